Source: an optimization exercise on an open RTL-to-GDS flow (aim: small area). Production flows keep margins and buffers that such runs may drop. Where RTL was checked, it was by simulation tests only, not by an equivalence proof against the original. The runs stand in the order in which they began. Some may have run side by side, so a run need not build on the results above it, and the first need not be the original design. Not every run is shown, and edits may drop behaviour that the tests do not exercise. Only the layout flow was run in runs 3 to 5; the RTL was not checked for function there. In runs 5 to 16 the design's own scripts or RTL, not TritonCTS, make the clock network. The clock input has no modelled driver; a real chip could not lean on it and would need a root buffer or a full tree.

[run.sh]
#!/bin/bash
# synth_recipe.tcl (not shown) runs the flow's synth.tcl, then flattens the netlist and writes it again
# the make line also repeats each setting of config.mk as NAME=value (left out here)
make -C /OpenROAD-flow-scripts/flow DESIGN_CONFIG=/design/flow/config.mk WORK_HOME=/design/flow/orfs CLKGATE_MAP_FILE= SYNTH_SCRIPT=/design/flow/synth_recipe.tcl finish
[config.mk]
export PLATFORM = sky130hd
export DESIGN_NAME = uart_top
export DESIGN_NICKNAME = uart_top
export VERILOG_FILES = /design/flow/design.v
export SDC_FILE = /design/flow/constraint.sdc
export NUM_CORES = 4
export LEC_CHECK = 0
export CAP_MARGIN = 20
export CORE_MARGIN = 2
export CORE_UTILIZATION = 40
export SLEW_MARGIN = 20
[constraint.sdc]
create_clock -name core_clock -period 10.0 [get_ports {clk}]
set_input_delay 2.0000 -clock core_clock [delete_from_list [all_inputs] [get_ports {clk}]]
set_output_delay 2.0000 -clock core_clock [all_outputs]
set_load 0.01 [all_outputs]
[design.v]
module uart_debounce
#(
	parameter integer CLK_FREQ = 27_000_000, 	 
	parameter integer HOLD_MS  = 5				 
)
(
	input 	wire 	clk,		 
	input 	wire 	btn_press,	 
	output 	reg 	btn_result	 
);
localparam integer hold_max = (CLK_FREQ / 1000) * HOLD_MS; 	 
reg [17:0] counter;
reg 	   sync1;
reg        sync2;						  
always @(posedge clk)
begin
	sync1 <= btn_press;
	sync2 <= sync1;
end
wire btn_debounced = sync2;
always @(posedge clk)
begin
	if (sync2 == btn_result)		 
		counter <= 0;
	else if (counter == hold_max) 	 
	begin
		btn_result <= btn_debounced;
		counter <= 0;
	end
	else
		counter <= counter + 18'd1;
end
endmodule
module uart_rx 
#(
	parameter integer clk_frequency = 27, 	  
	parameter integer baud_rate 	= 115200  
)
(
	input 				i_clk, 			 
	input 				i_rst_n,	 	 
	input 				i_byte_accept, 	 
	input 				i_data_bit, 	 
	output reg 			o_done, 		 
	output reg [7:0] 	o_data_byte, 	 
	output reg 			framing_error	 
);
localparam integer clk_cycle = (clk_frequency * 1000000) / baud_rate;  
localparam s_idle 				= 3'b000;  
localparam s_start				= 3'b001;  
localparam s_data_byte 			= 3'b010;  
localparam s_stop 				= 3'b011;  
localparam s_hold 				= 3'b100;  
reg [2:0] 	current_state, next_state; 	 
reg		  	rx_sync1, rx_sync2;	    	 
reg [15:0] 	clock_counter;		         
reg [7:0] 	temp_data;					 
reg [2:0] 	bit_index;				     
always @(posedge i_clk or negedge i_rst_n) 
begin
	if (i_rst_n == 1'b0)
	begin
		rx_sync1 <= 1'b1;
		rx_sync2 <= 1'b1;
	end
	else
	begin
		rx_sync1 <= i_data_bit;
		rx_sync2 <= rx_sync1;
	end
end
wire synced_data_bit = rx_sync2;
wire start_fall = rx_sync2 & ~rx_sync1;  
always @(*)
begin
	next_state = current_state;  
	case (current_state)
		s_idle: 
			if (start_fall) 
				next_state = s_start;
		s_start:
			if (clock_counter == (clk_cycle / 2 - 1) && synced_data_bit == 1'b1)  
				next_state = s_idle;
			else if (clock_counter == clk_cycle - 1)  
				next_state = s_data_byte; 
		s_data_byte:
			if (clock_counter == clk_cycle - 1 && bit_index == 3'd7) 
				next_state = s_stop;
		s_stop:
			if (clock_counter == clk_cycle / 2 - 1)  
				next_state = s_hold;
		s_hold:
			if (i_byte_accept) 			
				next_state = s_idle;
		default:
			next_state = s_idle;
	endcase
end
always @(posedge i_clk or negedge i_rst_n)
begin
	if (i_rst_n == 1'b0)
		current_state <= s_idle;
	else
		current_state <= next_state;
end
always @(posedge i_clk or negedge i_rst_n)
begin
	if (i_rst_n == 1'b0)
		clock_counter <= 16'd0;
	else if ((current_state == s_data_byte && clock_counter == clk_cycle - 1) || next_state != current_state)  
		clock_counter <= 16'd0;
	else
		clock_counter <= clock_counter + 16'd1;
end
always @(posedge i_clk or negedge i_rst_n)
begin
	if (i_rst_n == 1'b0)
		bit_index <= 3'd0;
	else if (current_state == s_data_byte && clock_counter == clk_cycle - 1)
		bit_index <= bit_index + 3'd1;
	else if (current_state != s_data_byte)
		bit_index <= 3'd0;
end
always @(posedge i_clk or negedge i_rst_n)
begin
	if (i_rst_n == 1'b0)
		temp_data <= 8'd0;
    else if (current_state == s_idle && next_state == s_start)
		temp_data <= 8'd0;
	else if (current_state == s_data_byte && clock_counter == clk_cycle / 2 - 1)
		temp_data[bit_index] <= synced_data_bit;
end
always @(posedge i_clk or negedge i_rst_n) 
begin
	if (i_rst_n == 1'b0)
		framing_error <= 1'b0;
	else if (current_state ==s_idle && next_state == s_start)
		framing_error <= 1'b0;
	else if (current_state == s_stop && clock_counter == clk_cycle / 2 - 1)
		framing_error <= (synced_data_bit != 1'b1);
end
always @(posedge i_clk or negedge i_rst_n)
begin
	if (i_rst_n == 1'b0)
		o_data_byte <= 8'd0;
	else if (current_state == s_stop && next_state != current_state)
		o_data_byte <= temp_data;
end
always @(posedge i_clk or negedge i_rst_n)
begin
	if (i_rst_n == 1'b0)
		o_done <= 1'b0;
	else if (current_state == s_stop && next_state != current_state)
		o_done <= 1'b1;
	else if (current_state == s_hold && i_byte_accept == 1'b1)
		o_done <= 1'b0;
end
endmodule
module uart_tx
#(
	parameter integer clk_frequency = 27, 	  
	parameter integer baud_rate 	= 115200  
)
(
	input		 	i_clk, 			 
	input 			i_rst_n, 		 
	input [7:0] 	data_send, 		 
	input 			tx_valid,		 
	output reg		ready_tx,		 
	output reg 		o_tx 			 
);
localparam integer clk_cycle = (clk_frequency * 1000000) / baud_rate;  
localparam s_idle 	= 3'b000;  
localparam s_start 	= 3'b001;  
localparam s_send 	= 3'b010;  
localparam s_stop 	= 3'b011;  
reg [2:0] current_state, next_state;  
reg [15:0] clock_counter; 			  
reg [2:0] bit_index; 				  
reg [7:0] temp_data;				  
always @(*)
begin
	next_state = current_state;  
	case (current_state)
		s_idle:
			if (tx_valid == 1'b1)
				next_state = s_start;
		s_start:
			if (clock_counter == clk_cycle - 1)
				next_state = s_send;
		s_send:
			if (clock_counter == clk_cycle - 1 && bit_index == 3'd7)
				next_state = s_stop;
		s_stop:
			if (clock_counter == clk_cycle - 1)
				next_state = s_idle;
		default:
			next_state = s_idle;
	endcase	
end
always @(posedge i_clk or negedge i_rst_n)
begin
	if (i_rst_n == 1'b0)
		current_state <= s_idle;
	else
		current_state <= next_state;
end
always @(posedge i_clk  or negedge i_rst_n)
begin
	if (i_rst_n == 1'b0)
		ready_tx <= 1'b1;
	else
		ready_tx <= (current_state == s_idle);
end
always @(posedge i_clk or negedge i_rst_n)
begin
	if (i_rst_n == 1'b0)
		clock_counter <= 16'd0;
	else if (current_state != next_state || clock_counter == clk_cycle - 1) 
		clock_counter <= 16'd0;
	else
		clock_counter <= clock_counter + 16'd1;
end
always @(posedge i_clk  or negedge i_rst_n)
begin
	if (i_rst_n == 1'b0)
		bit_index <= 3'd0;
	else if (current_state == s_idle)
		bit_index <= 3'd0;
	else if (current_state == s_send && clock_counter == clk_cycle - 1)
		bit_index <= bit_index + 3'd1;
end
always @(posedge i_clk  or negedge i_rst_n)
begin
	if (i_rst_n == 1'b0)
		temp_data  <= 8'd0;
	else if (current_state == s_idle && tx_valid == 1'b1)
		temp_data  <= data_send;
end
always @(posedge i_clk  or negedge i_rst_n)
begin
	if (i_rst_n == 1'b0)
		o_tx <= 1'b1;
	else
	begin
		case (current_state)
			s_idle, s_stop:
				o_tx <= 1'b1;
			s_start:
				o_tx <= 1'b0;
			s_send:
				o_tx <= temp_data[bit_index];		
			default: 
				o_tx <= 1'b1;
		endcase
	end
end
endmodule
module uart_top
(
	input 	wire clk, 				 
	input 	wire rst_btn, 			 
	input 	wire BL616_UART_RX, 	 
	output 	wire BL616_UART_TX, 	 
	output 	reg LED0, 				 
	output	reg LED1,				 
	output 	reg LED2,				 
	output 	reg LED3,				 
	output 	wire LED4				 
);
wire rst_active, rst_n; 
assign rst_n = ~rst_active;  
uart_debounce
#(
	.CLK_FREQ	(27_000_000),
	.HOLD_MS 	(5)
)
DEBOUNCE
(
	.clk 		(clk),
	.btn_press 	(rst_btn),
	.btn_result (rst_active)     
);
wire 		rx_done;			 
wire [7:0] 	rx_data;			 
wire 		rx_framing_err; 	 
reg 		rx_ack;				 
reg 		error_detect;		 
reg [7:0]   rx_data_latched;     
reg [25:0]  delay_counter;       
reg         delay_active;        
reg 	tx_valid;				 
wire 	tx_ready;				 
uart_rx 
#(
	.clk_frequency(27), 		 
	.baud_rate(115200)			 
)
RX
(
	.i_clk         (clk),
    .i_rst_n       (rst_n),
    .i_byte_accept (rx_ack),
    .i_data_bit    (BL616_UART_RX),
    .o_done        (rx_done),
    .o_data_byte   (rx_data),
    .framing_error (rx_framing_err)
);
uart_tx
#(
	.clk_frequency(27), 		 
	.baud_rate(115200)			 
)
TX
(
    .i_clk    	 (clk),
    .i_rst_n   	 (rst_n),
    .data_send 	 (rx_data_latched),
    .tx_valid  	 (tx_valid),
    .ready_tx  	 (tx_ready),
    .o_tx      	 (BL616_UART_TX)
);
always @(posedge clk or negedge rst_n)
begin
    if (!rst_n)
    begin
        rx_data_latched <= 8'd0;
        tx_valid <= 1'b0;
        delay_counter <= 26'd0;
        delay_active <= 1'b0;
        rx_ack <= 1'b0;
    end
    else
    begin
        if (rx_done && !rx_ack)
        begin
            rx_data_latched <= rx_data;  	 
            rx_ack <= 1'b1;             	 
            delay_active <= 1'b1;       	 
            delay_counter <= 26'd0;     	 
        end
        else if (rx_ack && !rx_done)
        begin
            rx_ack <= 1'b0;          		 
        end
        if (delay_active)
        begin
            if (delay_counter < 26'd2_000_000)  
            begin
                delay_counter <= delay_counter + 26'd1;
            end
            else
            begin
                delay_active <= 1'b0;
                tx_valid <= 1'b1;        
            end
        end
        if (tx_valid && tx_ready)
        begin
            tx_valid <= 1'b0;
        end
    end
end
reg [24:0] heart_counter;
always @(posedge clk or negedge rst_n)
begin
	if (!rst_n)
	begin
		heart_counter <= 0;
		LED0 		  <= 1'b1;
	end
	else if (heart_counter == 27_000_000 - 1)
	begin
		heart_counter <= 0;
		LED0 <= ~LED0;
	end
	else
		heart_counter <= heart_counter + 25'd1;
end
reg [23:0] led1_counter, led2_counter;
reg rx_done_d;								 
wire rx_done_rise = rx_done && ~rx_done_d;
wire tx_accept = tx_valid && tx_ready;
always @(posedge clk or negedge rst_n)
begin
    if (!rst_n)
    begin
        led1_counter    <= 0;
        led2_counter    <= 0;
        LED1            <= 1'b1;   
        LED2            <= 1'b1;   
		rx_done_d 		<= 1'b0;
    end
    else
    begin
		rx_done_d <= rx_done;
        if (rx_done_rise)
            led1_counter <= 24'd5_400_000;   
        else if (led1_counter > 0)
        begin
            led1_counter <= led1_counter - 1;
            LED1 <= 1'b0;   
        end
        else
            LED1 <= 1'b1;   
        if (tx_accept)   
            led2_counter <= 24'd5_400_000;   
        else if (led2_counter > 0)
        begin
            led2_counter <= led2_counter - 1;
            LED2 <= 1'b0;   
        end
        else
            LED2 <= 1'b1;   
    end
end
always @(posedge clk or negedge rst_n)
begin
    if (!rst_n)
        error_detect <= 1'b0;   
    else if (rx_framing_err)	
        error_detect <= 1'b1;   
end
always @(posedge clk or negedge rst_n)
begin
    if (!rst_n)
        LED3 <= 1'b1;   
    else
        LED3 <= error_detect ? 1'b0 : 1'b1;   
end
assign LED4 = rst_n;
endmodule
==> results of run 1 <==
## Yosys cell counts, types with 5 or more instances
cell	instances	area, um2
a22o_1	6	52.55
a32o_1	5	50.05
dfstp_2	8	210.2
and3_1	26	162.7
dfxtp_1	20	400.4
inv_1	29	108.9
a31oi_1	22	137.6
nand2b_1	15	93.84
dfrtp_1	182	4554
buf_2	9	45.04
or3_1	12	75.07
o21ai_0	27	135.1
mux2_2	26	292.8
or2_2	5	31.28
nand2_1	75	281.5
or4_1	17	127.6
ha_1	18	225.2
and4_1	10	87.58
and2_1	7	43.79
xnor2_1	45	394.1
nor4_1	24	150.1
o211ai_1	7	52.55
nor3_1	22	110.1
nand3_1	54	270.3
nand4_1	19	118.9
clkbuf_1	26	97.59
xor2_1	44	385.4
nor2_1	131	491.7
a21oi_1	24	120.1
nor2b_1	10	62.56
a41oi_1	5	43.79
mux2i_1	13	130.1
## critical path, stage by stage (launching register included)
cell and delay, ns:
edfxtp_1 0.49, inv_8 0.46, clkdlybuf4s50_1 0.65
## through the flow
stage                     utilization (%)  worst slack [ns]  hold WS, ns
after floorplan                         -             3.645       0.3096
after global placement              41.96             6.349       0.3146
after detailed placement            41.97             6.336       0.3128
after CTS                           45.52             5.785       0.3267
after global routing                45.57             5.673       0.3364
final                               45.57             5.855       0.3257
## layer usage
layer / share of wire [%] / wire length, um / track usage [%]
met3: 2.6 / 482 / 2.285
met4: 2.2 / 415 / 4.183
met2: 46 / 8701 / 24.47
met1: 49 / 9182 / 20.42
met5: 0 / 0 / 0
## cell type report
type	count	area (um2)	area share (%)
flip-flops and latches	211	5195	45.53
multi-input cells	728	4691	41.11
clock buffers	37	750.7	6.580
well taps	330	412.9	3.619
clock inverters	7	137.6	1.206
inverters	29	116.4	1.020
repair buffers	11	106.4	0.9321
## final timing paths
path	depth (start not counted)	from	endpoint
setup reg to reg	7	led1_counter[0]	led1_counter[20]
setup / recovery	2	DEBOUNCE.btn_result	LED4
hold reg to reg	0	DEBOUNCE.sync1	DEBOUNCE.sync2
max in group asynchronous	2	DEBOUNCE.btn_result	TX.temp_data[3]
hold / removal	0	DEBOUNCE.sync1	DEBOUNCE.sync2
min in group asynchronous	1	DEBOUNCE.btn_result	led1_counter[20]
## cell families (layout without fill, tap and decap cells)
logic type | count (synthesis) | count (layout) | share of synthesized area, %
simple gates | 449 | 449 | 22.77
mux | 41 | 41 | 4.616
buf+inv | 67 | 84 | 2.678
fa+ha+maj | 18 | 18 | 2.222
other cells | 1 | 1 | 0.03699
xor+xnor | 89 | 89 | 7.689
flops | 211 | 211 | 51.25
compound gates | 130 | 130 | 8.739
## flip-flops by register name (all words and copies together) (netlist names), 3 cells and up
name and flops:
RX.clock_counter 16, rx_data_latched 8, TX.temp_data 8, RX.current_state 3, TX.bit_index 3, led2_counter 24, RX.o_data_byte 8, TX.clock_counter 16
DEBOUNCE.counter 18, RX.temp_data 8, RX.bit_index 3, led1_counter 24, delay_counter 26, heart_counter 25, TX.current_state 3
==> key figures, run 1 <==
Final layout
  – Fill count: 2,324
  – Post-route insts no fill: 1,353
  – Fin area: approximately 11,000 um2
  – Fin nets: between 1,000 and 1,500
  – Share of cells above drive strength 1: 9.677%
  – Number of diodes: 0
  – Commonest non-fill, non-tap cell in the layout: dfrtp_1
  – Most frequent cells in the layout: dfrtp_1, nor2_1, nand2_1, nand3_1, xnor2_1
  – Layout area overhead: 12.55%

Route
  – Post-route ant nets: 0
  – DR iter-0 viols: 481
  – Vias: around 7,200
  – Drt pass-1 iters: 5
  – Via-to-Cell Ratio: 5.290
  – Wirelength per Cell: between 10 and 15 um
  – DR DRC count: 0
  – Post-Route WL: 18,780 um

STA
  – Final hold viol count: 0
  – Max-Slew Margin vs Limit: 32.91%
  – Fmax: 0.2412 GHz
  – Crit share post-route: 41.45%
  – Final slew viol count: 0
  – RSZ-0062 raised after global routing: false
  – Slew @ Worst Pin: a little over 1 ns
  – Worst Skew: 0.02511 ns
  – Post-route setup TNS: 0 ns
  – Final setup viols: 0
  – Post-layout min period: 4.145 ns

Global route
  – Grt ovf: 0
  – GRT Resource Usage Total: 14.87%
  – First-pass GRT wire length: 33,780 um
  – Pin count of the biggest net entering global routing: 85
  – Initial antenna violation count: 0
  – Vias in the first global route: roughly 7,100

Clocking
  – H-tree Lvls: 1
  – # Post-CTS Setup Buffers: 0
  – Clock tree buffer depth: 3
  – CTS tree: built
  – Post-CTS sizing: 0
  – Worst-path clk slew: 0.06 ns
  – Clk sinks: between 200 and 250
  – Hold_buf cts: 0
  – Clock latency (worst-skew pair): ~0.53 ns
  – Total CTS buffers: 25
  – Root Buffer: clkbuf_16

Setup path
  – Crit Path Class: register to output pin
  – Register-to-register setup slack: roughly 7.1 ns
  – CP Capture Type: output pin
  – Critical Path AT: 2.15 ns
  – Max FO, Critical Path: 84
  – CP Launch Type: register
  – Required @ worst endpoint: 8.00 ns

Synthesis
  – Synth Instances: 1,006
  – Part of the Yosys area used for sequential elements: 51.25%
  – Cell area after synthesis: a little over 10,000 um2
  – Synth warnings: 4
  – Net Count, Synth: between 1,000 and 1,500
  – Seq cells post-synth: 211
  – Post-synth EDFFs: 1
  – Yosys cell types: 71
  – Avg Synthesized Cell Area: a little over 10 um2
  – Synth Flop Type: dfrtp_1
  – Async S/R FF share, synth: 90.05%

Min path
  – Worst hold path class: register to register

Place
  – Placed Area: approximately 11,000 um2
  – HPWL after DPL: 12,100 um
  – Placed Cells: 1,309
  – Gpl congestion: 0.7584
  – IO buf count: 8

Floorplan
  – Row count: 58
  – Die span in x: about 160 um
  – Num ports: 9
  – Die Ht: around 160 um
  – Die area: approximately 27,000 um2
  – Core Footprint: 25,040 um2
  – Initial core utilization: 40.49%

Run
  – Maxcap violations: 0

Outcome
  – Status: no timing/DRC/antenna violations
Power of run 1 is not shown: the default activity estimate is doubtful for this run.
==> run 2: changes to the inputs <==
==> design.v (replaced) <==
module uart_debounce
(
	input 	wire 	clk,
	input 	wire 	btn_press,
	output 	reg 	btn_result,
	output 	wire 	rst
);
localparam [17:0] SEED = 18'hf2be;
reg [17:0] counter;
reg        sync1;
reg        sync2;
always @(posedge clk)
begin
	sync1 <= btn_press;
	sync2 <= sync1;
end
wire diff = sync2 ^ btn_result;
wire term = (counter[16:0] == 17'd0);
assign rst = btn_result | (diff & term);
always @(posedge clk)
begin
	btn_result <= btn_result ^ (diff & term);
	if (!diff || term)
		counter <= SEED;
	else
		counter <= {counter[16:0], counter[17] ^ counter[6]};
end
endmodule
module uart_rx
(
	input 				i_clk,
	input 				i_rst,			 
	input 				i_data_bit,
	output 				o_latch,		 
	output 				o_ferr,			 
	output reg [7:0] 	o_data_byte
);
localparam [3:0] P_STOP = 4'd0, P_H1 = 4'd1, P_H2 = 4'd2, P_IDLE = 4'd3,
                 P_E1 = 4'd4, P_E2 = 4'd5, P_START = 4'd7;
localparam [7:0] CSEED = 8'h70, T116 = 8'h91;
reg [3:0] phase;
reg [7:0] cnt;
reg       rx_sync1, rx_sync2;
wire start_fall = rx_sync2 & ~rx_sync1;
wire t116 = (cnt == T116);
wire t233 = (cnt[6:0] == 7'd0);
wire idle = (phase == P_IDLE);
assign o_latch = (phase == P_H1) | (phase == P_E1);
assign o_ferr  = (phase == P_E2);
always @(posedge i_clk)
begin
	if (i_rst) begin
		rx_sync1 <= 1'b1;
		rx_sync2 <= 1'b1;
	end else begin
		rx_sync1 <= i_data_bit;
		rx_sync2 <= rx_sync1;
	end
end
always @(posedge i_clk)
begin
	if (i_rst || idle || t233)
		cnt <= CSEED;
	else
		cnt <= {cnt[6:0], cnt[7] ^ cnt[5] ^ cnt[4] ^ cnt[3]};
end
always @(posedge i_clk)
begin
	if (i_rst)
		phase <= P_IDLE;
	else case (phase)
		P_IDLE:  if (start_fall) phase <= P_START;
		P_START: if (t116 && rx_sync2) phase <= P_IDLE;
		         else if (t233) phase <= 4'd8;
		P_STOP:  if (t116) phase <= rx_sync2 ? P_H1 : P_E1;
		P_H1:    phase <= P_H2;
		P_E1:    phase <= P_E2;
		P_H2, P_E2: phase <= P_IDLE;
		default: if (phase[3] && t233) phase <= phase + 4'd1;
	endcase
end
always @(posedge i_clk)
begin
	if (phase[3] && t116)
		o_data_byte <= {rx_sync2, o_data_byte[7:1]};
end
endmodule
module uart_tx
(
	input		 	i_clk,
	input 			i_rst,			 
	input [7:0] 	data_send,
	input 			tx_valid,
	output reg		ready_tx,
	output reg 		o_tx
);
localparam [3:0] P_STOP = 4'd0, P_IDLE = 4'd1, P_START = 4'd7;
localparam [7:0] CSEED = 8'h70;
reg [3:0] phase;
reg [7:0] cnt;
reg [7:0] temp_data;
wire idle = (phase == P_IDLE);
wire t233 = (cnt[6:0] == 7'd0);
always @(posedge i_clk)
begin
	if (i_rst || idle || t233)
		cnt <= CSEED;
	else
		cnt <= {cnt[6:0], cnt[7] ^ cnt[5] ^ cnt[4] ^ cnt[3]};
end
always @(posedge i_clk)
begin
	if (i_rst)
		phase <= P_IDLE;
	else if (idle) begin
		if (tx_valid) phase <= P_START;
	end else if (t233)
		phase <= phase + 4'd1;
end
always @(posedge i_clk)
begin
	if (i_rst)
		ready_tx <= 1'b1;
	else
		ready_tx <= idle;
end
always @(posedge i_clk)
begin
	if (idle && tx_valid)
		temp_data <= data_send;
end
always @(posedge i_clk)
begin
	if (i_rst)
		o_tx <= 1'b1;
	else if (phase[3])
		o_tx <= temp_data[phase[2:0]];
	else
		o_tx <= (phase != P_START);
end
endmodule
module uart_top
(
	input 	wire clk,
	input 	wire rst_btn,
	input 	wire BL616_UART_RX,
	output 	wire BL616_UART_TX,
	output 	reg LED0,
	output	reg LED1,
	output 	reg LED2,
	output 	reg LED3,
	output 	wire LED4
);
localparam [20:0] DLY_SEED = 21'h17de1f;	 
localparam [22:0] LED_SEED = 23'h17fac4;	 
localparam [24:0] HB_SEED  = 25'h6145f8;	 
wire rst_active, rst;
uart_debounce DEBOUNCE
(
	.clk 		(clk),
	.btn_press 	(rst_btn),
	.btn_result (rst_active),
	.rst        (rst)
);
assign LED4 = ~rst_active;
wire       rx_latch, rx_ferr;
wire [7:0] rx_data;
reg  [7:0] rx_data_latched;
reg        tx_valid;
wire       tx_ready;
uart_rx RX
(
	.i_clk       (clk),
	.i_rst       (rst),
	.i_data_bit  (BL616_UART_RX),
	.o_latch     (rx_latch),
	.o_ferr      (rx_ferr),
	.o_data_byte (rx_data)
);
uart_tx TX
(
	.i_clk     (clk),
	.i_rst     (rst),
	.data_send (rx_data_latched),
	.tx_valid  (tx_valid),
	.ready_tx  (tx_ready),
	.o_tx      (BL616_UART_TX)
);
wire tx_accept = tx_valid & tx_ready;
always @(posedge clk)
	if (rx_latch)
		rx_data_latched <= rx_data;
reg  [20:0] dly;
wire dly_low0  = (dly[19:0] == 20'd0);
wire dly_idle  = dly_low0 & ~dly[20];
wire dly_end   = dly_low0 &  dly[20];
always @(posedge clk)
begin
	if (rst)
		dly <= 21'd0;
	else if (rx_latch && dly_idle)
		dly <= DLY_SEED;
	else
		dly <= {dly[19:0], (dly[20] ^ dly[1]) & ~dly_low0};
end
always @(posedge clk)
begin
	if (rst)
		tx_valid <= 1'b0;
	else if (tx_accept)
		tx_valid <= 1'b0;
	else if (dly_end)
		tx_valid <= 1'b1;
end
reg  [24:0] hb;
wire hb_end = (hb[23:0] == 24'd0);
always @(posedge clk)
begin
	if (rst || hb_end)
		hb <= HB_SEED;
	else
		hb <= {hb[23:0], hb[24] ^ hb[2]};
end
always @(posedge clk)
begin
	if (rst)
		LED0 <= 1'b1;
	else if (hb_end)
		LED0 <= ~LED0;
end
reg  [22:0] l1, l2;
wire l1_low0 = (l1[21:0] == 22'd0);
wire l2_low0 = (l2[21:0] == 22'd0);
wire l1_idle = l1_low0 & ~l1[22];
wire l2_idle = l2_low0 & ~l2[22];
always @(posedge clk)
begin
	if (rst)
		l1 <= 23'd0;
	else if (rx_latch)
		l1 <= LED_SEED;
	else
		l1 <= {l1[21:0], (l1[22] ^ l1[4]) & ~l1_low0};
end
always @(posedge clk)
begin
	if (rst)
		l2 <= 23'd0;
	else if (tx_accept)
		l2 <= LED_SEED;
	else
		l2 <= {l2[21:0], (l2[22] ^ l2[4]) & ~l2_low0};
end
always @(posedge clk)
begin
	if (rst) begin
		LED1 <= 1'b1;
		LED2 <= 1'b1;
	end else begin
		if (!rx_latch)
			LED1 <= l1_idle;
		if (!tx_accept)
			LED2 <= l2_idle;
	end
end
always @(posedge clk)
begin
	if (rst)
		LED3 <= 1'b1;
	else if (rx_ferr)
		LED3 <= 1'b0;
end
endmodule
==> run 2 against run 1 <==
  * Still clean on timing, DRC and antenna
  * Register-to-register slack improved by 0.41 ns
  * Maximum frequency rose by 17%
  * Worst hold slack improved by 0.012 ns
  * Flip-flop and latch count shrank 41
  * Via count down 50%
  * Cell count down 46%
==> key figures, run 2 <==
Outcome
  – Status: no timing/DRC/antenna violations

STA
  – WHS: 0.3381 ns (+0.01239 ns)
  – Slew @ Worst Pin: 0.9219 ns (-0.08435 ns)
  – Final slew viol count: 0 (unchanged)
  – Max-Slew Margin vs Limit: 38.54% (+5.6 points)
  – Fmax: 0.2828 GHz (+17%)
  – Crit share post-route: 35.36% (-6.1 points)
  – RSZ-0062 raised after global routing: false
  – Post-layout min period: 3.536 ns (-0.6091 ns)
  – Post-route setup TNS: 0 ns (unchanged)
  – Worst Skew: 0.01020 ns (-0.01492 ns)
  – Final setup viols: 0 (unchanged)
  – Final hold viol count: 0 (unchanged)

Floorplan
  – Die area: 15,270 um2 (-43%)
  – Initial core utilization: 41.03% (+0.54 points)
  – Die span in x: 123.6 um (-24%)
  – Row count: 43 (-26%)
  – Die Ht: 123.6 um (-24%)
  – Num ports: 9 (unchanged)
  – Core Footprint: 13,930 um2 (-44%)

Route
  – DR iter-0 viols: 252 (-48%)
  – Post-route ant nets: 0 (unchanged)
  – DR DRC count: 0 (unchanged)
  – Post-Route WL: 9325 um (-50%)
  – Via-to-Cell Ratio: 4.885 (-7.7%)
  – Wirelength per Cell: 12.77 um (-8.0%)
  – Vias: 3,566 (-50%)
  – Drt pass-1 iters: 5 (unchanged)

Final layout
  – Sequential standard cell area: 3654 um2 (-30%)
  – Fin nets: 546 (-47%)
  – Number of diodes: 0 (unchanged)
  – Layout area overhead: 15.19%
  – Fill count: 1,251 (-46%)
  – Multi-input logic area: 1938 um2 (-59%)
  – Commonest non-fill, non-tap cell in the layout: dfxtp_1
  – Reg with most FFs: hb
  – Largest register FFs: 25 (-3.8%)
  – Most frequent cells in the layout: dfxtp_1, nor2_1, and2_1, nor4_1, edfxtp_1
  – Post-route insts no fill: 730 (-46%)
  – Share of cells above drive strength 1: 10.36% (+0.69 points)
  – Regs by FF count: hb: 25 flops, l1: 23 flops, l2: 23 flops
  – Fin area: 6586 um2 (-42%)

Clocking
  – Clock latency (worst-skew pair): 0.42 ns (-0.11 ns)
  – Post-CTS sizing: 0 (unchanged)
  – Hold_buf cts: 0 (unchanged)
  – Clk sinks: 170 (-19%)
  – Total CTS buffers: 17 (-32%)
  – Root Buffer: clkbuf_16
  – H-tree Lvls: 4 (+3)
  – # Post-CTS Setup Buffers: 0 (unchanged)
  – Clock tree buffer depth: 2 (-1)
  – Worst-path clk slew: 0.07 ns (about the same)
  – CTS tree: built

Setup path
  – Crit Path Class: register to output pin
  – Worst path cell trace: inv_1 -> clkdlybuf4s50_1
  – Required @ worst endpoint: 8.00 ns (about the same)
  – Critical-path top delay cell: clkdlybuf4s50_1
  – Slowest Stage Delay on Critical Path: 0.55 ns (-0.10 ns)
  – Critical Path AT: 1.54 ns (-0.61 ns)
  – CP Launch Type: register
  – R2R cell count: 6 (-1)
  – CP Capture Type: output pin
  – Max FO, Critical Path: 3 (-96%)

Synthesis
  – Area leader, netlist: dfxtp_1
  – Async S/R FF share, synth: 0% (-90 points)
  – Cell with the most instances after synthesis: dfxtp_1
  – Avg Synthesized Cell Area: 10.87 um2 (+7.9%)
  – Commonest cells post-synth: dfxtp_1, nor2_1, and2_1, nor4_1, edfxtp_1
  – Cell area after synthesis: 5718 um2 (-44%)
  – Synth warnings: 4 (unchanged)
  – Post-synth EDFFs: 25 (+24)
  – Net Count, Synth: 535 (-48%)
  – Seq cells post-synth: 170 (-19%)
  – Top cells by area, synth: dfxtp_1, edfxtp_1, nor2_1
  – Synth Flop Type: dfxtp_1
  – Top-area cell type share of the netlist area: 50.77% (+5.8 points)
  – Part of the Yosys area used for sequential elements: 63.89% (+13 points)
  – Synth Instances: 526 (-48%)
  – Yosys cell types: 47 (-34%)

Place
  – Placed Cells: 698 (-47%)
  – Placed Area: 5959 um2 (-43%)
  – IO buf count: 8 (unchanged)
  – Gpl congestion: 0.8474 (+12%)
  – HPWL after DPL: 5822 um (-52%)

Global route
  – Pin count of the biggest net entering global routing: 70 (-18%)
  – First-pass GRT wire length: 16,180 um (-52%)
  – Initial antenna violation count: 0 (unchanged)
  – Grt ovf: 0 (unchanged)
  – Vias in the first global route: 3,496 (-51%)
  – GRT Resource Usage Total: 13.65% (-1.2 points)

Min path
  – Hold path depth: 0 (unchanged)
  – Worst hold path class: register to register

Run
  – Maxcap violations: 0 (unchanged)
## run 2: layout make-up
class	count	area share [%]
inverters	12	0.6839
clock buffers	19	6.896
multi-input cells	325	29.43
flip-flops and latches	170	55.47
well taps	180	3.419
repair buffers	11	1.558
clock inverters	13	2.546
## run 2: kinds of logic (layout without fill, tap and decap cells)
kind of cell	count (synthesis)	after routing	synth area share, %
mux	6	6	1.488
flops	170	170	63.89
buf+inv	31	55	2.429
compound gates	33	33	4.420
fa+ha+maj	6	6	1.313
simple gates	266	266	24.31
xor+xnor	14	14	2.144
## run 2: per-stage QoR
stage | utilization, % | setup slack, ns
final | 47.27 | 6.464
after floorplan | - | 7.485
after global routing | 47.27 | 6.381
after CTS | 47.23 | 6.446
after global placement | 42.77 | 6.931
after detailed placement | 42.77 | 6.897
## run 2: worst paths after layout
path                  start             end  slack, ns
min          DEBOUNCE.sync1  DEBOUNCE.sync2       0.34
min reg2reg  DEBOUNCE.sync1  DEBOUNCE.sync2       0.34
max reg2reg     TX.phase[0]     TX.phase[1]       7.55
max                register            LED4       6.46
## run 2: routing by layer
| metal | vias to the layer above | part of all wire, % | global-route usage, % |
|---|---|---|---|
| met5 | - | 0 | 0 |
| met2 | 51 | 46 | 21.77 |
| met3 | 13 | 2.7 | 4.013 |
| li1 | 1819 | - | - |
| met4 | 0 | 2.0 | 6.179 |
| met1 | 1683 | 49 | 17.07 |
## run 2: worst max-delay path, delay by kind of cell (launching register included)
kind     cells  cell delay, ns
buf+inv      2            0.70
flops        1            0.41
Power of run 2 is not shown: the default activity estimate is doubtful for this run.
==> run 3: changes to the inputs <==
--- a/design.v
+++ b/design.v
@@ -190,18 +190,22 @@
 always @(posedge clk)
 	if (rx_latch)
 		rx_data_latched <= rx_data;
-reg  [20:0] dly;
+reg  [20:0] dly_q;
+localparam [20:0] DP = 21'h0aaaaa;
+wire [20:0] dly = dly_q ^ DP;
+reg  [20:0] dly_n;
 wire dly_low0  = (dly[19:0] == 20'd0);
 wire dly_idle  = dly_low0 & ~dly[20];
 wire dly_end   = dly_low0 &  dly[20];
 always @(posedge clk)
 begin
 	if (rst)
-		dly <= 21'd0;
+		dly_n = 21'd0;
 	else if (rx_latch && dly_idle)
-		dly <= DLY_SEED;
-	else
-		dly <= {dly[19:0], (dly[20] ^ dly[1]) & ~dly_low0};
+		dly_n = DLY_SEED;
+	else
+		dly_n = {dly[19:0], (dly[20] ^ dly[1]) & ~dly_low0};
+	dly_q <= dly_n ^ DP;
 end
 always @(posedge clk)
 begin
@@ -212,14 +216,18 @@
 	else if (dly_end)
 		tx_valid <= 1'b1;
 end
-reg  [24:0] hb;
+reg  [24:0] hb_q;
+localparam [24:0] HP = 25'h0aaaaaa;
+wire [24:0] hb = hb_q ^ HP;
+reg  [24:0] hb_n;
 wire hb_end = (hb[23:0] == 24'd0);
 always @(posedge clk)
 begin
 	if (rst || hb_end)
-		hb <= HB_SEED;
-	else
-		hb <= {hb[23:0], hb[24] ^ hb[2]};
+		hb_n = HB_SEED;
+	else
+		hb_n = {hb[23:0], hb[24] ^ hb[2]};
+	hb_q <= hb_n ^ HP;
 end
 always @(posedge clk)
 begin
@@ -228,7 +236,10 @@
 	else if (hb_end)
 		LED0 <= ~LED0;
 end
-reg  [22:0] l1, l2;
+reg  [22:0] l1_q, l2_q, l1_n, l2_n;
+localparam [22:0] LP = 23'h2aaaaa;
+wire [22:0] l1 = l1_q ^ LP;
+wire [22:0] l2 = l2_q ^ LP;
 wire l1_low0 = (l1[21:0] == 22'd0);
 wire l2_low0 = (l2[21:0] == 22'd0);
 wire l1_idle = l1_low0 & ~l1[22];
@@ -236,20 +247,22 @@
 always @(posedge clk)
 begin
 	if (rst)
-		l1 <= 23'd0;
+		l1_n = 23'd0;
 	else if (rx_latch)
-		l1 <= LED_SEED;
-	else
-		l1 <= {l1[21:0], (l1[22] ^ l1[4]) & ~l1_low0};
-end
-always @(posedge clk)
-begin
-	if (rst)
-		l2 <= 23'd0;
+		l1_n = LED_SEED;
+	else
+		l1_n = {l1[21:0], (l1[22] ^ l1[4]) & ~l1_low0};
+	l1_q <= l1_n ^ LP;
+end
+always @(posedge clk)
+begin
+	if (rst)
+		l2_n = 23'd0;
 	else if (tx_accept)
-		l2 <= LED_SEED;
-	else
-		l2 <= {l2[21:0], (l2[22] ^ l2[4]) & ~l2_low0};
+		l2_n = LED_SEED;
+	else
+		l2_n = {l2[21:0], (l2[22] ^ l2[4]) & ~l2_low0};
+	l2_q <= l2_n ^ LP;
 end
 always @(posedge clk)
 begin
==> flow/run.sh (new file) <==
#!/bin/bash
set -e
export CTS_ARGS="-sink_clustering_enable -repair_clock_nets -dont_use_dummy_load -sink_clustering_size 16 -sink_clustering_max_diameter 50 -buf_list {sky130_fd_sc_hd__clkbuf_4 sky130_fd_sc_hd__clkbuf_8}"
export BUFFER_PORTS_ARGS="-buffer_cell sky130_fd_sc_hd__buf_1"
bash standard.sh > standard.log 2>&1
==> standard.sh (new file) <==
#!/bin/bash
# synth_recipe.tcl (not shown) runs the flow's synth.tcl, then flattens the netlist and writes it again
# the make line also repeats each setting of config.mk as NAME=value (left out here)
make -C /OpenROAD-flow-scripts/flow DESIGN_CONFIG=/design/flow/config.mk WORK_HOME=/design/flow/orfs CLKGATE_MAP_FILE= SYNTH_SCRIPT=/design/flow/synth_recipe.tcl "${@:-finish}"
removed: run.sh
==> run 3 against run 2 <==
  * Still clean
  * Maximum frequency up 14%
  * Synthesized cell count is 7.6% lower
  * Count of clock-buffer cells in the layout decreased by 2
  * Worst hold slack worse by 0.0072 ns
  * Register-to-register slack got worse by 0.13 ns
  * Cell area fell by 9.4%
  * Worst setup slack better by 0.43 ns
  * Via count down 6.2%
  * Critical path type unchanged
  * Highest routed layer unchanged
==> key figures, run 3 <==
Outcome
  – Status: no timing/DRC/antenna violations

Route
  – Post-route ant nets: 0 (unchanged)
  – Vias: 3,344 (-6.2%)
  – Post-Route WL: 8736 um (-6.3%)
  – DR iter-0 viols: 185 (-27%)
  – Wirelength per Cell: 12.88 um (+0.87%)
  – Via-to-Cell Ratio: 4.932 (+0.97%)
  – Drt pass-1 iters: 4 (-1)
  – DR DRC count: 0 (unchanged)

STA
  – Final worst setup slack: 6.899 ns (+0.4346 ns)
  – Final setup viols: 0 (unchanged)
  – Post-route setup TNS: 0 ns (unchanged)
  – Worst Skew: 0.03836 ns (+0.02817 ns)
  – Post-layout min period: 3.101 ns (-0.4346 ns)
  – Final hold viol count: 0 (unchanged)
  – Fmax: 0.3224 GHz (+14%)
  – RSZ-0062 raised after global routing: false
  – Max-Slew Margin vs Limit: 44.11% (+5.6 points)
  – Slew @ Worst Pin: 0.8383 ns (-0.08362 ns)
  – Final slew viol count: 0 (unchanged)
  – Crit share post-route: 31.01% (-4.3 points)

Setup path
  – CP Launch Type: register
  – Register-to-register setup slack: 7.42 ns (-0.13 ns)
  – Critical Path AT: 1.10 ns (-0.44 ns)
  – Max FO, Critical Path: 4 (+1)
  – Required @ worst endpoint: 8.00 ns (about the same)
  – CP Capture Type: output pin
  – Crit Path Class: register to output pin

Synthesis
  – Synth Flop Type: dfxtp_1
  – Avg Synthesized Cell Area: 11.42 um2 (+5.0%)
  – Async S/R FF share, synth: 0% (unchanged)
  – Synth warnings: 4 (unchanged)
  – Post-synth EDFFs: 25 (unchanged)
  – Mux contribution to synthesized area: 1.534% (+0.046 points)
  – Cell area after synthesis: 5548 um2 (-3.0%)
  – Part of the Yosys area used for sequential elements: 65.85% (+2.0 points)
  – Top-area cell type share of the netlist area: 52.32% (+1.6 points)
  – Post-Synth XOR/XNOR Area: 2.210% (+0.066 points)
  – Post-synthesis adder-cell area fraction: 1.353% (+0.040 points)
  – Top cells by area, synth: dfxtp_1, edfxtp_1, nand2_1
  – Simple-gate share of the synthesized area: 19.06% (-5.3 points)
  – Area leader, netlist: dfxtp_1
  – Seq cells post-synth: 170 (unchanged)
  – Commonest cells post-synth: dfxtp_1, nand2_1, nor2_1, a21oi_1, edfxtp_1
  – Yosys cell types: 51 (+8.5%)
  – Complex-gate fraction of the synthesized area: 7.736% (+3.3 points)
  – Main combinational cell family by area after synthesis: simple AND/OR/NAND/NOR gates
  – Synth Instances: 486 (-7.6%)
  – Cell with the most instances after synthesis: dfxtp_1
  – Net Count, Synth: 495 (-7.5%)

Floorplan
  – Die span in x: 121.8 um (-1.4%)
  – Num ports: 9 (unchanged)
  – Die area: 14,830 um2 (-2.9%)
  – Initial core utilization: 40.44% (-0.60 points)
  – Core Footprint: 13,720 um2 (-1.5%)
  – Die Ht: 121.8 um (-1.4%)
  – Row count: 43 (unchanged)

Run
  – Maxcap violations: 0 (unchanged)

Clocking
  – Clk sinks: 170 (unchanged)
  – H-tree Lvls: 4 (unchanged)
  – Hold_buf cts: 0 (unchanged)
  – Total CTS buffers: 17 (unchanged)
  – Post-CTS sizing: 0 (unchanged)
  – # Post-CTS Setup Buffers: 0 (unchanged)
  – Root Buffer: clkbuf_8
  – CTS tree: built
  – Worst-path clk slew: 0.08 ns (about the same)
  – Clock latency (worst-skew pair): 0.44 ns (+0.02 ns)
  – Clock tree buffer depth: 2 (unchanged)

Final layout
  – Largest register FFs: 25 (unchanged)
  – Number of diodes: 0 (unchanged)
  – Finished Core Util: 43.50% (-3.8 points)
  – Reg with most FFs: hb_q
  – Fill count: 1,272 (+1.7%)
  – Layout area overhead: 7.578%
  – Post-route insts no fill: 678 (-7.1%)
  – Regs by FF count: hb_q: 25 flops, l1_q: 23 flops, l2_q: 23 flops
  – Most frequent cells in the layout: dfxtp_1, nand2_1, nor2_1, a21oi_1, edfxtp_1
  – Fin nets: 509 (-6.8%)
  – Share of cells above drive strength 1: 8.835% (-1.5 points)
  – Commonest non-fill, non-tap cell in the layout: dfxtp_1

Global route
  – Initial antenna violation count: 0 (unchanged)
  – Vias in the first global route: 3,335 (-4.6%)
  – Grt ovf: 0 (unchanged)
  – GRT Resource Usage Total: 13.27% (-0.38 points)
  – First-pass GRT wire length: 15,320 um (-5.3%)
  – Pin count of the biggest net entering global routing: 40 (-43%)

Place
  – IO buf count: 8 (unchanged)
  – Placed Cells: 661 (-5.3%)
  – HPWL after DPL: 5820 um (about the same)
  – Gpl congestion: 0.8065 (-4.8%)
  – Dpl ws: 7.354 ns (+0.4565 ns)

Min path
  – Worst hold path class: register to register
==> run 3: final timing paths <==
kind / start / endpoint / depth (start not counted)
max: register / LED4 / 2
min reg2reg: DEBOUNCE.sync1 / DEBOUNCE.sync2 / 0
min: DEBOUNCE.sync1 / DEBOUNCE.sync2 / 0
max reg2reg: DEBOUNCE.counter[1] / TX.cnt[3] / 5
==> run 3: cells by family after synthesis <==
group,after synthesis
simple gates,192
flops,170
compound gates,71
buf+inv,27
xor+xnor,14
mux,6
fa+ha+maj,6
==> run 3: critical path: stages, from the launching register on <==
cell and delay (ns):
edfxtp_1 0.45, inv_1 0.08, buf_1 0.14
==> run 3: per-layer routing <==
layer,share of wire (%),global-route usage (%),vias to the layer above,wire length [um]
li1,-,-,1702,-
met1,49,16.42,1590,4283
met2,46,20.91,37,4038
met3,2.6,3.933,15,227
met4,2.1,7.040,0,187
met5,0,0,-,0
==> run 3: per-stage QoR <==
stage	instance area, um2	hold WS [ns]
after floorplan	5548	0.3096
after global placement	5734	0.3113
after detailed placement	5734	0.3150
after CTS	5968	0.3335
after global routing	5968	0.3478
final	5968	0.3309
==> run 3: layout make-up <==
| cell class | instances | area, um2 | area share, % |
|---|---|---|---|
| multi-input cells | 289 | 1769 | 29.64 |
| flip-flops and latches | 170 | 3654 | 61.22 |
| well taps | 180 | 225.2 | 3.774 |
| repair buffers | 9 | 37.54 | 0.6289 |
| clock buffers | 17 | 234.0 | 3.920 |
| inverters | 13 | 48.80 | 0.8176 |
Power of run 3 is not shown: the default activity estimate is doubtful for this run.
==> run 4: changes to the inputs <==
==> design.v (replaced) <==
module uart_debounce
(
	input 	wire 	clk,
	input 	wire 	btn_press,
	output 	reg 	btn_result,
	output 	wire 	rst
);
localparam [17:0] SEED = 18'hf2be;
localparam [17:0] POL  = 18'h2aaaa;
reg  [17:0] cnt_q;
reg         sync1;
reg         sync2;
wire [17:0] s    = cnt_q ^ POL;
wire        diff = sync2 ^ btn_result;
wire        term = (s[16:0] == 17'd0);
assign rst = btn_result | (diff & term);
always @(posedge clk)
begin
	sync1 <= btn_press;
	sync2 <= sync1;
	btn_result <= btn_result ^ (diff & term);
	if (!diff || term)
		cnt_q <= SEED ^ POL;
	else
		cnt_q <= {s[16:0], s[17] ^ s[6]} ^ POL;
end
endmodule
module uart_rx
(
	input 				i_clk,
	input 				i_rst,			 
	input 				i_data_bit,
	output 				o_latch,		 
	output 				o_ferr,			 
	output reg [7:0] 	o_data_byte
);
localparam [3:0] P_STOP = 4'd0, P_H1 = 4'd1, P_H2 = 4'd2, P_IDLE = 4'd3,
                 P_E1 = 4'd4, P_E2 = 4'd5, P_START = 4'd7;
localparam [7:0] CSEED = 8'h70, T116 = 8'h91, CPOL = 8'haa;
reg  [3:0] phase;
reg  [7:0] cnt_q;
reg        rx_sync1, rx_sync2;
wire [7:0] cnt = cnt_q ^ CPOL;
wire start_fall = rx_sync2 & ~rx_sync1;
wire t116 = (cnt == T116);
wire t233 = (cnt[6:0] == 7'd0);
wire idle = (phase == P_IDLE);
assign o_latch = (phase == P_H1) | (phase == P_E1);
assign o_ferr  = (phase == P_E2);
always @(posedge i_clk)
begin
	if (i_rst) begin
		rx_sync1 <= 1'b1;
		rx_sync2 <= 1'b1;
	end else begin
		rx_sync1 <= i_data_bit;
		rx_sync2 <= rx_sync1;
	end
end
always @(posedge i_clk)
begin
	if (i_rst || idle || t233)
		cnt_q <= CSEED ^ CPOL;
	else
		cnt_q <= {cnt[6:0], cnt[7] ^ cnt[5] ^ cnt[4] ^ cnt[3]} ^ CPOL;
end
always @(posedge i_clk)
begin
	if (i_rst)
		phase <= P_IDLE;
	else case (phase)
		P_IDLE:  if (start_fall) phase <= P_START;
		P_START: if (t116 && rx_sync2) phase <= P_IDLE;
		         else if (t233) phase <= 4'd8;
		P_STOP:  if (t116) phase <= rx_sync2 ? P_H1 : P_E1;
		P_H1:    phase <= P_H2;
		P_E1:    phase <= P_E2;
		P_H2, P_E2: phase <= P_IDLE;
		default: if (phase[3] && t233) phase <= phase + 4'd1;
	endcase
end
always @(posedge i_clk)
begin
	if (phase[3] && t116)
		o_data_byte <= {rx_sync2, o_data_byte[7:1]};
end
endmodule
module uart_tx
(
	input		 	i_clk,
	input 			i_rst,			 
	input [7:0] 	data_send,
	input 			tx_valid,
	output reg 		o_tx
);
localparam [3:0] P_STOP = 4'd0, P_IDLE = 4'd1, P_START = 4'd7;
localparam [7:0] CSEED = 8'h70, CPOL = 8'haa;
reg  [3:0] phase;
reg  [7:0] cnt_q;
reg  [7:0] temp_data;
wire [7:0] cnt = cnt_q ^ CPOL;
wire idle = (phase == P_IDLE);
wire t233 = (cnt[6:0] == 7'd0);
always @(posedge i_clk)
begin
	if (i_rst || idle || t233)
		cnt_q <= CSEED ^ CPOL;
	else
		cnt_q <= {cnt[6:0], cnt[7] ^ cnt[5] ^ cnt[4] ^ cnt[3]} ^ CPOL;
end
always @(posedge i_clk)
begin
	if (i_rst)
		phase <= P_IDLE;
	else if (tx_valid)
		phase <= P_START;
	else if (!idle && t233)
		phase <= phase + 4'd1;
end
always @(posedge i_clk)
begin
	if (tx_valid)
		temp_data <= data_send;
end
always @(posedge i_clk)
begin
	if (i_rst)
		o_tx <= 1'b1;
	else if (phase[3])
		o_tx <= temp_data[phase[2:0]];
	else
		o_tx <= (phase != P_START);
end
endmodule
module uart_top
(
	input 	wire clk,
	input 	wire rst_btn,
	input 	wire BL616_UART_RX,
	output 	wire BL616_UART_TX,
	output 	reg LED0,
	output	reg LED1,
	output 	reg LED2,
	output 	reg LED3,
	output 	wire LED4
);
localparam [20:0] DLY_SEED = 21'h17de1f;	 
localparam [22:0] LED_SEED = 23'h17fac4;	 
localparam [24:0] HB_SEED  = 25'h6145f8;	 
localparam [20:0] DLY_POL  = 21'h0aaaaa;
localparam [22:0] LED_POL  = 23'h2aaaaa;
localparam [24:0] HB_POL   = 25'h0aaaaaa;
wire rst_active, rst;
uart_debounce DEBOUNCE
(
	.clk 		(clk),
	.btn_press 	(rst_btn),
	.btn_result (rst_active),
	.rst        (rst)
);
assign LED4 = ~rst_active;
wire       rx_latch, rx_ferr;
wire [7:0] rx_data;
reg  [7:0] rx_data_latched;
reg        tx_valid;
uart_rx RX
(
	.i_clk       (clk),
	.i_rst       (rst),
	.i_data_bit  (BL616_UART_RX),
	.o_latch     (rx_latch),
	.o_ferr      (rx_ferr),
	.o_data_byte (rx_data)
);
uart_tx TX
(
	.i_clk     (clk),
	.i_rst     (rst),
	.data_send (rx_data_latched),
	.tx_valid  (tx_valid),
	.o_tx      (BL616_UART_TX)
);
always @(posedge clk)
	if (rx_latch)
		rx_data_latched <= rx_data;
reg  [20:0] dly_q;
reg  [20:0] dly_n;
wire [20:0] dly      = dly_q ^ DLY_POL;
wire        dly_low0 = (dly[19:0] == 20'd0);
wire        dly_idle = dly_low0 & ~dly[20];
wire        dly_end  = dly_low0 &  dly[20];
always @(*)
begin
	if (rst)
		dly_n = 21'd0;
	else if (rx_latch && dly_idle)
		dly_n = DLY_SEED;
	else
		dly_n = {dly[19:0], (dly[20] ^ dly[1]) & ~dly_low0};
end
always @(posedge clk)
begin
	dly_q    <= dly_n ^ DLY_POL;
	tx_valid <= ~rst & dly_end;
end
reg  [24:0] hb_q;
reg  [24:0] hb_n;
wire [24:0] hb     = hb_q ^ HB_POL;
wire        hb_end = (hb[23:0] == 24'd0);
always @(*)
begin
	if (rst || hb_end)
		hb_n = HB_SEED;
	else
		hb_n = {hb[23:0], hb[24] ^ hb[2]};
end
always @(posedge clk)
begin
	hb_q <= hb_n ^ HB_POL;
	if (rst)
		LED0 <= 1'b1;
	else if (hb_end)
		LED0 <= ~LED0;
end
reg  [22:0] l1_q, l2_q, l1_n, l2_n;
wire [22:0] l1 = l1_q ^ LED_POL;
wire [22:0] l2 = l2_q ^ LED_POL;
wire l1_low0 = (l1[21:0] == 22'd0);
wire l2_low0 = (l2[21:0] == 22'd0);
wire l1_idle = l1_low0 & ~l1[22];
wire l2_idle = l2_low0 & ~l2[22];
always @(*)
begin
	if (rst)
		l1_n = 23'd0;
	else if (rx_latch)
		l1_n = LED_SEED;
	else
		l1_n = {l1[21:0], (l1[22] ^ l1[4]) & ~l1_low0};
	if (rst)
		l2_n = 23'd0;
	else if (tx_valid)
		l2_n = LED_SEED;
	else
		l2_n = {l2[21:0], (l2[22] ^ l2[4]) & ~l2_low0};
end
always @(posedge clk)
begin
	l1_q <= l1_n ^ LED_POL;
	l2_q <= l2_n ^ LED_POL;
	if (rst) begin
		LED1 <= 1'b1;
		LED2 <= 1'b1;
	end else begin
		if (!rx_latch)
			LED1 <= l1_idle;
		if (!tx_valid)
			LED2 <= l2_idle;
	end
end
always @(posedge clk)
begin
	if (rst)
		LED3 <= 1'b1;
	else if (rx_ferr)
		LED3 <= 1'b0;
end
endmodule
==> flow/run.sh (replaced) <==
#!/bin/bash
# The standard layout (standard.sh), with these changes:
#  - synthesis is the standard flow's own script (synth_recipe.tcl) with ABC run on an
#    area-oriented script (flow/area.abc) instead of ORFS's speed script;
#  - CTS adds no dummy loads and uses clkbuf_4 leaves and a clkbuf_8 root;
#    after it, leaf buffers whose flip-flops see a slow clock edge are
#    sized up (flow/post_cts.tcl);
#  - port buffers are buf_1;
# Each tool's output goes to the ORFS logs under orfs/logs; make's own output
# goes to flow_make.log.
set -euo pipefail
W=$PWD
{
  echo "proc abc {args} {"
  echo "  set i [lsearch -exact \$args -script]"
  echo "  if {\$i >= 0} { lset args [expr {\$i + 1}] $W/flow/area.abc }"
  echo "  yosys abc {*}\$args"
  echo "}"
  cat synth_recipe.tcl
} > flow_synth.tcl
sed "s#SYNTH_SCRIPT=[^ ]*#SYNTH_SCRIPT=$W/flow_synth.tcl#" standard.sh > flow_standard.sh
export CTS_ARGS="-sink_clustering_enable -repair_clock_nets -dont_use_dummy_load -root_buf sky130_fd_sc_hd__clkbuf_8 -buf_list sky130_fd_sc_hd__clkbuf_4"
export POST_CTS_TCL=$W/flow/post_cts.tcl
export BUFFER_PORTS_ARGS="-buffer_cell sky130_fd_sc_hd__buf_1"
bash flow_standard.sh > flow_make.log 2>&1
==> flow/area.abc (new file) <==
strash
dch -f
amap
mfs2 -a
strash
dch -f
amap
topo
==> flow/post_cts.tcl (new file) <==
estimate_parasitics -placement
for {set pass 0} {$pass < 3} {incr pass} {
  set slow {}
  foreach pin [get_pins -hierarchical */CLK] {
    if {[get_property $pin slew_max] > 0.100} {
      set net [get_nets -of_objects $pin]
      foreach drv [get_pins -of_objects $net -filter "direction==output"] {
        set inst [get_cells -of_objects $drv]
        set name [get_full_name $inst]
        if {[lsearch -exact $slow $name] < 0} { lappend slow $name }
      }
    }
  }
  if {[llength $slow] == 0} { break }
  foreach name $slow {
    set inst [get_cells $name]
    set master [get_property $inst ref_name]
    switch $master {
      sky130_fd_sc_hd__clkbuf_1 { set up sky130_fd_sc_hd__clkbuf_2 }
      sky130_fd_sc_hd__clkbuf_2 { set up sky130_fd_sc_hd__clkbuf_4 }
      sky130_fd_sc_hd__clkbuf_4 { set up sky130_fd_sc_hd__clkbuf_8 }
      sky130_fd_sc_hd__clkbuf_8 { set up sky130_fd_sc_hd__clkbuf_16 }
      default { set up "" }
    }
    if {$up ne ""} {
      puts "post_cts: $name $master -> $up"
      replace_cell $inst $up
    }
  }
  estimate_parasitics -placement
}
detailed_placement
check_placement -verbose
estimate_parasitics -placement
--- a/config.mk
+++ b/config.mk
@@ -5,7 +5,7 @@
 export SDC_FILE = /design/flow/constraint.sdc
 export NUM_CORES = 4
 export LEC_CHECK = 0
-export CAP_MARGIN = 20
+export CAP_MARGIN = 50
 export CORE_MARGIN = 2
-export CORE_UTILIZATION = 40
-export SLEW_MARGIN = 20
+export CORE_UTILIZATION = 70
+export SLEW_MARGIN = 50
==> run 4 against run 3 <==
  * Still clean on timing, DRC and antenna
  * Cell count is 9.6% lower
  * Synthesized area is 6.0% lower
  * Via count is 1.6% higher
  * Largest cell class unchanged
==> key figures, run 4 <==
Global route
  – Initial antenna violation count: 0 (unchanged)
  – Vias in the first global route: 3,255 (-2.4%)
  – Grt ovf: 0 (unchanged)
  – First-pass GRT wire length: 14,570 um (-4.9%)
  – GRT Resource Usage Total: 22.27% (+9.0 points)
  – Pin count of the biggest net entering global routing: 39 (-2.5%)

Route
  – Post-route ant nets: 0 (unchanged)
  – Drt pass-1 iters: 6 (+2)
  – Via-to-Cell Ratio: 5.542 (+12%)
  – Post-Route WL: 8254 um (-5.5%)
  – DR DRC count: 0 (unchanged)
  – Wirelength per Cell: 13.46 um (+4.5%)
  – DR iter-0 viols: 141 (-24%)
  – Vias: 3,397 (+1.6%)

Synthesis
  – Avg Synthesized Cell Area: 10.71 um2 (-6.1%)
  – Cell area after synthesis: 5218 um2 (-6.0%)
  – Commonest cells post-synth: dfxtp_1, nor2_1, nand2_1, clkinv_1
  – Net Count, Synth: 496 (+0.20%)
  – Top cells by area, synth: dfxtp_1, edfxtp_1, nor2_1
  – Cell with the most instances after synthesis: dfxtp_1
  – Part of the Yosys area used for sequential elements: 69.64% (+3.8 points)
  – Async S/R FF share, synth: 0% (unchanged)
  – Synth warnings: 4 (unchanged)
  – Seq cells post-synth: 169 (-0.59%)
  – Synth Instances: 487 (+0.21%)
  – Post-synth EDFFs: 25 (unchanged)
  – Top-area cell type share of the netlist area: 55.25% (+2.9 points)
  – Area leader, netlist: dfxtp_1
  – Synth Flop Type: dfxtp_1
  – Yosys cell types: 31 (-39%)

Setup path
  – Max FO, Critical Path: 3 (-1)
  – Required @ worst endpoint: 8.00 ns (about the same)
  – Crit Path Class: register to output pin
  – CP Capture Type: output pin
  – Register-to-register setup slack: 7.19 ns (-0.23 ns)
  – CP Launch Type: register
  – RR Startpoint: DEBOUNCE.cnt_q[8]
  – Critical Path AT: 1.11 ns (about the same)

STA
  – Final slew viol count: 0 (unchanged)
  – Max-Slew Margin vs Limit: 55.41% (+11 points)
  – Fmax: 0.3217 GHz (-0.23%)
  – Post-route setup TNS: 0 ns (unchanged)
  – Final setup viols: 0 (unchanged)
  – Final hold viol count: 0 (unchanged)
  – RSZ-0062 raised after global routing: false
  – Slew @ Worst Pin: 0.6680 ns (-0.1704 ns)
  – Crit share post-route: 31.08% (+0.070 points)
  – Worst Skew: 0.02551 ns (-0.01285 ns)
  – Post-layout min period: 3.108 ns (+0.007000 ns)

Final layout
  – Reg with most FFs: hb_q
  – Finished Core Util: 77.35% (+34 points)
  – Commonest non-fill, non-tap cell in the layout: dfxtp_1
  – Share of cells above drive strength 1: 4.864% (-4.0 points)
  – Layout area overhead: 7.530% (about the same)
  – Fin nets: 525 (+3.1%)
  – Regs by FF count: hb_q: 25 flops, l1_q: 23 flops, l2_q: 23 flops
  – Largest register FFs: 25 (unchanged)
  – Most frequent cells in the layout: dfxtp_1, nor2_1, nand2_1, clkinv_1, a21oi_1
  – Number of diodes: 0 (unchanged)

Floorplan
  – Die span in x: 90.34 um (-26%)
  – Core Footprint: 7253 um2 (-47%)
  – Num ports: 9 (unchanged)
  – Initial core utilization: 71.93% (+31 points)
  – Die Ht: 90.34 um (-26%)
  – Die area: 8160 um2 (-45%)
  – Row count: 31 (-28%)

Min path
  – Hold Startpoint: DEBOUNCE.sync1
  – Worst hold path class: register to register

Clocking
  – Clk sinks: 169 (-0.59%)
  – Clock latency (worst-skew pair): 0.42 ns (-0.02 ns)
  – CTS tree: built
  – Worst-path clk slew: 0.09 ns (about the same)

Place
  – Gpl congestion: 0.8641 (+7.1%)
  – IO buf count: 8 (unchanged)
  – HPWL after DPL: 5491 um (-5.7%)

Outcome
  – Status: no timing/DRC/antenna violations

Run
  – Maxcap violations: 0 (unchanged)
## run 4: cell types whose count changed after synthesis, sizes merged, moves of 9 or more
cell	change
nor4bb	-11
inv	-12
nand2	+9
nor2	+19
nand2b	-10
clkinv	+33
and2	-12
nand3	+12
## run 4: critical path: stages (launching register included)
cell and delay (ns):
edfxtp_1 0.41, clkinv_1 0.11, buf_1 0.17
## run 4: kinds of logic (layout without fill, tap and decap cells)
family	Yosys count	after routing	share of synthesized area [%]
AO/OA/AOI/OAI	88	88	9.904
XOR/XNOR	1	1	0.1679
adder cells (fa/ha/maj)	6	6	1.439
buffers and inverters	34	61	2.446
flip-flops	169	169	69.64
AND/OR/NAND/NOR	189	189	16.40
## run 4: path summary, 6_finish.rpt
kind | end | cells after the start
max | LED4 | 2
min | DEBOUNCE.sync2 | 0
max reg2reg | l1_q[10] | 8
min reg2reg | DEBOUNCE.sync2 | 0
## run 4: cell type report
cell class	instances	area, um2
Tap cell	99	123.9
Inverter	34	128.9
Sequential cell	169	3633
Timing Repair Buffer	10	45.04
Clock buffer	17	202.7
Multi-Input combinational cell	284	1476
Fill cell	496	1643
## run 4: per-stage QoR
| step | hold WS (ns) | instances | instance area, um2 | worst slack [ns] |
|---|---|---|---|---|
| final | 0.3291 | 613 | 5610 | 6.892 |
| after floorplan | 0.3096 | 487 | 5218 | 4.937 |
| after global routing | 0.3429 | 613 | 5610 | 6.823 |
| after global placement | 0.3122 | 596 | 5390 | 6.904 |
| after detailed placement | 0.3157 | 596 | 5405 | 7.215 |
## run 4: per-layer routing
metal,routed length (um),up-vias,global-route usage [%],share of wire [%]
li1,-,1749,-,-
met1,3970,1586,29.48,48
met2,3895,51,35.65,47
met3,285,11,6.010,3.5
met4,102,0,8.077,1.2
met5,0,-,0,0
Power of run 4 is not shown: the default activity estimate is doubtful for this run.
==> run 5: changes to the inputs <==
--- a/design.v
+++ b/design.v
@@ -36,7 +36,7 @@
 );
 localparam [3:0] P_STOP = 4'd0, P_H1 = 4'd1, P_H2 = 4'd2, P_IDLE = 4'd3,
                  P_E1 = 4'd4, P_E2 = 4'd5, P_START = 4'd7;
-localparam [7:0] CSEED = 8'h70, T116 = 8'h91, CPOL = 8'haa;
+localparam [7:0] CSEED = 8'he5, T116 = 8'ha7, CPOL = 8'haa;
 reg  [3:0] phase;
 reg  [7:0] cnt_q;
 reg        rx_sync1, rx_sync2;
@@ -62,7 +62,7 @@
 	if (i_rst || idle || t233)
 		cnt_q <= CSEED ^ CPOL;
 	else
-		cnt_q <= {cnt[6:0], cnt[7] ^ cnt[5] ^ cnt[4] ^ cnt[3]} ^ CPOL;
+		cnt_q <= {cnt[6:0], cnt[7] ^ (cnt[3] | cnt[4])} ^ CPOL;
 end
 always @(posedge i_clk)
 begin
@@ -91,45 +91,33 @@
 	input 			i_rst,			 
 	input [7:0] 	data_send,
 	input 			tx_valid,
-	output reg 		o_tx
-);
-localparam [3:0] P_STOP = 4'd0, P_IDLE = 4'd1, P_START = 4'd7;
-localparam [7:0] CSEED = 8'h70, CPOL = 8'haa;
-reg  [3:0] phase;
+	output 			o_tx
+);
+localparam [7:0] CSEED = 8'he5, CPOL = 8'haa;
 reg  [7:0] cnt_q;
-reg  [7:0] temp_data;
+reg  [9:0] frame;
 wire [7:0] cnt = cnt_q ^ CPOL;
-wire idle = (phase == P_IDLE);
-wire t233 = (cnt[6:0] == 7'd0);
-always @(posedge i_clk)
-begin
-	if (i_rst || idle || t233)
+wire t233  = (cnt[6:0] == 7'd0);
+assign o_tx = frame[0];
+always @(posedge i_clk)
+begin
+	if (i_rst)
 		cnt_q <= CSEED ^ CPOL;
-	else
-		cnt_q <= {cnt[6:0], cnt[7] ^ cnt[5] ^ cnt[4] ^ cnt[3]} ^ CPOL;
+	else if (tx_valid)
+		cnt_q <= 8'h80 ^ CPOL;
+	else if (t233)
+		cnt_q <= CSEED ^ CPOL;
+	else
+		cnt_q <= {cnt[6:0], cnt[7] ^ (cnt[3] | cnt[4])} ^ CPOL;
 end
 always @(posedge i_clk)
 begin
 	if (i_rst)
-		phase <= P_IDLE;
+		frame <= 10'h3ff;
 	else if (tx_valid)
-		phase <= P_START;
-	else if (!idle && t233)
-		phase <= phase + 4'd1;
-end
-always @(posedge i_clk)
-begin
-	if (tx_valid)
-		temp_data <= data_send;
-end
-always @(posedge i_clk)
-begin
-	if (i_rst)
-		o_tx <= 1'b1;
-	else if (phase[3])
-		o_tx <= temp_data[phase[2:0]];
-	else
-		o_tx <= (phase != P_START);
+		frame <= {data_send, 2'b01};
+	else if (t233)
+		frame <= {1'b1, frame[9:1]};
 end
 endmodule
 module uart_top
==> flow/run.sh (replaced) <==
#!/bin/bash
# The standard layout (standard.sh), with these changes:
#  - synthesis is the standard flow's own script (synth_recipe.tcl) with ABC run on an
#    area-oriented script (flow/area.abc) instead of ORFS's speed script;
#  - the clock tree is a clkbuf_8 root driving five clkbuf_16 leaves, built
#    by flow/pre_cts.tcl in place of TritonCTS;
#  - port buffers are buf_1.
# Each tool's output goes to the ORFS logs under orfs/logs; make's own output
# goes to flow_make.log.
set -euo pipefail
W=$PWD
{
  echo "proc abc {args} {"
  echo "  set i [lsearch -exact \$args -script]"
  echo "  if {\$i >= 0} { lset args [expr {\$i + 1}] $W/flow/area.abc }"
  echo "  yosys abc {*}\$args"
  echo "}"
  cat synth_recipe.tcl
} > flow_synth.tcl
sed "s#SYNTH_SCRIPT=[^ ]*#SYNTH_SCRIPT=$W/flow_synth.tcl#" standard.sh > flow_standard.sh
export PRE_CTS_TCL=$W/flow/pre_cts.tcl
export BUFFER_PORTS_ARGS="-buffer_cell sky130_fd_sc_hd__buf_1"
bash flow_standard.sh > flow_make.log 2>&1
==> flow/pre_cts.tcl (new file) <==
# Replaces TritonCTS with a two-level clock tree: the clock port drives one
# root buffer, placed at the centre of the leaves, which drives NLEAF leaf
# buffers, each placed at the centre of a cluster of flip-flops (k-means with
# equal-size clusters on their placed positions) and driving their clock pins. The rest of ORFS's
# CTS step (legalisation, timing repair) runs unchanged after it.
proc manual_clock_tree {nleaf master rootmaster} {
  set block [ord::get_db_block]
  set clknet [$block findNet clk]
  set sinks {}
  foreach it [$clknet getITerms] {
    set inst [$it getInst]
    lassign [$inst getLocation] x y
    set m [$inst getMaster]
    set x [expr {$x + [$m getWidth] / 2}]
    set y [expr {$y + [$m getHeight] / 2}]
    lappend sinks [list $it $x $y]
  }
  set n [llength $sinks]
  puts "manual_cts: $n clock sinks, $nleaf leaf buffers of $master"
  set sorted [lsort -integer -index 1 $sinks]
  set cx {}
  set cy {}
  for {set k 0} {$k < $nleaf} {incr k} {
    set s [lindex $sorted [expr {int(($k + 0.5) * $n / $nleaf)}]]
    lappend cx [lindex $s 1]
    lappend cy [lindex $s 2]
  }
  # k-means with a capacity of ceil(n / nleaf) sinks per cluster: each pass
  # assigns sinks to the nearest centre with room, closest pairs first.
  set cap [expr {($n + $nleaf - 1) / $nleaf}]
  for {set iter 0} {$iter < 30} {incr iter} {
    set pairs {}
    set i 0
    foreach s $sinks {
      for {set k 0} {$k < $nleaf} {incr k} {
        set d [expr {abs([lindex $s 1] - [lindex $cx $k]) + abs([lindex $s 2] - [lindex $cy $k])}]
        lappend pairs [list $d $i $k]
      }
      incr i
    }
    set pairs [lsort -integer -index 0 $pairs]
    set asg [lrepeat $n -1]
    set cnt [lrepeat $nleaf 0]
    foreach p $pairs {
      lassign $p d i k
      if {[lindex $asg $i] >= 0 || [lindex $cnt $k] >= $cap} { continue }
      lset asg $i $k
      lset cnt $k [expr {[lindex $cnt $k] + 1}]
    }
    set sx [lrepeat $nleaf 0]
    set sy [lrepeat $nleaf 0]
    foreach s $sinks a $asg {
      lset sx $a [expr {[lindex $sx $a] + [lindex $s 1]}]
      lset sy $a [expr {[lindex $sy $a] + [lindex $s 2]}]
    }
    for {set k 0} {$k < $nleaf} {incr k} {
      if {[lindex $cnt $k] > 0} {
        lset cx $k [expr {[lindex $sx $k] / [lindex $cnt $k]}]
        lset cy $k [expr {[lindex $sy $k] / [lindex $cnt $k]}]
      }
    }
  }
  puts "manual_cts: cluster sizes $cnt"
  set mbuf [[ord::get_db] findMaster $master]
  set rx 0
  set ry 0
  for {set k 0} {$k < $nleaf} {incr k} {
    set rx [expr {$rx + [lindex $cx $k]}]
    set ry [expr {$ry + [lindex $cy $k]}]
  }
  set root [odb::dbInst_create $block [[ord::get_db] findMaster $rootmaster] "clkbuf_root"]
  $root setLocation [expr {$rx / $nleaf}] [expr {$ry / $nleaf}]
  $root setPlacementStatus PLACED
  set rootnet [odb::dbNet_create $block "clknet_root"]
  $rootnet setSigType CLOCK
  [$root findITerm A] connect $clknet
  [$root findITerm X] connect $rootnet
  set leafnets {}
  for {set k 0} {$k < $nleaf} {incr k} {
    set b [odb::dbInst_create $block $mbuf "clkbuf_leaf_$k"]
    $b setLocation [lindex $cx $k] [lindex $cy $k]
    $b setPlacementStatus PLACED
    set net [odb::dbNet_create $block "clknet_leaf_$k"]
    $net setSigType CLOCK
    [$b findITerm A] connect $rootnet
    [$b findITerm X] connect $net
    lappend leafnets $net
  }
  foreach s $sinks a $asg {
    set it [lindex $s 0]
    $it disconnect
    $it connect [lindex $leafnets $a]
  }
  set_propagated_clock [all_clocks]
}

proc remove_manual_clock_tree {nleaf} {
  set block [ord::get_db_block]
  set clknet [$block findNet clk]
  for {set k 0} {$k < $nleaf} {incr k} {
    set net [$block findNet "clknet_leaf_$k"]
    foreach it [$net getITerms] {
      if {[[$it getInst] getName] ne "clkbuf_leaf_$k"} {
        $it disconnect
        $it connect $clknet
      }
    }
    odb::dbInst_destroy [$block findInst "clkbuf_leaf_$k"]
    odb::dbNet_destroy $net
  }
  odb::dbInst_destroy [$block findInst "clkbuf_root"]
  odb::dbNet_destroy [$block findNet "clknet_root"]
}

proc max_clock_pin_slew {} {
  set mx 0
  foreach pin [get_pins -hierarchical */CLK] {
    set s [get_property $pin slew_max]
    if {$s > $mx} { set mx $s }
  }
  return $mx
}

rename clock_tree_synthesis orfs_clock_tree_synthesis
proc clock_tree_synthesis {args} {
  for {set nleaf 5} {$nleaf <= 10} {incr nleaf} {
    manual_clock_tree $nleaf sky130_fd_sc_hd__clkbuf_16 sky130_fd_sc_hd__clkbuf_8
    estimate_parasitics -placement
    set mx [max_clock_pin_slew]
    puts "manual_cts: $nleaf leaves, max clock-pin slew $mx"
    if {$mx < 0.126 || $nleaf == 10} { break }
    remove_manual_clock_tree $nleaf
  }
}
--- a/config.mk
+++ b/config.mk
@@ -5,7 +5,7 @@
 export SDC_FILE = /design/flow/constraint.sdc
 export NUM_CORES = 4
 export LEC_CHECK = 0
-export CAP_MARGIN = 50
+export CAP_MARGIN = 20
 export CORE_MARGIN = 2
-export CORE_UTILIZATION = 70
-export SLEW_MARGIN = 50
+export CORE_UTILIZATION = 60
+export SLEW_MARGIN = 20
removed: flow/post_cts.tcl
==> run 5 against run 4 <==
  * Critical path type is now register to register
  * Critical path depth rose by 7
  * Worst setup slack gained 0.056 ns
  * First-iteration DRC count up 7.8%
  * Sequential share of layout area increased by 0.49 points
  * Largest cell class unchanged
  * Still clean on timing, DRC and antenna
  * Via count decreased by 3.8%
  * Register-to-register slack got worse by 0.24 ns
  * Critical endpoint is now l1_q[0]
  * Flip-flop and latch count decreased by 3
  * Maximum frequency increased by 1.8%
  * Utilization decreased by 12 points
  * Worst hold slack better by 0.016 ns
==> key figures, run 5 <==
Place
  – HPWL after DPL: 5593 um (+1.8%)
  – Gpl congestion: 0.9095 (+5.3%)
  – IO buf count: 8 (unchanged)
  – Placed Area: 5215 um2 (-3.5%)

STA
  – Final setup viols: 0 (unchanged)
  – RSZ-0062 raised after global routing: false
  – Slew @ Worst Pin: 0.9959 ns (+0.3279 ns)
  – Fmax: 0.3276 GHz (+1.8%)
  – Post-route setup TNS: 0 ns (unchanged)
  – WHS: 0.3453 ns (+0.01618 ns)
  – Crit share post-route: 30.52% (-0.56 points)
  – Post-layout min period: 3.052 ns (-0.05639 ns)
  – Final hold viol count: 0 (unchanged)
  – Worst Skew: 0.01572 ns (-0.009787 ns)
  – Max-Slew Margin vs Limit: 33.61% (-22 points)
  – Final slew viol count: 0 (unchanged)

Final layout
  – Number of diodes: 0 (unchanged)
  – Fill count: 675 (+36%)
  – Reg with most FFs: hb_q
  – Fin area: 5354 um2 (-4.6%)
  – Finished Core Util: 65.49% (-12 points)
  – Most frequent cells in the layout: dfxtp_1, nor2_1, nand2_1, clkinv_1, o21ai_0
  – Layout area overhead: 6.337%
  – Largest register FFs: 25 (unchanged)
  – Commonest non-fill, non-tap cell in the layout: dfxtp_1
  – Regs by FF count: hb_q: 25 flops, l1_q: 23 flops, l2_q: 23 flops
  – Fin nets: 500 (-4.8%)
  – Share of cells above drive strength 1: 1.833% (-3.0 points)

Setup path
  – Worst path cell trace: or4_1 -> nor3_1 -> nand4b_1 -> o21ai_2 -> buf_4 -> clkinv_1 -> buf_4 -> nand2_1 -> nor2_1
  – Slowest Stage Delay on Critical Path: 0.53 ns (+0.12 ns)
  – CP delay by family, top: buffers and inverters
  – Max FO, Critical Path: 38 (+35)
  – Required @ worst endpoint: 10.30 ns (+2.30 ns)
  – CP bufs+invs: 3 (+1)
  – CP Capture Type: register
  – Top cell by count, worst path: buf_4
  – Critical-path top delay cell: or4_1
  – Critical Path AT: 3.35 ns (+2.24 ns)
  – Crit Path Class: register to register
  – CP Launch Type: register

Synthesis
  – Cell area after synthesis: 5035 um2 (-3.5%)
  – Synth Instances: 475 (-2.5%)
  – Commonest cells post-synth: dfxtp_1, nor2_1, nand2_1, clkinv_1, o21ai_0
  – Seq cells post-synth: 166 (-1.8%)
  – Net Count, Synth: 482 (-2.8%)
  – Post-synth EDFFs: 17 (-32%)
  – Top cells by area, synth: dfxtp_1, edfxtp_1, nor2_1
  – Yosys cell types: 34 (+9.7%)
  – Top-area cell type share of the netlist area: 59.24% (+4.0 points)
  – Synth warnings: 4 (unchanged)
  – Async S/R FF share, synth: 0% (unchanged)
  – Area leader, netlist: dfxtp_1
  – Synth Flop Type: dfxtp_1
  – Part of the Yosys area used for sequential elements: 69.38% (-0.26 points)
  – Avg Synthesized Cell Area: 10.60 um2 (-1.1%)
  – Cell with the most instances after synthesis: dfxtp_1

Clocking
  – Clock latency (worst-skew pair): 0.39 ns (-0.03 ns)
  – # Post-CTS Setup Buffers: 0
  – Hold_buf cts: 0
  – Post-CTS sizing: 0
  – Worst-path clk slew: 0.12 ns (+0.03 ns)

Global route
  – Pin count of the biggest net entering global routing: 39 (unchanged)
  – Grt ovf: 0 (unchanged)
  – Vias in the first global route: 3,069 (-5.7%)
  – GRT Resource Usage Total: 17.86% (-4.4 points)
  – First-pass GRT wire length: 13,500 um (-7.3%)
  – Initial antenna violation count: 0 (unchanged)

Min path
  – Worst hold path class: register to register

Floorplan
  – Die area: 9140 um2 (+12%)
  – Row count: 33 (+6.5%)
  – Initial core utilization: 61.59% (-10 points)
  – Num ports: 9 (unchanged)
  – Die span in x: 95.61 um (+5.8%)
  – Die Ht: 95.61 um (+5.8%)
  – Core Footprint: 8175 um2 (+13%)

Route
  – Vias: 3,269 (-3.8%)
  – Top routing layer in use: met4
  – Drt pass-1 iters: 4 (-2)
  – Wirelength per Cell: 13.84 um (+2.8%)
  – Post-route ant nets: 0 (unchanged)
  – DR iter-0 viols: 152 (+7.8%)
  – Routed length on met2: 3933 um (+0.98%)
  – Met3 WL: 284 um (-0.35%)
  – Via-to-Cell Ratio: 5.485 (-1.0%)
  – WL met1: 3940 um (-0.76%)
  – DR DRC count: 0 (unchanged)
  – Post-Route WL: 8249 um (about the same)

Run
  – Maxcap violations: 0 (unchanged)

Outcome
  – Status: no timing/DRC/antenna violations
[run 5: path summary, 6_finish.rpt]
kind              slack (ns)              start             end  cells past startpoint
setup reg to reg        6.95  DEBOUNCE.cnt_q[8]         l1_q[0]                      9
setup / recovery        6.95  DEBOUNCE.cnt_q[8]         l1_q[0]                      9
hold / removal          0.35     DEBOUNCE.sync1  DEBOUNCE.sync2                      0
hold reg to reg         0.35     DEBOUNCE.sync1  DEBOUNCE.sync2                      0
[run 5: cells by family after synthesis]
group / count (synthesis) / synth area share (%)
compound gates: 81 / 10.11
fa+ha+maj: 4 / 0.9941
buf+inv: 34 / 2.535
flops: 166 / 69.38
simple gates: 190 / 16.97
[run 5: final cells by class]
| type | instances | area (um2) | share of cell area (%) |
|---|---|---|---|
| plain buffers | 6 | 138.9 | 2.594 |
| inverters | 34 | 127.6 | 2.384 |
| multi-input cells | 275 | 1418 | 26.48 |
| flip-flops and latches | 166 | 3493 | 65.25 |
| well taps | 105 | 131.4 | 2.454 |
| repair buffers | 10 | 45.04 | 0.8413 |
[run 5: layer usage]
layer	vias to the layer above	track usage, %
li1	1678	-
met2	39	31.88
met4	0	1.905
met3	8	1.818
met1	1544	24.37
met5	-	0
[run 5: through the flow]
| stage | setup WS, ns | instances |
|---|---|---|
| floorplan | 4.717 | 475 |
| global placement | 7.075 | 590 |
| detailed placement | 6.961 | 590 |
| CTS | 6.927 | 596 |
| global route | 6.700 | 596 |
| finish | 6.948 | 596 |
Power of run 5 is not shown: the default activity estimate is doubtful for this run.
==> run 6: changes to the inputs <==
--- a/design.v
+++ b/design.v
@@ -18,7 +18,8 @@
 begin
 	sync1 <= btn_press;
 	sync2 <= sync1;
-	btn_result <= btn_result ^ (diff & term);
+	if (diff && term)
+		btn_result <= sync2;
 	if (!diff || term)
 		cnt_q <= SEED ^ POL;
 	else
@@ -34,8 +35,7 @@
 	output 				o_ferr,			 
 	output reg [7:0] 	o_data_byte
 );
-localparam [3:0] P_STOP = 4'd0, P_H1 = 4'd1, P_H2 = 4'd2, P_IDLE = 4'd3,
-                 P_E1 = 4'd4, P_E2 = 4'd5, P_START = 4'd7;
+localparam [3:0] P_STOP = 4'd7, P_H1 = 4'd4, P_H2 = 4'd2, P_IDLE = 4'd5, P_E1 = 4'd1, P_E2 = 4'd0, P_START = 4'd6;
 localparam [7:0] CSEED = 8'he5, T116 = 8'ha7, CPOL = 8'haa;
 reg  [3:0] phase;
 reg  [7:0] cnt_q;
@@ -45,6 +45,18 @@
 wire t116 = (cnt == T116);
 wire t233 = (cnt[6:0] == 7'd0);
 wire idle = (phase == P_IDLE);
+reg [3:0] phase_inc;
+always @(*)
+	case (phase[2:0])
+		3'b000: phase_inc = 4'b1001;
+		3'b001: phase_inc = 4'b1011;
+		3'b011: phase_inc = 4'b1010;
+		3'b010: phase_inc = 4'b1110;
+		3'b110: phase_inc = 4'b1111;
+		3'b111: phase_inc = 4'b1101;
+		3'b101: phase_inc = 4'b1100;
+		default: phase_inc = P_STOP;
+	endcase
 assign o_latch = (phase == P_H1) | (phase == P_E1);
 assign o_ferr  = (phase == P_E2);
 always @(posedge i_clk)
@@ -76,7 +88,7 @@
 		P_H1:    phase <= P_H2;
 		P_E1:    phase <= P_E2;
 		P_H2, P_E2: phase <= P_IDLE;
-		default: if (phase[3] && t233) phase <= phase + 4'd1;
+		default: if (phase[3] && t233) phase <= phase_inc;
 	endcase
 end
 always @(posedge i_clk)
==> run 6 against run 5 <==
  * Still clean
  * Register-to-register slack better by 0.02 ns
  * Critical path depth is 7 lower
  * Worst setup slack worse by 0.0013 ns
  * Cell area fell by 0.35%
  * Synthesized area shrank 0.50%
  * Global-route usage decreased by 0.37 points
  * Worst hold slack gained 0.0073 ns
  * Highest routed layer unchanged
==> key figures, run 6 <==
Outcome
  – Status: no timing/DRC/antenna violations

Synthesis
  – Synth Flop Type: dfxtp_1
  – Top-area cell type share of the netlist area: 59.54% (+0.30 points)
  – Commonest cells post-synth: dfxtp_1, nor2_1, nand2_1, clkinv_1, a21oi_1
  – Seq cells post-synth: 166 (unchanged)
  – Synth warnings: 4 (unchanged)
  – Synth Instances: 485 (+2.1%)
  – Cell with the most instances after synthesis: dfxtp_1
  – Simple-gate share of the synthesized area: 17.31% (+0.33 points)
  – Complex-gate fraction of the synthesized area: 10.41% (+0.30 points)
  – Net Count, Synth: 488 (+1.2%)
  – Yosys cell types: 33 (-2.9%)
  – Post-synthesis adder-cell area fraction: 0% (-0.99 points)
  – Post-Synth XOR/XNOR Area: 0% (unchanged)
  – Main combinational cell family by area after synthesis: simple AND/OR/NAND/NOR gates
  – Mux contribution to synthesized area: 0% (unchanged)
  – Async S/R FF share, synth: 0% (unchanged)
  – Post-synth EDFFs: 17 (unchanged)
  – Part of the Yosys area used for sequential elements: 69.73% (+0.35 points)
  – Cell area after synthesis: 5010 um2 (-0.50%)
  – Avg Synthesized Cell Area: 10.33 um2 (-2.5%)
  – Area leader, netlist: dfxtp_1
  – Top cells by area, synth: dfxtp_1, edfxtp_1, nor2_1

Final layout
  – Layout area overhead: 6.494%
  – Share of cells above drive strength 1: 1.992% (+0.16 points)
  – Regs by FF count: hb_q: 25 flops, l1_q: 23 flops, l2_q: 23 flops
  – Multi-input logic area: 1391 um2 (-1.9%)
  – Number of diodes: 0 (unchanged)
  – Largest register FFs: 25 (unchanged)
  – Most frequent cells in the layout: dfxtp_1, nor2_1, nand2_1, clkinv_1, a21oi_1
  – Commonest non-fill, non-tap cell in the layout: dfxtp_1
  – Fin nets: 507 (+1.4%)
  – Reg with most FFs: hb_q
  – Fill count: 689 (+2.1%)
  – Sequential standard cell area: 3493 um2 (unchanged)

Setup path
  – CP bufs+invs: 2 (-1)
  – Slowest Stage Delay on Critical Path: 0.43 ns (-0.10 ns)
  – Max FO, Critical Path: 3 (-92%)
  – CP delay by family, top: flip-flops
  – Critical Path AT: 1.05 ns (-2.30 ns)
  – Register-to-register setup slack: 6.97 ns (+0.02 ns)
  – R2R cell count: 8 (-1)
  – RR Startpoint: RX.phase[0]
  – CP Capture Type: output pin
  – CP Launch Type: register
  – Required @ worst endpoint: 8.00 ns (-2.30 ns)
  – Crit Path Class: register to output pin
  – Critical-path top delay cell: edfxtp_1
  – Worst path cell trace: clkinv_1 -> buf_1
  – RR Endpoint: dly_q[12]

Route
  – Post-route ant nets: 0 (unchanged)
  – Post-Route WL: 8007 um (-2.9%)
  – Via-to-Cell Ratio: 5.394 (-1.7%)
  – DR DRC count: 0 (unchanged)
  – Wirelength per Cell: 13.19 um (-4.7%)
  – DR iter-0 viols: 188 (+24%)
  – Vias: 3,274 (+0.15%)
  – Drt pass-1 iters: 4 (unchanged)

Min path
  – Hold path depth: 0 (unchanged)
  – Hold Startpoint: DEBOUNCE.sync1
  – Worst hold path class: register to register
  – Hold EP: DEBOUNCE.sync2

Place
  – IO buf count: 8 (unchanged)
  – HPWL after DPL: 5379 um (-3.8%)
  – Gpl congestion: 0.8442 (-7.2%)

STA
  – Post-layout min period: 3.053 ns (+0.001280 ns)
  – Post-route setup TNS: 0 ns (unchanged)
  – Final hold viol count: 0 (unchanged)
  – Crit share post-route: 30.53% (about the same)
  – Final slew viol count: 0 (unchanged)
  – RSZ-0062 raised after global routing: false
  – Fmax: 0.3275 GHz (about the same)
  – Max-Slew Margin vs Limit: 25.55% (-8.1 points)
  – Worst Skew: 0.01026 ns (-0.005462 ns)
  – Final setup viols: 0 (unchanged)
  – Slew @ Worst Pin: 1.089 ns (+0.09268 ns)

Global route
  – Grt ovf: 0 (unchanged)
  – GRT Resource Usage Total: 17.49% (-0.37 points)
  – Pin count of the biggest net entering global routing: 44 (+13%)
  – Initial antenna violation count: 0 (unchanged)
  – First-pass GRT wire length: 13,320 um (-1.3%)
  – Vias in the first global route: 3,053 (-0.52%)

Floorplan
  – Row count: 33 (unchanged)
  – Num ports: 9 (unchanged)
  – Die Ht: 95.38 um (-0.24%)
  – Initial core utilization: 61.59% (about the same)
  – Die span in x: 95.38 um (-0.24%)
  – Die area: 9096 um2 (-0.48%)
  – Core Footprint: 8134 um2 (-0.51%)

Clocking
  – # Post-CTS Setup Buffers: 0 (unchanged)
  – Post-CTS sizing: 0 (unchanged)
  – Worst-path clk slew: 0.11 ns (about the same)
  – Hold_buf cts: 0 (unchanged)
  – Clock latency (worst-skew pair): 0.40 ns (about the same)

Run
  – Maxcap violations: 0 (unchanged)
-- run 6: cell count changes after synthesis, sizes merged, moves of 4 or more --
| cell | previous run | this run |
|---|---|---|
| nor3 | 14 | 18 |
| nor2 | 66 | 77 |
| a222oi | 6 | 2 |
| a21oi | 24 | 29 |
| o22ai | 0 | 5 |
| ha | 4 | 0 |
| or4 | 6 | 2 |
-- run 6: through the flow --
| stage | cell area [um2] | std cells | hold WS [ns] | utilization (%) | setup slack, ns |
|---|---|---|---|---|---|
| after detailed placement | 5196 | 601 | 0.3197 | 63.88 | 6.969 |
| after CTS | 5335 | 607 | 0.3530 | 65.59 | 6.919 |
| after floorplan | 5010 | 485 | 0.3096 | - | 5.961 |
| after global routing | 5335 | 607 | 0.3684 | 65.59 | 6.719 |
| after global placement | 5196 | 601 | 0.3185 | 63.88 | 7.033 |
| final | 5335 | 607 | 0.3526 | 65.59 | 6.947 |
-- run 6: how the worst max path moves through the flow --
stage | startpoint | to | slack, ns | depth (start not counted)
final | DEBOUNCE.btn_result | LED4 | 6.95 | 2
after global routing | RX.phase[0] | dly_q[12] | 6.72 | 8
after CTS | DEBOUNCE.btn_result | LED4 | 6.92 | 2
after detailed placement | RX.phase[0] | dly_q[12] | 6.97 | 8
after global placement | RX.phase[0] | dly_q[4] | 7.03 | 8
after floorplan | DEBOUNCE.btn_result | TX.frame[0] | 5.96 | 8
-- run 6: cells by family after synthesis --
kind of cell / Yosys count
DFF: 166
buffers and inverters: 34
AOI/OAI and AO/OA: 87
and+or+nand+nor: 198
-- run 6: metal layers --
| metal | wire [um] | vias to the layer above | GRT usage, % |
|---|---|---|---|
| met5 | 0 | - | 0 |
| met4 | 105 | 0 | 1.905 |
| met3 | 263 | 11 | 1.818 |
| met2 | 3675 | 40 | 30.63 |
| met1 | 3962 | 1527 | 24.44 |
| li1 | - | 1696 | - |
-- run 6: layout make-up --
class	instances	share of cell area, %
inverters	34	2.392
multi-input cells	285	26.08
well taps	105	2.462
repair buffers	11	0.9850
plain buffers	6	2.603
flip-flops and latches	166	65.48
Power of run 6 is not shown: the default activity estimate is doubtful for this run.
==> run 7: changes to the inputs <==
--- a/design.v
+++ b/design.v
@@ -159,10 +159,9 @@
 	.rst        (rst)
 );
 assign LED4 = ~rst_active;
-wire       rx_latch, rx_ferr;
+wire       rx_latch, rx_ferr, tx_valid;
 wire [7:0] rx_data;
 reg  [7:0] rx_data_latched;
-reg        tx_valid;
 uart_rx RX
 (
 	.i_clk       (clk),
@@ -186,23 +185,22 @@
 reg  [20:0] dly_q;
 reg  [20:0] dly_n;
 wire [20:0] dly      = dly_q ^ DLY_POL;
-wire        dly_low0 = (dly[19:0] == 20'd0);
-wire        dly_idle = dly_low0 & ~dly[20];
-wire        dly_end  = dly_low0 &  dly[20];
+wire        dly_hi0  = (dly[20:1] == 20'd0);
+wire        dly_idle = dly_hi0;
+assign      tx_valid = dly_hi0 & dly[0];
 always @(*)
 begin
 	if (rst)
 		dly_n = 21'd0;
 	else if (rx_latch && dly_idle)
 		dly_n = DLY_SEED;
-	else
-		dly_n = {dly[19:0], (dly[20] ^ dly[1]) & ~dly_low0};
-end
-always @(posedge clk)
-begin
-	dly_q    <= dly_n ^ DLY_POL;
-	tx_valid <= ~rst & dly_end;
-end
+	else if (tx_valid)
+		dly_n = 21'd0;
+	else
+		dly_n = {dly[19:0], dly[20] ^ dly[1]};
+end
+always @(posedge clk)
+	dly_q <= dly_n ^ DLY_POL;
 reg  [24:0] hb_q;
 reg  [24:0] hb_n;
 wire [24:0] hb     = hb_q ^ HB_POL;
==> flow/run.sh (replaced) <==
#!/bin/bash
# The standard layout (standard.sh), with these changes:
#  - synthesis is the standard flow's own script (synth_recipe.tcl), but ABC runs once
#    for each area-oriented script flow/abc_*.script instead of ORFS's speed
#    script, and the smallest result is kept (flow/abc_bestof.tcl);
#  - the clock tree is a clkbuf_8 root driving clkbuf_16 leaves (the fewest,
#    from five, whose estimated clock-pin slew stays under 126 ps), built by
#    flow/pre_cts.tcl in place of TritonCTS;
#  - port buffers are buf_1.
# Each tool's output goes to the ORFS logs under orfs/logs; make's own output
# goes to flow_make.log.
set -euo pipefail
W=$PWD
{
  echo "set ::ABC_SCRIPTS [list $(ls $W/flow/abc_*.script | tr '\n' ' ')]"
  cat flow/abc_bestof.tcl
  cat synth_recipe.tcl
} > flow_synth.tcl
sed "s#SYNTH_SCRIPT=[^ ]*#SYNTH_SCRIPT=$W/flow_synth.tcl#" standard.sh > flow_standard.sh
export PRE_CTS_TCL=$W/flow/pre_cts.tcl
export BUFFER_PORTS_ARGS="-buffer_cell sky130_fd_sc_hd__buf_1"
bash flow_standard.sh > flow_make.log 2>&1
==> flow/abc_a1.script (new file) <==
strash
dch
map -a
mfs2
strash
dch
map -a
topo
dnsize -c
==> flow/abc_bestof.tcl (new file) <==
# Runs ABC once per script in ABC_SCRIPTS and keeps the smallest result.
proc abc {args} {
  set i [lsearch -exact $args -script]
  set l [lsearch -exact $args -liberty]
  if {$i < 0 || $l < 0} {
    yosys abc {*}$args
    return
  }
  set lib [lindex $args [expr {$l + 1}]]
  set report $::env(OBJECTS_DIR)/abc_area.txt
  yosys design -save pre_abc
  set best_area 1e18
  set best_script ""
  foreach script $::ABC_SCRIPTS {
    yosys design -load pre_abc
    lset args [expr {$i + 1}] $script
    yosys abc {*}$args
    yosys tee -q -o $report stat -liberty $lib
    set fh [open $report r]
    set text [read $fh]
    close $fh
    regexp {Chip area for module [^:]*:\s*([0-9.]+)} $text -> area
    puts "abc_bestof: $script area $area"
    if {$area < $best_area} {
      set best_area $area
      set best_script $script
      yosys design -save best_abc
    }
  }
  yosys design -load best_abc
  puts "abc_bestof: kept $best_script area $best_area"
}
==> flow/abc_c1.script (new file) <==
strash
dch
map -a
mfs2
strash
dch
map -a
mfs2
strash
dch
map -a
topo
dnsize -c
==> flow/abc_c6.script (new file) <==
strash
dch
map -a
mfs2 -a
strash
dch
map -a
topo
dnsize -c
==> flow/abc_d3.script (new file) <==
strash
dch -f
amap
mfs2 -a
strash
dch -f
amap
topo
==> flow/abc_ds1.script (new file) <==
strash
&get -n
&deepsyn -T 20 -S 1
&put
dch -f
amap
mfs2 -a
strash
dch -f
amap
topo
==> flow/abc_ds2.script (new file) <==
strash
&get -n
&deepsyn -T 20 -S 2
&put
dch -f
amap
mfs2 -a
strash
dch -f
amap
topo
==> flow/abc_ds3.script (new file) <==
strash
&get -n
&deepsyn -T 20 -S 3
&put
dch -f
amap
mfs2 -a
strash
dch -f
amap
topo
==> flow/abc_e1.script (new file) <==
strash
&get -n
&deepsyn -T 20
&put
dch -f
amap
mfs2 -a
strash
dch -f
amap
topo
removed: flow/area.abc
==> run 7 against run 6 <==
  * Synthesized area fell by 1.7%
  * Routed wire length is 1.9% lower
  * Utilization decreased by 0.11 points
  * Register-to-register slack got worse by 0.32 ns
  * Cell area is 0.68% lower
  * First-iteration DRC count is 39% lower
  * Die area shrank 1.6%
==> key figures, run 7 <==
STA
  – Max-Slew Margin vs Limit: 37.33% (+12 points)
  – Final setup viols: 0 (unchanged)
  – Final hold viol count: 0 (unchanged)
  – Fmax: 0.2984 GHz (-8.9%)
  – RSZ-0062 raised after global routing: false
  – Crit share post-route: 33.52% (+3.0 points)
  – Worst Skew: 0.01134 ns (+0.001075 ns)
  – Final slew viol count: 0 (unchanged)
  – Slew @ Worst Pin: 0.9283 ns (-0.1603 ns)
  – Post-layout min period: 3.352 ns (+0.2983 ns)
  – Post-route setup TNS: 0 ns (unchanged)

Floorplan
  – Num ports: 9 (unchanged)
  – Die area: 8951 um2 (-1.6%)
  – Initial core utilization: 60.87% (-0.72 points)
  – Die span in x: 94.61 um (-0.80%)
  – Row count: 33 (unchanged)
  – Core Footprint: 8093 um2 (-0.51%)
  – Die Ht: 94.61 um (-0.80%)

Global route
  – First-pass GRT wire length: 13,840 um (+3.9%)
  – Grt ovf: 0 (unchanged)
  – Initial antenna violation count: 0 (unchanged)
  – Pin count of the biggest net entering global routing: 30 (-32%)
  – Vias in the first global route: 3,142 (+2.9%)
  – GRT Resource Usage Total: 18.36% (+0.87 points)

Route
  – Post-Route WL: 7854 um (-1.9%)
  – Drt pass-1 iters: 4 (unchanged)
  – Wirelength per Cell: 13.36 um (+1.3%)
  – DR DRC count: 0 (unchanged)
  – Vias: 3,168 (-3.2%)
  – Via-to-Cell Ratio: 5.388 (-0.11%)
  – DR iter-0 viols: 115 (-39%)
  – Post-route ant nets: 0 (unchanged)

Final layout
  – Layout area overhead: 7.569%
  – Most frequent cells in the layout: dfxtp_1, nor2_1, nand2_1, o21ai_0, clkinv_1
  – Largest register FFs: 25 (unchanged)
  – Number of diodes: 0 (unchanged)
  – Share of cells above drive strength 1: 2.899% (+0.91 points)
  – Reg with most FFs: hb_q
  – Regs by FF count: hb_q: 25 flops, l1_q: 23 flops, l2_q: 23 flops
  – Commonest non-fill, non-tap cell in the layout: dfxtp_1
  – Fin area: 5299 um2 (-0.68%)
  – Fin nets: 488 (-3.7%)

Place
  – Placed Area: 5135 um2 (-1.2%)
  – Gpl congestion: 0.8627 (+2.2%)
  – HPWL after DPL: 5341 um (-0.71%)
  – IO buf count: 8 (unchanged)

Synthesis
  – Cell area after synthesis: 4926 um2 (-1.7%)
  – Commonest cells post-synth: dfxtp_1, nor2_1, nand2_1, o21ai_0, clkinv_1
  – Part of the Yosys area used for sequential elements: 70.51% (+0.78 points)
  – Yosys cell types: 32 (-3.0%)
  – Synth Flop Type: dfxtp_1
  – Avg Synthesized Cell Area: 10.66 um2 (+3.2%)
  – Synth warnings: 4 (unchanged)
  – Synth Instances: 462 (-4.7%)
  – Top cells by area, synth: dfxtp_1, edfxtp_1, nor2_1
  – Async S/R FF share, synth: 0% (unchanged)
  – Net Count, Synth: 465 (-4.7%)
  – Post-synth EDFFs: 17 (unchanged)
  – Seq cells post-synth: 165 (-0.60%)
  – Cell with the most instances after synthesis: dfxtp_1
  – Top-area cell type share of the netlist area: 60.15% (+0.61 points)
  – Area leader, netlist: dfxtp_1

Setup path
  – Max FO, Critical Path: 29 (+26)
  – Crit Path Class: register to register
  – Crit. Startpoint: DEBOUNCE.btn_result
  – CP Launch Type: register
  – CP Capture Type: register
  – Critical Path AT: 3.64 ns (+2.59 ns)
  – Required @ worst endpoint: 10.29 ns (+2.29 ns)
  – RR Startpoint: DEBOUNCE.btn_result

Clocking
  – Post-CTS sizing: 0 (unchanged)
  – # Post-CTS Setup Buffers: 0 (unchanged)
  – Worst-path clk slew: 0.10 ns (about the same)
  – Hold_buf cts: 0 (unchanged)
  – Clock latency (worst-skew pair): 0.40 ns (about the same)

Outcome
  – Status: no timing/DRC/antenna violations

Min path
  – Hold Startpoint: DEBOUNCE.sync1
  – Worst hold path class: register to register

Run
  – Maxcap violations: 0 (unchanged)
[run 7: changes by cell type after synthesis, sizes merged, moves of 5 or more]
cell,delta
nand2,-8
a21oi,-5
a22oi,-5
clkinv,-8
o21bai,+9
nand3,-5
nor3,-7
[run 7: through the flow]
step | worst slack [ns] | util, % | std cells | hold WS (ns)
finish | 6.648 | 65.48 | 588 | 0.3342
global route | 6.176 | 65.48 | 588 | 0.3461
CTS | 6.666 | 65.48 | 588 | 0.3350
detailed placement | 6.661 | 63.45 | 581 | 0.3121
global placement | 6.765 | 63.45 | 581 | 0.3168
floorplan | 5.534 | - | 462 | 0.3096
[run 7: layer usage]
metal | vias to the layer above | GRT usage, % | part of all wire (%)
li1 | 1643 | - | -
met1 | 1492 | 25.55 | 50
met2 | 23 | 31.50 | 46
met3 | 10 | 1.756 | 2.2
met4 | 0 | 3.744 | 1.9
met5 | - | 0 | 0
[run 7: area by class of cell]
type | instances | area, um2
Buffer | 7 | 163.9
Sequential cell | 165 | 3473
Timing Repair Buffer | 14 | 75.07
Fill cell | 685 | 2794
Tap cell | 105 | 131.4
Multi-Input combinational cell | 271 | 1358
Inverter | 26 | 97.59
[run 7: path summary, 6_finish.rpt]
kind	to	slack, ns	cells past startpoint
worst min register to register	DEBOUNCE.sync2	0.33	0
worst min-delay path	DEBOUNCE.sync2	0.33	0
worst max register to register	TX.frame[2]	6.65	13
worst max-delay path	TX.frame[2]	6.65	13
[run 7: worst max-delay path, cell delays in order (launching register included)]
cell and delay [ns]:
edfxtp_1 0.42, clkinv_1 0.09, nor2_1 0.04, a21oi_1 0.15, nor2_1 0.09, nor2_2 0.08
buf_4 0.28, clkinv_1 0.14, nor2_1 0.11, buf_4 0.23, clkinv_1 0.52, nor2_1 0.50
clkinv_1 0.29, o221a_1 0.30
[run 7: logic make-up after synthesis]
group | count (synthesis) | synth area share (%)
compound gates | 84 | 10.57
buf+inv | 26 | 1.981
flops | 165 | 70.51
simple gates | 187 | 16.94
Power of run 7 is not shown: the default activity estimate is doubtful for this run.
==> run 8: changes to the inputs <==
--- a/config.mk
+++ b/config.mk
@@ -8,4 +8,5 @@
 export CAP_MARGIN = 20
 export CORE_MARGIN = 2
 export CORE_UTILIZATION = 60
+export GPL_TIMING_DRIVEN = 0
 export SLEW_MARGIN = 20
==> run 8 against run 7 <==
  * Flip-flop and latch count did not move
  * Synthesized area is the same
  * Cell area decreased by 0.73%
  * Synthesized cell count did not move
  * Die area is the same
  * Highest routed layer unchanged
  * Routed wire length down 0.80%
  * Cell count fell by 1.0%
  * Utilization fell by 0.48 points
  * Worst setup slack lost 1.5 ns
  * Worst hold slack improved by 0.015 ns
  * Largest cell class unchanged
==> key figures, run 8 <==
Route
  – DR iter-0 viols: 126 (+9.6%)
  – Post-route ant nets: 0 (unchanged)
  – Post-Route WL: 7791 um (-0.80%)
  – Drt pass-1 iters: 4 (unchanged)
  – DR DRC count: 0 (unchanged)
  – Via-to-Cell Ratio: 5.436 (+0.90%)
  – Vias: 3,164 (-0.13%)
  – Wirelength per Cell: 13.39 um (+0.22%)

Setup path
  – Max FO, Critical Path: 24 (-17%)
  – RR Endpoint: TX.frame[3]
  – Crit Path Class: register to register
  – Required @ worst endpoint: 10.25 ns (-0.04 ns)
  – Register-to-register setup slack: 5.17 ns (-1.48 ns)
  – CP Launch Type: register
  – R2R cell count: 12 (-1)
  – Critical Path AT: 5.08 ns (+1.44 ns)
  – CP Capture Type: register
  – RR Startpoint: DEBOUNCE.btn_result

Global route
  – Vias in the first global route: 3,032 (-3.5%)
  – Grt ovf: 0 (unchanged)
  – First-pass GRT wire length: 13,340 um (-3.6%)
  – GRT Resource Usage Total: 17.81% (-0.55 points)
  – Initial antenna violation count: 0 (unchanged)
  – Pin count of the biggest net entering global routing: 34 (+13%)

Clocking
  – Hold_buf cts: 0 (unchanged)
  – Clock latency (worst-skew pair): 0.40 ns (about the same)
  – Worst-path clk slew: 0.12 ns (+0.02 ns)
  – # Post-CTS Setup Buffers: 0 (unchanged)
  – Post-CTS sizing: 0 (unchanged)

Min path
  – Hold Startpoint: DEBOUNCE.sync1
  – Hold path depth: 0 (unchanged)
  – Worst hold path class: register to register
  – Hold EP: DEBOUNCE.sync2

Synthesis
  – Synth Instances: 462 (unchanged)
  – Seq cells post-synth: 165 (unchanged)
  – Part of the Yosys area used for sequential elements: 70.51% (unchanged)
  – Synth warnings: 4 (unchanged)
  – Top-area cell type share of the netlist area: 60.15% (unchanged)
  – Net Count, Synth: 465 (unchanged)
  – Cell area after synthesis: 4926 um2 (unchanged)
  – Yosys cell types: 32 (unchanged)
  – Area leader, netlist: dfxtp_1
  – Async S/R FF share, synth: 0% (unchanged)
  – Post-synth EDFFs: 17 (unchanged)
  – Avg Synthesized Cell Area: 10.66 um2 (unchanged)
  – Cell with the most instances after synthesis: dfxtp_1
  – Synth Flop Type: dfxtp_1
  – Top cells by area, synth: dfxtp_1, edfxtp_1, nor2_1
  – Commonest cells post-synth: dfxtp_1, nor2_1, nand2_1, o21ai_0, clkinv_1

Final layout
  – Regs by FF count: hb_q: 25 flops, l1_q: 23 flops, l2_q: 23 flops
  – Fill count: 672 (-1.9%)
  – Share of cells above drive strength 1: 2.516% (-0.38 points)
  – Most frequent cells in the layout: dfxtp_1, nor2_1, nand2_1, o21ai_0, clkinv_1
  – Commonest non-fill, non-tap cell in the layout: dfxtp_1
  – Post-route insts no fill: 582 (-1.0%)
  – Layout area overhead: 6.782%
  – Largest register FFs: 25 (unchanged)
  – Reg with most FFs: hb_q
  – Fin nets: 482 (-1.2%)
  – Number of diodes: 0 (unchanged)

Floorplan
  – Die span in x: 94.61 um (unchanged)
  – Num ports: 9 (unchanged)
  – Row count: 33 (unchanged)
  – Initial core utilization: 60.87% (unchanged)
  – Die Ht: 94.61 um (unchanged)
  – Core Footprint: 8093 um2 (unchanged)
  – Die area: 8951 um2 (unchanged)

Outcome
  – Status: no timing/DRC/antenna violations

STA
  – Final worst setup slack: 5.165 ns (-1.483 ns)
  – Post-layout min period: 4.835 ns (+1.483 ns)
  – RSZ-0062 raised after global routing: false
  – Max-Slew Margin vs Limit: 40.48% (+3.2 points)
  – Final slew viol count: 0 (unchanged)
  – Worst Skew: 0.01753 ns (+0.006192 ns)
  – Fmax: 0.2068 GHz (-31%)
  – Final setup viols: 0 (unchanged)
  – Crit share post-route: 48.35% (+15 points)
  – Slew @ Worst Pin: 0.8816 ns (-0.04670 ns)
  – Post-route setup TNS: 0 ns (unchanged)
  – Final hold viol count: 0 (unchanged)

Place
  – Placed Cells: 576 (-0.86%)
  – HPWL after DPL: 5279 um (-1.2%)
  – IO buf count: 8 (unchanged)
  – Gpl congestion: 0.8390 (-2.7%)
  – Dpl ws: 5.065 ns (-1.596 ns)

Run
  – Maxcap violations: 0 (unchanged)
-- run 8: cell count changes in the layout (fill, tap and decap cells not counted), sizes merged --
cell    change
buf         -5
clkbuf      -1
-- run 8: worst max-delay path by stage --
| stage | start | to | slack, ns |
|---|---|---|---|
| final | DEBOUNCE.btn_result | TX.frame[3] | 5.17 |
| after floorplan | DEBOUNCE.btn_result | TX.frame[3] | 5.53 |
| after global routing | DEBOUNCE.btn_result | TX.frame[7] | 4.60 |
| after CTS | DEBOUNCE.btn_result | TX.frame[3] | 5.05 |
| after detailed placement | DEBOUNCE.btn_result | TX.frame[3] | 5.07 |
| after global placement | DEBOUNCE.btn_result | TX.frame[3] | 3.03 |
-- run 8: layer usage --
layer,global-route usage (%),share of wire (%),vias up
li1,-,-,1622
met1,23.86,48,1500
met2,32.51,48,35
met3,1.676,2.8,7
met4,1.812,1.2,0
met5,0,0,-
-- run 8: layout make-up --
type	count	area [um2]	area share (%)
buffer	6	138.9	2.640
inverter	26	97.59	1.855
multi-input combinational	271	1374	26.12
sequential	165	3473	66.03
tap	105	131.4	2.498
timing repair buffer	9	45.04	0.8563
-- run 8: cells by family (layout without fill, tap and decap cells) --
kind of cell | Yosys count | in the layout | share of synthesized area (%)
DFF | 165 | 165 | 70.51
AOI/OAI and AO/OA | 84 | 84 | 10.57
and+or+nand+nor | 187 | 187 | 16.94
buffers and inverters | 26 | 41 | 1.981
-- run 8: per-stage QoR --
stage	area [um2]	hold WS, ns	util [%]
floorplan	4926	0.3096	-
global placement	5087	0.3112	62.86
detailed placement	5121	0.3237	63.28
CTS	5260	0.3511	65.00
global route	5260	0.3515	65.00
finish	5260	0.3490	65.00
-- run 8: critical path, stage by stage (launching register included) --
cell and delay [ns]:
edfxtp_1 0.43, clkinv_1 0.10, nor2_1 0.04, a21oi_1 0.16
nor2_1 0.10, nor2_2 0.39, clkinv_1 0.69, nor2_2 0.87
clkinv_1 0.75, nor2_1 0.53, clkinv_1 0.32, o22ai_1 0.22
a31oi_1 0.07
Power of run 8 is not shown: the default activity estimate is doubtful for this run.
==> run 9: changes to the inputs <==
--- a/config.mk
+++ b/config.mk
@@ -8,5 +8,6 @@
 export CAP_MARGIN = 20
 export CORE_MARGIN = 2
 export CORE_UTILIZATION = 60
+export GPL_ROUTABILITY_DRIVEN = 0
 export GPL_TIMING_DRIVEN = 0
 export SLEW_MARGIN = 20
==> run 9 against run 8 <==
  * Global-route usage unchanged
  * Utilization unchanged
  * Via count did not move
  * Register-to-register slack about the same
  * Cell count unchanged
  * Cell area unchanged
  * Maximum frequency stayed put
  * Die area stayed put
  * Worst setup slack stayed put
  * First-iteration DRC count is the same
  * Critical path depth stayed put
  * Clock skew unchanged
  * Critical path type unchanged
  * Largest cell class unchanged
==> key figures, run 9 <==
Outcome
  – Status: no timing/DRC/antenna violations

Synthesis
  – Synth warnings: 4 (unchanged)
  – Post-synthesis adder-cell area fraction: 0% (unchanged)
  – Simple-gate share of the synthesized area: 16.94% (unchanged)
  – Synth Flop Type: dfxtp_1
  – Post-Synth XOR/XNOR Area: 0% (unchanged)
  – Mux contribution to synthesized area: 0% (unchanged)
  – Seq cells post-synth: 165 (unchanged)
  – Area leader, netlist: dfxtp_1
  – Cell area after synthesis: 4926 um2 (unchanged)
  – Cell with the most instances after synthesis: dfxtp_1
  – Top-area cell type share of the netlist area: 60.15% (unchanged)
  – Main combinational cell family by area after synthesis: simple AND/OR/NAND/NOR gates
  – Part of the Yosys area used for sequential elements: 70.51% (unchanged)
  – Avg Synthesized Cell Area: 10.66 um2 (unchanged)
  – Synth Instances: 462 (unchanged)
  – Yosys cell types: 32 (unchanged)
  – Top cells by area, synth: dfxtp_1, edfxtp_1, nor2_1
  – Complex-gate fraction of the synthesized area: 10.57% (unchanged)
  – Async S/R FF share, synth: 0% (unchanged)
  – Post-synth EDFFs: 17 (unchanged)
  – Commonest cells post-synth: dfxtp_1, nor2_1, nand2_1, o21ai_0, clkinv_1
  – Net Count, Synth: 465 (unchanged)

Global route
  – GRT Resource Usage Total: 17.81% (unchanged)
  – Initial antenna violation count: 0 (unchanged)
  – GR Util met1: 23.86% (unchanged)
  – Pin count of the biggest net entering global routing: 34 (unchanged)
  – Vias in the first global route: 3,032 (unchanged)
  – Grt met3 use: 1.676% (unchanged)
  – Grt ovf: 0 (unchanged)
  – First-pass GRT wire length: 13,340 um (unchanged)
  – Met2 Resource Use GR: 32.51% (unchanged)
  – Most used routing layer: met2

Route
  – DR DRC count: 0 (unchanged)
  – DR iter-0 viols: 126 (unchanged)
  – Post-Route WL: 7791 um (unchanged)
  – Vias: 3,164 (unchanged)
  – Drt pass-1 iters: 4 (unchanged)
  – Post-route ant nets: 0 (unchanged)
  – Wirelength per Cell: 13.39 um (unchanged)
  – Via-to-Cell Ratio: 5.436 (unchanged)

Setup path
  – Max FO, Critical Path: 24 (unchanged)
  – Crit Path Class: register to register
  – Critical Path AT: 5.08 ns (about the same)
  – CP Launch Type: register
  – R2R cell count: 12 (unchanged)
  – Required @ worst endpoint: 10.25 ns (about the same)
  – RR Startpoint: DEBOUNCE.btn_result
  – RR Endpoint: TX.frame[3]
  – CP Capture Type: register
  – Register-to-register setup slack: 5.17 ns (about the same)
  – CP Capture Point: TX.frame[3]
  – Crit. Startpoint: DEBOUNCE.btn_result

Final layout
  – Fin area: 5260 um2 (unchanged)
  – Regs by FF count: hb_q: 25 flops, l1_q: 23 flops, l2_q: 23 flops
  – Number of diodes: 0 (unchanged)
  – Commonest non-fill, non-tap cell in the layout: dfxtp_1
  – Layout area overhead: 6.782% (unchanged)
  – Sequential standard cell area: 3473 um2 (unchanged)
  – Fin nets: 482 (unchanged)
  – Largest register FFs: 25 (unchanged)
  – Share of cells above drive strength 1: 2.516% (unchanged)
  – Reg with most FFs: hb_q
  – Multi-input logic area: 1374 um2 (unchanged)
  – Fill count: 672 (unchanged)
  – Most frequent cells in the layout: dfxtp_1, nor2_1, nand2_1, o21ai_0, clkinv_1

Clocking
  – # Post-CTS Setup Buffers: 0 (unchanged)
  – Clock latency (worst-skew pair): 0.40 ns (about the same)
  – Worst-path clk slew: 0.12 ns (about the same)
  – Hold_buf cts: 0 (unchanged)
  – Post-CTS sizing: 0 (unchanged)

STA
  – Slew @ Worst Pin: 0.8816 ns (unchanged)
  – Worst Skew: 0.01753 ns (unchanged)
  – Fmax: 0.2068 GHz (unchanged)
  – Max-Slew Margin vs Limit: 40.48% (unchanged)
  – Final hold viol count: 0 (unchanged)
  – Post-route setup TNS: 0 ns (unchanged)
  – Post-layout min period: 4.835 ns (unchanged)
  – RSZ-0062 raised after global routing: false
  – Final slew viol count: 0 (unchanged)
  – Final setup viols: 0 (unchanged)
  – Crit share post-route: 48.35% (unchanged)

Run
  – Maxcap violations: 0 (unchanged)

Floorplan
  – Die span in x: 94.61 um (unchanged)
  – Num ports: 9 (unchanged)
  – Initial core utilization: 60.87% (unchanged)
  – Core Footprint: 8093 um2 (unchanged)
  – Die area: 8951 um2 (unchanged)
  – Row count: 33 (unchanged)
  – Die Ht: 94.61 um (unchanged)

Min path
  – Worst hold path class: register to register

Place
  – Placed Area: 5121 um2 (unchanged)
  – HPWL after DPL: 5279 um (unchanged)
  – IO buf count: 8 (unchanged)
[run 9: layout make-up]
class	instances	area share (%)
sequential	165	66.03
multi-input combinational	271	26.12
tap	105	2.498
inverter	26	1.855
buffer	6	2.640
timing repair buffer	9	0.8563
[run 9: per-stage QoR]
stage | hold slack, ns | utilization, % | worst slack (ns) | instances
after floorplan | 0.3096 | - | 5.534 | 462
after global placement | 0.3112 | 62.86 | 3.034 | 575
after detailed placement | 0.3237 | 63.28 | 5.065 | 576
after CTS | 0.3511 | 65.00 | 5.047 | 582
after global routing | 0.3515 | 65.00 | 4.595 | 582
final | 0.3490 | 65.00 | 5.165 | 582
[run 9: kinds of logic (layout without fill, tap and decap cells)]
kind of cell    count (synthesis)  in the layout
simple gates                  187            187
flops                         165            165
compound gates                 84             84
buf+inv                        26             41
[run 9: critical path, stage by stage, from the launching register on]
cell and delay (ns):
edfxtp_1 0.43, clkinv_1 0.10, nor2_1 0.04, a21oi_1 0.16, nor2_1 0.10, nor2_2 0.39
clkinv_1 0.69, nor2_2 0.87, clkinv_1 0.75, nor2_1 0.53, clkinv_1 0.32, o22ai_1 0.22
a31oi_1 0.07
[run 9: how the worst min path moves through the flow]
stage,to,cells after the start,start
after floorplan,DEBOUNCE.sync2,0,DEBOUNCE.sync1
after global placement,DEBOUNCE.sync2,0,DEBOUNCE.sync1
after detailed placement,DEBOUNCE.sync2,0,DEBOUNCE.sync1
final,DEBOUNCE.sync2,0,DEBOUNCE.sync1
after global routing,DEBOUNCE.sync2,0,DEBOUNCE.sync1
after CTS,DEBOUNCE.sync2,0,DEBOUNCE.sync1
[run 9: per-layer routing]
layer / wire length (um) / share of wire (%)
met1: 3749 / 48
met2: 3731 / 48
met3: 216 / 2.8
met4: 94 / 1.2
met5: 0 / 0
Power of run 9 is not shown: the default activity estimate is doubtful for this run.
==> run 10: changes to the inputs <==
==> config.mk (replaced) <==
export PLATFORM = sky130hd
export DESIGN_NAME = uart_top
export DESIGN_NICKNAME = uart_top
export VERILOG_FILES = /design/flow/design.v
export SDC_FILE = /design/flow/constraint.sdc
export NUM_CORES = 4
export LEC_CHECK = 0
export CAP_MARGIN = 5
export CORE_MARGIN = 2
export CORE_UTILIZATION = 65
export GPL_TIMING_DRIVEN = 0
export SLEW_MARGIN = 5
==> run 10 against run 9 <==
  * Critical path depth grew 1
  * Synthesized area is the same
  * Cell count down 0.86%
  * Worst setup slack worse by 0.70 ns
  * Clock skew shrank 0.0028 ns
  * Synthesized cell count stayed put
  * Global-route usage increased by 1.7 points
  * Worst hold slack worse by 0.0098 ns
  * Register-to-register slack worse by 0.70 ns
  * Critical path type unchanged
  * Critical endpoint is now TX.frame[7]
  * Largest cell class unchanged
==> key figures, run 10 <==
Outcome
  – Status: no timing/DRC/antenna violations

Final layout
  – Share of cells above drive strength 1: 2.301% (-0.21 points)
  – Finished Core Util: 72.31% (+7.3 points)
  – Most frequent cells in the layout: dfxtp_1, nor2_1, nand2_1, o21ai_0, clkinv_1
  – Fin nets: 483 (+0.21%)
  – Commonest non-fill, non-tap cell in the layout: dfxtp_1
  – Post-route insts no fill: 577 (-0.86%)
  – Largest register FFs: 25 (unchanged)
  – Layout area overhead: 7.036%
  – Reg with most FFs: hb_q
  – Number of diodes: 0 (unchanged)
  – Fin area: 5273 um2 (+0.24%)
  – Regs by FF count: hb_q: 25 flops, l1_q: 23 flops, l2_q: 23 flops

Synthesis
  – Cell area after synthesis: 4926 um2 (unchanged)
  – Top-area cell type share of the netlist area: 60.15% (unchanged)
  – Simple-gate share of the synthesized area: 16.94% (unchanged)
  – Synth warnings: 4 (unchanged)
  – Post-synthesis adder-cell area fraction: 0% (unchanged)
  – Complex-gate fraction of the synthesized area: 10.57% (unchanged)
  – Seq cells post-synth: 165 (unchanged)
  – Area leader, netlist: dfxtp_1
  – Avg Synthesized Cell Area: 10.66 um2 (unchanged)
  – Top cells by area, synth: dfxtp_1, edfxtp_1, nor2_1
  – Post-Synth XOR/XNOR Area: 0% (unchanged)
  – Part of the Yosys area used for sequential elements: 70.51% (unchanged)
  – Net Count, Synth: 465 (unchanged)
  – Post-synth EDFFs: 17 (unchanged)
  – Synth Flop Type: dfxtp_1
  – Cell with the most instances after synthesis: dfxtp_1
  – Main combinational cell family by area after synthesis: simple AND/OR/NAND/NOR gates
  – Yosys cell types: 32 (unchanged)
  – Commonest cells post-synth: dfxtp_1, nor2_1, nand2_1, o21ai_0, clkinv_1
  – Synth Instances: 462 (unchanged)
  – Mux contribution to synthesized area: 0% (unchanged)
  – Async S/R FF share, synth: 0% (unchanged)

Floorplan
  – Die area: 8291 um2 (-7.4%)
  – Die Ht: 91.06 um (-3.8%)
  – Row count: 31 (-6.1%)
  – Core Footprint: 7292 um2 (-9.9%)
  – Initial core utilization: 67.55% (+6.7 points)
  – Die span in x: 91.06 um (-3.8%)
  – Num ports: 9 (unchanged)

Min path
  – Hold Startpoint: DEBOUNCE.sync1
  – Worst hold path class: register to register
  – Hold path depth: 0 (unchanged)

Global route
  – Pin count of the biggest net entering global routing: 29 (-15%)
  – Grt ovf: 0 (unchanged)
  – Vias in the first global route: 3,087 (+1.8%)
  – Initial antenna violation count: 0 (unchanged)
  – GRT Resource Usage Total: 19.47% (+1.7 points)
  – First-pass GRT wire length: 13,860 um (+3.8%)

Route
  – Via-to-Cell Ratio: 5.593 (+2.9%)
  – DR DRC count: 0 (unchanged)
  – Wirelength per Cell: 13.67 um (+2.1%)
  – Post-route ant nets: 0 (unchanged)
  – Post-Route WL: 7885 um (+1.2%)
  – DR iter-0 viols: 105 (-17%)
  – Vias: 3,227 (+2.0%)
  – Drt pass-1 iters: 4 (unchanged)

Setup path
  – Critical Path AT: 5.76 ns (+0.68 ns)
  – R2R cell count: 13 (+1)
  – Required @ worst endpoint: 10.23 ns (-0.02 ns)
  – Max FO, Critical Path: 24 (unchanged)
  – CP Capture Type: register
  – Register-to-register setup slack: 4.47 ns (-0.70 ns)
  – RR Startpoint: DEBOUNCE.btn_result
  – Crit. Startpoint: DEBOUNCE.btn_result
  – Crit Path Class: register to register
  – CP Launch Type: register

STA
  – Final slew viol count: 0 (unchanged)
  – Slew @ Worst Pin: 1.261 ns (+0.3794 ns)
  – Max-Slew Margin vs Limit: 15.62% (-25 points)
  – Worst Skew: 0.01476 ns (-0.002771 ns)
  – Crit share post-route: 55.30% (+7.0 points)
  – Post-route setup TNS: 0 ns (unchanged)
  – Final setup viols: 0 (unchanged)
  – Fmax: 0.1808 GHz (-13%)
  – Final hold viol count: 0 (unchanged)
  – RSZ-0062 raised after global routing: false
  – Post-layout min period: 5.530 ns (+0.6958 ns)

Clocking
  – # Post-CTS Setup Buffers: 0 (unchanged)
  – Clock latency (worst-skew pair): 0.40 ns (about the same)
  – Worst-path clk slew: 0.10 ns (-0.02 ns)
  – Hold_buf cts: 0 (unchanged)
  – Post-CTS sizing: 0 (unchanged)

Place
  – Placed Area: 5097 um2 (-0.46%)
  – Placed Cells: 570 (-1.0%)
  – Gpl congestion: 0.8851
  – HPWL after DPL: 5347 um (+1.3%)
  – IO buf count: 8 (unchanged)

Run
  – Maxcap violations: 0 (unchanged)
==> run 10: final timing paths <==
kind	end
setup / recovery	TX.frame[7]
hold / removal	DEBOUNCE.sync2
setup reg to reg	TX.frame[7]
hold reg to reg	DEBOUNCE.sync2
==> run 10: metrics by stage <==
stage          worst slack, ns  hold WS, ns
2_1_floorplan            5.534       0.3096
3_3_place_gp             3.133       0.3095
3_5_place_dp             4.494       0.3200
4_1_cts                  4.457       0.3431
5_1_grt                  3.981       0.3491
6_report                 4.470       0.3392
==> run 10: cell type report <==
cell class,count,area [um2]
Multi-Input combinational cell,271,1369
Buffer,7,163.9
Inverter,26,97.59
Sequential cell,165,3473
Fill cell,550,2019
Tap cell,99,123.9
Timing Repair Buffer,9,45.04
==> run 10: metal layers <==
metal  vias up  track usage [%]  wire [um]
li1       1630                -          -
met1      1544            26.70       3800
met2        40            34.69       3706
met3        13            1.826        263
met4         0            2.525        115
met5         -                0          0
==> run 10: logic make-up (layout without fill, tap and decap cells) <==
group | Yosys count | after routing
simple gates | 187 | 187
flops | 165 | 165
compound gates | 84 | 84
buf+inv | 26 | 42
==> run 10: critical path, stage by stage (launching register included) <==
cell,delay [ns]
edfxtp_1,0.42
clkinv_1,0.09
nor2_1,0.04
a21oi_1,0.15
nor2_1,0.09
nor2_2,0.37
buf_8,0.23
clkinv_1,0.53
nor2_1,1.17
clkinv_1,0.96
nor2_1,0.60
clkinv_1,0.36
o22ai_1,0.27
a31oi_1,0.06
Power of run 10 is not shown: the default activity estimate is doubtful for this run.
==> run 11: changes to the inputs <==
--- a/config.mk
+++ b/config.mk
@@ -5,8 +5,8 @@
 export SDC_FILE = /design/flow/constraint.sdc
 export NUM_CORES = 4
 export LEC_CHECK = 0
-export CAP_MARGIN = 5
+export CAP_MARGIN = 20
 export CORE_MARGIN = 2
 export CORE_UTILIZATION = 65
 export GPL_TIMING_DRIVEN = 0
-export SLEW_MARGIN = 5
+export SLEW_MARGIN = 20
==> run 11 against run 10 <==
  * Worst setup slack improved by 0.65 ns
  * Worst hold slack improved by 0.0074 ns
  * Cell count fell by 0.17%
  * Critical endpoint is now TX.frame[3]
  * Critical path type unchanged
  * Clock skew rose by 0.00090 ns
  * Utilization fell by 0.27 points
  * Die area did not move
  * Sequential share of layout area rose by 0.25 points
  * Global-route usage fell by 0.15 points
  * Maximum frequency rose by 13%
==> key figures, run 11 <==
Setup path
  – CP delay by family, top: buffers and inverters
  – Critical-path top delay cell: nor2_2
  – RR Startpoint: DEBOUNCE.btn_result
  – R2R cell count: 13 (unchanged)
  – Top cell by count, worst path: clkinv_1
  – Max FO, Critical Path: 24 (unchanged)
  – Slowest Stage Delay on Critical Path: 0.83 ns (-0.34 ns)
  – CP Launch Type: register
  – Worst path cell trace: clkinv_1 -> nor2_1 -> a21oi_1 -> nor2_1 -> nor2_2 -> buf_8 -> clkinv_1 -> nor2_2 -> clkinv_1 -> nor2_1 -> clkinv_1 -> o22ai_1 -> a31oi_1
  – Critical Path AT: 5.13 ns (-0.63 ns)
  – CP bufs+invs: 5 (unchanged)
  – Required @ worst endpoint: 10.25 ns (+0.02 ns)
  – Register-to-register setup slack: 5.12 ns (+0.65 ns)
  – CP Capture Type: register
  – Crit path depth: 13 (unchanged)
  – RR Endpoint: TX.frame[3]
  – Crit Path Class: register to register

Place
  – HPWL after DPL: 5376 um (+0.53%)
  – Gpl congestion: 0.8851 (unchanged)
  – IO buf count: 8 (unchanged)

Global route
  – Initial antenna violation count: 0 (unchanged)
  – GRT Resource Usage Total: 19.32% (-0.15 points)
  – First-pass GRT wire length: 13,760 um (-0.70%)
  – Grt ovf: 0 (unchanged)
  – Met2 Resource Use GR: 33.83% (-0.86 points)
  – Most used routing layer: met2
  – Pin count of the biggest net entering global routing: 34 (+17%)
  – Vias in the first global route: 3,054 (-1.1%)
  – Grt met3 use: 2.075% (+0.25 points)
  – GR Util met1: 27.01% (+0.31 points)

Final layout
  – Reg with most FFs: hb_q
  – Fill count: 547 (-0.55%)
  – Regs by FF count: hb_q: 25 flops, l1_q: 23 flops, l2_q: 23 flops
  – Commonest non-fill, non-tap cell in the layout: dfxtp_1
  – Number of diodes: 0 (unchanged)
  – Fin nets: 482 (-0.21%)
  – Sequential standard cell area: 3473 um2 (unchanged)
  – Most frequent cells in the layout: dfxtp_1, nor2_1, nand2_1, o21ai_0, clkinv_1
  – Largest register FFs: 25 (unchanged)
  – Multi-input logic area: 1374 um2 (+0.37%)
  – Layout area overhead: 6.629%
  – Share of cells above drive strength 1: 2.516% (+0.21 points)

Synthesis
  – Synth warnings: 4 (unchanged)
  – Top-area cell type share of the netlist area: 60.15% (unchanged)
  – Net Count, Synth: 465 (unchanged)
  – Part of the Yosys area used for sequential elements: 70.51% (unchanged)
  – Cell area after synthesis: 4926 um2 (unchanged)
  – Top cells by area, synth: dfxtp_1, edfxtp_1, nor2_1
  – Synth Flop Type: dfxtp_1
  – Avg Synthesized Cell Area: 10.66 um2 (unchanged)
  – Synth Instances: 462 (unchanged)
  – Commonest cells post-synth: dfxtp_1, nor2_1, nand2_1, o21ai_0, clkinv_1
  – Seq cells post-synth: 165 (unchanged)
  – Area leader, netlist: dfxtp_1
  – Post-synth EDFFs: 17 (unchanged)
  – Yosys cell types: 32 (unchanged)
  – Async S/R FF share, synth: 0% (unchanged)
  – Cell with the most instances after synthesis: dfxtp_1

Floorplan
  – Initial core utilization: 67.55% (unchanged)
  – Die Ht: 91.06 um (unchanged)
  – Num ports: 9 (unchanged)
  – Row count: 31 (unchanged)
  – Die area: 8291 um2 (unchanged)
  – Die span in x: 91.06 um (unchanged)
  – Core Footprint: 7292 um2 (unchanged)

STA
  – Slew @ Worst Pin: 0.9297 ns (-0.3313 ns)
  – RSZ-0062 raised after global routing: false
  – Crit share post-route: 48.76% (-6.5 points)
  – Final setup viols: 0 (unchanged)
  – Worst Skew: 0.01566 ns (+0.0008972 ns)
  – Post-route setup TNS: 0 ns (unchanged)
  – Post-layout min period: 4.876 ns (-0.6543 ns)
  – Max-Slew Margin vs Limit: 37.23% (+22 points)
  – Final slew viol count: 0 (unchanged)
  – Final hold viol count: 0 (unchanged)
  – Fmax: 0.2051 GHz (+13%)

Clocking
  – Hold_buf cts: 0 (unchanged)
  – Worst-path clk slew: 0.12 ns (+0.02 ns)
  – # Post-CTS Setup Buffers: 0 (unchanged)
  – Post-CTS sizing: 0 (unchanged)
  – Clock latency (worst-skew pair): 0.39 ns (about the same)

Route
  – Post-Route WL: 7753 um (-1.7%)
  – DR iter-0 viols: 98 (-6.7%)
  – Drt pass-1 iters: 4 (unchanged)
  – Wirelength per Cell: 13.46 um (-1.5%)
  – Vias: 3,157 (-2.2%)
  – DR DRC count: 0 (unchanged)
  – Post-route ant nets: 0 (unchanged)
  – Via-to-Cell Ratio: 5.481 (-2.0%)

Min path
  – Worst hold path class: register to register
  – Hold EP: DEBOUNCE.sync2
  – Hold Startpoint: DEBOUNCE.sync1
  – Hold path depth: 0 (unchanged)

Outcome
  – Status: no timing/DRC/antenna violations

Run
  – Maxcap violations: 0 (unchanged)
[run 11: worst max path at each step]
| stage | start | end | slack [ns] |
|---|---|---|---|
| CTS | DEBOUNCE.btn_result | TX.frame[3] | 5.10 |
| global placement | DEBOUNCE.btn_result | TX.frame[3] | 3.13 |
| global route | DEBOUNCE.btn_result | TX.frame[3] | 4.61 |
| detailed placement | DEBOUNCE.btn_result | TX.frame[3] | 5.03 |
| floorplan | DEBOUNCE.btn_result | TX.frame[3] | 5.53 |
| finish | DEBOUNCE.btn_result | TX.frame[3] | 5.12 |
[run 11: routing by layer]
metal | wire [um] | share of wire, %
met1 | 3724 | 48
met2 | 3696 | 48
met3 | 254 | 3.3
met4 | 78 | 1.0
met5 | 0 | 0
[run 11: kinds of logic after synthesis]
| kind of cell | after synthesis | share of synthesized area (%) |
|---|---|---|
| compound gates | 84 | 10.57 |
| buf+inv | 26 | 1.981 |
| simple gates | 187 | 16.94 |
| flops | 165 | 70.51 |
[run 11: cell type report]
| class | instances | area share, % |
|---|---|---|
| flip-flops and latches | 165 | 66.13 |
| multi-input cells | 271 | 26.16 |
| plain buffers | 6 | 2.644 |
| well taps | 99 | 2.358 |
| inverters | 26 | 1.858 |
| repair buffers | 9 | 0.8576 |
[run 11: per-stage QoR]
| step | utilization (%) | cell area (um2) | worst slack (ns) | hold slack [ns] | instances |
|---|---|---|---|---|---|
| after CTS | 72.03 | 5253 | 5.099 | 0.3486 | 576 |
| after global placement | 69.66 | 5080 | 3.133 | 0.3095 | 569 |
| after detailed placement | 70.13 | 5114 | 5.028 | 0.3226 | 570 |
| after global routing | 72.03 | 5253 | 4.605 | 0.3467 | 576 |
| after floorplan | - | 4926 | 5.534 | 0.3096 | 462 |
| final | 72.03 | 5253 | 5.124 | 0.3467 | 576 |
Power of run 11 is not shown: the default activity estimate is doubtful for this run.
==> run 12: changes to the inputs <==
--- a/flow/pre_cts.tcl
+++ b/flow/pre_cts.tcl
@@ -1,6 +1,6 @@
-# Replaces TritonCTS with a two-level clock tree: the clock port drives one
-# root buffer, placed at the centre of the leaves, which drives NLEAF leaf
-# buffers, each placed at the centre of a cluster of flip-flops (k-means with
+# Replaces TritonCTS with a manual clock tree: the clock port drives either
+# the leaf buffers directly or one root buffer, placed at the centre of the
+# leaves, which drives them. There are NLEAF leaf buffers, each placed at the centre of a cluster of flip-flops (k-means with
 # equal-size clusters on their placed positions) and driving their clock pins. The rest of ORFS's
 # CTS step (legalisation, timing repair) runs unchanged after it.
 proc manual_clock_tree {nleaf master rootmaster} {
@@ -68,13 +68,17 @@
     set rx [expr {$rx + [lindex $cx $k]}]
     set ry [expr {$ry + [lindex $cy $k]}]
   }
-  set root [odb::dbInst_create $block [[ord::get_db] findMaster $rootmaster] "clkbuf_root"]
-  $root setLocation [expr {$rx / $nleaf}] [expr {$ry / $nleaf}]
-  $root setPlacementStatus PLACED
-  set rootnet [odb::dbNet_create $block "clknet_root"]
-  $rootnet setSigType CLOCK
-  [$root findITerm A] connect $clknet
-  [$root findITerm X] connect $rootnet
+  if {$rootmaster eq ""} {
+    set rootnet $clknet
+  } else {
+    set root [odb::dbInst_create $block [[ord::get_db] findMaster $rootmaster] "clkbuf_root"]
+    $root setLocation [expr {$rx / $nleaf}] [expr {$ry / $nleaf}]
+    $root setPlacementStatus PLACED
+    set rootnet [odb::dbNet_create $block "clknet_root"]
+    $rootnet setSigType CLOCK
+    [$root findITerm A] connect $clknet
+    [$root findITerm X] connect $rootnet
+  }
   set leafnets {}
   for {set k 0} {$k < $nleaf} {incr k} {
     set b [odb::dbInst_create $block $mbuf "clkbuf_leaf_$k"]
@@ -94,7 +98,7 @@
   set_propagated_clock [all_clocks]
 }
 
-proc remove_manual_clock_tree {nleaf} {
+proc remove_manual_clock_tree {nleaf rooted} {
   set block [ord::get_db_block]
   set clknet [$block findNet clk]
   for {set k 0} {$k < $nleaf} {incr k} {
@@ -108,8 +112,10 @@
     odb::dbInst_destroy [$block findInst "clkbuf_leaf_$k"]
     odb::dbNet_destroy $net
   }
-  odb::dbInst_destroy [$block findInst "clkbuf_root"]
-  odb::dbNet_destroy [$block findNet "clknet_root"]
+  if {$rooted} {
+    odb::dbInst_destroy [$block findInst "clkbuf_root"]
+    odb::dbNet_destroy [$block findNet "clknet_root"]
+  }
 }
 
 proc max_clock_pin_slew {} {
@@ -123,12 +129,18 @@
 
 rename clock_tree_synthesis orfs_clock_tree_synthesis
 proc clock_tree_synthesis {args} {
+  manual_clock_tree 4 sky130_fd_sc_hd__clkbuf_16 ""
+  estimate_parasitics -placement
+  set mx [max_clock_pin_slew]
+  puts "manual_cts: 4 leaves without root, max clock-pin slew $mx"
+  if {$mx < 0.126} { return }
+  remove_manual_clock_tree 4 0
   for {set nleaf 5} {$nleaf <= 10} {incr nleaf} {
     manual_clock_tree $nleaf sky130_fd_sc_hd__clkbuf_16 sky130_fd_sc_hd__clkbuf_8
     estimate_parasitics -placement
     set mx [max_clock_pin_slew]
     puts "manual_cts: $nleaf leaves, max clock-pin slew $mx"
     if {$mx < 0.126 || $nleaf == 10} { break }
-    remove_manual_clock_tree $nleaf
+    remove_manual_clock_tree $nleaf 1
   }
 }
--- a/config.mk
+++ b/config.mk
@@ -7,6 +7,6 @@
 export LEC_CHECK = 0
 export CAP_MARGIN = 20
 export CORE_MARGIN = 2
-export CORE_UTILIZATION = 65
+export CORE_UTILIZATION = 80
 export GPL_TIMING_DRIVEN = 0
 export SLEW_MARGIN = 20
==> run 12 against run 11 <==
  * Still clean
  * Via count grew 7.0%
  * Worst setup slack lost 0.27 ns
  * Routed wire length grew 15%
  * Cell count fell by 4.2%
  * Cell area fell by 0.57%
  * Global-route usage up 7.6 points
  * Synthesized area is the same
  * Utilization grew 16 points
==> key figures, run 12 <==
Setup path
  – R2R cell count: 12 (-1)
  – RR Startpoint: DEBOUNCE.btn_result
  – Top cell by count, worst path: clkinv_1
  – CP bufs+invs: 4 (-1)
  – Required @ worst endpoint: 10.23 ns (-0.02 ns)
  – Worst path cell trace: clkinv_1 -> nor2_1 -> a21oi_1 -> nor2_1 -> nor2_2 -> clkinv_1 -> nor2_2 -> clkinv_1 -> nor2_1 -> clkinv_1 -> o22ai_1 -> a31oi_1
  – RR Endpoint: TX.frame[3]
  – Max FO, Critical Path: 24 (unchanged)
  – Critical-path top delay cell: nor2_2
  – Critical Path AT: 5.37 ns (+0.24 ns)
  – Slowest Stage Delay on Critical Path: 0.88 ns (+0.05 ns)
  – Register-to-register setup slack: 4.85 ns (-0.27 ns)
  – Crit path depth: 12 (-1)
  – CP delay by family, top: simple AND/OR/NAND/NOR gates
  – CP Launch Type: register
  – Crit Path Class: register to register
  – CP Capture Point: TX.frame[3]
  – Crit. Startpoint: DEBOUNCE.btn_result
  – CP Capture Type: register

Floorplan
  – Die area: 6801 um2 (-18%)
  – Initial core utilization: 83.20% (+16 points)
  – Die Ht: 82.47 um (-9.4%)
  – Core Footprint: 5921 um2 (-19%)
  – Die span in x: 82.47 um (-9.4%)
  – Num ports: 9 (unchanged)
  – Row count: 28 (-9.7%)

Route
  – Via-to-Cell Ratio: 6.120 (+12%)
  – DR iter-0 viols: 196 (+100%)
  – Vias: 3,378 (+7.0%)
  – Wirelength per Cell: 16.22 um (+20%)
  – Post-route ant nets: 0 (unchanged)
  – DR DRC count: 0 (unchanged)
  – Drt pass-1 iters: 4 (unchanged)
  – Post-Route WL: 8951 um (+15%)

Global route
  – Vias in the first global route: 3,241 (+6.1%)
  – Grt ovf: 0 (unchanged)
  – Initial antenna violation count: 0 (unchanged)
  – GRT Resource Usage Total: 26.89% (+7.6 points)
  – Pin count of the biggest net entering global routing: 34 (unchanged)
  – First-pass GRT wire length: 14,320 um (+4.1%)

Synthesis
  – Area leader, netlist: dfxtp_1
  – Async S/R FF share, synth: 0% (unchanged)
  – Synth Instances: 462 (unchanged)
  – Synth Flop Type: dfxtp_1
  – Commonest cells post-synth: dfxtp_1, nor2_1, nand2_1, o21ai_0, clkinv_1
  – Cell area after synthesis: 4926 um2 (unchanged)
  – Yosys cell types: 32 (unchanged)
  – Net Count, Synth: 465 (unchanged)
  – Post-synth EDFFs: 17 (unchanged)
  – Cell with the most instances after synthesis: dfxtp_1
  – Synth warnings: 4 (unchanged)
  – Avg Synthesized Cell Area: 10.66 um2 (unchanged)
  – Top-area cell type share of the netlist area: 60.15% (unchanged)
  – Seq cells post-synth: 165 (unchanged)
  – Top cells by area, synth: dfxtp_1, edfxtp_1, nor2_1
  – Part of the Yosys area used for sequential elements: 70.51% (unchanged)

Place
  – Placed Area: 5084 um2 (-0.59%)
  – IO buf count: 8 (unchanged)
  – Gpl congestion: 0.7859 (-11%)
  – HPWL after DPL: 5803 um (+8.0%)

Final layout
  – Most frequent cells in the layout: dfxtp_1, nor2_1, nand2_1, o21ai_0, clkinv_1
  – Fin area: 5223 um2 (-0.57%)
  – Layout area overhead: 6.020%
  – Number of diodes: 0 (unchanged)
  – Fill count: 291 (-47%)
  – Fin nets: 482 (unchanged)
  – Regs by FF count: hb_q: 25 flops, l1_q: 23 flops, l2_q: 23 flops
  – Largest register FFs: 25 (unchanged)
  – Commonest non-fill, non-tap cell in the layout: dfxtp_1
  – Reg with most FFs: hb_q
  – Share of cells above drive strength 1: 2.516% (unchanged)

STA
  – RSZ-0062 raised after global routing: false
  – Post-layout min period: 5.146 ns (+0.2699 ns)
  – Crit share post-route: 51.46% (+2.7 points)
  – Post-route setup TNS: 0 ns (unchanged)
  – Final hold viol count: 0 (unchanged)
  – Final setup viols: 0 (unchanged)
  – Worst Skew: 0.01623 ns (+0.0005734 ns)
  – Final slew viol count: 0 (unchanged)
  – Max-Slew Margin vs Limit: 28.39% (-8.8 points)
  – Slew @ Worst Pin: 1.061 ns (+0.1310 ns)
  – Fmax: 0.1943 GHz (-5.2%)

Clocking
  – Post-CTS sizing: 0 (unchanged)
  – Clock latency (worst-skew pair): 0.38 ns (about the same)
  – Worst-path clk slew: 0.12 ns (about the same)
  – Hold_buf cts: 0 (unchanged)
  – # Post-CTS Setup Buffers: 0 (unchanged)

Min path
  – Worst hold path class: register to register

Run
  – Maxcap violations: 0 (unchanged)

Outcome
  – Status: no timing/DRC/antenna violations
==> run 12: cell counts after synthesis <==
Identical to the previous run, type by type.
==> run 12: per-stage QoR <==
| step | setup WS (ns) | std cells | util [%] | hold WS, ns |
|---|---|---|---|---|
| after floorplan | 5.534 | 462 | - | 0.3096 |
| after global placement | 3.327 | 545 | 85.29 | 0.3111 |
| after detailed placement | 4.991 | 546 | 85.86 | 0.3157 |
| after CTS | 4.899 | 552 | 88.21 | 0.3411 |
| after global routing | 4.448 | 552 | 88.21 | 0.3550 |
| final | 4.854 | 552 | 88.21 | 0.3414 |
==> run 12: how the worst min path moves through the flow <==
stage	startpoint	to	slack (ns)	depth (start not counted)
2_1_floorplan	DEBOUNCE.sync1	DEBOUNCE.sync2	0.31	0
3_3_place_gp	DEBOUNCE.sync1	DEBOUNCE.sync2	0.31	0
3_5_place_dp	DEBOUNCE.sync1	DEBOUNCE.sync2	0.32	0
4_1_cts	DEBOUNCE.sync1	DEBOUNCE.sync2	0.34	0
5_1_grt	DEBOUNCE.sync1	DEBOUNCE.sync2	0.35	0
6_report	DEBOUNCE.sync1	DEBOUNCE.sync2	0.34	0
==> run 12: cells by family after synthesis <==
logic type | count (synthesis) | synth area share [%]
simple gates | 187 | 16.94
buf+inv | 26 | 1.981
compound gates | 84 | 10.57
flops | 165 | 70.51
==> run 12: worst register-to-register path, delay by kind of cell, from the launching register on <==
family	cells	cell delay [ns]
buffers and inverters	4	1.96
flip-flops	1	0.45
AND/OR/NAND/NOR	5	2.07
AO/OA/AOI/OAI	3	0.55
==> run 12: metal layers <==
metal,part of all wire [%],wire length [um],up-vias,track usage (%)
met1,42,3775,1653,33.51
li1,-,-,1623,-
met5,0,0,-,0
met3,4.1,364,18,2.283
met4,1.9,169,0,6.667
met2,52,4642,84,50.32
==> run 12: layout make-up <==
class	instances	area (um2)	area share [%]
Inverter	26	97.59	1.869
Tap cell	75	93.84	1.797
Sequential cell	165	3473	66.51
Timing Repair Buffer	9	45.04	0.8625
Multi-Input combinational cell	271	1374	26.31
Buffer	6	138.9	2.659
Power of run 12 is not shown: the default activity estimate is doubtful for this run.
==> run 13: changes to the inputs <==
--- a/design.v
+++ b/design.v
@@ -35,7 +35,7 @@
 	output 				o_ferr,			 
 	output reg [7:0] 	o_data_byte
 );
-localparam [3:0] P_STOP = 4'd7, P_H1 = 4'd4, P_H2 = 4'd2, P_IDLE = 4'd5, P_E1 = 4'd1, P_E2 = 4'd0, P_START = 4'd6;
+localparam [3:0] P_STOP = 4'd7, P_H1 = 4'd2, P_H2 = 4'd0, P_IDLE = 4'd5, P_E1 = 4'd4, P_E2 = 4'd6, P_START = 4'd3;
 localparam [7:0] CSEED = 8'he5, T116 = 8'ha7, CPOL = 8'haa;
 reg  [3:0] phase;
 reg  [7:0] cnt_q;
==> flow/pre_cts.tcl: back to that of run 5 <==
--- a/config.mk
+++ b/config.mk
@@ -7,6 +7,6 @@
 export LEC_CHECK = 0
 export CAP_MARGIN = 20
 export CORE_MARGIN = 2
-export CORE_UTILIZATION = 80
+export CORE_UTILIZATION = 65
 export GPL_TIMING_DRIVEN = 0
 export SLEW_MARGIN = 20
==> run 13 against run 12 <==
  * Clock skew shrank 0.0081 ns
  * Routed wire length shrank 13%
  * Sequential share of layout area fell by 0.71 points
  * Critical path depth increased by 1
  * Via count decreased by 4.5%
  * Synthesized area increased by 0.20%
  * Critical endpoint is now TX.frame[7]
  * Largest cell class unchanged
==> key figures, run 13 <==
Synthesis
  – Synth Instances: 458 (-0.87%)
  – Top cells by area, synth: dfxtp_1, edfxtp_1, nor2_1
  – Area leader, netlist: dfxtp_1
  – Avg Synthesized Cell Area: 10.78 um2 (+1.1%)
  – Async S/R FF share, synth: 0% (unchanged)
  – Post-synth EDFFs: 17 (unchanged)
  – Cell area after synthesis: 4936 um2 (+0.20%)
  – Yosys cell types: 32 (unchanged)
  – Commonest cells post-synth: dfxtp_1, nor2_1, nand2_1, o21ai_0, clkinv_1
  – Synth warnings: 4 (unchanged)
  – Part of the Yosys area used for sequential elements: 70.37% (-0.14 points)
  – Synth Flop Type: dfxtp_1
  – Net Count, Synth: 461 (-0.86%)
  – Cell with the most instances after synthesis: dfxtp_1
  – Seq cells post-synth: 165 (unchanged)
  – Top-area cell type share of the netlist area: 60.03% (-0.12 points)

Setup path
  – RR Startpoint: DEBOUNCE.btn_result
  – Top cell by count, worst path: clkinv_1
  – Critical Path AT: 5.08 ns (-0.29 ns)
  – R2R cell count: 13 (+1)
  – Max FO, Critical Path: 23 (-4.2%)
  – RR Endpoint: TX.frame[7]
  – Critical-path top delay cell: nor2_2
  – CP Launch Type: register
  – Crit Path Class: register to register
  – Crit. Startpoint: DEBOUNCE.btn_result
  – Slowest Stage Delay on Critical Path: 0.79 ns (-0.09 ns)
  – CP Capture Point: TX.frame[7]
  – Register-to-register setup slack: 5.17 ns (+0.31 ns)
  – CP Capture Type: register
  – Worst path cell trace: clkinv_1 -> nor2_1 -> a21oi_1 -> nor2_1 -> nor2_2 -> buf_8 -> clkinv_1 -> nor2_2 -> clkinv_1 -> nor2_1 -> clkinv_1 -> o22ai_1 -> a31oi_1
  – Required @ worst endpoint: 10.25 ns (+0.02 ns)

Route
  – Drt pass-1 iters: 4 (unchanged)
  – DR DRC count: 0 (unchanged)
  – Via-to-Cell Ratio: 5.632 (-8.0%)
  – Wirelength per Cell: 13.58 um (-16%)
  – DR iter-0 viols: 108 (-45%)
  – Post-route ant nets: 0 (unchanged)
  – Post-Route WL: 7780 um (-13%)
  – Vias: 3,227 (-4.5%)

Place
  – IO buf count: 8 (unchanged)
  – Gpl congestion: 0.9300 (+18%)
  – HPWL after DPL: 5110 um (-12%)
  – Dpl ws: 5.121 ns (+0.1295 ns)
  – Placed Area: 5115 um2 (+0.62%)

Final layout
  – Reg with most FFs: hb_q
  – Most frequent cells in the layout: dfxtp_1, nor2_1, nand2_1, o21ai_0, clkinv_1
  – Commonest non-fill, non-tap cell in the layout: dfxtp_1
  – Number of diodes: 0 (unchanged)
  – Fill count: 564 (+94%)
  – Fin area: 5279 um2 (+1.1%)
  – Regs by FF count: hb_q: 25 flops, l1_q: 23 flops, l2_q: 23 flops
  – Largest register FFs: 25 (unchanged)
  – Layout area overhead: 6.945%
  – Share of cells above drive strength 1: 2.321% (-0.20 points)
  – Fin nets: 479 (-0.62%)

Floorplan
  – Die span in x: 91.14 um (+11%)
  – Num ports: 9 (unchanged)
  – Row count: 31 (+11%)
  – Die area: 8307 um2 (+22%)
  – Core Footprint: 7292 um2 (+23%)
  – Die Ht: 91.14 um (+11%)
  – Initial core utilization: 67.69% (-16 points)

Global route
  – First-pass GRT wire length: 13,600 um (-5.1%)
  – Initial antenna violation count: 0 (unchanged)
  – GRT Resource Usage Total: 18.93% (-8.0 points)
  – Pin count of the biggest net entering global routing: 29 (-15%)
  – Vias in the first global route: 3,095 (-4.5%)
  – Grt ovf: 0 (unchanged)

STA
  – Post-layout min period: 4.832 ns (-0.3138 ns)
  – Worst Skew: 0.008121 ns (-0.008107 ns)
  – Final worst setup slack: 5.168 ns (+0.3138 ns)
  – Final hold viol count: 0 (unchanged)
  – Final setup viols: 0 (unchanged)
  – Max-Slew Margin vs Limit: 30.03% (+1.6 points)
  – Slew @ Worst Pin: 1.046 ns (-0.01506 ns)
  – Crit share post-route: 48.32% (-3.1 points)
  – Post-route setup TNS: 0 ns (unchanged)
  – Final slew viol count: 0 (unchanged)
  – RSZ-0062 raised after global routing: false
  – Fmax: 0.2069 GHz (+6.5%)
  – WHS: 0.3360 ns (-0.005432 ns)

Clocking
  – Post-CTS sizing: 0 (unchanged)
  – # Post-CTS Setup Buffers: 0 (unchanged)
  – Hold_buf cts: 0 (unchanged)
  – Worst-path clk slew: 0.10 ns (-0.02 ns)
  – Clock latency (worst-skew pair): 0.39 ns (about the same)

Outcome
  – Status: no timing/DRC/antenna violations

Run
  – Maxcap violations: 0 (unchanged)

Min path
  – Worst hold path class: register to register
  – Hold path depth: 0 (unchanged)
-- run 13: cell types whose count changed in the layout (fill, tap and decap cells not counted), sizes merged, moves of 4 or more --
cell    previous run  this run
nand3             12        17
nand2             52        47
nand4b             1         5
nor2              76        70
-- run 13: worst max-delay path, delay by kind of cell, from the launching register on --
family | cells | cell delay [ns]
DFF | 1 | 0.43
and+or+nand+nor | 5 | 1.85
AOI/OAI and AO/OA | 3 | 0.48
buffers and inverters | 5 | 1.93
-- run 13: area by class of cell --
| class | count | area, um2 | share of cell area (%) |
|---|---|---|---|
| well taps | 99 | 123.9 | 2.347 |
| multi-input cells | 268 | 1379 | 26.12 |
| inverters | 25 | 93.84 | 1.778 |
| repair buffers | 9 | 45.04 | 0.8533 |
| plain buffers | 7 | 163.9 | 3.105 |
| flip-flops and latches | 165 | 3473 | 65.80 |
-- run 13: how the worst min path moves through the flow --
| stage | startpoint | end | slack, ns |
|---|---|---|---|
| after floorplan | DEBOUNCE.sync1 | DEBOUNCE.sync2 | 0.31 |
| after global placement | DEBOUNCE.sync1 | DEBOUNCE.sync2 | 0.31 |
| after detailed placement | DEBOUNCE.sync1 | DEBOUNCE.sync2 | 0.31 |
| after CTS | DEBOUNCE.sync1 | DEBOUNCE.sync2 | 0.34 |
| after global routing | DEBOUNCE.sync1 | DEBOUNCE.sync2 | 0.35 |
| final | DEBOUNCE.sync1 | DEBOUNCE.sync2 | 0.34 |
-- run 13: logic make-up after synthesis --
kind of cell | count (synthesis) | share of synthesized area, %
buffers and inverters | 25 | 1.901
flip-flops | 165 | 70.37
XOR/XNOR | 1 | 0.1775
AO/OA/AOI/OAI | 82 | 10.44
AND/OR/NAND/NOR | 185 | 17.11
-- run 13: routing by layer --
layer | share of wire, % | up-vias | global-route usage (%)
met5 | 0 | - | 0
met4 | 1.2 | 0 | 2.020
met3 | 3.8 | 9 | 2.075
met2 | 46 | 50 | 33.09
met1 | 49 | 1554 | 26.54
li1 | - | 1614 | -
-- run 13: stage by stage --
step,instances,util (%)
4_1_cts,573,72.39
3_5_place_dp,566,70.14
3_3_place_gp,565,69.80
5_1_grt,573,72.39
6_report,573,72.39
2_1_floorplan,458,-
Power of run 13 is not shown: the default activity estimate is doubtful for this run.
==> run 14: changes to the inputs <==
--- a/flow/run.sh
+++ b/flow/run.sh
@@ -4,8 +4,9 @@
 #    for each area-oriented script flow/abc_*.script instead of ORFS's speed
 #    script, and the smallest result is kept (flow/abc_bestof.tcl);
 #  - the clock tree is a clkbuf_8 root driving clkbuf_16 leaves (the fewest,
-#    from five, whose estimated clock-pin slew stays under 126 ps), built by
-#    flow/pre_cts.tcl in place of TritonCTS;
+#    from five, whose estimated clock-pin slew stays under 126 ps, over
+#    several clusterings of the flip-flops), built by flow/pre_cts.tcl in
+#    place of TritonCTS;
 #  - port buffers are buf_1.
 # Each tool's output goes to the ORFS logs under orfs/logs; make's own output
 # goes to flow_make.log.
--- a/flow/pre_cts.tcl
+++ b/flow/pre_cts.tcl
@@ -3,7 +3,7 @@
 # buffers, each placed at the centre of a cluster of flip-flops (k-means with
 # equal-size clusters on their placed positions) and driving their clock pins. The rest of ORFS's
 # CTS step (legalisation, timing repair) runs unchanged after it.
-proc manual_clock_tree {nleaf master rootmaster} {
+proc manual_clock_tree {nleaf master rootmaster {mode 0} {slack 0}} {
   set block [ord::get_db_block]
   set clknet [$block findNet clk]
   set sinks {}
@@ -17,7 +17,19 @@
   }
   set n [llength $sinks]
   puts "manual_cts: $n clock sinks, $nleaf leaf buffers of $master"
-  set sorted [lsort -integer -index 1 $sinks]
+  # initial centres: quantiles of the sinks sorted by x, y, x+y or x-y
+  set keyed {}
+  foreach s $sinks {
+    lassign $s it x y
+    switch $mode {
+      0 { set key $x }
+      1 { set key $y }
+      2 { set key [expr {$x + $y}] }
+      default { set key [expr {$x - $y}] }
+    }
+    lappend keyed [list $it $x $y $key]
+  }
+  set sorted [lsort -integer -index 3 $keyed]
   set cx {}
   set cy {}
   for {set k 0} {$k < $nleaf} {incr k} {
@@ -25,9 +37,9 @@
     lappend cx [lindex $s 1]
     lappend cy [lindex $s 2]
   }
-  # k-means with a capacity of ceil(n / nleaf) sinks per cluster: each pass
+  # k-means with a capacity of ceil(n / nleaf) + slack sinks per cluster: each pass
   # assigns sinks to the nearest centre with room, closest pairs first.
-  set cap [expr {($n + $nleaf - 1) / $nleaf}]
+  set cap [expr {($n + $nleaf - 1) / $nleaf + $slack}]
   for {set iter 0} {$iter < 30} {incr iter} {
     set pairs {}
     set i 0
@@ -124,11 +136,27 @@
 rename clock_tree_synthesis orfs_clock_tree_synthesis
 proc clock_tree_synthesis {args} {
   for {set nleaf 5} {$nleaf <= 10} {incr nleaf} {
-    manual_clock_tree $nleaf sky130_fd_sc_hd__clkbuf_16 sky130_fd_sc_hd__clkbuf_8
-    estimate_parasitics -placement
-    set mx [max_clock_pin_slew]
-    puts "manual_cts: $nleaf leaves, max clock-pin slew $mx"
-    if {$mx < 0.126 || $nleaf == 10} { break }
-    remove_manual_clock_tree $nleaf
+    set best 1e9
+    set best_cfg {0 0}
+    foreach mode {0 1 2 3} {
+      foreach slack {0 3} {
+        manual_clock_tree $nleaf sky130_fd_sc_hd__clkbuf_16 sky130_fd_sc_hd__clkbuf_8 $mode $slack
+        estimate_parasitics -placement
+        set mx [max_clock_pin_slew]
+        puts "manual_cts: $nleaf leaves, order $mode, slack $slack, max clock-pin slew $mx"
+        remove_manual_clock_tree $nleaf
+        if {$mx < $best} {
+          set best $mx
+          set best_cfg [list $mode $slack]
+        }
+      }
+    }
+    if {$best < 0.126 || $nleaf == 10} {
+      lassign $best_cfg mode slack
+      manual_clock_tree $nleaf sky130_fd_sc_hd__clkbuf_16 sky130_fd_sc_hd__clkbuf_8 $mode $slack
+      estimate_parasitics -placement
+      puts "manual_cts: kept $nleaf leaves, order $mode, slack $slack, max clock-pin slew [max_clock_pin_slew]"
+      break
+    }
   }
 }
==> run 14 against run 13 <==
  * Die area did not move
  * Utilization fell by 0.34 points
  * Cell area fell by 0.47%
  * Maximum frequency shrank 0.52%
  * Synthesized cell count did not move
  * Global-route usage fell by 0.22 points
  * Flip-flop and latch count is the same
  * Via count decreased by 0.99%
  * Critical path type unchanged
  * Critical endpoint unchanged
  * Largest cell class unchanged
==> key figures, run 14 <==
Synthesis
  – Cell area after synthesis: 4936 um2 (unchanged)
  – Part of the Yosys area used for sequential elements: 70.37% (unchanged)
  – Commonest cells post-synth: dfxtp_1, nor2_1, nand2_1, o21ai_0, clkinv_1
  – Top-area cell type share of the netlist area: 60.03% (unchanged)
  – Cell with the most instances after synthesis: dfxtp_1
  – Post-synth EDFFs: 17 (unchanged)
  – Avg Synthesized Cell Area: 10.78 um2 (unchanged)
  – Async S/R FF share, synth: 0% (unchanged)
  – Area leader, netlist: dfxtp_1
  – Yosys cell types: 32 (unchanged)
  – Synth warnings: 4 (unchanged)
  – Synth Instances: 458 (unchanged)
  – Synth Flop Type: dfxtp_1
  – Seq cells post-synth: 165 (unchanged)
  – Net Count, Synth: 461 (unchanged)
  – Top cells by area, synth: dfxtp_1, edfxtp_1, nor2_1

Route
  – Wirelength per Cell: 13.51 um (-0.49%)
  – Post-Route WL: 7728 um (-0.67%)
  – Drt pass-1 iters: 4 (unchanged)
  – Post-route ant nets: 0 (unchanged)
  – DR DRC count: 0 (unchanged)
  – Via-to-Cell Ratio: 5.586 (-0.82%)
  – Vias: 3,195 (-0.99%)
  – DR iter-0 viols: 161 (+49%)

Setup path
  – Max FO, Critical Path: 23 (unchanged)
  – Crit Path Class: register to register
  – Worst path cell trace: clkinv_1 -> nor2_1 -> a21oi_1 -> nor2_1 -> nor2_2 -> buf_8 -> clkinv_1 -> nor2_2 -> clkinv_1 -> nor2_1 -> clkinv_1 -> o22ai_1 -> a31oi_1
  – Critical-path top delay cell: nor2_2
  – CP Capture Type: register
  – CP bufs+invs: 5 (unchanged)
  – CP Launch Type: register
  – CP delay by family, top: buffers and inverters
  – Required @ worst endpoint: 10.24 ns (about the same)
  – Critical Path AT: 5.10 ns (+0.02 ns)
  – Slowest Stage Delay on Critical Path: 0.80 ns (about the same)
  – Top cell by count, worst path: clkinv_1

Place
  – HPWL after DPL: 5110 um (unchanged)
  – Gpl congestion: 0.9300 (unchanged)
  – Dpl ws: 5.121 ns (unchanged)
  – Placed Area: 5115 um2 (unchanged)
  – IO buf count: 8 (unchanged)

Floorplan
  – Core Footprint: 7292 um2 (unchanged)
  – Die Ht: 91.14 um (unchanged)
  – Initial core utilization: 67.69% (unchanged)
  – Die span in x: 91.14 um (unchanged)
  – Num ports: 9 (unchanged)
  – Die area: 8307 um2 (unchanged)
  – Row count: 31 (unchanged)

STA
  – Final setup viols: 0 (unchanged)
  – WHS: 0.3390 ns (+0.002981 ns)
  – Worst Skew: 0.01135 ns (+0.003224 ns)
  – Post-route setup TNS: 0 ns (unchanged)
  – Slew @ Worst Pin: 1.009 ns (-0.03677 ns)
  – Fmax: 0.2059 GHz (-0.52%)
  – Final worst setup slack: 5.143 ns (-0.02502 ns)
  – Post-layout min period: 4.857 ns (+0.02502 ns)
  – Max-Slew Margin vs Limit: 32.49% (+2.5 points)
  – Crit share post-route: 48.57% (+0.25 points)
  – Final hold viol count: 0 (unchanged)
  – Final slew viol count: 0 (unchanged)
  – RSZ-0062 raised after global routing: false

Global route
  – GRT Resource Usage Total: 18.71% (-0.22 points)
  – Pin count of the biggest net entering global routing: 34 (+17%)
  – Grt ovf: 0 (unchanged)
  – First-pass GRT wire length: 13,460 um (-1.1%)
  – Initial antenna violation count: 0 (unchanged)
  – Vias in the first global route: 3,077 (-0.58%)

Min path
  – Worst hold path class: register to register

Final layout
  – Fin nets: 478 (-0.21%)
  – Number of diodes: 0 (unchanged)
  – Reg with most FFs: hb_q
  – Regs by FF count: hb_q: 25 flops, l1_q: 23 flops, l2_q: 23 flops
  – Commonest non-fill, non-tap cell in the layout: dfxtp_1
  – Share of cells above drive strength 1: 2.114% (-0.21 points)
  – Largest register FFs: 25 (unchanged)
  – Fin area: 5254 um2 (-0.47%)
  – Most frequent cells in the layout: dfxtp_1, nor2_1, nand2_1, o21ai_0, clkinv_1
  – Layout area overhead: 6.439%

Clocking
  – Worst-path clk slew: 0.11 ns (about the same)
  – Post-CTS sizing: 0 (unchanged)
  – Hold_buf cts: 0 (unchanged)
  – Clock latency (worst-skew pair): 0.39 ns (about the same)
  – # Post-CTS Setup Buffers: 0 (unchanged)

Outcome
  – Status: no timing/DRC/antenna violations

Run
  – Maxcap violations: 0 (unchanged)
run 14: cell counts after synthesis:
No cell type changed its count.
run 14: cell type report:
class                   instances  area, um2
plain buffers                   6      138.9
fillers                       563       2038
inverters                      25      93.84
multi-input cells             268       1379
flip-flops and latches        165       3473
well taps                      99      123.9
repair buffers                  9      45.04
run 14: kinds of logic after synthesis:
group	Yosys count	share of synthesized area, %
simple gates	185	17.11
flops	165	70.37
compound gates	82	10.44
buf+inv	25	1.901
xor+xnor	1	0.1775
run 14: stage by stage:
step	util [%]	cells
finish	72.05	572
global placement	69.80	565
CTS	72.05	572
floorplan	-	458
detailed placement	70.14	566
global route	72.05	572
run 14: layer usage:
layer	wire [um]	GRT usage, %
met1	3829	26.18
met2	3569	32.78
met3	196	1.328
met4	133	3.030
met5	0	0
run 14: final timing paths:
kind / cells past startpoint / slack, ns / startpoint / end
setup / recovery: 13 / 5.14 / DEBOUNCE.btn_result / TX.frame[7]
hold / removal: 0 / 0.34 / DEBOUNCE.sync1 / DEBOUNCE.sync2
setup reg to reg: 13 / 5.14 / DEBOUNCE.btn_result / TX.frame[7]
hold reg to reg: 0 / 0.34 / DEBOUNCE.sync1 / DEBOUNCE.sync2
Power of run 14 is not shown: the default activity estimate is doubtful for this run.
==> run 15: changes to the inputs <==
==> flow/abc_dj500_0.script (new file) <==
strash
&get -n
&deepsyn -I 1 -J 500 -S 0 -T 900
&put
dch -f
amap
mfs2 -a
strash
dch -f
amap
topo
==> flow/abc_dj500_1.script (new file) <==
strash
&get -n
&deepsyn -I 1 -J 500 -S 1 -T 900
&put
dch -f
amap
mfs2 -a
strash
dch -f
amap
topo
==> flow/abc_dj50_0.script (new file) <==
strash
&get -n
&deepsyn -I 1 -J 50 -S 0 -T 300
&put
dch -f
amap
mfs2 -a
strash
dch -f
amap
topo
==> flow/abc_dj50_2.script (new file) <==
strash
&get -n
&deepsyn -I 1 -J 50 -S 2 -T 300
&put
dch -f
amap
mfs2 -a
strash
dch -f
amap
topo
removed: flow/abc_ds1.script
removed: flow/abc_ds2.script
removed: flow/abc_ds3.script
removed: flow/abc_e1.script
==> run 15 against run 14 <==
  * Register-to-register slack about the same
  * Still clean
  * Cell count unchanged
  * Routed wire length unchanged
  * Cell area unchanged
  * Critical endpoint unchanged
  * Clock skew unchanged
  * Worst setup slack unchanged
  * Synthesized area unchanged
==> key figures, run 15 <==
Synthesis
  – Part of the Yosys area used for sequential elements: 70.37% (unchanged)
  – Commonest cells post-synth: dfxtp_1, nor2_1, nand2_1, o21ai_0, clkinv_1
  – Post-synth EDFFs: 17 (unchanged)
  – Synth Flop Type: dfxtp_1
  – Net Count, Synth: 461 (unchanged)
  – Yosys cell types: 32 (unchanged)
  – Top cells by area, synth: dfxtp_1, edfxtp_1, nor2_1
  – Cell with the most instances after synthesis: dfxtp_1
  – Synth warnings: 4 (unchanged)
  – Top-area cell type share of the netlist area: 60.03% (unchanged)
  – Synth Instances: 458 (unchanged)
  – Async S/R FF share, synth: 0% (unchanged)
  – Seq cells post-synth: 165 (unchanged)
  – Cell area after synthesis: 4936 um2 (unchanged)
  – Avg Synthesized Cell Area: 10.78 um2 (unchanged)
  – Area leader, netlist: dfxtp_1

Setup path
  – Required @ worst endpoint: 10.24 ns (about the same)
  – Slowest Stage Delay on Critical Path: 0.80 ns (about the same)
  – Critical Path AT: 5.10 ns (about the same)
  – Crit Path Class: register to register
  – Worst path cell trace: clkinv_1 -> nor2_1 -> a21oi_1 -> nor2_1 -> nor2_2 -> buf_8 -> clkinv_1 -> nor2_2 -> clkinv_1 -> nor2_1 -> clkinv_1 -> o22ai_1 -> a31oi_1
  – Top cell by count, worst path: clkinv_1
  – Max FO, Critical Path: 23 (unchanged)
  – CP delay by family, top: buffers and inverters
  – Critical-path top delay cell: nor2_2
  – CP Capture Type: register
  – CP Launch Type: register
  – CP bufs+invs: 5 (unchanged)

Clocking
  – # Post-CTS Setup Buffers: 0 (unchanged)
  – Hold_buf cts: 0 (unchanged)
  – Post-CTS sizing: 0 (unchanged)
  – Clock latency (worst-skew pair): 0.39 ns (about the same)
  – Worst-path clk slew: 0.11 ns (about the same)

STA
  – Final worst setup slack: 5.143 ns (unchanged)
  – Final hold viol count: 0 (unchanged)
  – RSZ-0062 raised after global routing: false
  – Post-layout min period: 4.857 ns (unchanged)
  – Fmax: 0.2059 GHz (unchanged)
  – Crit share post-route: 48.57% (unchanged)
  – Max-Slew Margin vs Limit: 32.49% (unchanged)
  – Post-route setup TNS: 0 ns (unchanged)
  – Final setup viols: 0 (unchanged)
  – Worst Skew: 0.01135 ns (unchanged)
  – Slew @ Worst Pin: 1.009 ns (unchanged)
  – Final slew viol count: 0 (unchanged)

Floorplan
  – Die Ht: 91.14 um (unchanged)
  – Die span in x: 91.14 um (unchanged)
  – Num ports: 9 (unchanged)
  – Die area: 8307 um2 (unchanged)
  – Core Footprint: 7292 um2 (unchanged)
  – Initial core utilization: 67.69% (unchanged)
  – Row count: 31 (unchanged)

Min path
  – Worst hold path class: register to register

Final layout
  – Layout area overhead: 6.439% (unchanged)
  – Regs by FF count: hb_q: 25 flops, l1_q: 23 flops, l2_q: 23 flops
  – Fin nets: 478 (unchanged)
  – Reg with most FFs: hb_q
  – Fin area: 5254 um2 (unchanged)
  – Largest register FFs: 25 (unchanged)
  – Share of cells above drive strength 1: 2.114% (unchanged)
  – Sequential standard cell area: 3473 um2 (unchanged)
  – Most frequent cells in the layout: dfxtp_1, nor2_1, nand2_1, o21ai_0, clkinv_1
  – Multi-input logic area: 1379 um2 (unchanged)
  – Number of diodes: 0 (unchanged)
  – Fill count: 563 (unchanged)
  – Commonest non-fill, non-tap cell in the layout: dfxtp_1

Route
  – Post-Route WL: 7728 um (unchanged)
  – Wirelength per Cell: 13.51 um (unchanged)
  – Drt pass-1 iters: 4 (unchanged)
  – DR DRC count: 0 (unchanged)
  – DR iter-0 viols: 161 (unchanged)
  – Via-to-Cell Ratio: 5.586 (unchanged)
  – Vias: 3,195 (unchanged)
  – Post-route ant nets: 0 (unchanged)

Global route
  – Grt ovf: 0 (unchanged)
  – Vias in the first global route: 3,077 (unchanged)
  – First-pass GRT wire length: 13,460 um (unchanged)
  – GRT Resource Usage Total: 18.71% (unchanged)
  – Pin count of the biggest net entering global routing: 34 (unchanged)
  – Initial antenna violation count: 0 (unchanged)

Place
  – Placed Area: 5115 um2 (unchanged)
  – Dpl ws: 5.121 ns (unchanged)
  – HPWL after DPL: 5110 um (unchanged)
  – Gpl congestion: 0.9300 (unchanged)
  – IO buf count: 8 (unchanged)

Outcome
  – Status: no timing/DRC/antenna violations

Run
  – Maxcap violations: 0 (unchanged)
==> run 15: path summary, 6_finish.rpt <==
check                                         start              to  slack, ns  depth (start not counted)
worst min-delay path                 DEBOUNCE.sync1  DEBOUNCE.sync2       0.34                          0
worst max register to register  DEBOUNCE.btn_result     TX.frame[7]       5.14                         13
worst max-delay path            DEBOUNCE.btn_result     TX.frame[7]       5.14                         13
worst min register to register       DEBOUNCE.sync1  DEBOUNCE.sync2       0.34                          0
==> run 15: metrics by stage <==
stage	hold slack [ns]	util, %	cells
2_1_floorplan	0.3096	-	458
3_3_place_gp	0.3105	69.80	565
3_5_place_dp	0.3147	70.14	566
4_1_cts	0.3412	72.05	572
5_1_grt	0.3523	72.05	572
6_report	0.3390	72.05	572
==> run 15: kinds of logic (layout without fill, tap and decap cells) <==
logic type	after synthesis	count (layout)	synth area share, %
AND/OR/NAND/NOR	185	185	17.11
flip-flops	165	165	70.37
XOR/XNOR	1	1	0.1775
AO/OA/AOI/OAI	82	82	10.44
buffers and inverters	25	40	1.901
==> run 15: cell type report <==
| class | count | area share (%) |
|---|---|---|
| Inverter | 25 | 1.786 |
| Tap cell | 99 | 2.358 |
| Sequential cell | 165 | 66.11 |
| Buffer | 6 | 2.643 |
| Multi-Input combinational cell | 268 | 26.24 |
| Timing Repair Buffer | 9 | 0.8573 |
==> run 15: layer usage <==
layer | vias to the layer above | GRT usage, % | routed length, um | share of wire [%]
li1 | 1617 | - | - | -
met1 | 1520 | 26.18 | 3829 | 50
met2 | 44 | 32.78 | 3569 | 46
met3 | 14 | 1.328 | 196 | 2.5
met4 | 0 | 3.030 | 133 | 1.7
met5 | - | 0 | 0 | 0
Power of run 15 is not shown: the default activity estimate is doubtful for this run.
==> run 16: changes to the inputs <==
==> flow/abc_dj20_1.script (new file) <==
strash
&get -n
&deepsyn -I 1 -J 20 -S 1 -T 900
&put
dch -f
amap
mfs2 -a
strash
dch -f
amap
topo
==> flow/abc_dj20_4.script (new file) <==
strash
&get -n
&deepsyn -I 1 -J 20 -S 4 -T 900
&put
dch -f
amap
mfs2 -a
strash
dch -f
amap
topo
==> run 16 against run 15 <==
  * Still clean
  * Clock skew up 0.014 ns
  * Sequential share of layout area up 0.30 points
  * Worst setup slack better by 0.74 ns
  * Global-route usage up 0.50 points
  * Die area down 0.24%
  * First-iteration DRC count down 49%
==> key figures, run 16 <==
Outcome
  – Status: no timing/DRC/antenna violations

Floorplan
  – Row count: 31 (unchanged)
  – Die span in x: 91.03 um (-0.12%)
  – Num ports: 9 (unchanged)
  – Die Ht: 91.03 um (-0.12%)
  – Core Footprint: 7292 um2 (unchanged)
  – Die area: 8286 um2 (-0.24%)
  – Initial core utilization: 67.52% (-0.17 points)

Min path
  – Hold Startpoint: DEBOUNCE.sync1
  – Worst hold path class: register to register

STA
  – Worst Skew: 0.02531 ns (+0.01397 ns)
  – Post-route setup TNS: 0 ns (unchanged)
  – Crit share post-route: 41.16% (-7.4 points)
  – WHS: 0.3434 ns (+0.004417 ns)
  – RSZ-0062 raised after global routing: false
  – Post-layout min period: 4.116 ns (-0.7408 ns)
  – Final setup viols: 0 (unchanged)
  – Fmax: 0.2429 GHz (+18%)
  – Final hold viol count: 0 (unchanged)
  – Final slew viol count: 0 (unchanged)
  – Max-Slew Margin vs Limit: 37.52% (+5.0 points)
  – Slew @ Worst Pin: 0.9337 ns (-0.07522 ns)

Setup path
  – CP bufs+invs: 3 (-2)
  – Required @ worst endpoint: 10.28 ns (+0.04 ns)
  – Top cell by count, worst path: clkinv_1
  – Critical Path AT: 4.40 ns (-0.70 ns)
  – CP Launch Type: register
  – CP delay by family, top: simple AND/OR/NAND/NOR gates
  – Crit Path Class: register to register
  – Worst path cell trace: clkinv_1 -> nor2_1 -> a21oi_1 -> nor2_1 -> nor2_4 -> clkinv_1 -> nor2_2 -> clkinv_1 -> a2111oi_0
  – RR Startpoint: DEBOUNCE.btn_result
  – CP Capture Type: register
  – Crit. Startpoint: DEBOUNCE.btn_result
  – Critical-path top delay cell: nor2_2
  – Slowest Stage Delay on Critical Path: 0.80 ns (about the same)
  – Max FO, Critical Path: 30 (+30%)

Final layout
  – Fin nets: 490 (+2.5%)
  – Layout area overhead: 6.226%
  – Number of diodes: 0 (unchanged)
  – Regs by FF count: hb_q: 25 flops, l1_q: 23 flops, l2_q: 23 flops
  – Reg with most FFs: hb_q
  – Fin area: 5230 um2 (-0.45%)
  – Share of cells above drive strength 1: 1.856% (-0.26 points)
  – Largest register FFs: 25 (unchanged)
  – Commonest non-fill, non-tap cell in the layout: dfxtp_1
  – Fill count: 560 (-0.53%)
  – Most frequent cells in the layout: dfxtp_1, nor2_1, nand2_1, a21oi_1, o21ai_0

Synthesis
  – Area leader, netlist: dfxtp_1
  – Synth warnings: 4 (unchanged)
  – Synth Flop Type: dfxtp_1
  – Cell with the most instances after synthesis: dfxtp_1
  – Async S/R FF share, synth: 0% (unchanged)
  – Avg Synthesized Cell Area: 10.45 um2 (-3.0%)
  – Seq cells post-synth: 165 (unchanged)
  – Net Count, Synth: 474 (+2.8%)
  – Commonest cells post-synth: dfxtp_1, nor2_1, nand2_1, a21oi_1, o21ai_0
  – Top cells by area, synth: dfxtp_1, edfxtp_1, nor2_1
  – Part of the Yosys area used for sequential elements: 70.55% (+0.18 points)
  – Cell area after synthesis: 4923 um2 (-0.25%)
  – Post-synth EDFFs: 17 (unchanged)
  – Yosys cell types: 29 (-9.4%)
  – Top-area cell type share of the netlist area: 60.18% (+0.15 points)
  – Synth Instances: 471 (+2.8%)

Route
  – Met3 WL: 209 um (+6.6%)
  – Post-Route WL: 7754 um (+0.34%)
  – Top routing layer in use: met4
  – Vias: 3,270 (+2.3%)
  – Post-route ant nets: 0 (unchanged)
  – Wirelength per Cell: 13.28 um (-1.7%)
  – Via-to-Cell Ratio: 5.599 (+0.24%)
  – DR iter-0 viols: 82 (-49%)
  – DR DRC count: 0 (unchanged)
  – Drt pass-1 iters: 4 (unchanged)
  – Routed length on met2: 3674 um (+2.9%)
  – WL met1: 3742 um (-2.3%)

Global route
  – Vias in the first global route: 3,162 (+2.8%)
  – Initial antenna violation count: 0 (unchanged)
  – Grt ovf: 0 (unchanged)
  – Pin count of the biggest net entering global routing: 34 (unchanged)
  – GRT Resource Usage Total: 19.21% (+0.50 points)
  – First-pass GRT wire length: 13,700 um (+1.8%)

Place
  – IO buf count: 8 (unchanged)
  – Placed Area: 5089 um2 (-0.51%)
  – HPWL after DPL: 5088 um (-0.43%)
  – Gpl congestion: 0.9024 (-3.0%)

Run
  – Maxcap violations: 0 (unchanged)

Clocking
  – # Post-CTS Setup Buffers: 0 (unchanged)
  – Post-CTS sizing: 0 (unchanged)
  – Worst-path clk slew: 0.11 ns (about the same)
  – Hold_buf cts: 0 (unchanged)
  – Clock latency (worst-skew pair): 0.40 ns (about the same)
==> run 16: cell count changes in the layout (fill, tap and decap cells not counted), moves of 3 or more <==
| cell | delta |
|---|---|
| nor3_1 | +8 |
| or3_1 | -4 |
| nand2_1 | +3 |
| a21oi_1 | +6 |
| o221a_1 | -5 |
| or4_1 | +3 |
| o21bai_1 | -9 |
| nor2_1 | +19 |
==> run 16: worst paths after layout <==
check / end / slack [ns] / cells after the start
setup reg to reg: l2_q[0] / 5.88 / 9
hold / removal: DEBOUNCE.sync2 / 0.34 / 0
hold reg to reg: DEBOUNCE.sync2 / 0.34 / 0
setup / recovery: l2_q[0] / 5.88 / 9
==> run 16: through the flow <==
step | worst slack, ns | util (%) | std cells
floorplan | 6.034 | - | 471
global route | 5.323 | 71.72 | 584
finish | 5.884 | 71.72 | 584
global placement | 4.020 | 69.63 | 578
CTS | 5.394 | 71.69 | 584
detailed placement | 5.474 | 69.78 | 578
==> run 16: kinds of logic (layout without fill, tap and decap cells) <==
family	after synthesis	in the layout	synth area share [%]
simple gates	207	207	18.65
flops	165	165	70.55
compound gates	75	75	8.869
buf+inv	23	37	1.753
xor+xnor	1	1	0.1779
==> run 16: cell type report <==
cell class              count  area, um2  area share, %
multi-input cells         283       1378          26.34
flip-flops and latches    165       3473          66.41
repair buffers              8      30.03         0.5742
inverters                  23      86.33          1.651
plain buffers               6      138.9          2.655
well taps                  99      123.9          2.368
==> run 16: routing by layer <==
layer  GRT usage (%)  vias up
li1                -     1645
met1           26.42     1570
met2           33.77       42
met3           1.743       13
met4           3.409        0
met5               0        -
==> run 16: worst reg2reg max path: cells and delay by family, from the launching register on <==
family | cells | cell delay, ns
AOI/OAI and AO/OA | 2 | 0.61
buffers and inverters | 3 | 1.47
DFF | 1 | 0.45
and+or+nand+nor | 4 | 1.49
Power of run 16 is not shown: the default activity estimate is doubtful for this run.

static timing again, ports no longer ideal:
Ports are ideal in the flow. The routed layouts listed here were re-timed in OpenROAD.
Step 1: set_driving_cell puts a clkbuf_16 on clk and a buf_2 on each other input, an assumption about the parent block.
Step 2 moves the port delays by t, midway between the first and last clock arrival at a register: inputs arrive t later, outputs are due t later. That takes back most of the time a late clock gives input paths.
a / b / c = no drivers / after step 1 / after step 2; a / b = the first two.
run	t (ns)	slack for setup (ns)	worst hold slack (ns)	worst slew at a driven data input, ns	pins driven straight from the clock port
run 1	0.566	5.855 / 5.805 / 6.370	0.326 / 0.326 / 0.326	0.03	1
run 2	0.456	6.464 / 6.424 / 6.879	0.338 / 0.338 / 0.338	0.03	1
run 3	0.460	6.899 / 6.863 / 7.323	0.331 / 0.331 / 0.331	0.03	1
run 4	0.440	6.892 / 6.860 / 7.195	0.329 / 0.329 / 0.329	0.03	1
run 5	0.417	6.948 / 6.918 / 6.948	0.345 / 0.345 / 0.345	0.03	1
run 6	0.422	6.947 / 6.915 / 6.975	0.353 / 0.353 / 0.353	0.03	1
run 7	0.423	6.648 / 6.648 / 6.648	0.334 / 0.334 / 0.334	0.03	1
run 8	0.418	5.165 / 5.165 / 5.165	0.349 / 0.349 / 0.349	0.03	1
run 9	0.418	5.165 / 5.165 / 5.165	0.349 / 0.349 / 0.349	0.03	1
run 10	0.420	4.470 / 4.470 / 4.470	0.339 / 0.339 / 0.339	0.03	1
run 11	0.412	5.124 / 5.124 / 5.124	0.347 / 0.347 / 0.347	0.03	1
run 12	0.399	4.854 / 4.854 / 4.854	0.341 / 0.341 / 0.341	0.03	1
run 13	0.420	5.168 / 5.168 / 5.168	0.336 / 0.336 / 0.336	0.03	1
run 14	0.410	5.143 / 5.143 / 5.143	0.339 / 0.339 / 0.339	0.03	1
run 15	0.410	5.143 / 5.143 / 5.143	0.339 / 0.339 / 0.339	0.03	1
run 16	0.422	5.884 / 5.884 / 5.884	0.343 / 0.343 / 0.343	0.03	1
After both steps setup and hold are still met in every run listed.
